Source: an optimization exercise on an open RTL-to-GDS flow (aim: small area). Production flows keep margins and buffers that such runs may drop.
RTL that was checked went through simulation tests only; none was proved equivalent to the original.
The runs stand in the order in which they began. Some may have run side by side, so a run need not build on the results above it, and the first need not be the original design.
Some runs may be left out. An edit can pass the tests and still lose a function that they never use.
For runs 1 and 2, only the layout was checked, not whether the RTL still works.
Power figures rest on the tool's default switching activity, not on a simulated workload.

**flow/config.mk**
```make
export PLATFORM = sky130hd
export DESIGN_NAME = top
export DESIGN_NICKNAME = top
export VERILOG_FILES = /design/flow/design.v
export SDC_FILE = /design/flow/constraint.sdc
export NUM_CORES = 4
export LEC_CHECK = 0
export CAP_MARGIN = 20
export CORE_MARGIN = 2
export CORE_UTILIZATION = 40
export SLEW_MARGIN = 20
```
**flow/constraint.sdc**
```tcl
create_clock -name core_clock -period 20.0 [get_ports {clk}]
set_input_delay 4.0000 -clock core_clock [delete_from_list [all_inputs] [get_ports {clk}]]
set_output_delay 4.0000 -clock core_clock [all_outputs]
set_load 0.01 [all_outputs]
```
**flow/design.v**
```verilog
module  counter60(
        input                   clk                     ,
        input                   rst_n                   ,
        input                   key2                    ,
        input                   key3                    ,
        input         [ 2: 0]   adjust                  ,
        input         [ 2: 0]   mode                    ,
        input                   en                      ,
        output  wire  [ 3: 0]   cnt_l                   ,
        output  wire  [ 3: 0]   cnt_h                   ,
        output  wire            cout 
);
reg     [ 3: 0]                 cnt0                            ;
wire                            add_cnt0                        ;
wire                            end_cnt0                        ;
reg     [ 3: 0]                 cnt1                            ;
wire                            add_cnt1                        ;
wire                            end_cnt1                        ;
always @(posedge clk or negedge rst_n)begin
    if(!rst_n)begin
        cnt0 <= 0;
    end
    else if(adjust == mode)begin
        if(key2)begin
            if(cnt0 == 'd9)
                cnt0    <=  'd0;
            else
                cnt0    <=  cnt0 + 1'b1;
        end
        else if(key3)begin
            if(cnt0 == 'd0)
                cnt0    <=  'd9;
            else
                cnt0    <=  cnt0 - 1'b1;    
        end
    end
    else if(add_cnt0)begin
        if(end_cnt0)
            cnt0 <= 0;
        else
            cnt0 <= cnt0 + 1;
    end
end
assign  add_cnt0        =       en;
assign  end_cnt0        =       (add_cnt0 && cnt0 == 10-1);
always @(posedge clk or negedge rst_n)begin 
    if(!rst_n)begin
        cnt1 <= 0;
    end
    else if(adjust == mode)begin
        if(key2 && cnt0 == 'd9)begin 
            if(cnt1 == 'd5)
                cnt1    <=  'd0;
            else
                cnt1    <=  cnt1 + 1'b1;
        end
        else if(key3 && cnt0 == 'd0)begin 
            if(cnt1 == 'd0)
                cnt1    <=  'd5;
            else    
                cnt1    <=  cnt1 - 1'b1;
        end
    end
    else if(add_cnt1)begin
        if(end_cnt1)
            cnt1 <= 0;
        else
            cnt1 <= cnt1 + 1;
    end
end
assign  add_cnt1        =       end_cnt0;
assign  end_cnt1        =       add_cnt1 && cnt1 == 6-1;
assign  cnt_l           =       cnt0;
assign  cnt_h           =       cnt1;
assign  cout            =       end_cnt1;
endmodule
module  counter24(
        input                   clk                     ,
        input                   rst_n                   ,
        input                   key2                    ,
        input                   key3                    ,
        input         [ 2: 0]   adjust                  ,
        input         [ 2: 0]   mode                    ,
        input                   en                      ,
        output  wire  [ 3: 0]   cnt_l                   ,
        output  wire  [ 3: 0]   cnt_h                   
);
reg     [ 3: 0]                 cnt0                            ;
wire                            add_cnt0                        ;
wire                            end_cnt0                        ;
reg     [ 3: 0]                 cnt1                            ;
wire                            add_cnt1                        ;
wire                            end_cnt1                        ;
always @(posedge clk or negedge rst_n)begin
    if(!rst_n)begin
        cnt0 <= 0;
    end
    else if(adjust == mode)begin
        if(key2)begin
            if((cnt0 == 10-1 && cnt1 < 2) || (cnt0 == 4-1 && cnt1 == 2))
                cnt0    <=  'd0;
            else
                cnt0    <=  cnt0 + 1'b1;
        end
        else if(key3)begin
            if(cnt0 == 'd0 && cnt1 == 'd0)
                cnt0    <=  'd3;
            else if(cnt0 == 'd0 && cnt1 != 'd0)
                cnt0    <=  'd9;
            else
                cnt0    <=  cnt0 - 1'b1;  
        end
    end
    else if(add_cnt0)begin
        if(end_cnt0)
            cnt0 <= 0;
        else
            cnt0 <= cnt0 + 1;
    end
end
assign  add_cnt0        =       en;
assign  end_cnt0        =       (add_cnt0 && cnt0 == 10-1 && cnt1 < 2) || (add_cnt0 && cnt0 == 4-1 && cnt1 == 2);
always @(posedge clk or negedge rst_n)begin 
    if(!rst_n)begin
        cnt1 <= 0;
    end
    else if(adjust == mode)begin
        if(key2 && cnt0 == 'd9 && cnt1 < 2) 
            cnt1    <=  cnt1 + 1'b1;
        else if(key2 && cnt0 == 'd3 && cnt1 == 2)
            cnt1    <=  'd0;
        else if(key3 && cnt0 == 'd0)begin 
            if(cnt1 == 'd0)
                cnt1    <=  'd2;
            else    
                cnt1    <=  cnt1 - 1'b1;
        end
    end
    else if(add_cnt1)begin
        if(end_cnt1)
            cnt1 <= 0;
        else
            cnt1 <= cnt1 + 1;
    end
end
assign  add_cnt1        =       end_cnt0;
assign  end_cnt1        =       add_cnt1 && cnt1 == 3-1;
assign  cnt_l           =       cnt0;
assign  cnt_h           =       cnt1;
endmodule
module  debounce(
        input                   clk                     ,
        input                   rst_n                   ,
        input                   key_in                  ,
        output  wire            key_out 
);
parameter   TIME_20MS           =        100                    ; 
parameter   TIME_0_5S           =        2500                   ; 
reg     [11: 0]                 cnt                             ;
wire                            add_cnt                         ;
wire                            end_cnt                         ;
reg     [ 1: 0]                 key_r                           ; 
always  @(posedge clk or negedge rst_n)begin
    if(rst_n==1'b0)begin
        key_r   <=      'd0;
    end
    else begin
        key_r   <=      {key_r[0],key_in};
    end
end
always @(posedge clk or negedge rst_n)begin
    if(!rst_n)begin
        cnt <= 0;
    end
    else if(add_cnt)begin
        if(end_cnt)
            cnt <= 0;  
        else
            cnt <= cnt + 1;
    end
    else begin
        cnt <=  0;
    end
end
assign  add_cnt     =       key_r[1] == 1'b0;       
assign  end_cnt     =       add_cnt && cnt == TIME_0_5S-1;   
assign  key_out     =       add_cnt && cnt == TIME_20MS-1; 
endmodule
module  alarm(
        input                   clk                     ,
        input                   rst_n                   ,
        input                   key1                    ,
        input                   key2                    ,
        input                   key3                    ,
        output  wire  [ 3: 0]   sec_l                   ,
        output  wire  [ 3: 0]   sec_h                   ,
        output  wire  [ 3: 0]   min_l                   ,
        output  wire  [ 3: 0]   min_h                   ,
        output  wire  [ 3: 0]   hour_l                  ,
        output  wire  [ 3: 0]   hour_h                  ,
        output  wire  [ 3: 0]   alarm_min_l             ,
        output  wire  [ 3: 0]   alarm_min_h             ,
        output  wire  [ 3: 0]   alarm_hour_l            ,
        output  wire  [ 3: 0]   alarm_hour_h            ,
        output  reg   [ 2: 0]   adjust 
);
parameter   ADJUST_END  =       6                               ; 
parameter   TIME_1S     =       5000                            ; 
reg     [12: 0]                 cnt                             ;
wire                            add_cnt                         ;
wire                            end_cnt                         ;
wire                            add_adjust                      ;
wire                            end_adjust                      ; 
wire                            en                              ; 
wire                            sec_cout                        ;
wire                            min_cout                        ; 
always @(posedge clk or negedge rst_n)begin
    if(!rst_n)begin
        cnt <= 0;
    end
    else if(add_cnt)begin
        if(end_cnt)
            cnt <= 0;
        else
            cnt <= cnt + 1;
    end
end
assign  add_cnt     =       1'd1;       
assign  end_cnt     =       add_cnt && cnt == TIME_1S-1;   
always @(posedge clk or negedge rst_n)begin
    if(!rst_n)begin
        adjust <= 0;
    end
    else if(add_adjust)begin
        if(end_adjust)
            adjust <= 0;
        else
            adjust <= adjust + 1;
    end
end
assign  add_adjust     =       key1;       
assign  end_adjust     =       add_adjust && adjust == ADJUST_END-1;   
assign  en      =       adjust == 'd0 && end_cnt;
counter60   sec_inst(
        .clk                    (clk                    ),
        .rst_n                  (rst_n                  ),
        .key2                   (key2                   ),
        .key3                   (key3                   ),
        .adjust                 (adjust                 ),
        .mode                   (3'd1                   ),
        .en                     (en                     ),
        .cnt_l                  (sec_l                  ),
        .cnt_h                  (sec_h                  ),
        .cout                   (sec_cout               )
);
counter60   min_inst(
        .clk                    (clk                    ),
        .rst_n                  (rst_n                  ),
        .key2                   (key2                   ),
        .key3                   (key3                   ),
        .adjust                 (adjust                 ),
        .mode                   (3'd2                   ),
        .en                     (sec_cout               ),
        .cnt_l                  (min_l                  ),
        .cnt_h                  (min_h                  ),
        .cout                   (min_cout               )
);
counter24   hour_inst(
        .clk                    (clk                    ),
        .rst_n                  (rst_n                  ),
        .key2                   (key2                   ),
        .key3                   (key3                   ),
        .adjust                 (adjust                 ),
        .mode                   (3'd3                   ),
        .en                     (min_cout               ),
        .cnt_l                  (hour_l                 ),
        .cnt_h                  (hour_h                 )
);
counter60   alarm_min_inst(
        .clk                    (clk                    ),
        .rst_n                  (rst_n                  ),
        .key2                   (key2                   ),
        .key3                   (key3                   ),
        .adjust                 (adjust                 ),
        .mode                   (3'd4                   ),
        .en                     (1'b0                   ),
        .cnt_l                  (alarm_min_l            ),
        .cnt_h                  (alarm_min_h            ),
        .cout                   (                       )
);
counter24   alarm_hour_inst(
        .clk                    (clk                    ),
        .rst_n                  (rst_n                  ),
        .key2                   (key2                   ),
        .key3                   (key3                   ),
        .adjust                 (adjust                 ),
        .mode                   (3'd5                   ),
        .en                     (1'b0                   ),
        .cnt_l                  (alarm_hour_l           ),
        .cnt_h                  (alarm_hour_h           )
);
endmodule
module  led(
        input                   clk                     ,
        input                   rst_n                   ,
        input         [ 3: 0]   alarm_min_l             ,
        input         [ 3: 0]   alarm_min_h             ,
        input         [ 3: 0]   alarm_hour_l            ,
        input         [ 3: 0]   alarm_hour_h            ,
        input         [ 3: 0]   min_l                   ,
        input         [ 3: 0]   min_h                   ,
        input         [ 3: 0]   hour_l                  ,
        input         [ 3: 0]   hour_h                  ,
        output  reg             led 
);
parameter   TIME_0_1S   =       500                             ; 
reg     [ 8: 0]                 cnt                             ;
wire                            add_cnt                         ;
wire                            end_cnt                         ; 
wire                            alarm                           ;
assign  alarm       =       (alarm_hour_h == hour_h) && (alarm_hour_l == hour_l) && (alarm_min_h == min_h) && (alarm_min_l == min_l);
always @(posedge clk or negedge rst_n)begin
    if(!rst_n)begin
        cnt <= 0;
    end
    else if(add_cnt)begin
        if(end_cnt)
            cnt <= 0;
        else
            cnt <= cnt + 1;
    end
end
assign  add_cnt     =       alarm;       
assign  end_cnt     =       add_cnt && cnt == TIME_0_1S-1;   
always  @(posedge clk or negedge rst_n)begin
    if(rst_n==1'b0)begin
        led <=  1'b0;
    end
    else if(alarm && end_cnt)begin
        led <=  ~led;
    end
    else if(alarm)
        led <=  led;
    else
        led <=  1'b0;
end
endmodule
module  lcd(
        input                   clk                     ,
        input                   rst_n                   ,
        input         [ 3: 0]   sec_l                   ,
        input         [ 3: 0]   sec_h                   ,
        input         [ 3: 0]   min_l                   ,
        input         [ 3: 0]   min_h                   ,
        input         [ 3: 0]   hour_l                  ,
        input         [ 3: 0]   hour_h                  ,
        input         [ 3: 0]   alarm_min_l             ,
        input         [ 3: 0]   alarm_min_h             ,
        input         [ 3: 0]   alarm_hour_l            ,
        input         [ 3: 0]   alarm_hour_h            ,
        input         [ 2: 0]   adjust                  ,
        output  reg             rs                      ,
        output  wire            rw                      ,
        output  wire            en                      ,
        output  wire            on                      ,
        output  reg   [ 7: 0]   data                    
);
parameter   TIME_15MS   =       75                              ; 
parameter   TIME_0_2S   =       1000                            ; 
parameter   TIME_500HZ  =       5                               ; 
parameter   IDLE        =       6'd0                            ; 
parameter   INIT        =       6'd1                            ;
parameter   S0          =       6'd2                            ;
parameter   S1          =       6'd3                            ;
parameter   S2          =       6'd4                            ; 
parameter   S3          =       6'd5                            ;
parameter   ROW1        =       6'd6                            ; 
parameter   ONE0        =       6'd7                            ; 
parameter   ONE1        =       6'd8                            ; 
parameter   ONE2        =       6'd9                            ; 
parameter   ONE3        =       6'd10                           ; 
parameter   ONE4        =       6'd11                           ; 
parameter   ONE5        =       6'd12                           ; 
parameter   ONE6        =       6'd13                           ; 
parameter   ONE7        =       6'd14                           ; 
parameter   ONE8        =       6'd15                           ; 
parameter   ONE9        =       6'd16                           ; 
parameter   ONE10       =       6'd17                           ; 
parameter   ONE11       =       6'd18                           ; 
parameter   ONE12       =       6'd19                           ; 
parameter   ONE13       =       6'd20                           ; 
parameter   ONE14       =       6'd21                           ; 
parameter   ONE15       =       6'd22                           ; 
parameter   ROW2        =       6'd23                           ; 
parameter   TWO0        =       6'd24                           ; 
parameter   TWO1        =       6'd25                           ; 
parameter   TWO2        =       6'd26                           ; 
parameter   TWO3        =       6'd27                           ; 
parameter   TWO4        =       6'd28                           ; 
parameter   TWO5        =       6'd29                           ; 
parameter   TWO6        =       6'd30                           ; 
parameter   TWO7        =       6'd31                           ; 
parameter   TWO8        =       6'd32                           ; 
parameter   TWO9        =       6'd33                           ; 
parameter   TWO10       =       6'd34                           ; 
parameter   TWO11       =       6'd35                           ; 
parameter   TWO12       =       6'd36                           ; 
parameter   TWO13       =       6'd37                           ; 
parameter   TWO14       =       6'd38                           ; 
parameter   TWO15       =       6'd39                           ; 
reg     [ 5: 0]                 status_c                        ;
reg     [ 5: 0]                 status_n                        ; 
wire    [ 7: 0]                 one_0                           ; 
wire    [ 7: 0]                 one_1                           ; 
wire    [ 7: 0]                 one_2                           ; 
wire    [ 7: 0]                 one_3                           ; 
wire    [ 7: 0]                 one_4                           ; 
wire    [ 7: 0]                 one_5                           ; 
reg     [ 7: 0]                 one_6                           ; 
reg     [ 7: 0]                 one_7                           ; 
wire    [ 7: 0]                 one_8                           ; 
reg     [ 7: 0]                 one_9                           ; 
reg     [ 7: 0]                 one_10                          ; 
wire    [ 7: 0]                 one_11                          ; 
wire    [ 7: 0]                 one_12                          ; 
wire    [ 7: 0]                 one_13                          ; 
wire    [ 7: 0]                 one_14                          ; 
wire    [ 7: 0]                 one_15                          ;
wire    [ 7: 0]                 two_0                           ; 
wire    [ 7: 0]                 two_1                           ; 
wire    [ 7: 0]                 two_2                           ; 
wire    [ 7: 0]                 two_3                           ; 
wire    [ 7: 0]                 two_4                           ; 
wire    [ 7: 0]                 two_5                           ; 
reg     [ 7: 0]                 two_6                           ; 
reg     [ 7: 0]                 two_7                           ; 
wire    [ 7: 0]                 two_8                           ; 
reg     [ 7: 0]                 two_9                           ; 
reg     [ 7: 0]                 two_10                          ; 
wire    [ 7: 0]                 two_11                          ; 
reg     [ 7: 0]                 two_12                          ; 
reg     [ 7: 0]                 two_13                          ; 
wire    [ 7: 0]                 two_14                          ; 
wire    [ 7: 0]                 two_15                          ; 
reg                             scan_flag                       ; 
reg     [ 9: 0]                 cnt1                            ;
wire                            add_cnt1                        ;
wire                            end_cnt1                        ;
reg     [ 2: 0]                 cnt                             ;
wire                            add_cnt                         ;
wire                            end_cnt                         ;
reg                             lcd_clk                         ; 
reg     [ 6: 0]                 cnt2                            ;
wire                            add_cnt2                        ;
wire                            end_cnt2                        ;
reg                             flag                            ; 
assign  on          =       1'b1; 
assign  rw          =       1'b0; 
assign  en          =       lcd_clk;
assign  one_0       =       "A";
assign  one_1       =       "l";
assign  one_2       =       "a";
assign  one_3       =       "r";
assign  one_4       =       "m";
assign  one_5       =       ":";
assign  one_8       =       "-";
assign  one_11      =       " ";
assign  one_12      =       " ";
assign  one_13      =       " ";
assign  one_14      =       " ";
assign  one_15      =       " ";
assign  two_0       =       "C";
assign  two_1       =       "l";
assign  two_2       =       "o";
assign  two_3       =       "c";
assign  two_4       =       "k";
assign  two_5       =       ":";
assign  two_8       =       "-";
assign  two_11      =       "-";
assign  two_14      =       " ";
assign  two_15      =       " ";
always @(posedge clk or negedge rst_n)begin
    if(!rst_n)begin
        cnt1 <= 0;
    end
    else if(add_cnt1)begin
        if(end_cnt1)
            cnt1 <= 0;
        else
            cnt1 <= cnt1 + 1;
    end
end
assign  add_cnt1        =       1'b1;       
assign  end_cnt1        =       add_cnt1 && cnt1 == TIME_0_2S-1;
always  @(posedge clk or negedge rst_n)begin
    if(rst_n==1'b0)begin
        scan_flag   <=  1'b0;
    end
    else if(end_cnt1)begin
        scan_flag   <=  ~scan_flag;
    end
end
always  @(posedge clk or negedge rst_n)begin
    if(rst_n==1'b0)begin
        two_12  <=  8'h30;
        two_13  <=  8'h30;
    end
    else if(adjust == 'd1 && scan_flag)begin
        two_12  <=  8'h20; 
        two_13  <=  8'h20;
    end
    else begin
        two_12  <=  sec_h + 8'h30;
        two_13  <=  sec_l + 8'h30;
    end
end
always  @(posedge clk or negedge rst_n)begin
    if(rst_n==1'b0)begin
        two_9   <=  8'h30;
        two_10  <=  8'h30;
    end
    else if(adjust == 'd2 && scan_flag)begin
        two_9   <=  8'h20; 
        two_10  <=  8'h20;
    end
    else begin
        two_9   <=  min_h + 8'h30;
        two_10  <=  min_l + 8'h30;
    end
end
always  @(posedge clk or negedge rst_n)begin
    if(rst_n==1'b0)begin
        two_6   <=  8'h30;
        two_7   <=  8'h30;
    end
    else if(adjust == 'd3 && scan_flag)begin
        two_6   <=  8'h20; 
        two_7   <=  8'h20;
    end
    else begin
        two_6   <=  hour_h + 8'h30;
        two_7   <=  hour_l + 8'h30;
    end
end
always  @(posedge clk or negedge rst_n)begin
    if(rst_n==1'b0)begin
        one_9   <=      8'h30;
        one_10  <=      8'h30;
    end
    else if(adjust == 'd4 && scan_flag)begin
        one_9   <=      8'h20;
        one_10  <=      8'h20;
    end
    else begin
        one_9   <=      alarm_min_h + 8'h30;
        one_10  <=      alarm_min_l + 8'h30;
    end
end
always  @(posedge clk or negedge rst_n)begin
    if(rst_n==1'b0)begin
        one_6   <=      8'h30;
        one_7   <=      8'h30;
    end
    else if(adjust == 'd5 && scan_flag)begin
        one_6   <=      8'h20;
        one_7   <=      8'h20;
    end
    else begin
        one_6   <=      alarm_hour_h + 8'h30;
        one_7   <=      alarm_hour_l + 8'h30;
    end
end
always @(posedge clk or negedge rst_n)begin
    if(!rst_n)begin
        cnt <= 0;
    end
    else if(add_cnt)begin
        if(end_cnt)
            cnt <= 0;
        else
            cnt <= cnt + 1;
    end
end
assign  add_cnt     =       1'b1;       
assign  end_cnt     =       add_cnt && cnt == TIME_500HZ-1;   
always  @(posedge clk or negedge rst_n)begin
    if(rst_n==1'b0)begin
        lcd_clk     <=      1'b0;
    end
    else if(end_cnt)begin
        lcd_clk     <=      ~lcd_clk;
    end
end
always @(posedge clk or negedge rst_n)begin
    if(!rst_n)begin
        cnt2 <= 0;
    end
    else if(add_cnt2)begin
        if(end_cnt2)
            cnt2 <= 0;
        else
            cnt2 <= cnt2 + 1;
    end
end
assign  add_cnt2        =       flag == 1'b0;       
assign  end_cnt2        =       add_cnt2 && cnt2 == TIME_15MS-1;
always  @(posedge clk or negedge rst_n)begin
    if(rst_n==1'b0)begin
        flag    <=  1'b0;
    end
    else if(end_cnt2)begin
        flag    <=  1'b1;
    end
end
always@(posedge clk or negedge rst_n)begin
    if(!rst_n)begin
        status_c <= IDLE;
    end
    else if(end_cnt && lcd_clk == 1'b0)begin
        status_c <= status_n;
    end
end
always@(*)begin
    case(status_c)
        IDLE:begin
            rs           =      1'b0;   
            data         =      8'h38;
            if(flag)                    
                status_n     =      INIT; 
            else
                status_n     =      status_c;
        end
        INIT:begin
            rs           =      1'b0;   
            data         =      8'h38;
            status_n     =      S0; 
        end
        S0:begin
            rs           =      1'b0;   
            data         =      8'h08;
            status_n     =      S1; 
        end
        S1:begin
            rs           =      1'b0;   
            data         =      8'h01;
            status_n     =      S2; 
        end
        S2:begin
            rs           =      1'b0;   
            data         =      8'h06;
            status_n     =      S3; 
        end
        S3:begin
            rs           =      1'b0;   
            data         =      8'h0c;
            status_n     =      ROW1; 
        end
        ROW1:begin
            rs           =      1'b0;   
            data         =      8'h80;
            status_n     =      ONE0; 
        end
        ONE0:begin
            rs           =      1'b1;   
            data         =      one_0;
            status_n     =      ONE1; 
        end
        ONE1:begin
            rs           =      1'b1;   
            data         =      one_1;
            status_n     =      ONE2; 
        end
        ONE2:begin
            rs           =      1'b1;   
            data         =      one_2;
            status_n     =      ONE3; 
        end
        ONE3:begin
            rs           =      1'b1;   
            data         =      one_3;
            status_n     =      ONE4; 
        end
        ONE4:begin
            rs           =      1'b1;   
            data         =      one_4;
            status_n     =      ONE5; 
        end
        ONE5:begin
            rs           =      1'b1;   
            data         =      one_5;
            status_n     =      ONE6; 
        end
        ONE6:begin
            rs           =      1'b1;   
            data         =      one_6;
            status_n     =      ONE7; 
        end
        ONE7:begin
            rs           =      1'b1;   
            data         =      one_7;
            status_n     =      ONE8; 
        end
        ONE8:begin
            rs           =      1'b1;   
            data         =      one_8;
            status_n     =      ONE9; 
        end
        ONE9:begin
            rs           =      1'b1;   
            data         =      one_9;
            status_n     =      ONE10; 
        end
        ONE10:begin
            rs           =      1'b1;   
            data         =      one_10;
            status_n     =      ONE11; 
        end
        ONE11:begin
            rs           =      1'b1;   
            data         =      one_11;
            status_n     =      ONE12; 
        end
        ONE12:begin
            rs           =      1'b1;   
            data         =      one_12;
            status_n     =      ONE13; 
        end
        ONE13:begin
            rs           =      1'b1;   
            data         =      one_13;
            status_n     =      ONE14; 
        end
        ONE14:begin
            rs           =      1'b1;   
            data         =      one_14;
            status_n     =      ONE15; 
        end
        ONE15:begin
            rs           =      1'b1;   
            data         =      one_15;
            status_n     =      ROW2; 
        end
        ROW2:begin
            rs           =      1'b0;   
            data         =      8'hc0;
            status_n     =      TWO0; 
        end
        TWO0:begin
            rs           =      1'b1;   
            data         =      two_0;
            status_n     =      TWO1; 
        end
        TWO1:begin
            rs           =      1'b1;   
            data         =      two_1;
            status_n     =      TWO2; 
        end
        TWO2:begin
            rs           =      1'b1;   
            data         =      two_2;
            status_n     =      TWO3; 
        end
        TWO3:begin
            rs           =      1'b1;   
            data         =      two_3;
            status_n     =      TWO4; 
        end
        TWO4:begin
            rs           =      1'b1;   
            data         =      two_4;
            status_n     =      TWO5; 
        end
        TWO5:begin
            rs           =      1'b1;   
            data         =      two_5;
            status_n     =      TWO6; 
        end
        TWO6:begin
            rs           =      1'b1;   
            data         =      two_6;
            status_n     =      TWO7; 
        end
        TWO7:begin
            rs           =      1'b1;   
            data         =      two_7;
            status_n     =      TWO8; 
        end
        TWO8:begin
            rs           =      1'b1;   
            data         =      two_8;
            status_n     =      TWO9; 
        end
        TWO9:begin
            rs           =      1'b1;   
            data         =      two_9;
            status_n     =      TWO10; 
        end
        TWO10:begin
            rs           =      1'b1;   
            data         =      two_10;
            status_n     =      TWO11; 
        end
        TWO11:begin
            rs           =      1'b1;   
            data         =      two_11;
            status_n     =      TWO12; 
        end
        TWO12:begin
            rs           =      1'b1;   
            data         =      two_12;
            status_n     =      TWO13; 
        end
        TWO13:begin
            rs           =      1'b1;   
            data         =      two_13;
            status_n     =      TWO14; 
        end
        TWO14:begin
            rs           =      1'b1;   
            data         =      two_14;
            status_n     =      TWO15; 
        end
        TWO15:begin
            rs           =      1'b1;   
            data         =      two_15;
            status_n     =      ROW1; 
        end
        default:begin
            rs           =      1'b0;   
            data         =      8'h00;
            status_n     =      IDLE; 
        end
    endcase
end
endmodule
module  top(
        input                   clk                     ,
        input                   s_rst_n                 ,
        input                   key1                    , 
        input                   key2                    , 
        input                   key3                    , 
        output  wire            led                     , 
        output  wire            rs                      ,
        output  wire            rw                      ,
        output  wire            en                      ,
        output  wire            on                      ,
        output  wire  [ 7: 0]   data                    
);
wire                            key1_out                        ;
wire                            key2_out                        ; 
wire                            key3_out                        ; 
wire    [ 3: 0]                 sec_l                           ; 
wire    [ 3: 0]                 sec_h                           ;
wire    [ 3: 0]                 min_l                           ;
wire    [ 3: 0]                 min_h                           ;
wire    [ 3: 0]                 hour_l                          ;
wire    [ 3: 0]                 hour_h                          ;
wire    [ 3: 0]                 alarm_min_l                     ;
wire    [ 3: 0]                 alarm_min_h                     ;
wire    [ 3: 0]                 alarm_hour_l                    ;
wire    [ 3: 0]                 alarm_hour_h                    ;
wire    [ 2: 0]                 adjust                          ; 
reg     [ 1: 0]                 rst_r                           ; 
wire                            rst_n                           ; 
always  @(posedge clk or negedge s_rst_n)begin
    if(s_rst_n==1'b0)begin
        rst_r   <=  'd0;
    end
    else begin
        rst_r   <=  {rst_r[0],1'b1};
    end
end
assign  rst_n   =       rst_r[1];
lcd lcd_inst(
        .clk                    (clk                    ),
        .rst_n                  (rst_n                  ),
        .sec_l                  (sec_l                  ),
        .sec_h                  (sec_h                  ),
        .min_l                  (min_l                  ),
        .min_h                  (min_h                  ),
        .hour_l                 (hour_l                 ),
        .hour_h                 (hour_h                 ),
        .alarm_min_l            (alarm_min_l            ),
        .alarm_min_h            (alarm_min_h            ),
        .alarm_hour_l           (alarm_hour_l           ),
        .alarm_hour_h           (alarm_hour_h           ),
        .adjust                 (adjust                 ),
        .rs                     (rs                     ),
        .rw                     (rw                     ),
        .en                     (en                     ),
        .on                     (on                     ),
        .data                   (data                   )
);
alarm   alarm_inst(
        .clk                    (clk                    ),
        .rst_n                  (rst_n                  ),
        .key1                   (key1_out               ),
        .key2                   (key2_out               ),
        .key3                   (key3_out               ),
        .sec_l                  (sec_l                  ),
        .sec_h                  (sec_h                  ),
        .min_l                  (min_l                  ),
        .min_h                  (min_h                  ),
        .hour_l                 (hour_l                 ),
        .hour_h                 (hour_h                 ),
        .alarm_min_l            (alarm_min_l            ),
        .alarm_min_h            (alarm_min_h            ),
        .alarm_hour_l           (alarm_hour_l           ),
        .alarm_hour_h           (alarm_hour_h           ),
        .adjust                 (adjust                 )
);
led led_inst(
        .clk                    (clk                    ),
        .rst_n                  (rst_n                  ),
        .alarm_min_l            (alarm_min_l            ),
        .alarm_min_h            (alarm_min_h            ),
        .alarm_hour_l           (alarm_hour_l           ),
        .alarm_hour_h           (alarm_hour_h           ),
        .min_l                  (min_l                  ),
        .min_h                  (min_h                  ),
        .hour_l                 (hour_l                 ),
        .hour_h                 (hour_h                 ),
        .led                    (led                    )
);
debounce    debounce_inst1(
        .clk                    (clk                    ),
        .rst_n                  (rst_n                  ),
        .key_in                 (key1                   ),
        .key_out                (key1_out               )
);
debounce    debounce_inst2(
        .clk                    (clk                    ),
        .rst_n                  (rst_n                  ),
        .key_in                 (key2                   ),
        .key_out                (key2_out               )
);
debounce    debounce_inst3(
        .clk                    (clk                    ),
        .rst_n                  (rst_n                  ),
        .key_in                 (key3                   ),
        .key_out                (key3_out               )
);
endmodule
```
**flow/run.sh**
```bash
#!/bin/bash
# synth_recipe.tcl (not shown) runs the flow's synth.tcl, then flattens the netlist and writes it again
# the make line also repeats each setting of config.mk as NAME=value (left out here)
make -C /OpenROAD-flow-scripts/flow DESIGN_CONFIG=/design/flow/config.mk WORK_HOME=/design/flow/orfs CLKGATE_MAP_FILE= SYNTH_SCRIPT=/design/flow/synth_recipe.tcl finish
```
==> results of run 1 <==
-- cell families (layout without fill, tap and decap cells) --
group | count (synthesis) | after routing | synth area share
AO/OA/AOI/OAI | 273 | 273 | 0.170
multiplexers | 12 | 12 | 0.0124
adder cells (fa/ha/maj) | 41 | 41 | 0.0488
XOR/XNOR | 85 | 85 | 0.0709
AND/OR/NAND/NOR | 431 | 431 | 0.220
buffers and inverters | 99 | 101 | 0.0388
flip-flops | 184 | 184 | 0.439
other | 2 | 3 | 0.000715
-- state kept, by name (all words and copies together) (netlist names), 5 cells and up --
signal and count:
alarm_inst.cnt 13, lcd_inst.two_13 5, debounce_inst2.cnt 12, debounce_inst1.cnt 12
lcd_inst.cnt1 10, lcd_inst.cnt2 7, lcd_inst.one_6 5, debounce_inst3.cnt 12
lcd_inst.one_9 5, lcd_inst.two_9 5, led_inst.cnt 9, lcd_inst.status_c 6
lcd_inst.two_6 5
-- per-layer routing --
layer  GRT usage  vias to the layer above
met5           0                        -
met3      0.0272                       36
met4      0.0681                        0
met2       0.262                      180
li1            -                     4021
met1       0.249                     4000
-- metrics by stage --
stage | hold WS [ns] | instances | util | total power, mW | setup slack (ns)
3_5_place_dp | 0.339 | 1433 | 0.421 | 0.397 | 13.27
6_report | 0.348 | 1465 | 0.444 | 0.733 | 12.76
4_1_cts | 0.356 | 1465 | 0.444 | 0.744 | 12.80
3_3_place_gp | 0.334 | 1433 | 0.421 | 0.397 | 13.26
2_1_floorplan | 0.331 | 1128 | - | 0.393 | 14.33
5_1_grt | 0.356 | 1465 | 0.444 | 0.760 | 12.57
-- how the worst max path moves through the flow --
stage | to | slack [ns] | cells after the start
after CTS | data[0] | 12.80 | 7
after detailed placement | data[0] | 13.27 | 7
after global routing | data[0] | 12.57 | 7
after floorplan | data[0] | 14.33 | 8
after global placement | data[0] | 13.26 | 7
final | data[0] | 12.76 | 7
-- power groups by stage --
| stage | Sequential [mW] | Clock, mW | Combinational [mW] |
|---|---|---|---|
| after floorplan | 0.388 | 0 | 0.00477 |
| after global placement | 0.385 | 0 | 0.0117 |
| after detailed placement | 0.385 | 0 | 0.0118 |
| after CTS | 0.378 | 0.354 | 0.0118 |
| after global routing | 0.379 | 0.368 | 0.0134 |
| final | 0.378 | 0.344 | 0.0112 |
-- synthesized netlist by cell type, drive strengths merged (7+ instances only) --
cell type and instances:
nor2 109, buf 13, dfrtp 179, nand4 25, clkbuf 40, ha 41
a31oi 19, inv 46, nor2b 16, or3 7, mux2i 7, nor3 33
and3 18, a21oi 72, xnor2 51, a21o 7, nor4 11, and2 27
xor2 34, o22ai 10, o31ai 18, nand2b 13, nand3b 9, a22oi 16
o21a 7, o21ai 62, nand2 79, nand3 49
-- critical path: stages (launching register included) --
cell and delay (ns):
dfrtp_1 0.84, nand2_1 0.28, nor4_1 0.64, a22oi_1 0.21, nand4_1 0.14, nor2_1 0.07
o21ai_0 0.07, clkdlybuf4s50_1 0.56
-- area by class of cell --
cell class	instances	share of cell area
well taps	335	0.0364
inverters	46	0.0150
clock inverters	15	0.0158
repair buffers	23	0.0183
multi-input cells	845	0.477
clock buffers	17	0.0369
flip-flops and latches	184	0.401
==> flow_metrics.py, run 1 <==
metrics = {
    "power": {
        "p_leak_nw": 4.87,
        "clkPwrFrac": 0.469,
        "irDropWorstVdd_v": 0.0000480,
        "comb_power_share": 0.015,
        "power_switching_mw": 0.176,
        "swShare": 0.241,
        "intPower_mw": 0.556,
        "seq_power_share": 0.516,
        "p_per_area_nw_per_um2": 63.6,
    },
    "worst_setup_path": {
        "critPathArrivalTime_ns": 3.24,
        "reg2reg_from": "alarm_inst.min_inst.cnt0[1]$_DFFE_PN0P_",
        "r2r-end": "alarm_inst.hour_inst.cnt0[2]$_DFFE_PN0P_",
        "worstPathRequired_ns": 16.00,
        "r2r_cells": 8,
        "critPathCaptureType": "primary output",
        "r2r_setup_slack_ns": 17.30,
        "worst_setup_path_start_kind": "flop",
        "crit_fanout": 26,
        "crit_type": "flop to primary output",
        "startpoint": "lcd_inst.status_c[2]$_DFFE_PN0P_",
    },
    "finish": {
        "layout_common_cells": "dfrtp_1, nor2_1, nand2_1",
        "diodes": 0,
        "fillers": 2449,
        "final_common_cell": "dfrtp_1",
        "final_nets": 1163,
        "final_area_sq_um": 11500,
        "syn2layout_area_growth_pct": 9.66,
        "drive_gt1_frac": 0.0699,
        "multi_input_area_sq_um": 5490,
        "seqCellArea_sq_um": 4610,
    },
    "floorplan": {
        "die_w_um": 166,
        "num_rows": 59,
        "fp.dieArea_sq_um": 27600,
        "initial_utilization": 0.405,
        "core_sq_um": 25900,
        "die_h_um": 166,
        "ios": 18,
    },
    "detailed_routing": {
        "route.met3.wl_um": 948,
        "drt-total-wl_mm": 23.1,
        "antenna_left": 0,
        "via_per_inst": 5.62,
        "vias": 8237,
        "dr.pass1.iters": 6,
        "drtIter0Drc": 815,
        "route.met2.wl_mm": 10.2,
        "drcViolationCount": 0,
        "top_layer_used": "met4",
        "avgRoutedWirePerCell_um": 15.8,
        "met1Wirelength_mm": 11.4,
    },
    "sta": {
        "drv_slew": 0,
        "slew_headroom": 0.343,
        "setup_viol": 0,
        "period_needed_ns": 7.24,
        "worstMarginPinSlew_ns": 0.984,
        "period_share": 0.362,
        "clock.fmax_mhz": 138,
        "skew_ns": 0.0127,
        "rsz0062_at_grt": "false",
        "setup_tns_ns": 0,
        "hold_violations": 0,
    },
    "clock_tree": {
        "clock_path_buffers": 2,
        "post-cts-setup-buffers": 0,
        "clkTransAtPathRegs_ns": 0.07,
        "hold_buffers": 0,
        "ctsRootBufferMaster": "clkbuf_16",
        "ctsResizeCount": 0,
        "clock_sinks": 184,
        "clk_latency_ns": 0.45,
        "cts_tree": "done",
        "cts_buffers": 17,
        "cts_max_level": 4,
    },
    "synth": {
        "syn_area_per_cell_sq_um": 9.32,
        "ys_ff_latch": 184,
        "synthesis.area_sq_um": 10500,
        "synth.yosys.seq_area_share": 0.439,
        "synth_largest_area_cell": "dfrtp_1",
        "synth_cell_types": 86,
        "ys_warn_count": 7,
        "synth_edf_count": 0,
        "synthArstFlopShare": 1.00,
        "synth_cells": 1127,
        "netlist.area_leader.share": 0.426,
        "synth_area_leaders": "dfrtp_1, ha_1, xnor2_1",
        "synth_top_flop_cell": "dfrtp_1",
    },
    "flow_run": {
        "cap_violations": 0,
    },
    "global_routing": {
        "grt_max_degree": 78,
        "grt_pass1_vias": 7702,
        "gr-total-overflow": 0,
        "grt_pass1_wl_mm": 39.4,
        "grt.total_usage": 0.173,
        "antenna_found_initial": 0,
    },
    "placement": {
        "port_buffers": 15,
        "gp_congestion": 0.879,
        "place_area_sq_um": 10900,
        "post-dp-hpwl_mm": 16.4,
    },
    "status": {
        "status": "no timing/DRC/antenna violations",
    },
    "hold_path": {
        "hold_class": "flop to async pin",
    },
}
==> run 2, diff against run 1 <==
==> flow/design.v (replaced) <==
module  counter60(
        input         [ 3: 0]   l                       ,
        input         [ 2: 0]   h                       ,
        input                   inc                     ,
        input                   dec                     ,
        output  reg   [ 3: 0]   nl                      ,
        output  reg   [ 2: 0]   nh
);
always @(*) begin
    if(inc)
        nl = (l == 4'd9) ? 4'd0 : l + 1'b1;
    else if(dec)
        nl = (l == 4'd0) ? 4'd9 : l - 1'b1;
    else
        nl = l;
    if(inc && l == 4'd9)
        nh = (h == 3'd5) ? 3'd0 : h + 1'b1;
    else if(dec && l == 4'd0)
        nh = (h == 3'd0) ? 3'd5 : h - 1'b1;
    else
        nh = h;
end
endmodule
module  counter24(
        input         [ 3: 0]   l                       ,
        input         [ 1: 0]   h                       ,
        input                   inc                     ,
        input                   dec                     ,
        output  reg   [ 3: 0]   nl                      ,
        output  reg   [ 1: 0]   nh
);
wire    top     =   h == 2'd2 && l == 4'd3;
always @(*) begin
    if(inc)
        nl = (l == 4'd9 || top) ? 4'd0 : l + 1'b1;
    else if(dec)
        nl = (l != 4'd0) ? l - 1'b1 : (h == 2'd0) ? 4'd3 : 4'd9;
    else
        nl = l;
    if(inc && top)
        nh = 2'd0;
    else if(inc && l == 4'd9)
        nh = h + 1'b1;
    else if(dec && l == 4'd0)
        nh = (h == 2'd0) ? 2'd2 : h - 1'b1;
    else
        nh = h;
end
endmodule
module  debounce(
        input                   clk                     ,
        input                   rst_n                   ,
        input                   key_in                  ,
        output  wire            key_prev
);
reg     [ 1: 0]                 key_r                           ;
reg     [11: 0]                 cnt                             ;
always  @(posedge clk or negedge rst_n)begin
    if(!rst_n)
        key_r   <=  2'd0;
    else
        key_r   <=  {key_r[0],key_in};
end
wire    run     =   !key_r[1] && !(cnt == 12'd2499);
always  @(posedge clk or negedge rst_n)begin
    if(!rst_n)
        cnt     <=  12'd0;
    else if(run)
        cnt     <=  cnt + 1'b1;
    else
        cnt     <=  12'd0;
end
assign  key_prev    =   cnt == 12'd100;
endmodule
module  alarm(
        input                   clk                     ,
        input                   rst_n                   ,
        input                   k1                      , 
        input                   k2                      ,
        input                   k3                      ,
        input                   tick                    , 
        output  reg   [ 3: 0]   sec_l                   ,
        output  reg   [ 2: 0]   sec_h                   ,
        output  reg   [ 3: 0]   min_l                   ,
        output  reg   [ 2: 0]   min_h                   ,
        output  reg   [ 3: 0]   hour_l                  ,
        output  reg   [ 1: 0]   hour_h                  ,
        output  reg   [ 3: 0]   alarm_min_l             ,
        output  reg   [ 2: 0]   alarm_min_h             ,
        output  reg   [ 3: 0]   alarm_hour_l            ,
        output  reg   [ 1: 0]   alarm_hour_h            ,
        output  reg   [ 2: 0]   adjust                  ,
        output  wire  [ 3: 0]   n_min_l                 ,
        output  wire  [ 2: 0]   n_min_h                 ,
        output  wire  [ 3: 0]   n_hour_l                ,
        output  wire  [ 1: 0]   n_hour_h                ,
        output  wire  [ 3: 0]   n_alarm_min_l           ,
        output  wire  [ 2: 0]   n_alarm_min_h           ,
        output  wire  [ 3: 0]   n_alarm_hour_l          ,
        output  wire  [ 1: 0]   n_alarm_hour_h
);
wire    [ 3: 0]                 n_sec_l                         ;
wire    [ 2: 0]                 n_sec_h                         ;
wire    [ 2: 0]                 n_adjust                        ;
wire    run     =   adjust == 3'd0 && tick;
wire    sec59   =   sec_l == 4'd9 && sec_h == 3'd5;
wire    min59   =   min_l == 4'd9 && min_h == 3'd5;
assign  n_adjust    =   !k1 ? adjust : (adjust == 3'd5) ? 3'd0 : adjust + 1'b1;
counter60 sec_c (.l(sec_l), .h(sec_h),
        .inc((adjust == 3'd1 && k2) || run), .dec(adjust == 3'd1 && k3),
        .nl(n_sec_l), .nh(n_sec_h));
counter60 min_c (.l(min_l), .h(min_h),
        .inc((adjust == 3'd2 && k2) || (run && sec59)), .dec(adjust == 3'd2 && k3),
        .nl(n_min_l), .nh(n_min_h));
counter24 hour_c (.l(hour_l), .h(hour_h),
        .inc((adjust == 3'd3 && k2) || (run && sec59 && min59)), .dec(adjust == 3'd3 && k3),
        .nl(n_hour_l), .nh(n_hour_h));
counter60 amin_c (.l(alarm_min_l), .h(alarm_min_h),
        .inc(adjust == 3'd4 && k2), .dec(adjust == 3'd4 && k3),
        .nl(n_alarm_min_l), .nh(n_alarm_min_h));
counter24 ahour_c (.l(alarm_hour_l), .h(alarm_hour_h),
        .inc(adjust == 3'd5 && k2), .dec(adjust == 3'd5 && k3),
        .nl(n_alarm_hour_l), .nh(n_alarm_hour_h));
always @(posedge clk or negedge rst_n)begin
    if(!rst_n)begin
        sec_l <= 0; sec_h <= 0; min_l <= 0; min_h <= 0; hour_l <= 0; hour_h <= 0;
        alarm_min_l <= 0; alarm_min_h <= 0; alarm_hour_l <= 0; alarm_hour_h <= 0;
        adjust <= 0;
    end
    else begin
        sec_l <= n_sec_l; sec_h <= n_sec_h;
        min_l <= n_min_l; min_h <= n_min_h;
        hour_l <= n_hour_l; hour_h <= n_hour_h;
        alarm_min_l <= n_alarm_min_l; alarm_min_h <= n_alarm_min_h;
        alarm_hour_l <= n_alarm_hour_l; alarm_hour_h <= n_alarm_hour_h;
        adjust <= n_adjust;
    end
end
endmodule
module  led(
        input                   clk                     ,
        input                   rst_n                   ,
        input                   alarm                   ,
        output  reg             led
);
reg     [ 8: 0]                 cnt                             ;
wire    end_cnt =   cnt == 9'd499;
always @(posedge clk or negedge rst_n)begin
    if(!rst_n)begin
        cnt <= 0;
        led <= 1'b0;
    end
    else if(alarm)begin
        cnt <= end_cnt ? 9'd0 : cnt + 1'b1;
        led <= led ^ end_cnt;
    end
    else
        led <= 1'b0;
end
endmodule
module  lcd(
        input                   clk                     ,
        input                   rst_n                   ,
        input         [ 3: 0]   sec_l                   ,
        input         [ 2: 0]   sec_h                   ,
        input         [ 3: 0]   min_l                   ,
        input         [ 2: 0]   min_h                   ,
        input         [ 3: 0]   hour_l                  ,
        input         [ 1: 0]   hour_h                  ,
        input         [ 3: 0]   alarm_min_l             ,
        input         [ 2: 0]   alarm_min_h             ,
        input         [ 3: 0]   alarm_hour_l            ,
        input         [ 1: 0]   alarm_hour_h            ,
        input         [ 2: 0]   adjust                  ,
        output  wire            tick                    , 
        output  wire            rs                      ,
        output  wire            rw                      ,
        output  wire            en                      ,
        output  wire            on                      ,
        output  reg   [ 7: 0]   data
);
reg     [ 4: 0]                 j                               ;
reg     [ 6: 0]                 c100                            ;
reg                             scan                            ;
reg     [ 2: 0]                 q5                              ;
reg                             row                             ;
reg                             chr                             ;
reg     [ 3: 0]                 pos                             ;
wire    t4      =   !j[4] &&  j[3];
wire    t9      =    j[4] && !j[3];
wire    t0      =   !j[4] && !j[0];
wire    adv     =   t0 && c100 == 7'd0;
assign  tick    =   adv && q5 == 3'd4;
assign  en      =   j[4];
assign  on      =   1'b1;
assign  rw      =   1'b0;
assign  rs      =   chr;
always @(posedge clk or negedge rst_n)begin
    if(!rst_n)begin
        j       <=  5'd0;
        c100    <=  7'd0;
        scan    <=  1'b1;
        q5      <=  3'd7;
    end
    else begin
        j       <=  {j[3:0], ~j[4]};
        if(t9)
            c100    <=  (c100 == 7'd99) ? 7'd0 : c100 + 1'b1;
        if(adv)begin
            scan    <=  ~scan;
            q5      <=  q5[2] ? 3'd0 : q5 + 1'b1;
        end
    end
end
always @(posedge clk or negedge rst_n)begin
    if(!rst_n)begin
        row     <=  1'b0;
        chr     <=  1'b0;
        pos     <=  4'd10;
    end
    else if(t4)begin
        if(chr)begin
            pos     <=  pos + 1'b1;
            if(pos == 4'd15)begin
                chr     <=  1'b0;
                row     <=  ~row;
            end
        end
        else if(pos == 4'd0)
            chr     <=  1'b1;
        else if(pos != 4'd10 || c100 == 7'd8)
            pos     <=  pos + 1'b1;
    end
end
wire    blank1  =   scan && adjust == 3'd1;
wire    blank2  =   scan && adjust == 3'd2;
wire    blank3  =   scan && adjust == 3'd3;
wire    blank4  =   scan && adjust == 3'd4;
wire    blank5  =   scan && adjust == 3'd5;
always @(*)begin
    if(!chr)begin
        case(pos)
            4'd0:   data = row ? 8'hc0 : 8'h80;
            4'd12:  data = 8'h08;
            4'd13:  data = 8'h01;
            4'd14:  data = 8'h06;
            4'd15:  data = 8'h0c;
            default:data = 8'h38;
        endcase
    end
    else if(!row)begin
        case(pos)
            4'd0:   data = "A";
            4'd1:   data = "l";
            4'd2:   data = "a";
            4'd3:   data = "r";
            4'd4:   data = "m";
            4'd5:   data = ":";
            4'd6:   data = blank5 ? 8'h20 : {6'b001100, alarm_hour_h};
            4'd7:   data = blank5 ? 8'h20 : {4'b0011, alarm_hour_l};
            4'd8:   data = "-";
            4'd9:   data = blank4 ? 8'h20 : {5'b00110, alarm_min_h};
            4'd10:  data = blank4 ? 8'h20 : {4'b0011, alarm_min_l};
            default:data = " ";
        endcase
    end
    else begin
        case(pos)
            4'd0:   data = "C";
            4'd1:   data = "l";
            4'd2:   data = "o";
            4'd3:   data = "c";
            4'd4:   data = "k";
            4'd5:   data = ":";
            4'd6:   data = blank3 ? 8'h20 : {6'b001100, hour_h};
            4'd7:   data = blank3 ? 8'h20 : {4'b0011, hour_l};
            4'd8:   data = "-";
            4'd9:   data = blank2 ? 8'h20 : {5'b00110, min_h};
            4'd10:  data = blank2 ? 8'h20 : {4'b0011, min_l};
            4'd11:  data = "-";
            4'd12:  data = blank1 ? 8'h20 : {5'b00110, sec_h};
            4'd13:  data = blank1 ? 8'h20 : {4'b0011, sec_l};
            default:data = " ";
        endcase
    end
end
endmodule
module  top(
        input                   clk                     ,
        input                   s_rst_n                 ,
        input                   key1                    ,
        input                   key2                    ,
        input                   key3                    ,
        output  wire            led                     ,
        output  wire            rs                      ,
        output  wire            rw                      ,
        output  wire            en                      ,
        output  wire            on                      ,
        output  wire  [ 7: 0]   data
);
reg     [ 1: 0]                 rst_r                           ;
wire                            rst_n                           ;
wire                            k1, k2, k3, tick                ;
wire    [ 3: 0]                 sec_l, min_l, hour_l, alarm_min_l, alarm_hour_l;
wire    [ 2: 0]                 sec_h, min_h, alarm_min_h       ;
wire    [ 1: 0]                 hour_h, alarm_hour_h            ;
wire    [ 3: 0]                 n_min_l, n_hour_l, n_alarm_min_l, n_alarm_hour_l;
wire    [ 2: 0]                 n_min_h, n_alarm_min_h          ;
wire    [ 1: 0]                 n_hour_h, n_alarm_hour_h        ;
wire    [ 2: 0]                 adjust                          ;
always  @(posedge clk or negedge s_rst_n)begin
    if(s_rst_n==1'b0)
        rst_r   <=  'd0;
    else
        rst_r   <=  {rst_r[0],1'b1};
end
assign  rst_n   =       rst_r[1];
debounce debounce_inst1 (.clk(clk), .rst_n(rst_n), .key_in(key1), .key_prev(k1));
debounce debounce_inst2 (.clk(clk), .rst_n(rst_n), .key_in(key2), .key_prev(k2));
debounce debounce_inst3 (.clk(clk), .rst_n(rst_n), .key_in(key3), .key_prev(k3));
alarm alarm_inst (
        .clk(clk), .rst_n(rst_n), .k1(k1), .k2(k2), .k3(k3), .tick(tick),
        .sec_l(sec_l), .sec_h(sec_h), .min_l(min_l), .min_h(min_h),
        .hour_l(hour_l), .hour_h(hour_h),
        .alarm_min_l(alarm_min_l), .alarm_min_h(alarm_min_h),
        .alarm_hour_l(alarm_hour_l), .alarm_hour_h(alarm_hour_h),
        .adjust(adjust),
        .n_min_l(n_min_l), .n_min_h(n_min_h), .n_hour_l(n_hour_l), .n_hour_h(n_hour_h),
        .n_alarm_min_l(n_alarm_min_l), .n_alarm_min_h(n_alarm_min_h),
        .n_alarm_hour_l(n_alarm_hour_l), .n_alarm_hour_h(n_alarm_hour_h));
led led_inst (
        .clk(clk), .rst_n(rst_n),
        .alarm(n_alarm_min_l == n_min_l && n_alarm_min_h == n_min_h &&
               n_alarm_hour_l == n_hour_l && n_alarm_hour_h == n_hour_h),
        .led(led));
lcd lcd_inst (
        .clk(clk), .rst_n(rst_n),
        .sec_l(sec_l), .sec_h(sec_h), .min_l(min_l), .min_h(min_h),
        .hour_l(hour_l), .hour_h(hour_h),
        .alarm_min_l(alarm_min_l), .alarm_min_h(alarm_min_h),
        .alarm_hour_l(alarm_hour_l), .alarm_hour_h(alarm_hour_h),
        .adjust(adjust), .tick(tick),
        .rs(rs), .rw(rw), .en(en), .on(on), .data(data));
endmodule
==> run 2 against run 1 <==
  * Register-to-register slack worse by 1.9 ns
  * Maximum frequency is 0.52% lower
  * Area after synthesis decreased by 30%
  * Synthesized cell count fell by 26%
  * Highest routed layer unchanged
  * Still clean
  * First-iteration DRC count shrank 47%
  * Count of clock-buffer cells in the layout fell by 8
  * Sequential cell count down 72
  * Global-route usage is 0.52 points higher
  * Non-clock buffer count fell by 4
  * Utilization is 0.35 points lower
  * Cell count is 28% lower
  * Critical path type unchanged
  * Combinational power shrank about 20%
  * Critical endpoint is now data[3]
==> flow_metrics.py, run 2 <==
metrics = {
    "synth": {
        "synth.mux.area_fraction": 0.0216,
        "synth_edf_count": 0,
        "synth_top_flop_cell": "dfrtp_1",
        "synthAdderAreaFrac": 0.0514,
        "ys_warn_count": 7,
        "synthXorXnorAreaFrac": 0.0732,
        "synthArstFlopShare": 1.00,
        "synth_cell_types": 77,
        "synth_compound_area_frac": 0.184,
        "syn_area_per_cell_sq_um": 8.74,
        "synthesis.area_sq_um": 7300,
        "synth_largest_area_cell": "dfrtp_1",
        "yosys.area_share.simple": 0.233,
        "synth_most_common_cell": "dfrtp_1",
        "synth_area_leaders": "dfrtp_1, ha_1, nor2_1",
        "ys_ff_latch": 112,
        "synth_common_cells": "dfrtp_1, nor2_1, nand2_1, inv_1, o21ai_0",
        "netlist.area_leader.share": 0.363,
        "synth_cells": 835,
        "synth.yosys.seq_area_share": 0.385,
        "synth_top_family_by_area": "simple AND/OR/NAND/NOR gates",
    },
    "sta": {
        "rsz0062_at_grt": "false",
        "clock.fmax_mhz": 137,
        "final.setup.worst_slack_ns": 12.72,
        "slew_headroom": 0.445,
        "worstMarginPinSlew_ns": 0.831,
        "hold_violations": 0,
        "drv_slew": 0,
        "period_share": 0.364,
        "setup_tns_ns": 0,
        "skew_ns": 0.0126,
        "period_needed_ns": 7.28,
        "whs_ns": 0.351,
        "setup_viol": 0,
    },
    "detailed_routing": {
        "dr.pass1.iters": 7,
        "avgRoutedWirePerCell_um": 16.0,
        "antenna_left": 0,
        "drt-total-wl_mm": 16.9,
        "vias": 6003,
        "drcViolationCount": 0,
        "drtIter0Drc": 433,
        "via_per_inst": 5.68,
    },
    "hold_path": {
        "whs_path_depth": 0,
        "hold_class": "flop to flop",
    },
    "power": {
        "irDropWorstVdd_v": 0.0000415,
        "p_per_area_nw_per_um2": 56.3,
        "p_total_mw": 0.446,
        "p_leak_nw": 3.43,
    },
    "finish": {
        "diodes": 0,
        "fillers": 1778,
        "largest_registers": "debounce_inst1.cnt x12, debounce_inst2.cnt x12, debounce_inst3.cnt x12",
        "final_common_cell": "dfrtp_1",
        "layout_common_cells": "dfrtp_1, nor2_1, nand2_1",
        "finalNonFillerCells": 1056,
        "final_area_sq_um": 7920,
        "syn2layout_area_growth_pct": 8.50,
        "drive_gt1_frac": 0.0568,
        "utilization": 0.441,
        "final_nets": 857,
    },
    "worst_setup_path": {
        "r2r_cells": 9,
        "slowest_delay_ns": 0.65,
        "cpMaxStageDelayCell": "ha_1",
        "crit_type": "flop to primary output",
        "worstPathRequired_ns": 16.00,
        "path_cells": "ha_1 > nor2_1 > a22oi_1 > nor2_1 > nand2_1 > nand2_1 > o22ai_1 > nand2_1 > o311ai_0 > clkdlybuf4s50_1",
        "critPathArrivalTime_ns": 3.28,
        "critPathCaptureType": "primary output",
        "cpMostUsedCell": "nand2_1",
        "crit_fanout": 22,
        "worst_setup_path_start_kind": "flop",
    },
    "clock_tree": {
        "clkTransAtPathRegs_ns": 0.08,
        "cts_max_level": 3,
        "clk_latency_ns": 0.37,
        "hold_buffers": 0,
        "clock_sinks": 112,
        "ctsRootBufferMaster": "clkbuf_16",
        "cts_buffers": 9,
        "cts_tree": "done",
        "ctsResizeCount": 0,
        "post-cts-setup-buffers": 0,
        "clock_path_buffers": 2,
    },
    "placement": {
        "post-dp-hpwl_mm": 12.1,
        "dp_slack_ns": 13.14,
        "port_buffers": 15,
        "dp.cells": 1040,
        "gp_congestion": 0.884,
        "place_area_sq_um": 7580,
    },
    "flow_run": {
        "cap_violations": 0,
    },
    "floorplan": {
        "num_rows": 49,
        "core_sq_um": 18000,
        "initial_utilization": 0.406,
        "die_h_um": 139,
        "fp.dieArea_sq_um": 19400,
        "ios": 18,
        "die_w_um": 139,
    },
    "global_routing": {
        "antenna_found_initial": 0,
        "gr-total-overflow": 0,
        "grt_max_degree": 58,
        "grt_pass1_wl_mm": 28.4,
        "grt_pass1_vias": 5526,
        "grt.total_usage": 0.178,
    },
    "status": {
        "status": "no timing/DRC/antenna violations",
    },
}
## run 2: logic make-up (layout without fill, tap and decap cells)
kind of cell	Yosys count	count (layout)
AOI/OAI and AO/OA	194	194
xor gates and xnor gates	61	61
adders and majority gates	30	30
buffers and inverters	93	84
DFF	112	112
muxes	15	15
other	2	3
and+or+nand+nor	328	328
## run 2: where the power goes
| group | leakage (nW) | internal (mW) | switching (mW) |
|---|---|---|---|
| clock | 0.166 | 0.113 | 0.0912 |
| sequential | 1.48 | 0.229 | 0.00413 |
| combinational | 1.78 | 0.00305 | 0.00594 |
| total | 3.43 | 0.344 | 0.101 |
## run 2: routing by layer
layer | wire length, um | vias to the layer above | track usage | part of all wire
met3 | 727 | 25 | 0.0328 | 0.043
met5 | 0 | - | 0 | 0
met1 | 8170 | 2880 | 0.253 | 0.48
li1 | - | 2969 | - | -
met4 | 325 | 0 | 0.0521 | 0.019
met2 | 7640 | 129 | 0.278 | 0.45
## run 2: final cells by class
type	count	area (sq um)	share of cell area
flip-flops and latches	112	2810	0.355
inverters	49	184	0.0232
clock buffers	9	225	0.0284
repair buffers	19	180	0.0227
multi-input cells	631	4120	0.520
clock inverters	7	113	0.0142
well taps	229	287	0.0362
## run 2: critical path, delay by kind of cell (launching register included)
| family | cells | cell delay [ns] |
|---|---|---|
| AOI/OAI and AO/OA | 3 | 0.58 |
| adders and majority gates | 1 | 0.65 |
| buffers and inverters | 1 | 0.59 |
| DFF | 1 | 0.56 |
| and+or+nand+nor | 5 | 0.52 |
## run 2: final timing paths
| path | from | endpoint | slack [ns] |
|---|---|---|---|
| hold reg to reg | lcd_inst.j[1]$_DFF_PN0_ | lcd_inst.j[2]$_DFF_PN0_ | 0.35 |
| setup reg to reg | debounce_inst2.cnt[3]$_DFF_PN0_ | led_inst.cnt[2]$_DFFE_PN0P_ | 15.36 |
| min in group asynchronous | rst_r[1]$_DFF_PN0_ | alarm_inst.alarm_min_l[1]$_DFF_PN0_ | 0.37 |
| setup / recovery | lcd_inst.pos[1]$_DFFE_PN1P_ | data[3] | 12.72 |
| max in group asynchronous | s_rst_n | rst_r[1]$_DFF_PN0_ | 16.08 |
| hold / removal | lcd_inst.j[1]$_DFF_PN0_ | lcd_inst.j[2]$_DFF_PN0_ | 0.35 |
==> run 3, diff against run 2 <==
--- a/flow/design.v
+++ b/flow/design.v
@@ -1,48 +1,29 @@
 module  counter60(
         input         [ 3: 0]   l                       ,
         input         [ 2: 0]   h                       ,
+        input                   is24                    ,
         input                   inc                     ,
         input                   dec                     ,
         output  reg   [ 3: 0]   nl                      ,
         output  reg   [ 2: 0]   nh
 );
+wire    top24   =   is24 && h == 3'd2 && l == 4'd3;
+wire    l9      =   l == 4'd9;
+wire    l0      =   l == 4'd0;
+wire    h0      =   h == 3'd0;
 always @(*) begin
     if(inc)
-        nl = (l == 4'd9) ? 4'd0 : l + 1'b1;
+        nl = (l9 || top24) ? 4'd0 : l + 1'b1;
     else if(dec)
-        nl = (l == 4'd0) ? 4'd9 : l - 1'b1;
+        nl = !l0 ? l - 1'b1 : (is24 && h0) ? 4'd3 : 4'd9;
     else
         nl = l;
-    if(inc && l == 4'd9)
-        nh = (h == 3'd5) ? 3'd0 : h + 1'b1;
-    else if(dec && l == 4'd0)
-        nh = (h == 3'd0) ? 3'd5 : h - 1'b1;
-    else
-        nh = h;
-end
-endmodule
-module  counter24(
-        input         [ 3: 0]   l                       ,
-        input         [ 1: 0]   h                       ,
-        input                   inc                     ,
-        input                   dec                     ,
-        output  reg   [ 3: 0]   nl                      ,
-        output  reg   [ 1: 0]   nh
-);
-wire    top     =   h == 2'd2 && l == 4'd3;
-always @(*) begin
-    if(inc)
-        nl = (l == 4'd9 || top) ? 4'd0 : l + 1'b1;
-    else if(dec)
-        nl = (l != 4'd0) ? l - 1'b1 : (h == 2'd0) ? 4'd3 : 4'd9;
-    else
-        nl = l;
-    if(inc && top)
-        nh = 2'd0;
-    else if(inc && l == 4'd9)
-        nh = h + 1'b1;
-    else if(dec && l == 4'd0)
-        nh = (h == 2'd0) ? 2'd2 : h - 1'b1;
+    if(inc && top24)
+        nh = 3'd0;
+    else if(inc && l9)
+        nh = (!is24 && h == 3'd5) ? 3'd0 : h + 1'b1;
+    else if(dec && l0)
+        nh = !h0 ? h - 1'b1 : is24 ? 3'd2 : 3'd5;
     else
         nh = h;
 end
@@ -61,16 +42,14 @@
     else
         key_r   <=  {key_r[0],key_in};
 end
-wire    run     =   !key_r[1] && !(cnt == 12'd2499);
-always  @(posedge clk or negedge rst_n)begin
-    if(!rst_n)
-        cnt     <=  12'd0;
-    else if(run)
-        cnt     <=  cnt + 1'b1;
+wire    run     =   !key_r[1] && !((cnt & 12'h5ff) == 12'h05a);
+always  @(posedge clk)begin
+    if(run && rst_n)
+        cnt     <=  {cnt[10:0], ~(cnt[0] ^ cnt[11])};
     else
         cnt     <=  12'd0;
 end
-assign  key_prev    =   cnt == 12'd100;
+assign  key_prev    =   (cnt & 12'h5ff) == 12'h1d6;   
 endmodule
 module  alarm(
         input                   clk                     ,
@@ -102,25 +81,36 @@
 wire    [ 3: 0]                 n_sec_l                         ;
 wire    [ 2: 0]                 n_sec_h                         ;
 wire    [ 2: 0]                 n_adjust                        ;
-wire    run     =   adjust == 3'd0 && tick;
+wire    mode0   =   adjust == 3'd0;
 wire    sec59   =   sec_l == 4'd9 && sec_h == 3'd5;
 wire    min59   =   min_l == 4'd9 && min_h == 3'd5;
-assign  n_adjust    =   !k1 ? adjust : (adjust == 3'd5) ? 3'd0 : adjust + 1'b1;
-counter60 sec_c (.l(sec_l), .h(sec_h),
-        .inc((adjust == 3'd1 && k2) || run), .dec(adjust == 3'd1 && k3),
-        .nl(n_sec_l), .nh(n_sec_h));
-counter60 min_c (.l(min_l), .h(min_h),
-        .inc((adjust == 3'd2 && k2) || (run && sec59)), .dec(adjust == 3'd2 && k3),
-        .nl(n_min_l), .nh(n_min_h));
-counter24 hour_c (.l(hour_l), .h(hour_h),
-        .inc((adjust == 3'd3 && k2) || (run && sec59 && min59)), .dec(adjust == 3'd3 && k3),
-        .nl(n_hour_l), .nh(n_hour_h));
-counter60 amin_c (.l(alarm_min_l), .h(alarm_min_h),
-        .inc(adjust == 3'd4 && k2), .dec(adjust == 3'd4 && k3),
-        .nl(n_alarm_min_l), .nh(n_alarm_min_h));
-counter24 ahour_c (.l(alarm_hour_l), .h(alarm_hour_h),
-        .inc(adjust == 3'd5 && k2), .dec(adjust == 3'd5 && k3),
-        .nl(n_alarm_hour_l), .nh(n_alarm_hour_h));
+wire    sel_s   =   adjust == 3'd1 || (mode0 && !sec59);
+wire    sel_m   =   adjust == 3'd2 || (mode0 && sec59 && !min59);
+wire    sel_h   =   adjust == 3'd3 || (mode0 && sec59 && min59);
+wire    sel_am  =   adjust == 3'd4;
+wire    sel_ah  =   adjust == 3'd5;
+wire    clr_s   =   mode0 && tick && sec59;
+wire    clr_m   =   mode0 && tick && sec59 && min59;
+wire    [ 3: 0]                 f_l, nf_l                       ;
+wire    [ 2: 0]                 f_h, nf_h                       ;
+assign  f_l     =   {4{sel_s}} & sec_l | {4{sel_m}} & min_l | {4{sel_h}} & hour_l |
+                    {4{sel_am}} & alarm_min_l | {4{sel_ah}} & alarm_hour_l;
+assign  f_h     =   {3{sel_s}} & sec_h | {3{sel_m}} & min_h | {3{sel_h}} & {1'b0, hour_h} |
+                    {3{sel_am}} & alarm_min_h | {3{sel_ah}} & {1'b0, alarm_hour_h};
+counter60 cnt_inst (.l(f_l), .h(f_h), .is24(sel_h || sel_ah),
+        .inc(mode0 ? tick : k2), .dec(!mode0 && k3),
+        .nl(nf_l), .nh(nf_h));
+assign  n_adjust        =   !k1 ? adjust : (adjust == 3'd5) ? 3'd0 : adjust + 1'b1;
+assign  n_sec_l         =   sel_s ? nf_l : clr_s ? 4'd0 : sec_l;
+assign  n_sec_h         =   sel_s ? nf_h : clr_s ? 3'd0 : sec_h;
+assign  n_min_l         =   sel_m ? nf_l : clr_m ? 4'd0 : min_l;
+assign  n_min_h         =   sel_m ? nf_h : clr_m ? 3'd0 : min_h;
+assign  n_hour_l        =   sel_h ? nf_l : hour_l;
+assign  n_hour_h        =   sel_h ? nf_h[1:0] : hour_h;
+assign  n_alarm_min_l   =   sel_am ? nf_l : alarm_min_l;
+assign  n_alarm_min_h   =   sel_am ? nf_h : alarm_min_h;
+assign  n_alarm_hour_l  =   sel_ah ? nf_l : alarm_hour_l;
+assign  n_alarm_hour_h  =   sel_ah ? nf_h[1:0] : alarm_hour_h;
 always @(posedge clk or negedge rst_n)begin
     if(!rst_n)begin
         sec_l <= 0; sec_h <= 0; min_l <= 0; min_h <= 0; hour_l <= 0; hour_h <= 0;
@@ -144,18 +134,18 @@
         output  reg             led
 );
 reg     [ 8: 0]                 cnt                             ;
-wire    end_cnt =   cnt == 9'd499;
+wire    end_cnt =   cnt == 9'h043;
+always @(posedge clk)begin
+    if(!rst_n || (alarm && end_cnt))
+        cnt <= 9'd0;
+    else if(alarm)
+        cnt <= {cnt[7:0], ~(cnt[3] ^ cnt[8])};
+end
 always @(posedge clk or negedge rst_n)begin
-    if(!rst_n)begin
-        cnt <= 0;
+    if(!rst_n)
         led <= 1'b0;
-    end
-    else if(alarm)begin
-        cnt <= end_cnt ? 9'd0 : cnt + 1'b1;
-        led <= led ^ end_cnt;
-    end
     else
-        led <= 1'b0;
+        led <= alarm && (led ^ end_cnt);
 end
 endmodule
 module  lcd(
@@ -189,7 +179,7 @@
 wire    t4      =   !j[4] &&  j[3];
 wire    t9      =    j[4] && !j[3];
 wire    t0      =   !j[4] && !j[0];
-wire    adv     =   t0 && c100 == 7'd0;
+wire    adv     =   t0 && (c100 & 7'h3f) == 7'h00;     
 assign  tick    =   adv && q5 == 3'd4;
 assign  en      =   j[4];
 assign  on      =   1'b1;
@@ -198,20 +188,23 @@
 always @(posedge clk or negedge rst_n)begin
     if(!rst_n)begin
         j       <=  5'd0;
-        c100    <=  7'd0;
         scan    <=  1'b1;
         q5      <=  3'd7;
     end
     else begin
         j       <=  {j[3:0], ~j[4]};
-        if(t9)
-            c100    <=  (c100 == 7'd99) ? 7'd0 : c100 + 1'b1;
         if(adv)begin
             scan    <=  ~scan;
             q5      <=  q5[2] ? 3'd0 : q5 + 1'b1;
         end
     end
 end
+always @(posedge clk)begin
+    if(!rst_n || (t9 && (c100 & 7'h5f) == 7'h5b))    
+        c100    <=  7'd0;
+    else if(t9)
+        c100    <=  {c100[5:0], ~(c100[2] ^ c100[6])};
+end
 always @(posedge clk or negedge rst_n)begin
     if(!rst_n)begin
         row     <=  1'b0;
@@ -228,7 +221,7 @@
         end
         else if(pos == 4'd0)
             chr     <=  1'b1;
-        else if(pos != 4'd10 || c100 == 7'd8)
+        else if(pos != 4'd10 || (c100 & 7'h5d) == 7'h40)
             pos     <=  pos + 1'b1;
     end
 end
--- a/flow/config.mk
+++ b/flow/config.mk
@@ -9,3 +9,4 @@
 export CORE_MARGIN = 2
 export CORE_UTILIZATION = 40
 export SLEW_MARGIN = 20
+export SYNTH_HIERARCHICAL = 1
==> run 3 against run 2 <==
  * Routed wire length decreased by 18%
  * Final area is 16% lower
  * Critical endpoint is now data[0]
  * Sequential cell count stayed put
  * Cell count decreased by 25%
  * Global-route usage grew 0.13 points
  * Setup slack gained 0.10 ns
  * Count of clock-buffer cells in the layout unchanged
  * Critical path depth down 2
  * Synthesized cell count down 28%
==> flow_metrics.py, run 3 <==
metrics = {
    "synth": {
        "syn_area_per_cell_sq_um": 10.1,
        "synth_edf_count": 0,
        "synth_cell_types": 92,
        "synth.yosys.seq_area_share": 0.419,
        "synth_top_flop_cell": "dfrtp_1",
        "synth_common_cells": "dfrtp_1, dfxtp_1, nand2_1, a21oi_1, nor2_1",
        "netlist.area_leader.share": 0.222,
        "synthesis.area_sq_um": 6090,
        "ys_ff_latch": 112,
        "synth_most_common_cell": "dfrtp_1",
        "synth_largest_area_cell": "dfrtp_1",
        "synth_cells": 604,
        "ys_warn_count": 12,
        "synth_area_leaders": "dfrtp_1, dfxtp_1, mux2_2",
        "synthArstFlopShare": 0.536,
    },
    "power": {
        "irDropWorstVdd_v": 0.0000544,
        "p_leak_nw": 2.73,
        "p_per_area_nw_per_um2": 63.1,
    },
    "clock_tree": {
        "clock_sinks": 112,
        "ctsRootBufferMaster": "clkbuf_16",
        "cts_max_level": 3,
        "clk_latency_ns": 0.36,
        "post-cts-setup-buffers": 0,
        "clock_path_buffers": 2,
        "ctsResizeCount": 0,
        "cts_tree": "done",
        "cts_buffers": 9,
        "clkTransAtPathRegs_ns": 0.07,
        "hold_buffers": 0,
    },
    "detailed_routing": {
        "drcViolationCount": 0,
        "vias": 4610,
        "via_per_inst": 5.78,
        "dr.pass1.iters": 5,
        "drt-total-wl_mm": 13.9,
        "antenna_left": 0,
        "avgRoutedWirePerCell_um": 17.4,
        "drtIter0Drc": 373,
    },
    "global_routing": {
        "gr-total-overflow": 0,
        "grt_pass1_vias": 4528,
        "grt.total_usage": 0.179,
        "grt_max_degree": 39,
        "antenna_found_initial": 0,
        "grt_pass1_wl_mm": 23.3,
    },
    "worst_setup_path": {
        "path_cells": "inv_1 > ha_1 > o21ai_1 > a221oi_2 > o211a_1 > inv_1 > o221ai_1 > clkdlybuf4s50_1",
        "worst_setup_path_start_kind": "flop",
        "cpMaxStageDelayCell": "ha_1",
        "slowest_delay_ns": 0.65,
        "critPathArrivalTime_ns": 3.18,
        "crit_type": "flop to primary output",
        "worstPathRequired_ns": 16.00,
        "critPathCaptureType": "primary output",
        "crit_fanout": 22,
        "cpMostUsedCell": "inv_1",
    },
    "sta": {
        "setup_tns_ns": 0,
        "period_needed_ns": 7.18,
        "whs_ns": 0.353,
        "slew_headroom": 0.269,
        "hold_violations": 0,
        "rsz0062_at_grt": "false",
        "drv_slew": 0,
        "setup_viol": 0,
        "skew_ns": 0.0159,
        "worstMarginPinSlew_ns": 1.10,
        "period_share": 0.359,
        "clock.fmax_mhz": 139,
    },
    "finish": {
        "diodes": 0,
        "largest_registers": "debounce_inst1.cnt x12, debounce_inst2.cnt x12, debounce_inst3.cnt x12",
        "drive_gt1_frac": 0.161,
        "syn2layout_area_growth_pct": 9.06,
        "final_common_cell": "dfrtp_1",
        "final_nets": 624,
        "layout_common_cells": "dfrtp_1, dfxtp_1, nand2_1",
        "fillers": 1384,
    },
    "floorplan": {
        "core_sq_um": 15000,
        "die_h_um": 127,
        "ios": 18,
        "num_rows": 45,
        "initial_utilization": 0.405,
        "fp.dieArea_sq_um": 16200,
        "die_w_um": 127,
    },
    "status": {
        "status": "no timing/DRC/antenna violations",
    },
    "placement": {
        "post-dp-hpwl_mm": 10.0,
        "port_buffers": 15,
        "gp_congestion": 0.933,
    },
    "hold_path": {
        "hold_class": "flop to flop",
    },
    "flow_run": {
        "cap_violations": 0,
    },
}
-- run 3: cell types whose count changed in the layout (fill, tap and decap cells not counted), sizes merged, moves of 34 or more --
cell   change
o21ai     -34
dfxtp     +52
dfrtp     -52
nor2      -62
-- run 3: cell families after synthesis --
family / synth area share
adder cells (fa/ha/maj): 0.0308
XOR/XNOR: 0.0374
AND/OR/NAND/NOR: 0.229
AO/OA/AOI/OAI: 0.172
other: 0.00185
multiplexers: 0.0707
buffers and inverters: 0.0396
flip-flops: 0.419
-- run 3: path summary, 6_finish.rpt --
| check | from | to | slack, ns | cells past startpoint |
|---|---|---|---|---|
| setup / recovery | lcd_inst.pos[0]$_DFFE_PN0P_ | data[0] | 12.82 | 8 |
| hold / removal | debounce_inst3.key_r[0]$_DFF_PN0_ | debounce_inst3.key_r[1]$_DFF_PN0_ | 0.35 | 0 |
| setup reg to reg | alarm_inst.adjust[1]$_DFFE_PN0P_ | led_inst.cnt[2]$_SDFFE_PP0P_ | 14.16 | 19 |
| hold reg to reg | debounce_inst3.key_r[0]$_DFF_PN0_ | debounce_inst3.key_r[1]$_DFF_PN0_ | 0.35 | 0 |
| max in group asynchronous | s_rst_n | rst_r[1]$_DFF_PN0_ | 16.07 | 1 |
| min in group asynchronous | rst_r[1]$_DFF_PN0_ | debounce_inst1.key_r[0]$_DFF_PN0_ | 0.36 | 0 |
-- run 3: through the flow --
stage	total power, mW	worst slack, ns	util	cell area (sq um)	instances
after global routing	0.438	12.61	0.442	6640	797
after detailed placement	0.247	13.26	0.422	6340	781
after global placement	0.247	13.35	0.422	6340	781
after CTS	0.426	12.86	0.442	6640	797
final	0.419	12.82	0.442	6640	797
after floorplan	0.244	14.15	-	6090	604
-- run 3: area by class of cell --
type,instances,area (sq um),area share
multi-input combinational,440,3300,0.497
sequential,112,2550,0.384
tap,188,235,0.0354
clock buffer,9,225,0.0339
timing repair buffer,18,173,0.0260
inverter,23,86.3,0.0130
clock inverter,7,72.6,0.0109
-- run 3: power breakdown --
| part | switching, mW | internal, mW |
|---|---|---|
| Sequential | 0.00412 | 0.229 |
| Clock | 0.0878 | 0.0887 |
| Combinational | 0.00499 | 0.00448 |
| Total | 0.0969 | 0.322 |
-- run 3: per-layer routing --
| layer | up-vias | track usage | wire length [um] | share of wire |
|---|---|---|---|---|
| li1 | 2197 | - | - | - |
| met1 | 2231 | 0.244 | 6410 | 0.46 |
| met2 | 155 | 0.275 | 6350 | 0.46 |
| met3 | 27 | 0.0515 | 794 | 0.057 |
| met4 | 0 | 0.0601 | 318 | 0.023 |
| met5 | - | 0 | 0 | 0 |
-- run 3: critical path: cells and delay by family (launching register included) --
kind / cells / cell delay, ns
buffers and inverters: 3 / 0.76
flip-flops: 1 / 0.42
AO/OA/AOI/OAI: 4 / 1.00
adder cells (fa/ha/maj): 1 / 0.65
-- run 3: modules after synthesis, one instance, submodules excluded --
module,area [sq um],cells
counter60,490,68
top,199,20
alarm,1800,144
lcd,1790,221
debounce,455,36
led,444,43
==> run 4, diff against run 3 <==
--- a/flow/config.mk
+++ b/flow/config.mk
@@ -7,6 +7,7 @@
 export LEC_CHECK = 0
 export CAP_MARGIN = 20
 export CORE_MARGIN = 2
-export CORE_UTILIZATION = 40
+export CORE_UTILIZATION = 70
+export CTS_BUF_LIST = sky130_fd_sc_hd__clkbuf_8
 export SLEW_MARGIN = 20
 export SYNTH_HIERARCHICAL = 1
==> run 4 against run 3 <==
  * Non-clock buffer count grew 1
  * Synthesized cell count is the same
  * Utilization up 31 points
  * Die area is 42% lower
  * Final area shrank 2.8%
  * Routed wire length down 1.7%
  * Sequential cell count unchanged
  * Global-route usage rose by 12 points
  * Combinational power is 13% higher
  * Setup slack got worse by 0.059 ns
  * Clock power fell by 21%
  * Largest cell class unchanged
==> flow_metrics.py, run 4 <==
metrics = {
    "status": {
        "status": "no timing/DRC/antenna violations",
    },
    "worst_setup_path": {
        "worst_setup_path_start_kind": "flop",
        "r2r_setup_slack_ns": 14.21,
        "crit_type": "flop to primary output",
        "r2r-end": "led_inst.cnt[2]$_SDFFE_PP0P_",
        "worstPathRequired_ns": 16.00,
        "critPathCaptureType": "primary output",
        "reg2reg_from": "alarm_inst.adjust[0]$_DFFE_PN0P_",
        "critPathArrivalTime_ns": 3.24,
        "crit_fanout": 22,
        "r2r_cells": 19,
    },
    "global_routing": {
        "grt_max_degree": 67,
        "antenna_found_initial": 0,
        "grt.total_usage": 0.297,
        "gr-total-overflow": 0,
        "grt_pass1_vias": 4586,
        "grt_pass1_wl_mm": 22.8,
    },
    "clock_tree": {
        "clock_path_buffers": 2,
        "cts_tree": "done",
        "hold_buffers": 0,
        "clk_latency_ns": 0.39,
        "cts_max_level": 3,
        "ctsRootBufferMaster": "clkbuf_8",
        "post-cts-setup-buffers": 0,
        "clkTransAtPathRegs_ns": 0.11,
        "cts_buffers": 9,
        "clock_sinks": 112,
        "ctsResizeCount": 0,
    },
    "detailed_routing": {
        "drt-total-wl_mm": 13.6,
        "via_per_inst": 6.61,
        "drtIter0Drc": 359,
        "dr.pass1.iters": 5,
        "drcViolationCount": 0,
        "antenna_left": 0,
        "avgRoutedWirePerCell_um": 19.0,
        "vias": 4746,
    },
    "sta": {
        "period_needed_ns": 7.24,
        "period_share": 0.362,
        "hold_violations": 0,
        "rsz0062_at_grt": "false",
        "drv_slew": 0,
        "setup_tns_ns": 0,
        "setup_viol": 0,
        "worstMarginPinSlew_ns": 1.01,
        "slew_headroom": 0.320,
        "skew_ns": 0.0124,
        "clock.fmax_mhz": 138,
    },
    "synth": {
        "synthArstFlopShare": 0.536,
        "synthesis.area_sq_um": 6090,
        "synth_area_leaders": "dfrtp_1, dfxtp_1, mux2_2",
        "synth.yosys.seq_area_share": 0.419,
        "ys_ff_latch": 112,
        "synth_cells": 604,
        "synth_cell_types": 92,
        "synth_largest_area_cell": "dfrtp_1",
        "synth_top_flop_cell": "dfrtp_1",
        "synth_common_cells": "dfrtp_1, dfxtp_1, nand2_1, a21oi_1, nor2_1",
        "synth_most_common_cell": "dfrtp_1",
        "syn_area_per_cell_sq_um": 10.1,
        "netlist.area_leader.share": 0.222,
        "ys_warn_count": 12,
        "synth_edf_count": 0,
    },
    "power": {
        "p_leak_nw": 2.69,
        "irDropWorstVdd_v": 0.0000583,
        "p_per_area_nw_per_um2": 59.1,
    },
    "floorplan": {
        "core_sq_um": 8590,
        "die_h_um": 97.3,
        "die_w_um": 97.3,
        "num_rows": 34,
        "fp.dieArea_sq_um": 9460,
        "ios": 18,
        "initial_utilization": 0.709,
    },
    "finish": {
        "syn2layout_area_growth_pct": 6.02,
        "final_common_cell": "dfrtp_1",
        "largest_registers": "debounce_inst1.cnt x12, debounce_inst2.cnt x12, debounce_inst3.cnt x12",
        "finalNonFillerCells": 718,
        "fillers": 603,
        "drive_gt1_frac": 0.162,
        "final_nets": 625,
        "diodes": 0,
        "layout_common_cells": "dfrtp_1, dfxtp_1, nand2_1",
    },
    "placement": {
        "dp.cells": 702,
        "port_buffers": 15,
        "gp_congestion": 0.955,
        "post-dp-hpwl_mm": 9.63,
    },
    "hold_path": {
        "hold_class": "flop to async pin",
    },
    "flow_run": {
        "cap_violations": 0,
    },
}
run 4: cell types whose count changed in the layout (fill, tap and decap cells not counted):
cell,change
clkinv_4,-1
inv_12,-1
clkbuf_8,+10
buf_4,+1
inv_6,+1
clkinv_8,+1
clkbuf_16,-9
clkinv_2,-1
run 4: cells by family after synthesis:
group / after synthesis / share of synthesized area
and+or+nand+nor: 217 / 0.229
AOI/OAI and AO/OA: 139 / 0.172
DFF: 112 / 0.419
buffers and inverters: 52 / 0.0396
muxes: 40 / 0.0707
xor gates and xnor gates: 26 / 0.0374
adders and majority gates: 15 / 0.0308
other: 3 / 0.00185
run 4: where the power goes:
| group | internal, mW | switching [mW] |
|---|---|---|
| sequential | 0.229 | 0.00307 |
| clock | 0.0528 | 0.0864 |
| combinational | 0.00440 | 0.00625 |
run 4: Yosys stat by module, one instance, submodules excluded:
module | cells | copies in the design | area [sq um] | flip-flops and latches
lcd | 221 | 1 | 1790 | 22
counter60 | 68 | 1 | 490 | 0
led | 43 | 1 | 444 | 10
top | 20 | 1 | 199 | 2
alarm | 144 | 1 | 1800 | 36
debounce | 36 | 3 | 455 | 14
run 4: layout make-up:
cell class | instances | area [sq um] | area share
repair buffers | 19 | 180 | 0.0279
clock inverters | 6 | 67.6 | 0.0105
clock buffers | 10 | 138 | 0.0213
inverters | 23 | 86.3 | 0.0134
well taps | 108 | 135 | 0.0209
multi-input cells | 440 | 3300 | 0.511
flip-flops and latches | 112 | 2550 | 0.395
run 4: per-stage QoR:
step	area (sq um)	power [mW]	setup slack, ns	util	hold slack [ns]
floorplan	6090	0.244	14.15	-	0.331
global placement	6250	0.247	13.33	0.728	0.0815
detailed placement	6250	0.247	13.23	0.728	0.0918
CTS	6460	0.385	12.80	0.751	0.0927
global route	6460	0.394	12.55	0.751	0.0979
finish	6460	0.382	12.76	0.751	0.0869
run 4: how the worst max path moves through the flow:
| stage | to | startpoint |
|---|---|---|
| after floorplan | data[2] | lcd_inst.pos[1]$_DFFE_PN1P_ |
| after global placement | data[0] | lcd_inst.pos[0]$_DFFE_PN0P_ |
| after detailed placement | data[0] | lcd_inst.pos[0]$_DFFE_PN0P_ |
| after CTS | data[0] | lcd_inst.pos[0]$_DFFE_PN0P_ |
| after global routing | data[0] | lcd_inst.pos[0]$_DFFE_PN0P_ |
| final | data[0] | lcd_inst.pos[0]$_DFFE_PN0P_ |
run 4: layer usage:
| metal | vias to the layer above | share of wire | track usage |
|---|---|---|---|
| li1 | 2199 | - | - |
| met2 | 216 | 0.47 | 0.467 |
| met5 | - | 0 | 0 |
| met3 | 41 | 0.072 | 0.0633 |
| met1 | 2290 | 0.43 | 0.413 |
| met4 | 0 | 0.027 | 0.0951 |
run 4: worst max-delay path, stage by stage, from the launching register on:
cell and delay [ns]:
dfrtp_1 0.43, inv_1 0.13, ha_1 0.65, o21ai_1 0.20, a221oi_2 0.37, o211a_1 0.26
inv_1 0.06, o221ai_1 0.18, clkdlybuf4s50_1 0.57
==> run 5, diff against run 4 <==
--- a/flow/design.v
+++ b/flow/design.v
@@ -174,8 +174,8 @@
 reg                             scan                            ;
 reg     [ 2: 0]                 q5                              ;
 reg                             row                             ;
-reg                             chr                             ;
-reg     [ 3: 0]                 pos                             ;
+reg     [ 2: 0]                 grp                             ;
+reg     [ 1: 0]                 sub                             ;
 wire    t4      =   !j[4] &&  j[3];
 wire    t9      =    j[4] && !j[3];
 wire    t0      =   !j[4] && !j[0];
@@ -184,7 +184,6 @@
 assign  en      =   j[4];
 assign  on      =   1'b1;
 assign  rw      =   1'b0;
-assign  rs      =   chr;
 always @(posedge clk or negedge rst_n)begin
     if(!rst_n)begin
         j       <=  5'd0;
@@ -205,78 +204,80 @@
     else if(t9)
         c100    <=  {c100[5:0], ~(c100[2] ^ c100[6])};
 end
+wire    idle    =   grp == 3'd6 && sub == 2'd0;
+wire    last    =   grp == 3'd5 && sub == 2'd1;
 always @(posedge clk or negedge rst_n)begin
     if(!rst_n)begin
         row     <=  1'b0;
-        chr     <=  1'b0;
-        pos     <=  4'd10;
+        grp     <=  3'd6;
+        sub     <=  2'd0;
     end
-    else if(t4)begin
-        if(chr)begin
-            pos     <=  pos + 1'b1;
-            if(pos == 4'd15)begin
-                chr     <=  1'b0;
-                row     <=  ~row;
-            end
+    else if(t4 && (!idle || (c100 & 7'h5d) == 7'h40))begin    
+        if(last)begin
+            row     <=  ~row;
+            grp     <=  3'd0;
+            sub     <=  2'd0;
         end
-        else if(pos == 4'd0)
-            chr     <=  1'b1;
-        else if(pos != 4'd10 || (c100 & 7'h5d) == 7'h40)
-            pos     <=  pos + 1'b1;
+        else if(sub == 2'd2)begin
+            grp     <=  grp + 1'b1;
+            sub     <=  2'd0;
+        end
+        else
+            sub     <=  sub + 1'b1;
     end
 end
+wire    cmd     =   (grp == 3'd0 && sub == 2'd0) || grp[2:1] == 2'b11;
+assign  rs      =   !cmd;
 wire    blank1  =   scan && adjust == 3'd1;
 wire    blank2  =   scan && adjust == 3'd2;
 wire    blank3  =   scan && adjust == 3'd3;
 wire    blank4  =   scan && adjust == 3'd4;
 wire    blank5  =   scan && adjust == 3'd5;
+reg     [ 3: 0]                 f_l                             ;
+reg     [ 2: 0]                 f_h                             ;
+reg                             f_on                            ;
 always @(*)begin
-    if(!chr)begin
-        case(pos)
-            4'd0:   data = row ? 8'hc0 : 8'h80;
-            4'd12:  data = 8'h08;
-            4'd13:  data = 8'h01;
-            4'd14:  data = 8'h06;
-            4'd15:  data = 8'h0c;
-            default:data = 8'h38;
-        endcase
-    end
-    else if(!row)begin
-        case(pos)
-            4'd0:   data = "A";
-            4'd1:   data = "l";
-            4'd2:   data = "a";
-            4'd3:   data = "r";
-            4'd4:   data = "m";
-            4'd5:   data = ":";
-            4'd6:   data = blank5 ? 8'h20 : {6'b001100, alarm_hour_h};
-            4'd7:   data = blank5 ? 8'h20 : {4'b0011, alarm_hour_l};
-            4'd8:   data = "-";
-            4'd9:   data = blank4 ? 8'h20 : {5'b00110, alarm_min_h};
-            4'd10:  data = blank4 ? 8'h20 : {4'b0011, alarm_min_l};
-            default:data = " ";
-        endcase
-    end
-    else begin
-        case(pos)
-            4'd0:   data = "C";
-            4'd1:   data = "l";
-            4'd2:   data = "o";
-            4'd3:   data = "c";
-            4'd4:   data = "k";
-            4'd5:   data = ":";
-            4'd6:   data = blank3 ? 8'h20 : {6'b001100, hour_h};
-            4'd7:   data = blank3 ? 8'h20 : {4'b0011, hour_l};
-            4'd8:   data = "-";
-            4'd9:   data = blank2 ? 8'h20 : {5'b00110, min_h};
-            4'd10:  data = blank2 ? 8'h20 : {4'b0011, min_l};
-            4'd11:  data = "-";
-            4'd12:  data = blank1 ? 8'h20 : {5'b00110, sec_h};
-            4'd13:  data = blank1 ? 8'h20 : {4'b0011, sec_l};
-            default:data = " ";
-        endcase
-    end
+    case({row, grp})
+        4'b0_010:   begin f_l = alarm_hour_l; f_h = {1'b0, alarm_hour_h}; f_on = !blank5; end
+        4'b0_011:   begin f_l = alarm_min_l;  f_h = alarm_min_h;          f_on = !blank4; end
+        4'b1_010:   begin f_l = hour_l;       f_h = {1'b0, hour_h};       f_on = !blank3; end
+        4'b1_011:   begin f_l = min_l;        f_h = min_h;                f_on = !blank2; end
+        4'b1_100:   begin f_l = sec_l;        f_h = sec_h;                f_on = !blank1; end
+        default:    begin f_l = 4'd0;         f_h = 3'd0;                 f_on = 1'b0;    end
+    endcase
+end
+wire    dig     =   f_on && sub != 2'd0;
+wire    [ 3: 0] v   =   !dig ? 4'd0 : (sub == 2'd1) ? {1'b0, f_h} : f_l;
+reg     [ 7: 0]                 cdata                           ;
+always @(*)begin
+    case({row, grp, sub})
+        6'b0_000_00:    cdata = 8'h80;
+        6'b0_000_01:    cdata = "A";
+        6'b0_000_10:    cdata = "l";
+        6'b0_001_00:    cdata = "a";
+        6'b0_001_01:    cdata = "r";
+        6'b0_001_10:    cdata = "m";
+        6'b0_010_00:    cdata = ":";
+        6'b0_011_00:    cdata = "-";
+        6'b0_110_00:    cdata = 8'h38;
+        6'b0_110_01:    cdata = 8'h38;
+        6'b0_110_10:    cdata = 8'h08;
+        6'b0_111_00:    cdata = 8'h01;
+        6'b0_111_01:    cdata = 8'h06;
+        6'b0_111_10:    cdata = 8'h0c;
+        6'b1_000_00:    cdata = 8'hc0;
+        6'b1_000_01:    cdata = "C";
+        6'b1_000_10:    cdata = "l";
+        6'b1_001_00:    cdata = "o";
+        6'b1_001_01:    cdata = "c";
+        6'b1_001_10:    cdata = "k";
+        6'b1_010_00:    cdata = ":";
+        6'b1_011_00:    cdata = "-";
+        6'b1_100_00:    cdata = "-";
+        default:        cdata = " ";
+    endcase
 end
+always @(*) data = cdata | {3'b000, dig, v};
 endmodule
 module  top(
         input                   clk                     ,
==> flow/flow/run.sh (new file) <==
#!/bin/bash
# Layout flow: the standard synthesis, then the combinational logic
# between the registers is mapped again with an area-oriented ABC script
# (registers, their names and cell types are kept as synthesis made them),
# then the standard layout from floorplan to finish.
set -euo pipefail
R=orfs/results/sky130hd/top/base

# 1. standard synthesis
bash standard.sh synth > log_1_standard_synth.log 2>&1

# 2. re-map the combinational logic
cp $R/1_2_yosys.v netlist_standard.v
sed -e "s#@LIB@#$FLOW_HOME/platforms/sky130hd/lib/sky130_fd_sc_hd__tt_025C_1v80.lib#g" \
    -e "s#@ABC@#$PWD/flow/area.abc#g" \
    -e "s#@DONTUSE@#$(cat flow/dont_use.txt | sed 's/^/-dont_use /' | tr '\n' ' ')#g" \
    flow/remap.ys > remap.ys
yosys -l log_2_remap.log -q remap.ys > log_2_remap.stdout 2>&1
# keep the standard netlist if the new one is not smaller or lost a register
std_ff=$(grep -c "sky130_fd_sc_hd__d[f]" netlist_standard.v || true)
new_ff=$(grep -c "sky130_fd_sc_hd__d[f]" netlist_remapped.v || true)
if [[ "$std_ff" == "$new_ff" ]] && [[ -s netlist_remapped.v ]]; then
  sleep 1
  cp netlist_remapped.v $R/1_2_yosys.v
  touch $R/1_2_yosys.v
else
  echo "remap not used: registers $std_ff vs $new_ff" > log_2_remap_skipped.log
fi

# 3. standard layout on the new netlist
bash standard.sh > log_3_standard_finish.log 2>&1
==> flow/flow/area.abc (new file) <==
strash
&get -n
&st
&dch -f
&nf -a -R 1000
&put
==> flow/flow/dont_use.txt (new file) <==
sky130_fd_sc_hd__probe_p_8
sky130_fd_sc_hd__probec_p_8
sky130_fd_sc_hd__lpflow_bleeder_1
sky130_fd_sc_hd__lpflow_clkbufkapwr_1
sky130_fd_sc_hd__lpflow_clkbufkapwr_16
sky130_fd_sc_hd__lpflow_clkbufkapwr_2
sky130_fd_sc_hd__lpflow_clkbufkapwr_4
sky130_fd_sc_hd__lpflow_clkbufkapwr_8
sky130_fd_sc_hd__lpflow_clkinvkapwr_1
sky130_fd_sc_hd__lpflow_clkinvkapwr_16
sky130_fd_sc_hd__lpflow_clkinvkapwr_2
sky130_fd_sc_hd__lpflow_clkinvkapwr_4
sky130_fd_sc_hd__lpflow_clkinvkapwr_8
sky130_fd_sc_hd__lpflow_decapkapwr_12
sky130_fd_sc_hd__lpflow_decapkapwr_3
sky130_fd_sc_hd__lpflow_decapkapwr_4
sky130_fd_sc_hd__lpflow_decapkapwr_6
sky130_fd_sc_hd__lpflow_decapkapwr_8
sky130_fd_sc_hd__lpflow_inputiso0n_1
sky130_fd_sc_hd__lpflow_inputiso0p_1
sky130_fd_sc_hd__lpflow_inputiso1n_1
sky130_fd_sc_hd__lpflow_inputiso1p_1
sky130_fd_sc_hd__lpflow_inputisolatch_1
sky130_fd_sc_hd__lpflow_isobufsrc_1
sky130_fd_sc_hd__lpflow_isobufsrc_16
sky130_fd_sc_hd__lpflow_isobufsrc_2
sky130_fd_sc_hd__lpflow_isobufsrc_4
sky130_fd_sc_hd__lpflow_isobufsrc_8
sky130_fd_sc_hd__lpflow_isobufsrckapwr_16
sky130_fd_sc_hd__lpflow_lsbuf_lh_hl_isowell_tap_1
sky130_fd_sc_hd__lpflow_lsbuf_lh_hl_isowell_tap_2
sky130_fd_sc_hd__lpflow_lsbuf_lh_hl_isowell_tap_4
sky130_fd_sc_hd__lpflow_lsbuf_lh_isowell_4
sky130_fd_sc_hd__lpflow_lsbuf_lh_isowell_tap_1
sky130_fd_sc_hd__lpflow_lsbuf_lh_isowell_tap_2
sky130_fd_sc_hd__lpflow_lsbuf_lh_isowell_tap_4
sky130_fd_sc_hd__fill_1
sky130_fd_sc_hd__fill_2
sky130_fd_sc_hd__fill_4
sky130_fd_sc_hd__fill_8
==> flow/flow/remap.ys (new file) <==
# cell functions from the library; registers and tie cells stay black boxes
read_liberty -ignore_miss_func @LIB@
blackbox sky130_fd_sc_hd__df* sky130_fd_sc_hd__sdf* sky130_fd_sc_hd__edf* sky130_fd_sc_hd__sedf* sky130_fd_sc_hd__dl* sky130_fd_sc_hd__conb_1
read_verilog netlist_standard.v
hierarchy -top top
tee -o stat_standard.txt stat -liberty @LIB@ top
flatten top
opt -purge top
abc -liberty @LIB@ -script @ABC@ @DONTUSE@
opt_clean -purge
hilomap -singleton -hicell sky130_fd_sc_hd__conb_1 HI -locell sky130_fd_sc_hd__conb_1 LO
splitnets
opt_clean -purge
tee -o stat_remapped.txt stat -liberty @LIB@ top
select top
write_verilog -noattr -nohex -nodec -selected netlist_remapped.v
==> flow/standard.sh (new file) <==
#!/bin/bash
# synth_recipe.tcl (not shown) runs the flow's synth.tcl, then flattens the netlist and writes it again
# the make line also repeats each setting of config.mk as NAME=value (left out here)
make -C /OpenROAD-flow-scripts/flow DESIGN_CONFIG=/design/flow/config.mk WORK_HOME=/design/flow/orfs CLKGATE_MAP_FILE= SYNTH_SCRIPT=/design/flow/synth_recipe.tcl "${@:-finish}"
--- a/flow/config.mk
+++ b/flow/config.mk
@@ -8,6 +8,5 @@
 export CAP_MARGIN = 20
 export CORE_MARGIN = 2
 export CORE_UTILIZATION = 70
-export CTS_BUF_LIST = sky130_fd_sc_hd__clkbuf_8
 export SLEW_MARGIN = 20
 export SYNTH_HIERARCHICAL = 1
removed: flow/run.sh
==> run 5 against run 4 <==
  * Global-route usage up 3.0 points
  * Via count down 1.4%
  * Synthesized cell count down 3.8%
  * Maximum frequency down 6.1%
  * Critical path type unchanged
  * Largest cell class unchanged
  * Largest power group unchanged
==> flow_metrics.py, run 5 <==
metrics = {
    "clock_tree": {
        "hold_buffers": 0,
        "ctsResizeCount": 0,
        "clock_path_buffers": 2,
        "post-cts-setup-buffers": 0,
        "ctsRootBufferMaster": "clkbuf_8",
        "cts_tree": "done",
        "clkTransAtPathRegs_ns": 0.12,
        "clock_sinks": 112,
        "cts_max_level": 3,
        "cts_buffers": 9,
        "clk_latency_ns": 0.38,
    },
    "worst_setup_path": {
        "r2r_setup_slack_ns": 13.54,
        "path_cells": "nand2_1 > nor3_1 > a21boi_0 > o21ai_0 > a311o_1 > nand3_1 > clkdlybuf4s50_1",
        "crit_type": "flop to primary output",
        "r2r-end": "led_inst.cnt[7]$_SDFFE_PP0P_",
        "r2r_cells": 18,
        "cpMaxStageDelayCell": "dfrtp_1",
        "critPathArrivalTime_ns": 3.71,
        "slowest_delay_ns": 1.01,
        "startpoint": "lcd_inst.row$_DFFE_PN0P_",
        "cp-endpoint": "data[1]",
        "critPathCaptureType": "primary output",
        "worstPathRequired_ns": 16.00,
        "worst_setup_path_start_kind": "flop",
        "crit_fanout": 29,
        "reg2reg_from": "alarm_inst.adjust[0]$_DFFE_PN0P_",
    },
    "status": {
        "status": "no timing/DRC/antenna violations",
    },
    "detailed_routing": {
        "dr.pass1.iters": 6,
        "drcViolationCount": 0,
        "vias": 4679,
        "antenna_left": 0,
        "via_per_inst": 6.55,
        "drt-total-wl_mm": 13.1,
        "avgRoutedWirePerCell_um": 18.3,
        "drtIter0Drc": 613,
    },
    "sta": {
        "clock.fmax_mhz": 130,
        "skew_ns": 0.0168,
        "setup_tns_ns": 0,
        "period_needed_ns": 7.71,
        "final.setup.worst_slack_ns": 12.29,
        "whs_ns": 0.0490,
        "slew_headroom": 0.280,
        "period_share": 0.385,
        "hold_violations": 0,
        "worstMarginPinSlew_ns": 1.07,
        "setup_viol": 0,
        "rsz0062_at_grt": "false",
        "drv_slew": 0,
    },
    "power": {
        "clkPwrFrac": 0.363,
        "irDropWorstVdd_v": 0.0000591,
        "swShare": 0.247,
        "comb_power_share": 0.026,
        "seq_power_share": 0.612,
        "intPower_mw": 0.286,
        "p_leak_nw": 2.20,
        "power_switching_mw": 0.0936,
        "p_per_area_nw_per_um2": 66.6,
    },
    "floorplan": {
        "core_sq_um": 7210,
        "die_w_um": 90.1,
        "num_rows": 31,
        "initial_utilization": 0.720,
        "fp.dieArea_sq_um": 8130,
        "ios": 18,
        "die_h_um": 90.1,
    },
    "placement": {
        "dp.cells": 698,
        "dp_slack_ns": 12.84,
        "port_buffers": 15,
        "gp_congestion": 0.957,
        "post-dp-hpwl_mm": 9.22,
    },
    "synth": {
        "synthesis.area_sq_um": 5190,
        "ys_warn_count": 12,
        "syn_area_per_cell_sq_um": 8.94,
        "synth_cells": 581,
    },
    "finish": {
        "finalNonFillerCells": 714,
        "multi_input_area_sq_um": 2580,
        "seqCellArea_sq_um": 2550,
        "final_common_cell": "nand2_1",
        "fillers": 486,
        "syn2layout_area_growth_pct": 9.71,
        "layout_common_cells": "nand2_1, nor2_1, dfrtp_1",
        "drive_gt1_frac": 0.0423,
        "diodes": 0,
        "largest_registers": "debounce_inst1.cnt x12, debounce_inst2.cnt x12, debounce_inst3.cnt x12",
        "utilization": 0.790,
        "final_nets": 615,
    },
    "global_routing": {
        "grt_max_degree": 72,
        "gr-total-overflow": 0,
        "grt.total_usage": 0.327,
        "antenna_found_initial": 0,
        "grt_pass1_vias": 4382,
        "grt_pass1_wl_mm": 21.4,
    },
    "flow_run": {
        "cap_violations": 0,
    },
    "hold_path": {
        "hold_class": "flop to async pin",
    },
}
run 5: cell types whose count changed in the layout (fill, tap and decap cells not counted), moves of 13 or more:
cell | before | now
mux2_2 | 24 | 0
ha_1 | 15 | 0
nor3_1 | 4 | 19
and2_0 | 0 | 41
a22o_1 | 16 | 3
clkinv_1 | 0 | 17
nor2_1 | 25 | 58
o21ai_0 | 17 | 50
and2_1 | 21 | 0
inv_1 | 23 | 0
and3_1 | 19 | 3
a21oi_1 | 26 | 47
nand2_1 | 50 | 69
run 5: critical path, delay by kind of cell, from the launching register on:
| kind | cells | cell delay (ns) |
|---|---|---|
| flip-flops | 1 | 1.01 |
| buffers and inverters | 1 | 0.53 |
| AO/OA/AOI/OAI | 3 | 0.87 |
| AND/OR/NAND/NOR | 3 | 0.93 |
run 5: power groups by stage:
stage / Clock (mW) / Combinational, mW / Sequential, mW
6_report: 0.138 / 0.00981 / 0.232
5_1_grt: 0.146 / 0.0113 / 0.233
4_1_cts: 0.137 / 0.00996 / 0.232
3_5_place_dp: 0 / 0.00994 / 0.237
3_3_place_gp: 0 / 0.00941 / 0.236
2_1_floorplan: 0 / 0.00509 / 0.237
run 5: cell type report:
class	count	area share
Timing Repair Buffer	18	0.0303
Tap cell	99	0.0217
Sequential cell	112	0.448
Inverter	17	0.0112
Clock buffer	10	0.0241
Multi-Input combinational cell	452	0.453
Clock inverter	6	0.0121
run 5: how the worst min path moves through the flow:
| stage | to | from | slack [ns] | cells after the start |
|---|---|---|---|---|
| 4_1_cts | debounce_inst3.key_r[0]$_DFF_PN0_ | rst_r[1]$_DFF_PN0_ | 0.05 | 0 |
| 2_1_floorplan | debounce_inst1.key_r[1]$_DFF_PN0_ | debounce_inst1.key_r[0]$_DFF_PN0_ | 0.33 | 0 |
| 3_3_place_gp | debounce_inst3.key_r[0]$_DFF_PN0_ | rst_r[1]$_DFF_PN0_ | 0.04 | 0 |
| 6_report | debounce_inst3.key_r[0]$_DFF_PN0_ | rst_r[1]$_DFF_PN0_ | 0.05 | 0 |
| 3_5_place_dp | debounce_inst3.key_r[0]$_DFF_PN0_ | rst_r[1]$_DFF_PN0_ | 0.04 | 0 |
| 5_1_grt | debounce_inst3.key_r[0]$_DFF_PN0_ | rst_r[1]$_DFF_PN0_ | 0.06 | 0 |
run 5: metrics by stage:
stage	total power, mW	cell area, sq um
after floorplan	0.243	5190
after global placement	0.246	5490
after detailed placement	0.247	5490
after CTS	0.379	5700
after global routing	0.390	5700
final	0.380	5700
run 5: layer usage:
metal | vias to the layer above | GRT usage | share of wire
li1 | 2137 | - | -
met1 | 2220 | 0.456 | 0.42
met2 | 269 | 0.493 | 0.45
met3 | 53 | 0.0872 | 0.10
met4 | 0 | 0.124 | 0.034
met5 | - | 0 | 0
==> run 6, diff against run 5 <==
--- a/flow/flow/run.sh
+++ b/flow/flow/run.sh
@@ -27,5 +27,6 @@
   echo "remap not used: registers $std_ff vs $new_ff" > log_2_remap_skipped.log
 fi
 
-# 3. standard layout on the new netlist
-bash standard.sh > log_3_standard_finish.log 2>&1
+# 3. standard layout on the new netlist; ports are buffered with the
+# smallest buffer (every port still gets its buffer)
+bash standard.sh "BUFFER_PORTS_ARGS=-buffer_cell sky130_fd_sc_hd__buf_1" finish > log_3_standard_finish.log 2>&1
==> run 6 against run 5 <==
  * Still clean on timing, DRC and antenna
  * Combinational power fell by 6.9%
  * Routed wire length is 3.7% lower
  * Register-to-register slack better by 0.04 ns
  * Critical path depth grew 5
  * Sequential cell count is the same
  * Synthesized cell count unchanged
  * Total power increased by 3.3%
  * Largest power group unchanged
==> flow_metrics.py, run 6 <==
metrics = {
    "power": {
        "p_total_mw": 0.392,
        "p_leak_nw": 2.17,
        "irDropWorstVdd_v": 0.0000560,
        "p_per_area_nw_per_um2": 69.6,
    },
    "worst_setup_path": {
        "crit_buf_inv": 2,
        "cpMaxStageDelayCell": "nor2_1",
        "startpoint": "alarm_inst.adjust[1]$_DFFE_PN0P_",
        "cp-endpoint": "data[3]",
        "r2r_setup_slack_ns": 13.58,
        "worst_setup_path_start_kind": "flop",
        "reg2reg_from": "alarm_inst.adjust[0]$_DFFE_PN0P_",
        "slowest_delay_ns": 0.73,
        "cp.depth": 12,
        "r2r_cells": 18,
        "crit_fanout": 16,
        "cpMostUsedCell": "nand2_1",
        "worstPathRequired_ns": 16.00,
        "critPathArrivalTime_ns": 3.27,
        "critPathCaptureType": "primary output",
        "crit_type": "flop to primary output",
        "r2r-end": "led_inst.cnt[7]$_SDFFE_PP0P_",
        "crit_family": "simple AND/OR/NAND/NOR gates",
        "path_cells": "clkinv_1 > nand2_1 > nor2_1 > nand2_1 > o21ai_0 > nand2_1 > nand3_1 > o211ai_1 > o21ai_0 > nand4b_1 > nand3_1 > buf_1",
    },
    "placement": {
        "port_buffers": 15,
        "post-dp-hpwl_mm": 8.83,
        "gp_congestion": 1.00,
        "dp_slack_ns": 13.21,
    },
    "floorplan": {
        "ios": 18,
        "die_h_um": 90.1,
        "num_rows": 31,
        "core_sq_um": 7210,
        "initial_utilization": 0.720,
        "die_w_um": 90.1,
        "fp.dieArea_sq_um": 8130,
    },
    "clock_tree": {
        "hold_buffers": 0,
        "cts_tree": "done",
        "cts_max_level": 3,
        "clkTransAtPathRegs_ns": 0.11,
        "clock_path_buffers": 2,
        "clock_sinks": 112,
        "post-cts-setup-buffers": 0,
        "ctsRootBufferMaster": "clkbuf_8",
        "clk_latency_ns": 0.39,
        "ctsResizeCount": 0,
        "cts_buffers": 9,
    },
    "sta": {
        "setup_viol": 0,
        "final.setup.worst_slack_ns": 12.73,
        "clock.fmax_mhz": 138,
        "hold_violations": 0,
        "drv_slew": 0,
        "setup_tns_ns": 0,
        "skew_ns": 0.0119,
        "period_needed_ns": 7.27,
        "worstMarginPinSlew_ns": 0.945,
        "slew_headroom": 0.362,
        "period_share": 0.363,
        "rsz0062_at_grt": "false",
    },
    "status": {
        "status": "no timing/DRC/antenna violations",
    },
    "synth": {
        "synth_cells": 581,
        "synthesis.area_sq_um": 5190,
        "syn_area_per_cell_sq_um": 8.94,
        "ys_warn_count": 12,
    },
    "global_routing": {
        "grt_pass1_wl_mm": 21.4,
        "gr-total-overflow": 0,
        "grt.total_usage": 0.329,
        "grt_max_degree": 67,
        "grt_pass1_vias": 4361,
        "antenna_found_initial": 0,
    },
    "detailed_routing": {
        "drcViolationCount": 0,
        "avgRoutedWirePerCell_um": 17.6,
        "drtIter0Drc": 623,
        "vias": 4616,
        "drt-total-wl_mm": 12.6,
        "antenna_left": 0,
        "dr.pass1.iters": 8,
        "via_per_inst": 6.46,
    },
    "flow_run": {
        "cap_violations": 0,
    },
    "finish": {
        "utilization": 0.781,
        "layout_common_cells": "nand2_1, nor2_1, dfrtp_1",
        "largest_registers": "debounce_inst1.cnt x12, debounce_inst2.cnt x12, debounce_inst3.cnt x12",
        "final_nets": 615,
        "diodes": 0,
        "final_common_cell": "nand2_1",
        "syn2layout_area_growth_pct": 8.43,
        "drive_gt1_frac": 0.0423,
    },
    "hold_path": {
        "hold_class": "flop to async pin",
    },
}
-- run 6: worst min-delay path by stage --
stage	start	endpoint	slack [ns]	cells past startpoint
2_1_floorplan	debounce_inst1.key_r[0]$_DFF_PN0_	debounce_inst1.key_r[1]$_DFF_PN0_	0.33	0
3_3_place_gp	rst_r[1]$_DFF_PN0_	debounce_inst2.key_r[0]$_DFF_PN0_	0.08	0
3_5_place_dp	rst_r[1]$_DFF_PN0_	debounce_inst2.key_r[0]$_DFF_PN0_	0.09	0
4_1_cts	rst_r[1]$_DFF_PN0_	debounce_inst2.key_r[0]$_DFF_PN0_	0.1	0
5_1_grt	rst_r[1]$_DFF_PN0_	debounce_inst2.key_r[0]$_DFF_PN0_	0.11	0
6_report	rst_r[1]$_DFF_PN0_	debounce_inst2.key_r[0]$_DFF_PN0_	0.09	0
-- run 6: area by class of cell --
class	instances	area [sq um]
well taps	99	124
flip-flops and latches	112	2550
repair buffers	18	78.8
clock inverters	6	85.1
fillers	502	1580
inverters	17	63.8
multi-input cells	452	2580
clock buffers	10	149
-- run 6: where the power goes --
group	switching, mW	leakage [nW]	internal, mW
clock network	0.0828	0.118	0.0681
logic	0.00622	0.857	0.00291
registers	0.00309	1.20	0.229
-- run 6: layer usage --
metal | global-route usage | wire [um] | vias to the layer above
met5 | 0 | 0 | -
met4 | 0.144 | 477 | 0
met3 | 0.0696 | 1140 | 45
met2 | 0.499 | 5650 | 254
met1 | 0.459 | 5330 | 2174
li1 | - | - | 2143
-- run 6: per-stage QoR --
| stage | hold slack (ns) | instances | cell area, sq um |
|---|---|---|---|
| 6_report | 0.0911 | 714 | 5630 |
| 5_1_grt | 0.109 | 714 | 5630 |
| 4_1_cts | 0.0980 | 714 | 5630 |
| 3_5_place_dp | 0.0866 | 698 | 5400 |
| 3_3_place_gp | 0.0761 | 698 | 5400 |
| 2_1_floorplan | 0.331 | 581 | 5190 |
-- run 6: worst reg2reg max path: stages, from the launching register on --
cell	delay [ns]
dfrtp_1	0.82
nor2_1	0.21
nand2_1	0.24
nor3_1	0.13
a21o_1	0.40
a221oi_1	0.69
and2_0	0.28
clkinv_1	0.13
nor3_1	0.22
nand2b_1	0.19
a21oi_1	0.37
nor2_1	0.09
a21oi_1	0.55
o21ai_0	0.25
xor2_1	0.21
nor4_1	0.41
nand4_1	0.59
and2_0	0.38
o21a_1	0.18
==> run 7, diff against run 6 <==
--- a/flow/flow/run.sh
+++ b/flow/flow/run.sh
@@ -27,6 +27,10 @@
   echo "remap not used: registers $std_ff vs $new_ff" > log_2_remap_skipped.log
 fi
 
-# 3. standard layout on the new netlist; ports are buffered with the
-# smallest buffer (every port still gets its buffer)
-bash standard.sh "BUFFER_PORTS_ARGS=-buffer_cell sky130_fd_sc_hd__buf_1" finish > log_3_standard_finish.log 2>&1
+# 3. standard layout on the new netlist
+# flow/make_args.txt: one more make variable per line for these steps
+args=()
+if [[ -f flow/make_args.txt ]]; then
+  while IFS= read -r line; do [[ -n "$line" ]] && args+=("$line"); done < flow/make_args.txt
+fi
+bash standard.sh "${args[@]}" finish > log_3_standard_finish.log 2>&1
==> flow/flow/make_args.txt (new file) <==
BUFFER_PORTS_ARGS=-buffer_cell sky130_fd_sc_hd__buf_1
CTS_ARGS=-sink_clustering_enable -repair_clock_nets -dont_use_dummy_load
==> run 7 against run 6 <==
  * Synthesized cell count did not move
  * Largest power group unchanged
  * Clock power down 28%
  * Critical endpoint unchanged
  * Combinational power shrank 0.5%
  * Utilization fell by 1.5 points
  * Global-route usage shrank 0.83 points
  * Routed wire length down 2.2%
  * Via count is 1.8% lower
  * Hold slack lost 0.0017 ns
==> flow_metrics.py, run 7 <==
metrics = {
    "clock_tree": {
        "cts_tree": "done",
        "hold_buffers": 0,
        "cts_max_level": 3,
        "cts_buffers": 9,
        "clock_sinks": 112,
        "ctsRootBufferMaster": "clkbuf_8",
        "clkTransAtPathRegs_ns": 0.12,
        "post-cts-setup-buffers": 0,
        "clk_latency_ns": 0.38,
        "clock_path_buffers": 2,
        "ctsResizeCount": 0,
    },
    "worst_setup_path": {
        "critPathCaptureType": "primary output",
        "worst_setup_path_start_kind": "flop",
        "critPathArrivalTime_ns": 3.27,
        "r2r_cells": 18,
        "crit_fanout": 19,
        "worstPathRequired_ns": 16.00,
        "crit_type": "flop to primary output",
    },
    "placement": {
        "gp_congestion": 1.00,
        "post-dp-hpwl_mm": 8.83,
        "place_area_sq_um": 5400,
        "dp.cells": 698,
        "dp_slack_ns": 13.21,
        "port_buffers": 15,
    },
    "global_routing": {
        "gr-total-overflow": 0,
        "antenna_found_initial": 0,
        "grt.total_usage": 0.320,
        "grt_max_degree": 67,
        "grt_pass1_wl_mm": 20.9,
        "grt_pass1_vias": 4276,
    },
    "detailed_routing": {
        "antenna_left": 0,
        "dr.pass1.iters": 6,
        "drt-total-wl_mm": 12.3,
        "via_per_inst": 6.41,
        "vias": 4535,
        "drcViolationCount": 0,
        "drtIter0Drc": 588,
        "avgRoutedWirePerCell_um": 17.4,
    },
    "status": {
        "status": "no timing/DRC/antenna violations",
    },
    "synth": {
        "ys_warn_count": 12,
        "synth_cells": 581,
        "syn_area_per_cell_sq_um": 8.94,
        "synthesis.area_sq_um": 5190,
    },
    "floorplan": {
        "initial_utilization": 0.720,
        "num_rows": 31,
        "die_h_um": 90.1,
        "core_sq_um": 7210,
        "ios": 18,
        "fp.dieArea_sq_um": 8130,
        "die_w_um": 90.1,
    },
    "sta": {
        "rsz0062_at_grt": "false",
        "worstMarginPinSlew_ns": 0.973,
        "setup_viol": 0,
        "skew_ns": 0.0385,
        "slew_headroom": 0.343,
        "final.setup.worst_slack_ns": 12.73,
        "period_needed_ns": 7.27,
        "drv_slew": 0,
        "period_share": 0.364,
        "clock.fmax_mhz": 138,
        "hold_violations": 0,
        "setup_tns_ns": 0,
    },
    "hold_path": {
        "hold_class": "flop to async pin",
    },
    "power": {
        "irDropWorstVdd_v": 0.0000496,
        "p_leak_nw": 2.12,
        "p_per_area_nw_per_um2": 63.2,
    },
    "finish": {
        "final_area_sq_um": 5520,
        "layout_common_cells": "nand2_1, nor2_1, dfrtp_1",
        "diodes": 0,
        "drive_gt1_frac": 0.0313,
        "utilization": 0.766,
        "largest_registers": "debounce_inst1.cnt x12, debounce_inst2.cnt x12, debounce_inst3.cnt x12",
        "finalNonFillerCells": 707,
        "final_common_cell": "nand2_1",
        "final_nets": 615,
        "syn2layout_area_growth_pct": 6.31,
    },
    "flow_run": {
        "cap_violations": 0,
    },
}
run 7: cell types whose count changed in the layout (fill, tap and decap cells not counted), sizes merged:
cell    before  now
bufinv       1    0
clkbuf      10    9
clkinv      21   17
inv          1    0
run 7: final timing paths:
kind | endpoint | from | slack (ns)
worst max-delay path | data[3] | alarm_inst.adjust[0]$_DFFE_PN0P_ | 12.73
worst min-delay path | debounce_inst2.key_r[0]$_DFF_PN0_ | rst_r[1]$_DFF_PN0_ | 0.09
worst max register to register | led_inst.cnt[7]$_SDFFE_PP0P_ | alarm_inst.adjust[0]$_DFFE_PN0P_ | 13.62
worst min register to register | debounce_inst2.key_r[0]$_DFF_PN0_ | rst_r[1]$_DFF_PN0_ | 0.09
max in group asynchronous | rst_r[1]$_DFF_PN0_ | s_rst_n | 16.48
min in group core_clock | debounce_inst1.key_r[1]$_DFF_PN0_ | debounce_inst1.key_r[0]$_DFF_PN0_ | 0.33
run 7: layout make-up:
class	count	area (sq um)
flip-flops and latches	112	2550
multi-input cells	452	2580
repair buffers	18	78.8
inverters	17	63.8
fillers	528	1690
well taps	99	124
clock buffers	9	124
run 7: power breakdown:
| group | total, mW | internal (mW) | switching [mW] |
|---|---|---|---|
| clock network | 0.108 | 0.0407 | 0.0670 |
| registers | 0.232 | 0.229 | 0.00307 |
| logic | 0.00908 | 0.00291 | 0.00618 |
| total | 0.349 | 0.273 | 0.0763 |
run 7: worst max-delay path: stages, from the launching register on:
cell and delay, ns:
dfrtp_1 0.66, nor2_1 0.83, nand2_1 0.12, o21ai_0 0.10, nand2_1 0.08, nand3_1 0.08, o211ai_1 0.09, o21ai_0 0.50
nand4b_1 0.20, nand3_1 0.10, buf_1 0.14
run 7: per-stage QoR:
stage	power [mW]	hold WS [ns]
finish	0.349	0.0894
global route	0.360	0.109
CTS	0.350	0.0980
detailed placement	0.246	0.0866
global placement	0.245	0.0761
floorplan	0.243	0.331
run 7: per-layer routing:
| layer | GRT usage | up-vias | routed length (um) |
|---|---|---|---|
| met2 | 0.482 | 226 | 5450 |
| met5 | 0 | - | 0 |
| met3 | 0.0721 | 41 | 1130 |
| li1 | - | 2135 | - |
| met4 | 0.113 | 0 | 379 |
| met1 | 0.461 | 2133 | 5360 |
==> run 8, diff against run 7 <==
==> flow/flow/make_args.txt (replaced) <==
BUFFER_PORTS_ARGS=-buffer_cell sky130_fd_sc_hd__buf_1
CTS_ARGS=-sink_clustering_enable -repair_clock_nets -dont_use_dummy_load -buf_list sky130_fd_sc_hd__clkbuf_16 -sink_clustering_size 40
==> run 8 against run 7 <==
  * Critical path type unchanged
  * Hold slack lost 0.0031 ns
  * Still clean
  * Area after synthesis is the same
  * Largest cell class unchanged
  * Clock skew shrank 0.012 ns
  * Total power grew 13%
==> flow_metrics.py, run 8 <==
metrics = {
    "status": {
        "status": "no timing/DRC/antenna violations",
    },
    "clock_tree": {
        "post-cts-setup-buffers": 0,
        "cts_tree": "done",
        "clkTransAtPathRegs_ns": 0.08,
        "clock_path_buffers": 2,
        "hold_buffers": 0,
        "clk_latency_ns": 0.36,
        "clock_sinks": 112,
        "ctsResizeCount": 0,
        "cts_max_level": 3,
        "cts_buffers": 9,
        "ctsRootBufferMaster": "clkbuf_16",
    },
    "worst_setup_path": {
        "worst_setup_path_start_kind": "flop",
        "worstPathRequired_ns": 16.00,
        "crit_type": "flop to primary output",
        "critPathCaptureType": "primary output",
        "slowest_delay_ns": 0.96,
        "crit_family": "flip-flops",
        "crit_fanout": 29,
        "crit_buf_inv": 1,
        "critPathArrivalTime_ns": 3.19,
        "path_cells": "nand2_1 > nor3_1 > a21boi_0 > o21ai_0 > a311o_1 > nand3_1 > buf_1",
        "cpMaxStageDelayCell": "dfrtp_1",
    },
    "power": {
        "irDropWorstVdd_v": 0.0000524,
        "p_per_area_nw_per_um2": 70.1,
        "p_total_mw": 0.394,
        "p_leak_nw": 2.17,
    },
    "floorplan": {
        "initial_utilization": 0.720,
        "fp.dieArea_sq_um": 8130,
        "die_h_um": 90.1,
        "die_w_um": 90.1,
        "num_rows": 31,
        "core_sq_um": 7210,
        "ios": 18,
    },
    "placement": {
        "place_area_sq_um": 5400,
        "post-dp-hpwl_mm": 8.83,
        "gp_congestion": 1.00,
        "port_buffers": 15,
        "dp.cells": 698,
    },
    "detailed_routing": {
        "vias": 4520,
        "drt-total-wl_mm": 12.6,
        "drtIter0Drc": 630,
        "drcViolationCount": 0,
        "via_per_inst": 6.39,
        "avgRoutedWirePerCell_um": 17.8,
        "dr.pass1.iters": 6,
        "antenna_left": 0,
    },
    "finish": {
        "finalNonFillerCells": 707,
        "final_area_sq_um": 5620,
        "largest_registers": "debounce_inst1.cnt x12, debounce_inst2.cnt x12, debounce_inst3.cnt x12",
        "diodes": 0,
        "final_common_cell": "nand2_1",
        "layout_common_cells": "nand2_1, nor2_1, dfrtp_1",
        "final_nets": 615,
        "syn2layout_area_growth_pct": 8.26,
        "drive_gt1_frac": 0.0313,
    },
    "global_routing": {
        "antenna_found_initial": 0,
        "grt.total_usage": 0.329,
        "grt_max_degree": 67,
        "gr-total-overflow": 0,
        "grt_pass1_wl_mm": 21.4,
        "grt_pass1_vias": 4370,
    },
    "sta": {
        "hold_violations": 0,
        "worstMarginPinSlew_ns": 0.953,
        "setup_tns_ns": 0,
        "period_needed_ns": 7.19,
        "slew_headroom": 0.357,
        "rsz0062_at_grt": "false",
        "skew_ns": 0.0261,
        "clock.fmax_mhz": 139,
        "setup_viol": 0,
        "period_share": 0.360,
        "drv_slew": 0,
    },
    "synth": {
        "ys_warn_count": 12,
        "synth_cells": 581,
        "syn_area_per_cell_sq_um": 8.94,
        "synthesis.area_sq_um": 5190,
    },
    "hold_path": {
        "hold_class": "flop to async pin",
    },
    "flow_run": {
        "cap_violations": 0,
    },
}
==> run 8: per-stage QoR <==
step                worst slack [ns]  utilization  hold WS (ns)
floorplan                      13.85            -         0.331
global placement               13.28        0.748        0.0761
detailed placement             13.21        0.748        0.0866
CTS                            12.85        0.780        0.0944
global route                   12.45        0.780         0.107
finish                         12.81        0.780        0.0863
==> run 8: worst paths after layout <==
| kind | from | end | slack (ns) | cells after the start |
|---|---|---|---|---|
| setup / recovery | lcd_inst.row$_DFFE_PN0P_ | data[1] | 12.81 | 7 |
| hold / removal | rst_r[1]$_DFF_PN0_ | debounce_inst2.key_r[0]$_DFF_PN0_ | 0.09 | 0 |
| setup reg to reg | alarm_inst.adjust[0]$_DFFE_PN0P_ | led_inst.cnt[2]$_SDFFE_PP0P_ | 13.60 | 18 |
| hold reg to reg | rst_r[1]$_DFF_PN0_ | debounce_inst2.key_r[0]$_DFF_PN0_ | 0.09 | 0 |
| max in group asynchronous | s_rst_n | rst_r[1]$_DFF_PN0_ | 16.44 | 1 |
| min in group core_clock | debounce_inst1.key_r[0]$_DFF_PN0_ | debounce_inst1.key_r[1]$_DFF_PN0_ | 0.34 | 0 |
==> run 8: power breakdown <==
group / switching [mW] / total, mW / internal (mW) / leakage [nW]
combinational: 0.00622 / 0.00912 / 0.00291 / 0.857
clock: 0.0733 / 0.153 / 0.0796 / 0.111
sequential: 0.00313 / 0.232 / 0.229 / 1.20
==> run 8: layout make-up <==
| type | instances | area (sq um) |
|---|---|---|
| Timing Repair Buffer | 18 | 78.8 |
| Inverter | 17 | 63.8 |
| Multi-Input combinational cell | 452 | 2580 |
| Clock buffer | 9 | 225 |
| Sequential cell | 112 | 2550 |
| Fill cell | 507 | 1590 |
| Tap cell | 99 | 124 |
==> run 8: per-layer routing <==
| layer | part of all wire | vias up | GRT usage |
|---|---|---|---|
| li1 | - | 2145 | - |
| met1 | 0.43 | 2116 | 0.465 |
| met2 | 0.45 | 224 | 0.504 |
| met3 | 0.093 | 35 | 0.0629 |
| met4 | 0.029 | 0 | 0.131 |
| met5 | 0 | - | 0 |
==> run 9, diff against run 8 <==
==> flow/flow/make_args.txt (replaced) <==
BUFFER_PORTS_ARGS=-buffer_cell sky130_fd_sc_hd__buf_1
CTS_ARGS=-sink_clustering_enable -repair_clock_nets -dont_use_dummy_load -buf_list sky130_fd_sc_hd__clkbuf_8 -sink_clustering_size 12
==> run 9 against run 8 <==
  * Utilization down 1.4 points
  * Area after synthesis unchanged
  * Register-to-register slack better by 0.02 ns
  * Cell count unchanged
  * Via count up 0.33%
  * Total power down 12%
  * First-iteration DRC count down 6.7%
  * Synthesized cell count unchanged
  * Maximum frequency down 1.1%
  * Sequential power about the same
  * Die area unchanged
  * Non-clock buffer count unchanged
  * Largest cell class unchanged
==> flow_metrics.py, run 9 <==
metrics = {
    "floorplan": {
        "die_w_um": 90.1,
        "die_h_um": 90.1,
        "core_sq_um": 7210,
        "num_rows": 31,
        "fp.dieArea_sq_um": 8130,
        "ios": 18,
        "initial_utilization": 0.720,
    },
    "global_routing": {
        "gr-total-overflow": 0,
        "grt_max_degree": 67,
        "grt.total_usage": 0.320,
        "grt_pass1_vias": 4276,
        "grt_pass1_wl_mm": 20.9,
        "antenna_found_initial": 0,
    },
    "clock_tree": {
        "hold_buffers": 0,
        "clock_sinks": 112,
        "ctsResizeCount": 0,
        "cts_tree": "done",
        "cts_max_level": 3,
        "cts_buffers": 9,
        "post-cts-setup-buffers": 0,
        "clkTransAtPathRegs_ns": 0.12,
        "clk_latency_ns": 0.38,
        "ctsRootBufferMaster": "clkbuf_8",
        "clock_path_buffers": 2,
    },
    "worst_setup_path": {
        "worstPathRequired_ns": 16.00,
        "crit_type": "flop to primary output",
        "crit_buf_inv": 1,
        "cp.depth": 10,
        "critPathCaptureType": "primary output",
        "r2r_setup_slack_ns": 13.62,
        "crit_family": "simple AND/OR/NAND/NOR gates",
        "r2r_cells": 18,
        "critPathArrivalTime_ns": 3.27,
        "worst_setup_path_start_kind": "flop",
        "path_cells": "nor2_1 > nand2_1 > o21ai_0 > nand2_1 > nand3_1 > o211ai_1 > o21ai_0 > nand4b_1 > nand3_1 > buf_1",
        "cpMaxStageDelayCell": "nor2_1",
        "slowest_delay_ns": 0.83,
        "crit_fanout": 19,
    },
    "placement": {
        "post-dp-hpwl_mm": 8.83,
        "gp_congestion": 1.00,
        "place_area_sq_um": 5400,
        "port_buffers": 15,
        "dp_slack_ns": 13.21,
    },
    "sta": {
        "whs_ns": 0.0894,
        "rsz0062_at_grt": "false",
        "skew_ns": 0.0385,
        "final.setup.worst_slack_ns": 12.73,
        "worstMarginPinSlew_ns": 0.973,
        "drv_slew": 0,
        "clock.fmax_mhz": 138,
        "hold_violations": 0,
        "setup_tns_ns": 0,
        "slew_headroom": 0.343,
        "period_share": 0.364,
        "setup_viol": 0,
        "period_needed_ns": 7.27,
    },
    "detailed_routing": {
        "drt-total-wl_mm": 12.3,
        "avgRoutedWirePerCell_um": 17.4,
        "via_per_inst": 6.41,
        "drcViolationCount": 0,
        "drtIter0Drc": 588,
        "antenna_left": 0,
        "vias": 4535,
        "dr.pass1.iters": 6,
    },
    "finish": {
        "drive_gt1_frac": 0.0313,
        "final_common_cell": "nand2_1",
        "largest_registers": "debounce_inst1.cnt x12, debounce_inst2.cnt x12, debounce_inst3.cnt x12",
        "final_area_sq_um": 5520,
        "final_nets": 615,
        "utilization": 0.766,
        "syn2layout_area_growth_pct": 6.31,
        "diodes": 0,
        "layout_common_cells": "nand2_1, nor2_1, dfrtp_1",
    },
    "synth": {
        "syn_area_per_cell_sq_um": 8.94,
        "ys_warn_count": 12,
        "synth_cells": 581,
        "synthesis.area_sq_um": 5190,
    },
    "power": {
        "p_leak_nw": 2.12,
        "p_per_area_nw_per_um2": 63.2,
        "irDropWorstVdd_v": 0.0000496,
    },
    "flow_run": {
        "cap_violations": 0,
    },
    "status": {
        "status": "no timing/DRC/antenna violations",
    },
    "hold_path": {
        "hold_class": "flop to async pin",
    },
}
==> run 9: worst paths after layout <==
kind / to / from
worst max-delay path: data[3] / alarm_inst.adjust[0]$_DFFE_PN0P_
worst min-delay path: debounce_inst2.key_r[0]$_DFF_PN0_ / rst_r[1]$_DFF_PN0_
worst max register to register: led_inst.cnt[7]$_SDFFE_PP0P_ / alarm_inst.adjust[0]$_DFFE_PN0P_
worst min register to register: debounce_inst2.key_r[0]$_DFF_PN0_ / rst_r[1]$_DFF_PN0_
max in group asynchronous: rst_r[1]$_DFF_PN0_ / s_rst_n
min in group core_clock: debounce_inst1.key_r[1]$_DFF_PN0_ / debounce_inst1.key_r[0]$_DFF_PN0_
==> run 9: area by class of cell <==
type                       instances  area, sq um
multi-input combinational        452         2580
sequential                       112         2550
timing repair buffer              18         78.8
tap                               99          124
clock buffer                       9          124
fill                             528         1690
inverter                          17         63.8
==> run 9: metal layers <==
layer,GRT usage,vias to the layer above,routed length (um)
li1,-,2135,-
met3,0.0721,41,1130
met4,0.113,0,379
met2,0.482,226,5450
met1,0.461,2133,5360
met5,0,-,0
==> run 9: report_power, final <==
part / internal (mW) / total [mW] / switching (mW)
registers: 0.229 / 0.232 / 0.00307
logic: 0.00291 / 0.00908 / 0.00618
clock network: 0.0407 / 0.108 / 0.0670
total: 0.273 / 0.349 / 0.0763
==> run 9: stage by stage <==
| step | instances | power [mW] |
|---|---|---|
| 2_1_floorplan | 581 | 0.243 |
| 3_3_place_gp | 698 | 0.245 |
| 3_5_place_dp | 698 | 0.246 |
| 4_1_cts | 707 | 0.350 |
| 5_1_grt | 707 | 0.360 |
| 6_report | 707 | 0.349 |
==> run 10, diff against run 9 <==
==> flow/flow/run.sh (replaced) <==
#!/bin/bash
# Layout flow: the standard synthesis, then the combinational logic
# between the registers is mapped again with area-oriented ABC scripts
# (registers, their names and cell types are kept as synthesis made them;
# each new netlist must be fully mapped and is proved equivalent to the
# standard one, register pins taken as cut points; the smallest is used),
# then the standard layout from floorplan to finish.
set -euo pipefail
R=orfs/results/sky130hd/top/base
LIB=$FLOW_HOME/platforms/sky130hd/lib/sky130_fd_sc_hd__tt_025C_1v80.lib
DONTUSE=$(sed 's/^/-dont_use /' flow/dont_use.txt | tr '\n' ' ')

# 1. standard synthesis
bash standard.sh synth > log_1_standard_synth.log 2>&1

# 2. re-map the combinational logic
cp $R/1_2_yosys.v netlist_standard.v
best=""; best_area=""
for abc in flow/abc_s*.abc; do
  s=$(basename $abc .abc)
  sed -e "s#@LIB@#$LIB#g" -e "s#@ABC@#$PWD/$abc#g" -e "s#@DONTUSE@#$DONTUSE#g" \
      -e "s#@OUT@#netlist_$s.v#g" -e "s#@STAT@#stat_$s.txt#g" flow/remap.ys > remap_$s.ys
  if ! timeout 600 yosys -l log_2_remap_$s.log -q remap_$s.ys > /dev/null 2>&1; then continue; fi
  [[ -s netlist_$s.v ]] || continue
  # fully mapped: no generic cells left
  if grep -q '\$_' stat_$s.txt; then echo "$s: not mapped" >> log_2_choice.log; continue; fi
  std_ff=$(grep -c "sky130_fd_sc_hd__d[f]" netlist_standard.v || true)
  new_ff=$(grep -c "sky130_fd_sc_hd__d[f]" netlist_$s.v || true)
  if [[ "$std_ff" != "$new_ff" ]]; then echo "$s: registers $new_ff vs $std_ff" >> log_2_choice.log; continue; fi
  sed -e "s#@LIB@#$LIB#g" -e "s#@GOLD@#netlist_standard.v#g" -e "s#@GATE@#netlist_$s.v#g" flow/check.ys > check_$s.ys
  if ! timeout 600 yosys -l log_2_check_$s.log -q check_$s.ys > /dev/null 2>&1; then echo "$s: not proved equivalent" >> log_2_choice.log; continue; fi
  grep -q "SUCCESS" log_2_check_$s.log || { echo "$s: no proof" >> log_2_choice.log; continue; }
  a=$(grep "Chip area" stat_$s.txt | awk '{print $NF}')
  echo "$s: area $a, equivalent" >> log_2_choice.log
  if [[ -z "$best" ]] || awk -v a="$a" -v b="$best_area" 'BEGIN{exit !(a<b)}'; then best=$s; best_area=$a; fi
done
if [[ -n "$best" ]]; then
  echo "using $best ($best_area)" >> log_2_choice.log
  sleep 1
  cp netlist_$best.v $R/1_2_yosys.v
  touch $R/1_2_yosys.v
else
  echo "using the standard netlist" >> log_2_choice.log
fi

# 3. standard layout on the new netlist
# flow/make_args.txt: one more make variable per line for these steps
args=()
if [[ -f flow/make_args.txt ]]; then
  while IFS= read -r line; do [[ -n "$line" ]] && args+=("$line"); done < flow/make_args.txt
fi
bash standard.sh "${args[@]}" finish > log_3_standard_finish.log 2>&1
==> flow/flow/abc_s1.abc (new file) <==
strash
&get -n
&st
&dch -f
&nf -a -R 1000
&put
==> flow/flow/abc_s2.abc (new file) <==
strash
&get -n
&st
&dch -f
&nf -a -R 1000
&put
strash
&get -n
&st
&dch -f
&nf -a -R 1000
&put
==> flow/flow/abc_s3.abc (new file) <==
strash
&get -n
&st
&dch -f
&nf -a -R 1000
&put
strash
&get -n
&st
&dch -f
&nf -a -R 1000
&put
strash
&get -n
&st
&dch -f
&nf -a -R 1000
&put
strash
&get -n
&st
&dch -f
&nf -a -R 1000
&put
strash
&get -n
&st
&dch -f
&nf -a -R 1000
&put
==> flow/flow/abc_s4.abc (new file) <==
strash
dc2
strash
&get -n
&st
&dch -f
&nf -a -R 1000
&put
strash
&get -n
&st
&dch -f
&nf -a -R 1000
&put
==> flow/flow/abc_s5.abc (new file) <==
strash
dc2
&get -n
&st
&dch -f
&nf -a -R 1000
&put
==> flow/flow/check.ys (new file) <==
read_liberty -ignore_miss_func @LIB@
blackbox sky130_fd_sc_hd__df* sky130_fd_sc_hd__sdf* sky130_fd_sc_hd__edf* sky130_fd_sc_hd__sedf* sky130_fd_sc_hd__dl*
read_verilog @GOLD@
hierarchy -top top
flatten
delete t:$scopeinfo
opt_clean -purge
expose -evert t:sky130_fd_sc_hd__df*
rename top gold
design -stash gold_d
read_liberty -ignore_miss_func @LIB@
blackbox sky130_fd_sc_hd__df* sky130_fd_sc_hd__sdf* sky130_fd_sc_hd__edf* sky130_fd_sc_hd__sedf* sky130_fd_sc_hd__dl*
read_verilog @GATE@
hierarchy -top top
flatten
delete t:$scopeinfo
opt_clean -purge
expose -evert t:sky130_fd_sc_hd__df*
rename top gate
design -stash gate_d
design -copy-from gold_d -as gold gold
design -copy-from gate_d -as gate gate
miter -equiv -flatten -make_assert gold gate miter
hierarchy -top miter
sat -verify -prove-asserts -show-ports miter
==> flow/flow/make_args.txt (replaced) <==
BUFFER_PORTS_ARGS=-buffer_cell sky130_fd_sc_hd__buf_1
CTS_ARGS=-sink_clustering_enable -repair_clock_nets -dont_use_dummy_load
--- a/flow/flow/remap.ys
+++ b/flow/flow/remap.ys
@@ -11,6 +11,6 @@
 hilomap -singleton -hicell sky130_fd_sc_hd__conb_1 HI -locell sky130_fd_sc_hd__conb_1 LO
 splitnets
 opt_clean -purge
-tee -o stat_remapped.txt stat -liberty @LIB@ top
+tee -o @STAT@ stat -liberty @LIB@ top
 select top
-write_verilog -noattr -nohex -nodec -selected netlist_remapped.v
+write_verilog -noattr -nohex -nodec -selected @OUT@
removed: flow/flow/area.abc
==> run 10 against run 9 <==
  * Global-route usage increased by 0.47 points
  * Non-clock buffer count rose by 2
  * First-iteration DRC count decreased by 1.5%
  * Synthesized cell count is 5.2% lower
  * Maximum frequency is 7.8% higher
  * Sequential share of layout area up 1.2 points
  * Utilization up 1.7 points
  * Critical endpoint is now data[2]
  * Largest cell class is now registers
==> flow_metrics.py, run 10 <==
metrics = {
    "status": {
        "status": "no timing/DRC/antenna violations",
    },
    "clock_tree": {
        "ctsResizeCount": 0,
        "hold_buffers": 0,
        "cts_buffers": 9,
        "clock_path_buffers": 2,
        "clkTransAtPathRegs_ns": 0.11,
        "post-cts-setup-buffers": 0,
        "clk_latency_ns": 0.38,
        "ctsRootBufferMaster": "clkbuf_8",
        "cts_tree": "done",
        "cts_max_level": 3,
        "clock_sinks": 112,
    },
    "placement": {
        "post-dp-hpwl_mm": 8.58,
        "dp_slack_ns": 13.73,
        "port_buffers": 15,
        "gp_congestion": 0.950,
    },
    "global_routing": {
        "grt_pass1_vias": 4059,
        "gr-total-overflow": 0,
        "grt_max_degree": 45,
        "grt_pass1_wl_mm": 19.3,
        "grt.total_usage": 0.325,
        "antenna_found_initial": 0,
    },
    "detailed_routing": {
        "vias": 4326,
        "dr.pass1.iters": 6,
        "antenna_left": 0,
        "avgRoutedWirePerCell_um": 17.8,
        "drtIter0Drc": 579,
        "via_per_inst": 6.40,
        "drt-total-wl_mm": 12.0,
        "drcViolationCount": 0,
    },
    "power": {
        "swShare": 0.215,
        "p_per_area_nw_per_um2": 64.6,
        "power_switching_mw": 0.0748,
        "comb_power_share": 0.025,
        "clkPwrFrac": 0.305,
        "p_leak_nw": 2.13,
        "irDropWorstVdd_v": 0.0000508,
        "seq_power_share": 0.670,
        "intPower_mw": 0.273,
    },
    "worst_setup_path": {
        "crit_buf_inv": 1,
        "crit_family": "simple AND/OR/NAND/NOR gates",
        "crit_type": "flop to primary output",
        "crit_fanout": 11,
        "slowest_delay_ns": 0.61,
        "critPathCaptureType": "primary output",
        "worst_setup_path_start_kind": "flop",
        "cpMaxStageDelayCell": "dfstp_2",
        "critPathArrivalTime_ns": 2.74,
        "path_cells": "nor2b_1 > nor2b_1 > a222oi_1 > a21oi_1 > a211oi_1 > a21oi_1 > a211oi_1 > nand3_1 > buf_1",
        "worstPathRequired_ns": 16.00,
    },
    "sta": {
        "rsz0062_at_grt": "false",
        "final.setup.worst_slack_ns": 13.26,
        "period_needed_ns": 6.74,
        "setup_tns_ns": 0,
        "slew_headroom": 0.363,
        "drv_slew": 0,
        "skew_ns": 0.0425,
        "hold_violations": 0,
        "whs_ns": 0.267,
        "setup_viol": 0,
        "clock.fmax_mhz": 148,
        "worstMarginPinSlew_ns": 0.955,
        "period_share": 0.337,
    },
    "finish": {
        "layout_common_cells": "nand2_1, a21oi_1, dfrtp_1",
        "final_common_cell": "nand2_1",
        "drive_gt1_frac": 0.0397,
        "final_nets": 587,
        "largest_registers": "debounce_inst1.cnt x12, debounce_inst2.cnt x12, debounce_inst3.cnt x12",
        "diodes": 0,
        "syn2layout_area_growth_pct": 6.97,
    },
    "floorplan": {
        "ios": 18,
        "die_h_um": 88.7,
        "initial_utilization": 0.732,
        "die_w_um": 88.7,
        "core_sq_um": 6870,
        "fp.dieArea_sq_um": 7880,
        "num_rows": 30,
    },
    "hold_path": {
        "hold_class": "flop to async pin",
    },
    "synth": {
        "synth_cells": 551,
        "syn_area_per_cell_sq_um": 9.12,
        "ys_warn_count": 12,
        "synthesis.area_sq_um": 5030,
    },
    "flow_run": {
        "cap_violations": 0,
    },
}
==> run 10: cell types whose count changed in the layout (fill, tap and decap cells not counted), moves of 7 or more <==
cell      before  now
o21ai_0       50   34
mux2i_1       11    2
clkinv_1      17   10
a21oi_1       47   58
nand3_1       19   11
nand2_1       69   77
nor2_1        58   51
nor3_1        19   12
a222oi_1       1    8
==> run 10: worst paths after layout <==
path / from / endpoint / slack [ns] / depth (start not counted)
worst max-delay path: lcd_inst.grp[1]$_DFFE_PN1P_ / data[2] / 13.26 / 9
worst min-delay path: rst_r[1]$_DFF_PN0_ / alarm_inst.alarm_min_h[0]$_DFF_PN0_ / 0.27 / 0
worst max register to register: alarm_inst.min_h[0]$_DFF_PN0_ / led_inst.cnt[2]$_SDFFE_PP0P_ / 14.51 / 19
worst min register to register: rst_r[1]$_DFF_PN0_ / alarm_inst.alarm_min_h[0]$_DFF_PN0_ / 0.27 / 0
max in group asynchronous: s_rst_n / rst_r[1]$_DFF_PN0_ / 16.47 / 1
min in group core_clock: rst_r[0]$_DFF_PN0_ / rst_r[1]$_DFF_PN0_ / 0.36 / 0
==> run 10: metrics by stage <==
stage / instances / cell area [sq um] / utilization / total power [mW]
after CTS: 676 / 5380 / 0.783 / 0.348
after detailed placement: 667 / 5250 / 0.765 / 0.246
final: 676 / 5380 / 0.783 / 0.347
after global routing: 676 / 5380 / 0.783 / 0.357
after floorplan: 551 / 5030 / - / 0.243
after global placement: 667 / 5250 / 0.765 / 0.245
==> run 10: area by class of cell <==
| cell class | instances | area [sq um] |
|---|---|---|
| Sequential cell | 112 | 2550 |
| Inverter | 10 | 37.5 |
| Timing Repair Buffer | 20 | 93.8 |
| Tap cell | 96 | 120 |
| Clock buffer | 9 | 124 |
| Fill cell | 479 | 1490 |
| Multi-Input combinational cell | 429 | 2450 |
==> run 10: layer usage <==
layer | vias to the layer above | part of all wire | global-route usage
met5 | - | 0 | 0
met4 | 0 | 0.033 | 0.134
met3 | 46 | 0.071 | 0.0793
met2 | 209 | 0.49 | 0.556
met1 | 2028 | 0.41 | 0.395
li1 | 2043 | - | -
==> run 10: power by group through the flow <==
stage | Clock, mW | Sequential [mW] | Combinational, mW
after detailed placement | 0 | 0.237 | 0.00878
final | 0.106 | 0.233 | 0.00869
after CTS | 0.106 | 0.233 | 0.00883
after global routing | 0.114 | 0.233 | 0.0101
after floorplan | 0 | 0.238 | 0.00536
after global placement | 0 | 0.237 | 0.00834
==> run 11, diff against run 10 <==
--- a/flow/design.v
+++ b/flow/design.v
@@ -111,7 +111,7 @@
 assign  n_alarm_min_h   =   sel_am ? nf_h : alarm_min_h;
 assign  n_alarm_hour_l  =   sel_ah ? nf_l : alarm_hour_l;
 assign  n_alarm_hour_h  =   sel_ah ? nf_h[1:0] : alarm_hour_h;
-always @(posedge clk or negedge rst_n)begin
+always @(posedge clk)begin
     if(!rst_n)begin
         sec_l <= 0; sec_h <= 0; min_l <= 0; min_h <= 0; hour_l <= 0; hour_h <= 0;
         alarm_min_l <= 0; alarm_min_h <= 0; alarm_hour_l <= 0; alarm_hour_h <= 0;
==> run 11 against run 10 <==
  * Routed wire length increased by 1.1%
  * Non-clock buffer count decreased by 1
  * Sequential cell count unchanged
  * Sequential power about the same
  * Global-route usage increased by 0.29 points
  * Count of clock-buffer cells in the layout unchanged
  * Maximum frequency increased by 0.34%
  * Critical endpoint unchanged
  * Largest cell class is now multi-input combinational cells
  * Highest routed layer unchanged
==> flow_metrics.py, run 11 <==
metrics = {
    "status": {
        "status": "no timing/DRC/antenna violations",
    },
    "power": {
        "irDropWorstVdd_v": 0.0000682,
        "seq_power_share": 0.663,
        "clkPwrFrac": 0.313,
        "swShare": 0.219,
        "p_per_area_nw_per_um2": 65.1,
        "intPower_mw": 0.271,
        "p_leak_nw": 1.91,
        "power_switching_mw": 0.0759,
        "comb_power_share": 0.024,
    },
    "clock_tree": {
        "cts_max_level": 3,
        "clkTransAtPathRegs_ns": 0.11,
        "post-cts-setup-buffers": 0,
        "clk_latency_ns": 0.37,
        "clock_sinks": 112,
        "ctsResizeCount": 0,
        "cts_tree": "done",
        "hold_buffers": 0,
        "clock_path_buffers": 2,
        "ctsRootBufferMaster": "clkbuf_8",
        "cts_buffers": 9,
    },
    "global_routing": {
        "antenna_found_initial": 0,
        "grt_pass1_vias": 4170,
        "gr-total-overflow": 0,
        "grt_pass1_wl_mm": 20.0,
        "grt_max_degree": 47,
        "grt.total_usage": 0.328,
    },
    "worst_setup_path": {
        "crit_type": "flop to primary output",
        "r2r_setup_slack_ns": 14.51,
        "path_cells": "mux4_2 > a22oi_1 > a211oi_1 > or4_1 > buf_1",
        "crit_fanout": 27,
        "startpoint": "lcd_inst.grp[0]$_DFFE_PN0P_",
        "critPathCaptureType": "primary output",
        "worst_setup_path_start_kind": "flop",
        "r2r_cells": 20,
        "reg2reg_from": "alarm_inst.sec_l[0]$_SDFFE_PN0P_",
        "cp-endpoint": "data[2]",
        "critPathArrivalTime_ns": 2.72,
        "worstPathRequired_ns": 16.00,
        "slowest_delay_ns": 0.84,
        "crit_buf_inv": 1,
        "r2r-end": "led_inst.cnt[2]$_SDFFE_PP0P_",
        "cp.depth": 5,
        "cpMaxStageDelayCell": "dfrtp_1",
        "crit_family": "flip-flops",
    },
    "detailed_routing": {
        "drt-total-wl_mm": 12.2,
        "dr.pass1.iters": 8,
        "antenna_left": 0,
        "avgRoutedWirePerCell_um": 17.2,
        "vias": 4495,
        "via_per_inst": 6.38,
        "drcViolationCount": 0,
        "drtIter0Drc": 669,
    },
    "sta": {
        "slew_headroom": 0.471,
        "clock.fmax_mhz": 149,
        "rsz0062_at_grt": "false",
        "setup_tns_ns": 0,
        "hold_violations": 0,
        "final.setup.worst_slack_ns": 13.28,
        "period_share": 0.336,
        "period_needed_ns": 6.72,
        "worstMarginPinSlew_ns": 0.787,
        "setup_viol": 0,
        "drv_slew": 0,
        "skew_ns": 0.0264,
    },
    "floorplan": {
        "ios": 18,
        "num_rows": 30,
        "core_sq_um": 6830,
        "initial_utilization": 0.730,
        "die_h_um": 88.4,
        "fp.dieArea_sq_um": 7820,
        "die_w_um": 88.4,
    },
    "finish": {
        "fillers": 504,
        "largest_registers": "debounce_inst1.cnt x12, debounce_inst2.cnt x12, debounce_inst3.cnt x12",
        "drive_gt1_frac": 0.0361,
        "final_nets": 616,
        "layout_common_cells": "dfxtp_1, nand2_1, nor2_1",
        "final_common_cell": "dfxtp_1",
        "syn2layout_area_growth_pct": 6.90,
        "diodes": 0,
    },
    "flow_run": {
        "cap_violations": 0,
    },
    "synth": {
        "syn_area_per_cell_sq_um": 8.58,
        "ys_warn_count": 12,
        "synthesis.area_sq_um": 4990,
        "synth_cells": 581,
    },
    "placement": {
        "port_buffers": 15,
        "post-dp-hpwl_mm": 8.51,
        "dp_slack_ns": 13.67,
        "gp_congestion": 0.987,
    },
    "hold_path": {
        "hold_class": "flop to async pin",
    },
}
==> run 11: cell type report <==
class | count | area (sq um) | share of cell area
flip-flops and latches | 112 | 2370 | 0.444
repair buffers | 19 | 86.3 | 0.0162
clock buffers | 9 | 124 | 0.0232
well taps | 96 | 120 | 0.0225
multi-input cells | 455 | 2580 | 0.484
inverters | 14 | 52.6 | 0.00986
==> run 11: how the worst min path moves through the flow <==
| stage | to | startpoint | depth (start not counted) | slack [ns] |
|---|---|---|---|---|
| floorplan | debounce_inst1.key_r[1]$_DFF_PN0_ | debounce_inst1.key_r[0]$_DFF_PN0_ | 0 | 0.33 |
| global placement | debounce_inst1.key_r[1]$_DFF_PN0_ | debounce_inst1.key_r[0]$_DFF_PN0_ | 0 | 0.33 |
| detailed placement | debounce_inst1.key_r[1]$_DFF_PN0_ | debounce_inst1.key_r[0]$_DFF_PN0_ | 0 | 0.34 |
| CTS | debounce_inst1.key_r[0]$_DFF_PN0_ | rst_r[1]$_DFF_PN0_ | 1 | 0.33 |
| global route | debounce_inst1.key_r[0]$_DFF_PN0_ | rst_r[1]$_DFF_PN0_ | 1 | 0.37 |
| finish | debounce_inst1.key_r[0]$_DFF_PN0_ | rst_r[1]$_DFF_PN0_ | 1 | 0.31 |
==> run 11: layer usage <==
metal  up-vias  global-route usage  part of all wire
met1      2114               0.434              0.42
met2       234               0.539              0.47
met5         -                   0                 0
li1       2125                   -                 -
met3        22              0.0942             0.095
met4         0              0.0744             0.014
==> run 11: power groups by stage <==
stage          Combinational (mW)  Sequential, mW  Clock (mW)
6_report                  0.00833           0.230       0.109
5_1_grt                   0.00950           0.231       0.117
4_1_cts                   0.00829           0.230       0.109
3_5_place_dp              0.00826           0.235           0
3_3_place_gp              0.00780           0.235           0
2_1_floorplan             0.00489           0.236           0
==> run 11: through the flow <==
stage               std cells  power [mW]  area (sq um)  utilization  hold WS [ns]
floorplan                 581       0.240          4990            -         0.331
global placement          696       0.243          5200        0.761         0.331
detailed placement        696       0.244          5200        0.761         0.340
CTS                       705       0.348          5320        0.779         0.331
global route              705       0.357          5330        0.780         0.371
finish                    705       0.347          5330        0.780         0.314
==> run 12, diff against run 11 <==
==> flow/flow/make_args.txt (replaced) <==
BUFFER_PORTS_ARGS=-buffer_cell sky130_fd_sc_hd__buf_1
CTS_ARGS=-repair_clock_nets -dont_use_dummy_load -buf_list sky130_fd_sc_hd__clkbuf_16 -sink_buffer_max_cap_derate 1.0
==> run 12 against run 11 <==
  * Still clean on timing, DRC and antenna
  * Clock power grew about 40%
  * Total power grew 13%
  * Cell count unchanged
  * Combinational power hardly changed
  * Area after synthesis is the same
  * Die area unchanged
  * Synthesized cell count did not move
  * Register-to-register slack lost 0.14 ns
  * Count of clock-buffer cells in the layout stayed put
  * Setup slack got worse by 0.00090 ns
  * Largest power group unchanged
==> flow_metrics.py, run 12 <==
metrics = {
    "worst_setup_path": {
        "slowest_delay_ns": 0.85,
        "worst_setup_path_start_kind": "flop",
        "crit_family": "flip-flops",
        "crit_type": "flop to primary output",
        "critPathArrivalTime_ns": 2.72,
        "worstPathRequired_ns": 16.00,
        "cpMostUsedCell": "a21oi_1",
        "path_cells": "and2_0 > a221oi_1 > a211oi_1 > a21oi_1 > a21oi_1 > o21ai_0 > nand4_1 > buf_1",
        "cpMaxStageDelayCell": "dfrtp_1",
        "r2r_setup_slack_ns": 14.37,
        "crit_fanout": 27,
        "crit_buf_inv": 1,
        "critPathCaptureType": "primary output",
    },
    "global_routing": {
        "gr-total-overflow": 0,
        "antenna_found_initial": 0,
        "grt.total_usage": 0.334,
        "grt_max_degree": 47,
        "grt_pass1_wl_mm": 20.3,
        "grt_pass1_vias": 4234,
    },
    "detailed_routing": {
        "drt-total-wl_mm": 12.3,
        "avgRoutedWirePerCell_um": 17.5,
        "via_per_inst": 6.52,
        "dr.pass1.iters": 6,
        "drcViolationCount": 0,
        "antenna_left": 0,
        "drtIter0Drc": 621,
        "vias": 4595,
    },
    "clock_tree": {
        "cts_tree": "done",
        "clkTransAtPathRegs_ns": 0.07,
        "hold_buffers": 0,
        "ctsResizeCount": 0,
        "cts_buffers": 9,
        "post-cts-setup-buffers": 0,
        "cts_max_level": 3,
        "clk_latency_ns": 0.34,
        "clock_sinks": 112,
        "clock_path_buffers": 2,
        "ctsRootBufferMaster": "clkbuf_16",
    },
    "sta": {
        "rsz0062_at_grt": "false",
        "slew_headroom": 0.436,
        "whs_ns": 0.327,
        "setup_tns_ns": 0,
        "clock.fmax_mhz": 149,
        "worstMarginPinSlew_ns": 0.845,
        "period_needed_ns": 6.72,
        "drv_slew": 0,
        "period_share": 0.336,
        "hold_violations": 0,
        "skew_ns": 0.0153,
        "setup_viol": 0,
    },
    "status": {
        "status": "no timing/DRC/antenna violations",
    },
    "synth": {
        "synth_cells": 581,
        "syn_area_per_cell_sq_um": 8.58,
        "synthesis.area_sq_um": 4990,
        "ys_warn_count": 12,
    },
    "power": {
        "irDropWorstVdd_v": 0.0000650,
        "p_leak_nw": 1.96,
        "p_per_area_nw_per_um2": 72.2,
    },
    "finish": {
        "largest_registers": "debounce_inst1.cnt x12, debounce_inst2.cnt x12, debounce_inst3.cnt x12",
        "finalNonFillerCells": 705,
        "layout_common_cells": "dfxtp_1, nand2_1, nor2_1",
        "utilization": 0.795,
        "final_area_sq_um": 5430,
        "drive_gt1_frac": 0.0361,
        "syn2layout_area_growth_pct": 8.93,
        "final_nets": 616,
        "diodes": 0,
        "final_common_cell": "dfxtp_1",
    },
    "floorplan": {
        "fp.dieArea_sq_um": 7820,
        "die_h_um": 88.4,
        "num_rows": 30,
        "initial_utilization": 0.730,
        "core_sq_um": 6830,
        "die_w_um": 88.4,
        "ios": 18,
    },
    "placement": {
        "dp.cells": 696,
        "gp_congestion": 0.987,
        "post-dp-hpwl_mm": 8.51,
        "place_area_sq_um": 5200,
        "port_buffers": 15,
    },
    "flow_run": {
        "cap_violations": 0,
    },
    "hold_path": {
        "hold_class": "flop to async pin",
    },
}
-- run 12: final cells by class --
cell class | instances | area [sq um]
clock buffers | 9 | 225
flip-flops and latches | 112 | 2370
repair buffers | 19 | 86.3
fillers | 494 | 1400
well taps | 96 | 120
multi-input cells | 455 | 2580
inverters | 14 | 52.6
-- run 12: metrics by stage --
| step | setup WS [ns] | power [mW] |
|---|---|---|
| 6_report | 13.28 | 0.392 |
| 5_1_grt | 13.12 | 0.401 |
| 4_1_cts | 13.33 | 0.392 |
| 3_5_place_dp | 13.67 | 0.244 |
| 3_3_place_gp | 13.72 | 0.243 |
| 2_1_floorplan | 13.94 | 0.240 |
-- run 12: worst register-to-register path: cells and delay by family (launching register included) --
| family | cells | cell delay (ns) |
|---|---|---|
| flip-flops | 1 | 0.43 |
| AND/OR/NAND/NOR | 9 | 1.97 |
| XOR/XNOR | 1 | 0.23 |
| buffers and inverters | 1 | 0.24 |
| AO/OA/AOI/OAI | 9 | 2.64 |
-- run 12: path summary, 6_finish.rpt --
path,end,startpoint,cells past startpoint
setup reg to reg,led_inst.cnt[2]$_SDFFE_PP0P_,alarm_inst.sec_l[0]$_SDFFE_PN0P_,20
setup / recovery,data[1],lcd_inst.grp[0]$_DFFE_PN0P_,8
hold reg to reg,debounce_inst1.key_r[0]$_DFF_PN0_,rst_r[1]$_DFF_PN0_,1
min in group core_clock,debounce_inst2.key_r[1]$_DFF_PN0_,debounce_inst2.key_r[0]$_DFF_PN0_,0
max in group asynchronous,rst_r[1]$_DFF_PN0_,s_rst_n,1
hold / removal,debounce_inst1.key_r[0]$_DFF_PN0_,rst_r[1]$_DFF_PN0_,1
-- run 12: metal layers --
metal,GRT usage,part of all wire,wire length [um],vias to the layer above
met2,0.539,0.46,5650,272
met4,0.117,0.030,373,0
met1,0.434,0.41,5080,2129
met5,0,0,0,-
li1,-,-,-,2142
met3,0.0924,0.098,1210,52
-- run 12: power breakdown --
group          internal (mW)  total [mW]  leakage, nW  switching [mW]
Sequential             0.228       0.230        0.985         0.00251
Combinational        0.00274     0.00833        0.864         0.00559
Clock                 0.0797       0.153        0.111          0.0736
==> run 13, diff against run 12 <==
==> flow/flow/make_args.txt (replaced) <==
BUFFER_PORTS_ARGS=-buffer_cell sky130_fd_sc_hd__buf_1
CTS_ARGS=-sink_clustering_enable -repair_clock_nets -dont_use_dummy_load -buf_list sky130_fd_sc_hd__clkbuf_16 -sink_clustering_size 100 -sink_clustering_max_diameter 300 -sink_buffer_max_cap_derate 1.0
==> run 13 against run 12 <==
  * Still clean
  * Sequential cell count did not move
  * Final area did not move
  * Area after synthesis did not move
  * Maximum frequency did not move
  * Cell count did not move
  * Critical path depth did not move
  * Synthesized cell count did not move
  * First-iteration DRC count did not move
  * Routed wire length did not move
  * Count of clock-buffer cells in the layout did not move
  * Via count did not move
  * Combinational power barely moved
  * Highest routed layer unchanged
==> flow_metrics.py, run 13 <==
metrics = {
    "status": {
        "status": "no timing/DRC/antenna violations",
    },
    "detailed_routing": {
        "met1Wirelength_mm": 5.08,
        "top_layer_used": "met4",
        "drtIter0Drc": 621,
        "antenna_left": 0,
        "avgRoutedWirePerCell_um": 17.5,
        "drcViolationCount": 0,
        "vias": 4595,
        "via_per_inst": 6.52,
        "drt-total-wl_mm": 12.3,
        "route.met2.wl_mm": 5.65,
        "dr.pass1.iters": 6,
        "route.met3.wl_mm": 1.21,
    },
    "clock_tree": {
        "clkTransAtPathRegs_ns": 0.07,
        "ctsResizeCount": 0,
        "cts_tree": "done",
        "clock_sinks": 112,
        "cts_buffers": 9,
        "post-cts-setup-buffers": 0,
        "clk_latency_ns": 0.34,
        "clock_path_buffers": 2,
        "cts_max_level": 3,
        "hold_buffers": 0,
        "ctsRootBufferMaster": "clkbuf_16",
    },
    "sta": {
        "slew_headroom": 0.436,
        "period_share": 0.336,
        "skew_ns": 0.0153,
        "period_needed_ns": 6.72,
        "hold_violations": 0,
        "drv_slew": 0,
        "clock.fmax_mhz": 149,
        "setup_tns_ns": 0,
        "worstMarginPinSlew_ns": 0.845,
        "rsz0062_at_grt": "false",
        "setup_viol": 0,
        "final.setup.worst_slack_ns": 13.28,
    },
    "finish": {
        "largest_registers": "debounce_inst1.cnt x12, debounce_inst2.cnt x12, debounce_inst3.cnt x12",
        "layout_common_cells": "dfxtp_1, nand2_1, nor2_1",
        "final_common_cell": "dfxtp_1",
        "drive_gt1_frac": 0.0361,
        "final_nets": 616,
        "syn2layout_area_growth_pct": 8.93,
        "fillers": 494,
        "diodes": 0,
    },
    "synth": {
        "ys_warn_count": 12,
        "synth_cells": 581,
        "syn_area_per_cell_sq_um": 8.58,
        "synthesis.area_sq_um": 4990,
    },
    "floorplan": {
        "fp.dieArea_sq_um": 7820,
        "ios": 18,
        "die_h_um": 88.4,
        "core_sq_um": 6830,
        "initial_utilization": 0.730,
        "die_w_um": 88.4,
        "num_rows": 30,
    },
    "global_routing": {
        "grt.total_usage": 0.334,
        "grt_pass1_wl_mm": 20.3,
        "grt_pass1_vias": 4234,
        "grt_max_degree": 47,
        "antenna_found_initial": 0,
        "gr-total-overflow": 0,
    },
    "placement": {
        "dp_slack_ns": 13.67,
        "gp_congestion": 0.987,
        "port_buffers": 15,
        "post-dp-hpwl_mm": 8.51,
    },
    "worst_setup_path": {
        "slowest_delay_ns": 0.85,
        "crit_family": "flip-flops",
        "worst_setup_path_start_kind": "flop",
        "critPathArrivalTime_ns": 2.72,
        "crit_fanout": 27,
        "path_cells": "and2_0 > a221oi_1 > a211oi_1 > a21oi_1 > a21oi_1 > o21ai_0 > nand4_1 > buf_1",
        "cpMostUsedCell": "a21oi_1",
        "worstPathRequired_ns": 16.00,
        "critPathCaptureType": "primary output",
        "cpMaxStageDelayCell": "dfrtp_1",
        "crit_type": "flop to primary output",
        "crit_buf_inv": 1,
    },
    "flow_run": {
        "cap_violations": 0,
    },
    "power": {
        "p_total_mw": 0.392,
        "irDropWorstVdd_v": 0.0000650,
        "p_per_area_nw_per_um2": 72.2,
        "p_leak_nw": 1.96,
    },
    "hold_path": {
        "hold_class": "flop to async pin",
    },
}
[run 13: cell counts in the layout (fill, tap and decap cells not counted)]
Identical to the previous run, type by type.
[run 13: stage by stage]
| stage | hold slack (ns) | utilization | cells | instance area, sq um |
|---|---|---|---|---|
| after floorplan | 0.331 | - | 581 | 4990 |
| after detailed placement | 0.340 | 0.761 | 696 | 5200 |
| final | 0.327 | 0.795 | 705 | 5430 |
| after CTS | 0.340 | 0.794 | 705 | 5430 |
| after global routing | 0.364 | 0.795 | 705 | 5430 |
| after global placement | 0.331 | 0.761 | 696 | 5200 |
[run 13: path summary, 6_finish.rpt]
kind	depth (start not counted)	endpoint	startpoint	slack (ns)
max	8	data[1]	lcd_inst.grp[0]$_DFFE_PN0P_	13.28
min	1	debounce_inst1.key_r[0]$_DFF_PN0_	rst_r[1]$_DFF_PN0_	0.33
min in group core_clock	0	debounce_inst2.key_r[1]$_DFF_PN0_	debounce_inst2.key_r[0]$_DFF_PN0_	0.35
max reg2reg	20	led_inst.cnt[2]$_SDFFE_PP0P_	alarm_inst.sec_l[0]$_SDFFE_PN0P_	14.37
max in group asynchronous	1	rst_r[1]$_DFF_PN0_	s_rst_n	16.44
min reg2reg	1	debounce_inst1.key_r[0]$_DFF_PN0_	rst_r[1]$_DFF_PN0_	0.33
[run 13: final cells by class]
| class | instances | area [sq um] | share of cell area |
|---|---|---|---|
| multi-input cells | 455 | 2580 | 0.475 |
| flip-flops and latches | 112 | 2370 | 0.436 |
| clock buffers | 9 | 225 | 0.0415 |
| well taps | 96 | 120 | 0.0221 |
| repair buffers | 19 | 86.3 | 0.0159 |
| inverters | 14 | 52.6 | 0.00967 |
[run 13: power breakdown]
| group | leakage (nW) | switching [mW] | total [mW] | internal [mW] |
|---|---|---|---|---|
| Combinational | 0.864 | 0.00559 | 0.00833 | 0.00274 |
| Clock | 0.111 | 0.0736 | 0.153 | 0.0797 |
| Sequential | 0.985 | 0.00251 | 0.230 | 0.228 |
| Total | 1.96 | 0.0817 | 0.392 | 0.310 |
[run 13: worst reg2reg max path, stage by stage (launching register included)]
cell      delay, ns
dfxtp_1        0.43
nand4_1        0.12
or4_1          0.50
a211oi_1       0.47
o21a_1         0.57
a221oi_1       0.34
nand3_1        0.22
or2_0          0.28
o21bai_1       0.23
o211ai_1       0.16
o31ai_1        0.10
o21ai_0        0.35
nand2_1        0.16
o21ai_0        0.17
xor2_1         0.23
nor4_1         0.31
nand3_1        0.15
nor4_2         0.16
buf_4          0.24
nand2b_1       0.07
a32o_1         0.25
[run 13: layer usage]
metal,vias to the layer above,global-route usage
met5,-,0
met4,0,0.117
met3,52,0.0924
met2,272,0.539
met1,2129,0.434
li1,2142,-
==> run 14, diff against run 13 <==
==> flow/flow/abc_s6.abc (new file) <==
strash
&get -n
&st
&dch -f
&nf -a -R 1000
&put
strash
&get -n
&st
&dch -f
&nf -a -R 1000
&put
strash
&get -n
&st
&dch -f
&nf -a -R 1000
&put
strash
&get -n
&st
&dch -f
&nf -a -R 1000
&put
strash
&get -n
&st
&dch -f
&nf -a -R 1000
&put
strash
&get -n
&st
&dch -f
&nf -a -R 1000
&put
strash
&get -n
&st
&dch -f
&nf -a -R 1000
&put
strash
&get -n
&st
&dch -f
&nf -a -R 1000
&put
strash
&get -n
&st
&dch -f
&nf -a -R 1000
&put
strash
&get -n
&st
&dch -f
&nf -a -R 1000
&put
==> flow/flow/abc_s7.abc (new file) <==
strash
&get -n
&st
&dch -f
&nf -a -R 1000
&put
strash
&get -n
&st
&dch -f
&nf -a -R 1000
&put
strash
&get -n
&st
&dch -f
&nf -a -R 1000
&put
strash
&get -n
&st
&dch -f
&nf -a -R 1000
&put
strash
&get -n
&st
&dch -f
&nf -a -R 1000
&put
strash
&get -n
&st
&dch -f
&nf -a -R 1000
&put
strash
&get -n
&st
&dch -f
&nf -a -R 1000
&put
strash
&get -n
&st
&dch -f
&nf -a -R 1000
&put
strash
&get -n
&st
&dch -f
&nf -a -R 1000
&put
strash
&get -n
&st
&dch -f
&nf -a -R 1000
&put
strash
&get -n
&st
&dch -f
&nf -a -R 1000
&put
strash
&get -n
&st
&dch -f
&nf -a -R 1000
&put
strash
&get -n
&st
&dch -f
&nf -a -R 1000
&put
strash
&get -n
&st
&dch -f
&nf -a -R 1000
&put
strash
&get -n
&st
&dch -f
&nf -a -R 1000
&put
==> flow/flow/abc_s8.abc (new file) <==
strash
&get -n
&st
&dch
&nf -a -R 1000
&put
strash
&get -n
&st
&dch
&nf -a -R 1000
&put
strash
&get -n
&st
&dch
&nf -a -R 1000
&put
strash
&get -n
&st
&dch
&nf -a -R 1000
&put
strash
&get -n
&st
&dch
&nf -a -R 1000
&put
strash
&get -n
&st
&dch
&nf -a -R 1000
&put
strash
&get -n
&st
&dch
&nf -a -R 1000
&put
strash
&get -n
&st
&dch
&nf -a -R 1000
&put
strash
&get -n
&st
&dch
&nf -a -R 1000
&put
strash
&get -n
&st
&dch
&nf -a -R 1000
&put
==> flow/flow/make_args.txt (replaced) <==
BUFFER_PORTS_ARGS=-buffer_cell sky130_fd_sc_hd__buf_1
CTS_ARGS=-sink_clustering_enable -repair_clock_nets -dont_use_dummy_load
==> run 14 against run 13 <==
  * Highest routed layer unchanged
  * First-iteration DRC count is 25% lower
  * Count of clock-buffer cells in the layout stayed put
  * Total power is 12% lower
  * Critical endpoint is now data[2]
  * Utilization is 2.4 points lower
  * Combinational power hardly changed
  * Global-route usage is 0.91 points lower
  * Hold slack better by 0.022 ns
  * Non-clock buffer count is 2 lower
  * Maximum frequency is 3.8% lower
  * Register-to-register slack better by 0.11 ns
  * Critical path depth is 1 higher
  * Clock power is 31% lower
==> flow_metrics.py, run 14 <==
metrics = {
    "status": {
        "status": "no timing/DRC/antenna violations",
    },
    "placement": {
        "post-dp-hpwl_mm": 8.22,
        "gp_congestion": 1.03,
        "place_area_sq_um": 5130,
        "port_buffers": 15,
        "dp.cells": 690,
    },
    "finish": {
        "diodes": 0,
        "syn2layout_area_growth_pct": 6.58,
        "final_nets": 610,
        "final_common_cell": "dfxtp_1",
        "largest_registers": "debounce_inst1.cnt x12, debounce_inst2.cnt x12, debounce_inst3.cnt x12",
        "layout_common_cells": "dfxtp_1, nand2_1, nor2_1",
        "final_area_sq_um": 5270,
        "drive_gt1_frac": 0.0315,
        "finalNonFillerCells": 699,
    },
    "clock_tree": {
        "ctsRootBufferMaster": "clkbuf_8",
        "clock_path_buffers": 2,
        "clkTransAtPathRegs_ns": 0.11,
        "ctsResizeCount": 0,
        "clk_latency_ns": 0.38,
        "post-cts-setup-buffers": 0,
        "clock_sinks": 112,
        "hold_buffers": 0,
        "cts_max_level": 3,
        "cts_buffers": 9,
        "cts_tree": "done",
    },
    "worst_setup_path": {
        "crit_type": "flop to primary output",
        "critPathArrivalTime_ns": 2.99,
        "crit_family": "simple AND/OR/NAND/NOR gates",
        "worstPathRequired_ns": 16.00,
        "slowest_delay_ns": 0.78,
        "critPathCaptureType": "primary output",
        "worst_setup_path_start_kind": "flop",
        "cpMaxStageDelayCell": "dfrtp_1",
        "crit_fanout": 23,
        "startpoint": "lcd_inst.row$_DFFE_PN0P_",
        "crit_buf_inv": 1,
        "path_cells": "nand2_1 > nor3_1 > nand2_1 > o21ai_0 > a211oi_1 > a211oi_1 > a41oi_1 > nand3_1 > buf_1",
        "reg2reg_from": "alarm_inst.sec_l[0]$_SDFFE_PN0P_",
    },
    "detailed_routing": {
        "vias": 4470,
        "drt-total-wl_mm": 11.9,
        "antenna_left": 0,
        "drtIter0Drc": 465,
        "drcViolationCount": 0,
        "via_per_inst": 6.39,
        "dr.pass1.iters": 6,
        "avgRoutedWirePerCell_um": 17.0,
    },
    "power": {
        "intPower_mw": 0.271,
        "seq_power_share": 0.669,
        "clkPwrFrac": 0.307,
        "power_switching_mw": 0.0731,
        "irDropWorstVdd_v": 0.0000602,
        "p_leak_nw": 1.82,
        "p_per_area_nw_per_um2": 65.3,
        "comb_power_share": 0.024,
        "p_total_mw": 0.344,
        "swShare": 0.212,
    },
    "synth": {
        "ys_warn_count": 12,
        "synthesis.area_sq_um": 4940,
        "syn_area_per_cell_sq_um": 8.57,
        "synth_cells": 577,
    },
    "global_routing": {
        "grt_pass1_vias": 3972,
        "grt_pass1_wl_mm": 19.3,
        "antenna_found_initial": 0,
        "grt.total_usage": 0.325,
        "use_met2": 0.501,
        "grt_max_degree": 45,
        "grt-busiest-layer": "met2",
        "globalRouteMet3Util": 0.0669,
        "gr-total-overflow": 0,
        "met1_usage": 0.452,
    },
    "sta": {
        "drv_slew": 0,
        "slew_headroom": 0.415,
        "clock.fmax_mhz": 143,
        "period_needed_ns": 6.99,
        "setup_viol": 0,
        "hold_violations": 0,
        "period_share": 0.349,
        "worstMarginPinSlew_ns": 0.871,
        "setup_tns_ns": 0,
        "rsz0062_at_grt": "false",
        "skew_ns": 0.0358,
    },
    "hold_path": {
        "hold_class": "flop to async pin",
    },
    "flow_run": {
        "cap_violations": 0,
    },
    "floorplan": {
        "die_h_um": 88.0,
        "initial_utilization": 0.723,
        "fp.dieArea_sq_um": 7750,
        "core_sq_um": 6830,
        "die_w_um": 88.0,
        "num_rows": 30,
        "ios": 18,
    },
}
## run 14: layer usage
metal  vias up  part of all wire
met5         -                 0
li1       2132                 -
met4         0             0.026
met3        33             0.084
met1      2082              0.43
met2       223              0.46
## run 14: area by class of cell
cell class / count / area (sq um)
Fill cell: 530 / 1560
Timing Repair Buffer: 17 / 71.3
Tap cell: 96 / 120
Clock buffer: 9 / 124
Inverter: 18 / 67.6
Multi-Input combinational cell: 447 / 2510
Sequential cell: 112 / 2370
## run 14: stage by stage
step	utilization	hold slack (ns)	setup slack, ns
2_1_floorplan	-	0.331	14.11
3_3_place_gp	0.751	0.330	13.69
3_5_place_dp	0.751	0.336	13.50
4_1_cts	0.770	0.356	13.10
5_1_grt	0.771	0.366	12.83
6_report	0.771	0.349	13.01
## run 14: power groups by stage
stage | Sequential, mW | Combinational (mW) | Clock, mW
2_1_floorplan | 0.236 | 0.00492 | 0
3_3_place_gp | 0.235 | 0.00779 | 0
3_5_place_dp | 0.235 | 0.00815 | 0
4_1_cts | 0.230 | 0.00823 | 0.107
5_1_grt | 0.231 | 0.00968 | 0.115
6_report | 0.230 | 0.00830 | 0.106
## run 14: worst paths after layout
kind / end / slack [ns] / depth (start not counted)
worst max-delay path: data[2] / 13.01 / 9
worst min-delay path: debounce_inst1.key_r[0]$_DFF_PN0_ / 0.35 / 1
worst max register to register: led_inst.cnt[4]$_SDFFE_PP0P_ / 14.48 / 17
worst min register to register: debounce_inst1.key_r[0]$_DFF_PN0_ / 0.35 / 1
max in group asynchronous: rst_r[0]$_DFF_PN0_ / 16.51 / 1
min in group core_clock: rst_r[1]$_DFF_PN0_ / 0.36 / 0
==> run 15, diff against run 14 <==
==> flow/flow/run.sh (replaced) <==
#!/bin/bash
# Layout flow: the standard synthesis, then the combinational logic
# between the registers is mapped again with area-oriented ABC scripts
# (registers, their names and cell types are kept as synthesis made them;
# each new netlist must be fully mapped and is proved equivalent to the
# standard one, register pins taken as cut points; the smallest is used),
# then the standard layout from floorplan to finish.
# The re-mapping starts from the standard netlist and from a second run of
# the standard synthesis with ABC_AREA=1 (a different starting structure).
set -uo pipefail
R=orfs/results/sky130hd/top/base
LIB=$FLOW_HOME/platforms/sky130hd/lib/sky130_fd_sc_hd__tt_025C_1v80.lib
DONTUSE=$(sed 's/^/-dont_use /' flow/dont_use.txt | tr '\n' ' ')

# 0. a second starting point: the standard synthesis with ABC_AREA=1
if bash standard.sh ABC_AREA=1 synth > log_0_alt_synth.log 2>&1 && [[ -s $R/1_2_yosys.v ]]; then
  cp $R/1_2_yosys.v netlist_alt.v
fi
rm -rf orfs

# 1. standard synthesis
set -e
bash standard.sh synth > log_1_standard_synth.log 2>&1
cp $R/1_2_yosys.v netlist_standard.v
set +e

# 2. re-map the combinational logic
remap() {  # $1 source name, $2 abc script
  local src=$1 abc=$2 s
  s=${src}_$(basename $abc .abc)
  sed -e "s#@LIB@#$LIB#g" -e "s#@ABC@#$PWD/$abc#g" -e "s#@DONTUSE@#$DONTUSE#g" \
      -e "s#@IN@#netlist_$src.v#g" -e "s#@STATIN@#stat_$src.txt#g" \
      -e "s#@OUT@#netlist_$s.v#g" -e "s#@STAT@#stat_$s.txt#g" flow/remap.ys > remap_$s.ys
  timeout 900 yosys -l log_2_remap_$s.log -q remap_$s.ys > /dev/null 2>&1 || { echo "$s: remap failed" > choice_$s.txt; return; }
  [[ -s netlist_$s.v ]] || { echo "$s: no netlist" > choice_$s.txt; return; }
  if grep -q '\$_' stat_$s.txt; then echo "$s: not mapped" > choice_$s.txt; return; fi
  sed -e "s#@LIB@#$LIB#g" -e "s#@GOLD@#netlist_standard.v#g" -e "s#@GATE@#netlist_$s.v#g" flow/check.ys > check_$s.ys
  timeout 900 yosys -l log_2_check_$s.log -q check_$s.ys > /dev/null 2>&1 || { echo "$s: not proved equivalent" > choice_$s.txt; return; }
  grep -q "SUCCESS" log_2_check_$s.log || { echo "$s: no proof" > choice_$s.txt; return; }
  echo "$s: area $(grep "Chip area" stat_$s.txt | awk '{print $NF}') equivalent" > choice_$s.txt
}
srcs=(standard); [[ -s netlist_alt.v ]] && srcs+=(alt)
n=0
for src in "${srcs[@]}"; do
  for abc in flow/abc_s*.abc; do
    remap $src $abc &
    n=$((n+1)); if (( n % ${NUM_CORES:-4} == 0 )); then wait; fi
  done
done
wait
cat choice_*.txt > log_2_choice.log
best=$(grep "equivalent$" log_2_choice.log | sort -t' ' -k3 -g | head -1 | cut -d: -f1)
if [[ -n "$best" ]]; then
  echo "using $best" >> log_2_choice.log
  sleep 1
  cp netlist_$best.v $R/1_2_yosys.v
  touch $R/1_2_yosys.v
else
  echo "using the standard netlist" >> log_2_choice.log
fi

# 3. standard layout on the new netlist
# flow/make_args.txt: one more make variable per line for these steps
set -e
args=()
if [[ -f flow/make_args.txt ]]; then
  while IFS= read -r line; do [[ -n "$line" ]] && args+=("$line"); done < flow/make_args.txt
fi
bash standard.sh "${args[@]}" finish > log_3_standard_finish.log 2>&1
--- a/flow/flow/remap.ys
+++ b/flow/flow/remap.ys
@@ -1,9 +1,9 @@
 # cell functions from the library; registers and tie cells stay black boxes
 read_liberty -ignore_miss_func @LIB@
 blackbox sky130_fd_sc_hd__df* sky130_fd_sc_hd__sdf* sky130_fd_sc_hd__edf* sky130_fd_sc_hd__sedf* sky130_fd_sc_hd__dl* sky130_fd_sc_hd__conb_1
-read_verilog netlist_standard.v
+read_verilog @IN@
 hierarchy -top top
-tee -o stat_standard.txt stat -liberty @LIB@ top
+tee -o @STATIN@ stat -liberty @LIB@ top
 flatten top
 opt -purge top
 abc -liberty @LIB@ -script @ABC@ @DONTUSE@
==> run 15 against run 14 <==
  * Utilization up 0.35 points
  * Largest cell class unchanged
  * Count of clock-buffer cells in the layout stayed put
  * Critical endpoint is now data[0]
  * Routed wire length decreased by 3.1%
  * Largest power group unchanged
  * Critical path type unchanged
==> flow_metrics.py, run 15 <==
metrics = {
    "status": {
        "status": "no timing/DRC/antenna violations",
    },
    "worst_setup_path": {
        "worst_setup_path_start_kind": "flop",
        "critPathCaptureType": "primary output",
        "slowest_delay_ns": 0.93,
        "worstPathRequired_ns": 16.00,
        "cpMaxStageDelayCell": "nor3_1",
        "cpMostUsedCell": "a21oi_1",
        "critPathArrivalTime_ns": 3.07,
        "crit_type": "flop to primary output",
        "crit_fanout": 22,
        "path_cells": "nor3_1 > a21oi_1 > a21oi_1 > nor2_1 > a41oi_1 > nand3_1 > nand4_1 > buf_1",
    },
    "placement": {
        "port_buffers": 15,
        "gp_congestion": 0.938,
        "post-dp-hpwl_mm": 8.01,
        "dp.cells": 680,
    },
    "sta": {
        "hold_violations": 0,
        "setup_tns_ns": 0,
        "clock.fmax_mhz": 141,
        "period_share": 0.354,
        "setup_viol": 0,
        "rsz0062_at_grt": "false",
        "drv_slew": 0,
        "slew_headroom": 0.235,
        "period_needed_ns": 7.07,
        "worstMarginPinSlew_ns": 1.13,
        "skew_ns": 0.0371,
    },
    "clock_tree": {
        "cts_max_level": 3,
        "clock_sinks": 112,
        "ctsRootBufferMaster": "clkbuf_8",
        "ctsResizeCount": 0,
        "cts_buffers": 9,
        "post-cts-setup-buffers": 0,
        "clock_path_buffers": 2,
        "clkTransAtPathRegs_ns": 0.11,
        "hold_buffers": 0,
        "clk_latency_ns": 0.36,
        "cts_tree": "done",
    },
    "detailed_routing": {
        "avgRoutedWirePerCell_um": 16.7,
        "dr.pass1.iters": 5,
        "drcViolationCount": 0,
        "via_per_inst": 6.34,
        "drt-total-wl_mm": 11.5,
        "vias": 4367,
        "drtIter0Drc": 461,
        "antenna_left": 0,
    },
    "power": {
        "p_leak_nw": 1.85,
        "irDropWorstVdd_v": 0.0000731,
        "p_total_mw": 0.343,
        "p_per_area_nw_per_um2": 65.2,
    },
    "finish": {
        "syn2layout_area_growth_pct": 6.91,
        "drive_gt1_frac": 0.0354,
        "largest_registers": "debounce_inst1.cnt x12, debounce_inst2.cnt x12, debounce_inst3.cnt x12",
        "layout_common_cells": "dfxtp_1, nor2_1, nand2_1",
        "final_nets": 600,
        "final_common_cell": "dfxtp_1",
        "finalNonFillerCells": 689,
        "utilization": 0.775,
        "diodes": 0,
    },
    "floorplan": {
        "ios": 18,
        "fp.dieArea_sq_um": 7720,
        "die_h_um": 87.9,
        "num_rows": 30,
        "initial_utilization": 0.724,
        "core_sq_um": 6790,
        "die_w_um": 87.9,
    },
    "synth": {
        "synthesis.area_sq_um": 4920,
        "synth_cells": 565,
        "syn_area_per_cell_sq_um": 8.71,
        "ys_warn_count": 12,
    },
    "global_routing": {
        "grt_pass1_vias": 3934,
        "grt_pass1_wl_mm": 18.9,
        "antenna_found_initial": 0,
        "grt.total_usage": 0.311,
        "gr-total-overflow": 0,
        "grt_max_degree": 48,
    },
    "flow_run": {
        "cap_violations": 0,
    },
    "hold_path": {
        "hold_class": "flop to async pin",
    },
}
==> run 15: changes by cell type in the layout (fill, tap and decap cells not counted), sizes merged, moves of 6 or more <==
cell / delta
nor2: +13
a22oi: -9
a211oi: -8
xor2: +7
clkinv: -10
a222oi: +7
nor3: +6
and2: +7
o21ai: -19
mux2i: +9
==> run 15: worst max-delay path, delay by kind of cell (launching register included) <==
kind | cells | cell delay, ns
compound gates | 3 | 0.70
buf+inv | 1 | 0.16
flops | 1 | 0.62
simple gates | 4 | 1.24
==> run 15: layout make-up <==
| class | count | area, sq um |
|---|---|---|
| Multi-Input combinational cell | 445 | 2530 |
| Sequential cell | 112 | 2370 |
| Fill cell | 467 | 1530 |
| Clock buffer | 9 | 124 |
| Tap cell | 96 | 120 |
| Timing Repair Buffer | 19 | 86.3 |
| Inverter | 8 | 30.0 |
==> run 15: per-layer routing <==
| layer | up-vias | GRT usage | wire length (um) |
|---|---|---|---|
| met2 | 221 | 0.502 | 5380 |
| li1 | 2086 | - | - |
| met5 | - | 0 | 0 |
| met3 | 16 | 0.0528 | 924 |
| met1 | 2044 | 0.432 | 5060 |
| met4 | 0 | 0.0937 | 146 |
==> run 15: stage by stage <==
step                      hold slack [ns]  instance area [sq um]  setup slack [ns]
after floorplan                     0.331                   4920             13.88
after global placement              0.315                   5140             13.51
after CTS                           0.339                   5260             12.96
after global routing                0.355                   5260             12.73
after detailed placement            0.330                   5140             13.35
final                               0.321                   5260             12.93
==> run 15: final timing paths <==
path | from | to | slack [ns] | cells after the start
worst max-delay path | lcd_inst.grp[0]$_DFFE_PN0P_ | data[0] | 12.93 | 8
worst min-delay path | rst_r[1]$_DFF_PN0_ | debounce_inst1.key_r[0]$_DFF_PN0_ | 0.32 | 1
worst max register to register | alarm_inst.min_l[0]$_SDFF_PN0_ | led_inst.cnt[0]$_SDFFE_PP0P_ | 13.46 | 20
worst min register to register | rst_r[1]$_DFF_PN0_ | debounce_inst1.key_r[0]$_DFF_PN0_ | 0.32 | 1
max in group asynchronous | s_rst_n | rst_r[1]$_DFF_PN0_ | 16.49 | 1
min in group core_clock | lcd_inst.j[2]$_DFF_PN0_ | lcd_inst.j[3]$_DFF_PN0_ | 0.34 | 0
==> run 15: report_power, final <==
group	total (mW)	internal, mW	switching [mW]
clock network	0.105	0.0407	0.0644
logic	0.00787	0.00233	0.00554
registers	0.230	0.228	0.00244
==> run 16, diff against run 15 <==
--- a/flow/design.v
+++ b/flow/design.v
@@ -42,14 +42,16 @@
     else
         key_r   <=  {key_r[0],key_in};
 end
-wire    run     =   !key_r[1] && !((cnt & 12'h5ff) == 12'h05a);
+localparam  [11: 0]             INV     =   12'h555             ;
+wire    [11: 0]                 s       =   cnt ^ INV           ;
+wire    run     =   !key_r[1] && !((s & 12'h5ff) == 12'h05a);
 always  @(posedge clk)begin
     if(run && rst_n)
-        cnt     <=  {cnt[10:0], ~(cnt[0] ^ cnt[11])};
+        cnt     <=  {s[10:0], ~(s[0] ^ s[11])} ^ INV;
     else
-        cnt     <=  12'd0;
+        cnt     <=  INV;
 end
-assign  key_prev    =   (cnt & 12'h5ff) == 12'h1d6;   
+assign  key_prev    =   (s & 12'h5ff) == 12'h1d6;   
 endmodule
 module  alarm(
         input                   clk                     ,
@@ -58,17 +60,17 @@
         input                   k2                      ,
         input                   k3                      ,
         input                   tick                    , 
-        output  reg   [ 3: 0]   sec_l                   ,
-        output  reg   [ 2: 0]   sec_h                   ,
-        output  reg   [ 3: 0]   min_l                   ,
-        output  reg   [ 2: 0]   min_h                   ,
-        output  reg   [ 3: 0]   hour_l                  ,
-        output  reg   [ 1: 0]   hour_h                  ,
-        output  reg   [ 3: 0]   alarm_min_l             ,
-        output  reg   [ 2: 0]   alarm_min_h             ,
-        output  reg   [ 3: 0]   alarm_hour_l            ,
-        output  reg   [ 1: 0]   alarm_hour_h            ,
-        output  reg   [ 2: 0]   adjust                  ,
+        output  wire  [ 3: 0]   sec_l                   ,
+        output  wire  [ 2: 0]   sec_h                   ,
+        output  wire  [ 3: 0]   min_l                   ,
+        output  wire  [ 2: 0]   min_h                   ,
+        output  wire  [ 3: 0]   hour_l                  ,
+        output  wire  [ 1: 0]   hour_h                  ,
+        output  wire  [ 3: 0]   alarm_min_l             ,
+        output  wire  [ 2: 0]   alarm_min_h             ,
+        output  wire  [ 3: 0]   alarm_hour_l            ,
+        output  wire  [ 1: 0]   alarm_hour_h            ,
+        output  wire  [ 2: 0]   adjust                  ,
         output  wire  [ 3: 0]   n_min_l                 ,
         output  wire  [ 2: 0]   n_min_h                 ,
         output  wire  [ 3: 0]   n_hour_l                ,
@@ -81,14 +83,19 @@
 wire    [ 3: 0]                 n_sec_l                         ;
 wire    [ 2: 0]                 n_sec_h                         ;
 wire    [ 2: 0]                 n_adjust                        ;
-wire    mode0   =   adjust == 3'd0;
+wire    mode0   =   !adjust[2] && !adjust[0];
+wire    mode1   =    adjust[0] && !adjust[1];
+wire    mode2   =    adjust[1] && !adjust[2];
+wire    mode3   =    adjust[2] &&  adjust[0];
+wire    mode4   =    adjust[1] && !adjust[0];
+wire    mode5   =    adjust[2] && !adjust[1];
 wire    sec59   =   sec_l == 4'd9 && sec_h == 3'd5;
 wire    min59   =   min_l == 4'd9 && min_h == 3'd5;
-wire    sel_s   =   adjust == 3'd1 || (mode0 && !sec59);
-wire    sel_m   =   adjust == 3'd2 || (mode0 && sec59 && !min59);
-wire    sel_h   =   adjust == 3'd3 || (mode0 && sec59 && min59);
-wire    sel_am  =   adjust == 3'd4;
-wire    sel_ah  =   adjust == 3'd5;
+wire    sel_s   =   mode1 || (mode0 && !sec59);
+wire    sel_m   =   mode2 || (mode0 && sec59 && !min59);
+wire    sel_h   =   mode3 || (mode0 && sec59 && min59);
+wire    sel_am  =   mode4;
+wire    sel_ah  =   mode5;
 wire    clr_s   =   mode0 && tick && sec59;
 wire    clr_m   =   mode0 && tick && sec59 && min59;
 wire    [ 3: 0]                 f_l, nf_l                       ;
@@ -100,7 +107,7 @@
 counter60 cnt_inst (.l(f_l), .h(f_h), .is24(sel_h || sel_ah),
         .inc(mode0 ? tick : k2), .dec(!mode0 && k3),
         .nl(nf_l), .nh(nf_h));
-assign  n_adjust        =   !k1 ? adjust : (adjust == 3'd5) ? 3'd0 : adjust + 1'b1;
+assign  n_adjust        =   !k1 ? adjust : {adjust[1:0], ~adjust[2]};
 assign  n_sec_l         =   sel_s ? nf_l : clr_s ? 4'd0 : sec_l;
 assign  n_sec_h         =   sel_s ? nf_h : clr_s ? 3'd0 : sec_h;
 assign  n_min_l         =   sel_m ? nf_l : clr_m ? 4'd0 : min_l;
@@ -111,19 +118,54 @@
 assign  n_alarm_min_h   =   sel_am ? nf_h : alarm_min_h;
 assign  n_alarm_hour_l  =   sel_ah ? nf_l : alarm_hour_l;
 assign  n_alarm_hour_h  =   sel_ah ? nf_h[1:0] : alarm_hour_h;
+reg     [ 3: 0]                 sec_l_n                         ;
+assign  sec_l = ~sec_l_n;
+reg     [ 2: 0]                 sec_h_n                         ;
+assign  sec_h = ~sec_h_n;
+reg     [ 3: 0]                 min_l_n                         ;
+assign  min_l = ~min_l_n;
+reg     [ 2: 0]                 min_h_n                         ;
+assign  min_h = ~min_h_n;
+reg     [ 3: 0]                 hour_l_n                        ;
+assign  hour_l = ~hour_l_n;
+reg     [ 1: 0]                 hour_h_n                        ;
+assign  hour_h = ~hour_h_n;
+reg     [ 3: 0]                 alarm_min_l_n                   ;
+assign  alarm_min_l = ~alarm_min_l_n;
+reg     [ 2: 0]                 alarm_min_h_n                   ;
+assign  alarm_min_h = ~alarm_min_h_n;
+reg     [ 3: 0]                 alarm_hour_l_n                  ;
+assign  alarm_hour_l = ~alarm_hour_l_n;
+reg     [ 1: 0]                 alarm_hour_h_n                  ;
+assign  alarm_hour_h = ~alarm_hour_h_n;
+reg     [ 2: 0]                 adjust_q                        ;
+assign  adjust = adjust_q;
 always @(posedge clk)begin
     if(!rst_n)begin
-        sec_l <= 0; sec_h <= 0; min_l <= 0; min_h <= 0; hour_l <= 0; hour_h <= 0;
-        alarm_min_l <= 0; alarm_min_h <= 0; alarm_hour_l <= 0; alarm_hour_h <= 0;
-        adjust <= 0;
+        sec_l_n <= {4{1'b1}};
+        sec_h_n <= {3{1'b1}};
+        min_l_n <= {4{1'b1}};
+        min_h_n <= {3{1'b1}};
+        hour_l_n <= {4{1'b1}};
+        hour_h_n <= {2{1'b1}};
+        alarm_min_l_n <= {4{1'b1}};
+        alarm_min_h_n <= {3{1'b1}};
+        alarm_hour_l_n <= {4{1'b1}};
+        alarm_hour_h_n <= {2{1'b1}};
+        adjust_q <= 3'd0;
     end
     else begin
-        sec_l <= n_sec_l; sec_h <= n_sec_h;
-        min_l <= n_min_l; min_h <= n_min_h;
-        hour_l <= n_hour_l; hour_h <= n_hour_h;
-        alarm_min_l <= n_alarm_min_l; alarm_min_h <= n_alarm_min_h;
-        alarm_hour_l <= n_alarm_hour_l; alarm_hour_h <= n_alarm_hour_h;
-        adjust <= n_adjust;
+        sec_l_n <= ~n_sec_l;
+        sec_h_n <= ~n_sec_h;
+        min_l_n <= ~n_min_l;
+        min_h_n <= ~n_min_h;
+        hour_l_n <= ~n_hour_l;
+        hour_h_n <= ~n_hour_h;
+        alarm_min_l_n <= ~n_alarm_min_l;
+        alarm_min_h_n <= ~n_alarm_min_h;
+        alarm_hour_l_n <= ~n_alarm_hour_l;
+        alarm_hour_h_n <= ~n_alarm_hour_h;
+        adjust_q <= n_adjust;
     end
 end
 endmodule
@@ -134,12 +176,14 @@
         output  reg             led
 );
 reg     [ 8: 0]                 cnt                             ;
-wire    end_cnt =   cnt == 9'h043;
+localparam  [ 8: 0]             INV     =   9'h0aa              ;
+wire    [ 8: 0]                 s       =   cnt ^ INV           ;
+wire    end_cnt =   s == 9'h043;
 always @(posedge clk)begin
     if(!rst_n || (alarm && end_cnt))
-        cnt <= 9'd0;
+        cnt <= INV;
     else if(alarm)
-        cnt <= {cnt[7:0], ~(cnt[3] ^ cnt[8])};
+        cnt <= {s[7:0], ~(s[3] ^ s[8])} ^ INV;
 end
 always @(posedge clk or negedge rst_n)begin
     if(!rst_n)
@@ -171,6 +215,8 @@
 );
 reg     [ 4: 0]                 j                               ;
 reg     [ 6: 0]                 c100                            ;
+localparam  [ 6: 0]             CINV    =   7'h2a               ;
+wire    [ 6: 0]                 cs      =   c100 ^ CINV         ;
 reg                             scan                            ;
 reg     [ 2: 0]                 q5                              ;
 reg                             row                             ;
@@ -179,7 +225,7 @@
 wire    t4      =   !j[4] &&  j[3];
 wire    t9      =    j[4] && !j[3];
 wire    t0      =   !j[4] && !j[0];
-wire    adv     =   t0 && (c100 & 7'h3f) == 7'h00;     
+wire    adv     =   t0 && (cs & 7'h3f) == 7'h00;     
 assign  tick    =   adv && q5 == 3'd4;
 assign  en      =   j[4];
 assign  on      =   1'b1;
@@ -199,10 +245,10 @@
     end
 end
 always @(posedge clk)begin
-    if(!rst_n || (t9 && (c100 & 7'h5f) == 7'h5b))    
-        c100    <=  7'd0;
+    if(!rst_n || (t9 && (cs & 7'h5f) == 7'h5b))    
+        c100    <=  CINV;
     else if(t9)
-        c100    <=  {c100[5:0], ~(c100[2] ^ c100[6])};
+        c100    <=  {cs[5:0], ~(cs[2] ^ cs[6])} ^ CINV;
 end
 wire    idle    =   grp == 3'd6 && sub == 2'd0;
 wire    last    =   grp == 3'd5 && sub == 2'd1;
@@ -212,7 +258,7 @@
         grp     <=  3'd6;
         sub     <=  2'd0;
     end
-    else if(t4 && (!idle || (c100 & 7'h5d) == 7'h40))begin    
+    else if(t4 && (!idle || (cs & 7'h5d) == 7'h40))begin    
         if(last)begin
             row     <=  ~row;
             grp     <=  3'd0;
@@ -228,11 +274,11 @@
 end
 wire    cmd     =   (grp == 3'd0 && sub == 2'd0) || grp[2:1] == 2'b11;
 assign  rs      =   !cmd;
-wire    blank1  =   scan && adjust == 3'd1;
-wire    blank2  =   scan && adjust == 3'd2;
-wire    blank3  =   scan && adjust == 3'd3;
-wire    blank4  =   scan && adjust == 3'd4;
-wire    blank5  =   scan && adjust == 3'd5;
+wire    blank1  =   scan && adjust[0] && !adjust[1];
+wire    blank2  =   scan && adjust[1] && !adjust[2];
+wire    blank3  =   scan && adjust[2] &&  adjust[0];
+wire    blank4  =   scan && adjust[1] && !adjust[0];
+wire    blank5  =   scan && adjust[2] && !adjust[1];
 reg     [ 3: 0]                 f_l                             ;
 reg     [ 2: 0]                 f_h                             ;
 reg                             f_on                            ;
--- a/flow/flow/run.sh
+++ b/flow/flow/run.sh
@@ -35,7 +35,7 @@
   [[ -s netlist_$s.v ]] || { echo "$s: no netlist" > choice_$s.txt; return; }
   if grep -q '\$_' stat_$s.txt; then echo "$s: not mapped" > choice_$s.txt; return; fi
   sed -e "s#@LIB@#$LIB#g" -e "s#@GOLD@#netlist_standard.v#g" -e "s#@GATE@#netlist_$s.v#g" flow/check.ys > check_$s.ys
-  timeout 900 yosys -l log_2_check_$s.log -q check_$s.ys > /dev/null 2>&1 || { echo "$s: not proved equivalent" > choice_$s.txt; return; }
+  timeout 900 yosys -l log_2_check_$s.log -q check_$s.ys > /dev/null 2>&1 || { echo "$s: no proof of equivalence" > choice_$s.txt; return; }
   grep -q "SUCCESS" log_2_check_$s.log || { echo "$s: no proof" > choice_$s.txt; return; }
   echo "$s: area $(grep "Chip area" stat_$s.txt | awk '{print $NF}') equivalent" > choice_$s.txt
 }
@@ -49,7 +49,7 @@
 done
 wait
 cat choice_*.txt > log_2_choice.log
-best=$(grep "equivalent$" log_2_choice.log | sort -t' ' -k3 -g | head -1 | cut -d: -f1)
+best=$(grep -E '^[a-z0-9_]+: area [0-9.]+ equivalent$' log_2_choice.log | sort -t' ' -k3 -g | head -1 | cut -d: -f1)
 if [[ -n "$best" ]]; then
   echo "using $best" >> log_2_choice.log
   sleep 1
==> run 16 against run 15 <==
  * Cell count is 0.44% lower
  * Combinational power is 2% higher
  * First-iteration DRC count stayed put
  * Area after synthesis is 0.79% lower
  * Register-to-register slack better by 0.94 ns
  * Critical path depth is 1 higher
  * Total power is 0.37% higher
  * Count of clock-buffer cells in the layout stayed put
  * Sequential power hardly changed
  * Sequential share of layout area is 0.61 points higher
  * Global-route usage is 0.064 points lower
  * Via count is 1.4% higher
==> flow_metrics.py, run 16 <==
metrics = {
    "power": {
        "p_total_mw": 0.344,
        "intPower_mw": 0.271,
        "comb_power_share": 0.023,
        "power_switching_mw": 0.0734,
        "p_per_area_nw_per_um2": 66.3,
        "clkPwrFrac": 0.308,
        "p_leak_nw": 1.94,
        "irDropWorstVdd_v": 0.0000517,
        "swShare": 0.213,
        "seq_power_share": 0.668,
    },
    "sta": {
        "slew_headroom": 0.364,
        "drv_slew": 0,
        "setup_tns_ns": 0,
        "skew_ns": 0.0281,
        "hold_violations": 0,
        "whs_ns": 0.342,
        "worstMarginPinSlew_ns": 0.944,
        "period_needed_ns": 6.85,
        "clock.fmax_mhz": 146,
        "rsz0062_at_grt": "false",
        "setup_viol": 0,
        "period_share": 0.342,
        "final.setup.worst_slack_ns": 13.15,
    },
    "synth": {
        "synthesis.area_sq_um": 4880,
        "ys_warn_count": 12,
        "syn_area_per_cell_sq_um": 8.45,
        "synth_cells": 578,
    },
    "detailed_routing": {
        "drcViolationCount": 0,
        "drtIter0Drc": 461,
        "route.met2.wl_mm": 5.29,
        "antenna_left": 0,
        "top_layer_used": "met4",
        "route.met3.wl_um": 804,
        "dr.pass1.iters": 7,
        "vias": 4428,
        "met1Wirelength_mm": 4.99,
        "drt-total-wl_mm": 11.4,
        "via_per_inst": 6.45,
        "avgRoutedWirePerCell_um": 16.6,
    },
    "floorplan": {
        "ios": 18,
        "die_w_um": 87.5,
        "num_rows": 30,
        "initial_utilization": 0.723,
        "fp.dieArea_sq_um": 7660,
        "die_h_um": 87.5,
        "core_sq_um": 6760,
    },
    "finish": {
        "layout_common_cells": "nand2_1, dfxtp_1, nor2_1",
        "drive_gt1_frac": 0.0330,
        "final_common_cell": "nand2_1",
        "multi_input_area_sq_um": 2450,
        "syn2layout_area_growth_pct": 6.38,
        "finalNonFillerCells": 686,
        "seqCellArea_sq_um": 2370,
        "largest_registers": "debounce_inst1.cnt x12, debounce_inst2.cnt x12, debounce_inst3.cnt x12",
        "fillers": 498,
        "utilization": 0.769,
        "diodes": 0,
        "final_area_sq_um": 5190,
        "final_nets": 613,
    },
    "global_routing": {
        "grt_max_degree": 69,
        "grt_pass1_wl_mm": 18.6,
        "gr-total-overflow": 0,
        "grt_pass1_vias": 3975,
        "grt.total_usage": 0.310,
        "antenna_found_initial": 0,
    },
    "worst_setup_path": {
        "path_cells": "clkinv_1 > nand2_1 > or2_0 > a31oi_1 > nor3_1 > nor2_1 > o21ai_0 > o21ai_0 > buf_1",
        "crit_fanout": 10,
        "cpMostUsedCell": "o21ai_0",
        "cpMaxStageDelayCell": "dfrtp_1",
        "slowest_delay_ns": 0.50,
        "critPathCaptureType": "primary output",
        "crit_type": "flop to primary output",
        "critPathArrivalTime_ns": 2.85,
        "worst_setup_path_start_kind": "flop",
        "worstPathRequired_ns": 16.00,
    },
    "placement": {
        "gp_congestion": 0.902,
        "place_area_sq_um": 5070,
        "port_buffers": 15,
        "post-dp-hpwl_mm": 8.07,
        "dp_slack_ns": 13.60,
        "dp.cells": 677,
    },
    "clock_tree": {
        "cts_tree": "done",
        "clock_sinks": 112,
        "ctsResizeCount": 0,
        "clkTransAtPathRegs_ns": 0.09,
        "clock_path_buffers": 2,
        "ctsRootBufferMaster": "clkbuf_8",
        "cts_buffers": 9,
        "post-cts-setup-buffers": 0,
        "clk_latency_ns": 0.37,
        "hold_buffers": 0,
        "cts_max_level": 3,
    },
    "hold_path": {
        "hold_class": "flop to flop",
    },
    "flow_run": {
        "cap_violations": 0,
    },
    "status": {
        "status": "no timing/DRC/antenna violations",
    },
}
-- run 16: power by group through the flow --
stage,Combinational [mW],Sequential (mW),Clock [mW]
6_report,0.00806,0.230,0.106
5_1_grt,0.00918,0.230,0.114
4_1_cts,0.00812,0.230,0.107
3_5_place_dp,0.00812,0.235,0
3_3_place_gp,0.00770,0.235,0
2_1_floorplan,0.00449,0.236,0
-- run 16: layout make-up --
type | instances | share of cell area
Multi-Input combinational cell | 449 | 0.472
Sequential cell | 112 | 0.456
Clock buffer | 9 | 0.0238
Tap cell | 80 | 0.0193
Timing Repair Buffer | 19 | 0.0166
Inverter | 17 | 0.0123
-- run 16: final timing paths --
| kind | startpoint | cells past startpoint | slack, ns | endpoint |
|---|---|---|---|---|
| worst min register to register | lcd_inst.j[2]$_DFF_PN0_ | 0 | 0.34 | lcd_inst.j[3]$_DFF_PN0_ |
| worst max register to register | alarm_inst.adjust_q[2]$_SDFFE_PN0P_ | 19 | 14.40 | led_inst.cnt[0]$_SDFFE_PP0P_ |
| worst max-delay path | lcd_inst.grp[0]$_DFFE_PN0P_ | 9 | 13.15 | data[1] |
| min in group asynchronous | rst_r[1]$_DFF_PN0_ | 1 | 0.37 | lcd_inst.j[3]$_DFF_PN0_ |
| worst min-delay path | lcd_inst.j[2]$_DFF_PN0_ | 0 | 0.34 | lcd_inst.j[3]$_DFF_PN0_ |
| max in group asynchronous | s_rst_n | 1 | 16.42 | rst_r[1]$_DFF_PN0_ |
-- run 16: critical path, delay by kind of cell, from the launching register on --
kind | cells | cell delay (ns)
buffers and inverters | 2 | 0.41
flip-flops | 1 | 0.50
AND/OR/NAND/NOR | 4 | 1.25
AO/OA/AOI/OAI | 3 | 0.33
-- run 16: metal layers --
metal / GRT usage / vias up
met3: 0.0540 / 43
met5: 0 / -
li1: - / 2121
met2: 0.495 / 206
met1: 0.426 / 2058
met4: 0.115 / 0
==> run 17, diff against run 16 <==
--- a/flow/flow/run.sh
+++ b/flow/flow/run.sh
@@ -6,7 +6,8 @@
 # standard one, register pins taken as cut points; the smallest is used),
 # then the standard layout from floorplan to finish.
 # The re-mapping starts from the standard netlist and from a second run of
-# the standard synthesis with ABC_AREA=1 (a different starting structure).
+# the standard synthesis with ABC_AREA=1 (a different starting structure),
+# then starts again from the three smallest results.
 set -uo pipefail
 R=orfs/results/sky130hd/top/base
 LIB=$FLOW_HOME/platforms/sky130hd/lib/sky130_fd_sc_hd__tt_025C_1v80.lib
@@ -39,17 +40,26 @@
   grep -q "SUCCESS" log_2_check_$s.log || { echo "$s: no proof" > choice_$s.txt; return; }
   echo "$s: area $(grep "Chip area" stat_$s.txt | awk '{print $NF}') equivalent" > choice_$s.txt
 }
+run_round() {  # remap each given netlist with each script, at most NUM_CORES at once
+  local n=0 src abc
+  for src in "$@"; do
+    for abc in flow/abc_s*.abc; do
+      remap $src $abc &
+      n=$((n+1)); if (( n % ${NUM_CORES:-4} == 0 )); then wait; fi
+    done
+  done
+  wait
+}
+ranked() {  # proved netlists, smallest first
+  cat choice_*.txt | grep -E '^[a-z0-9_]+: area [0-9.]+ equivalent$' | sort -t' ' -k3 -g | cut -d: -f1
+}
+# round 1: from the standard netlist (and the ABC_AREA=1 one)
 srcs=(standard); [[ -s netlist_alt.v ]] && srcs+=(alt)
-n=0
-for src in "${srcs[@]}"; do
-  for abc in flow/abc_s*.abc; do
-    remap $src $abc &
-    n=$((n+1)); if (( n % ${NUM_CORES:-4} == 0 )); then wait; fi
-  done
-done
-wait
+run_round "${srcs[@]}"
+# round 2: once more from the three smallest of round 1
+run_round $(ranked | head -3)
 cat choice_*.txt > log_2_choice.log
-best=$(grep -E '^[a-z0-9_]+: area [0-9.]+ equivalent$' log_2_choice.log | sort -t' ' -k3 -g | head -1 | cut -d: -f1)
+best=$(ranked | head -1)
 if [[ -n "$best" ]]; then
   echo "using $best" >> log_2_choice.log
   sleep 1
==> run 17 against run 16 <==
  * Still clean
  * Sequential share of layout area increased by 0.51 points
  * Sequential cell count did not move
  * Maximum frequency is 2.9% higher
  * Total power fell by 0.31%
  * Critical endpoint unchanged
==> flow_metrics.py, run 17 <==
metrics = {
    "global_routing": {
        "grt_max_degree": 69,
        "grt_pass1_vias": 4034,
        "met1_usage": 0.429,
        "use_met2": 0.493,
        "gr-total-overflow": 0,
        "antenna_found_initial": 0,
        "grt.total_usage": 0.313,
        "globalRouteMet3Util": 0.0758,
        "grt-busiest-layer": "met2",
        "grt_pass1_wl_mm": 18.9,
    },
    "power": {
        "p_leak_nw": 1.88,
        "swShare": 0.210,
        "seq_power_share": 0.672,
        "power_switching_mw": 0.0720,
        "irDropWorstVdd_v": 0.0000827,
        "comb_power_share": 0.024,
        "intPower_mw": 0.271,
        "clkPwrFrac": 0.304,
        "p_per_area_nw_per_um2": 66.8,
    },
    "floorplan": {
        "die_w_um": 87.0,
        "initial_utilization": 0.718,
        "fp.dieArea_sq_um": 7570,
        "ios": 18,
        "num_rows": 30,
        "die_h_um": 87.0,
        "core_sq_um": 6720,
    },
    "finish": {
        "final_common_cell": "dfxtp_1",
        "final_nets": 607,
        "largest_registers": "debounce_inst1.cnt x12, debounce_inst2.cnt x12, debounce_inst3.cnt x12",
        "fillers": 512,
        "syn2layout_area_growth_pct": 6.46,
        "drive_gt1_frac": 0.0333,
        "diodes": 0,
        "layout_common_cells": "dfxtp_1, nand2_1, nor2_1",
        "multi_input_area_sq_um": 2410,
        "seqCellArea_sq_um": 2370,
    },
    "sta": {
        "rsz0062_at_grt": "false",
        "period_share": 0.333,
        "final.setup.worst_slack_ns": 13.34,
        "worstMarginPinSlew_ns": 0.880,
        "period_needed_ns": 6.66,
        "clock.fmax_mhz": 150,
        "hold_violations": 0,
        "skew_ns": 0.0432,
        "drv_slew": 0,
        "slew_headroom": 0.407,
        "setup_tns_ns": 0,
        "setup_viol": 0,
    },
    "clock_tree": {
        "clock_sinks": 112,
        "hold_buffers": 0,
        "cts_max_level": 3,
        "post-cts-setup-buffers": 0,
        "ctsResizeCount": 0,
        "cts_buffers": 9,
        "clk_latency_ns": 0.38,
        "clkTransAtPathRegs_ns": 0.12,
        "clock_path_buffers": 2,
        "cts_tree": "done",
        "ctsRootBufferMaster": "clkbuf_8",
    },
    "synth": {
        "synth_cells": 572,
        "synthesis.area_sq_um": 4830,
        "ys_warn_count": 12,
        "syn_area_per_cell_sq_um": 8.44,
    },
    "worst_setup_path": {
        "worstPathRequired_ns": 16.00,
        "critPathCaptureType": "primary output",
        "crit_type": "flop to primary output",
        "r2r-end": "led_inst.cnt[0]$_SDFFE_PP0P_",
        "slowest_delay_ns": 0.70,
        "path_cells": "nor2b_1 > nand2_1 > a31oi_1 > nor3_1 > nand2_1 > nand2_1 > or3_1 > nand3_1 > buf_1",
        "cpMostUsedCell": "nand2_1",
        "reg2reg_from": "alarm_inst.min_h_n[1]$_SDFF_PN1_",
        "cpMaxStageDelayCell": "dfstp_2",
        "r2r_cells": 17,
        "r2r_setup_slack_ns": 13.63,
        "worst_setup_path_start_kind": "flop",
        "crit_fanout": 17,
        "critPathArrivalTime_ns": 2.66,
    },
    "hold_path": {
        "hold_class": "flop to flop",
        "whs_path_depth": 0,
        "hold_start": "debounce_inst2.key_r[0]$_DFF_PN0_",
        "hold-path-endpoint": "debounce_inst2.key_r[1]$_DFF_PN0_",
    },
    "detailed_routing": {
        "drtIter0Drc": 478,
        "vias": 4367,
        "via_per_inst": 6.42,
        "drt-total-wl_mm": 11.3,
        "drcViolationCount": 0,
        "dr.pass1.iters": 6,
        "avgRoutedWirePerCell_um": 16.6,
        "antenna_left": 0,
    },
    "status": {
        "status": "no timing/DRC/antenna violations",
    },
    "placement": {
        "gp_congestion": 0.956,
        "dp_slack_ns": 13.77,
        "port_buffers": 15,
        "post-dp-hpwl_mm": 8.07,
    },
    "flow_run": {
        "cap_violations": 0,
    },
}
-- run 17: changes by cell type in the layout (fill, tap and decap cells not counted), moves of 6 or more --
| cell | change |
|---|---|
| nand2_1 | -13 |
| o21ai_0 | -9 |
| a21oi_1 | +6 |
| o221ai_1 | -7 |
| nor2_1 | +11 |
| a22oi_1 | -7 |
| o22ai_1 | +10 |
-- run 17: through the flow --
step	hold slack [ns]	utilization	power, mW	cell area (sq um)	std cells
2_1_floorplan	0.331	-	0.241	4830	572
3_3_place_gp	0.334	0.746	0.243	5010	671
3_5_place_dp	0.338	0.746	0.244	5010	671
4_1_cts	0.337	0.765	0.344	5140	680
5_1_grt	0.338	0.765	0.352	5140	680
6_report	0.326	0.765	0.343	5140	680
-- run 17: power groups by stage --
| stage | Combinational [mW] | Clock (mW) | Sequential [mW] |
|---|---|---|---|
| CTS | 0.00819 | 0.106 | 0.230 |
| floorplan | 0.00450 | 0 | 0.236 |
| global route | 0.00919 | 0.112 | 0.231 |
| global placement | 0.00767 | 0 | 0.235 |
| detailed placement | 0.00815 | 0 | 0.235 |
| finish | 0.00812 | 0.104 | 0.231 |
-- run 17: worst max-delay path: cells and delay by family, from the launching register on --
family | cells | cell delay, ns
flops | 1 | 0.70
compound gates | 1 | 0.21
simple gates | 7 | 1.24
buf+inv | 1 | 0.15
-- run 17: worst max-delay path by stage --
stage,startpoint,end,slack (ns),cells past startpoint
3_5_place_dp,lcd_inst.grp[1]$_DFFE_PN1P_,data[1],13.77,9
4_1_cts,lcd_inst.grp[1]$_DFFE_PN1P_,data[1],13.38,9
2_1_floorplan,lcd_inst.grp[2]$_DFFE_PN1P_,data[1],14.09,8
3_3_place_gp,lcd_inst.grp[2]$_DFFE_PN1P_,data[1],13.82,9
5_1_grt,alarm_inst.min_h_n[1]$_SDFF_PN1_,led_inst.cnt[0]$_SDFFE_PP0P_,13.10,17
6_report,lcd_inst.grp[1]$_DFFE_PN1P_,data[1],13.34,9
-- run 17: layout make-up --
class | instances | share of cell area
Sequential cell | 112 | 0.462
Tap cell | 80 | 0.0195
Inverter | 13 | 0.00950
Timing Repair Buffer | 19 | 0.0168
Multi-Input combinational cell | 447 | 0.469
Clock buffer | 9 | 0.0241
-- run 17: metal layers --
metal / wire (um) / part of all wire / vias to the layer above
met5: 0 / 0 / -
met4: 287 / 0.025 / 0
met3: 942 / 0.083 / 41
met2: 5230 / 0.46 / 188
met1: 4840 / 0.43 / 2021
li1: - / - / 2117
==> run 18, diff against run 17 <==
--- a/flow/design.v
+++ b/flow/design.v
@@ -222,6 +222,7 @@
 reg                             row                             ;
 reg     [ 2: 0]                 grp                             ;
 reg     [ 1: 0]                 sub                             ;
+localparam  [ 1: 0]             SB0 = 2'b00, SB1 = 2'b01, SB2 = 2'b10;
 wire    t4      =   !j[4] &&  j[3];
 wire    t9      =    j[4] && !j[3];
 wire    t0      =   !j[4] && !j[0];
@@ -250,29 +251,29 @@
     else if(t9)
         c100    <=  {cs[5:0], ~(cs[2] ^ cs[6])} ^ CINV;
 end
-wire    idle    =   grp == 3'd6 && sub == 2'd0;
-wire    last    =   grp == 3'd5 && sub == 2'd1;
+wire    idle    =   grp == 3'd6 && sub == SB0;
+wire    last    =   grp == 3'd5 && sub == SB1;
 always @(posedge clk or negedge rst_n)begin
     if(!rst_n)begin
         row     <=  1'b0;
         grp     <=  3'd6;
-        sub     <=  2'd0;
+        sub     <=  SB0;
     end
     else if(t4 && (!idle || (cs & 7'h5d) == 7'h40))begin    
         if(last)begin
             row     <=  ~row;
             grp     <=  3'd0;
-            sub     <=  2'd0;
+            sub     <=  SB0;
         end
-        else if(sub == 2'd2)begin
+        else if(sub == SB2)begin
             grp     <=  grp + 1'b1;
-            sub     <=  2'd0;
+            sub     <=  SB0;
         end
         else
-            sub     <=  sub + 1'b1;
+            sub     <=  (sub == SB0) ? SB1 : SB2;
     end
 end
-wire    cmd     =   (grp == 3'd0 && sub == 2'd0) || grp[2:1] == 2'b11;
+wire    cmd     =   (grp == 3'd0 && sub == SB0) || grp[2:1] == 2'b11;
 assign  rs      =   !cmd;
 wire    blank1  =   scan && adjust[0] && !adjust[1];
 wire    blank2  =   scan && adjust[1] && !adjust[2];
@@ -292,34 +293,34 @@
         default:    begin f_l = 4'd0;         f_h = 3'd0;                 f_on = 1'b0;    end
     endcase
 end
-wire    dig     =   f_on && sub != 2'd0;
-wire    [ 3: 0] v   =   !dig ? 4'd0 : (sub == 2'd1) ? {1'b0, f_h} : f_l;
+wire    dig     =   f_on && sub != SB0;
+wire    [ 3: 0] v   =   !dig ? 4'd0 : (sub == SB1) ? {1'b0, f_h} : f_l;
 reg     [ 7: 0]                 cdata                           ;
 always @(*)begin
     case({row, grp, sub})
-        6'b0_000_00:    cdata = 8'h80;
-        6'b0_000_01:    cdata = "A";
-        6'b0_000_10:    cdata = "l";
-        6'b0_001_00:    cdata = "a";
-        6'b0_001_01:    cdata = "r";
-        6'b0_001_10:    cdata = "m";
-        6'b0_010_00:    cdata = ":";
-        6'b0_011_00:    cdata = "-";
-        6'b0_110_00:    cdata = 8'h38;
-        6'b0_110_01:    cdata = 8'h38;
-        6'b0_110_10:    cdata = 8'h08;
-        6'b0_111_00:    cdata = 8'h01;
-        6'b0_111_01:    cdata = 8'h06;
-        6'b0_111_10:    cdata = 8'h0c;
-        6'b1_000_00:    cdata = 8'hc0;
-        6'b1_000_01:    cdata = "C";
-        6'b1_000_10:    cdata = "l";
-        6'b1_001_00:    cdata = "o";
-        6'b1_001_01:    cdata = "c";
-        6'b1_001_10:    cdata = "k";
-        6'b1_010_00:    cdata = ":";
-        6'b1_011_00:    cdata = "-";
-        6'b1_100_00:    cdata = "-";
+        {1'b0, 3'b000, SB0}:    cdata = 8'h80;
+        {1'b0, 3'b000, SB1}:    cdata = "A";
+        {1'b0, 3'b000, SB2}:    cdata = "l";
+        {1'b0, 3'b001, SB0}:    cdata = "a";
+        {1'b0, 3'b001, SB1}:    cdata = "r";
+        {1'b0, 3'b001, SB2}:    cdata = "m";
+        {1'b0, 3'b010, SB0}:    cdata = ":";
+        {1'b0, 3'b011, SB0}:    cdata = "-";
+        {1'b0, 3'b110, SB0}:    cdata = 8'h38;
+        {1'b0, 3'b110, SB1}:    cdata = 8'h38;
+        {1'b0, 3'b110, SB2}:    cdata = 8'h08;
+        {1'b0, 3'b111, SB0}:    cdata = 8'h01;
+        {1'b0, 3'b111, SB1}:    cdata = 8'h06;
+        {1'b0, 3'b111, SB2}:    cdata = 8'h0c;
+        {1'b1, 3'b000, SB0}:    cdata = 8'hc0;
+        {1'b1, 3'b000, SB1}:    cdata = "C";
+        {1'b1, 3'b000, SB2}:    cdata = "l";
+        {1'b1, 3'b001, SB0}:    cdata = "o";
+        {1'b1, 3'b001, SB1}:    cdata = "c";
+        {1'b1, 3'b001, SB2}:    cdata = "k";
+        {1'b1, 3'b010, SB0}:    cdata = ":";
+        {1'b1, 3'b011, SB0}:    cdata = "-";
+        {1'b1, 3'b100, SB0}:    cdata = "-";
         default:        cdata = " ";
     endcase
 end
==> run 18 against run 17 <==
  * Register-to-register slack better by 0.07 ns
  * Critical path type unchanged
  * Total power increased by 0.99%
  * Sequential power about the same
  * Still clean on timing, DRC and antenna
  * Hold slack got worse by 0.0020 ns
  * Non-clock buffer count up 1
  * Maximum frequency down 4.3%
  * Critical endpoint is now data[0]
  * First-iteration DRC count shrank 12%
==> flow_metrics.py, run 18 <==
metrics = {
    "status": {
        "status": "no timing/DRC/antenna violations",
    },
    "finish": {
        "largest_registers": "debounce_inst1.cnt x12, debounce_inst2.cnt x12, debounce_inst3.cnt x12",
        "final_common_cell": "dfxtp_1",
        "diodes": 0,
        "drive_gt1_frac": 0.0351,
        "final_nets": 606,
        "layout_common_cells": "dfxtp_1, nor2_1, nand2_1",
        "fillers": 506,
        "syn2layout_area_growth_pct": 6.64,
        "finalNonFillerCells": 679,
    },
    "power": {
        "irDropWorstVdd_v": 0.0000584,
        "p_per_area_nw_per_um2": 67.7,
        "p_leak_nw": 1.87,
        "p_total_mw": 0.346,
    },
    "sta": {
        "setup_viol": 0,
        "hold_violations": 0,
        "worstMarginPinSlew_ns": 0.986,
        "period_needed_ns": 6.96,
        "setup_tns_ns": 0,
        "clock.fmax_mhz": 144,
        "period_share": 0.348,
        "rsz0062_at_grt": "false",
        "drv_slew": 0,
        "skew_ns": 0.0452,
        "slew_headroom": 0.336,
    },
    "placement": {
        "dp.cells": 670,
        "port_buffers": 15,
        "gp_congestion": 0.945,
        "post-dp-hpwl_mm": 8.20,
    },
    "detailed_routing": {
        "via_per_inst": 6.41,
        "drt-total-wl_mm": 11.5,
        "antenna_left": 0,
        "dr.pass1.iters": 7,
        "avgRoutedWirePerCell_um": 16.9,
        "drtIter0Drc": 423,
        "drcViolationCount": 0,
        "vias": 4355,
    },
    "clock_tree": {
        "cts_buffers": 9,
        "ctsResizeCount": 0,
        "clk_latency_ns": 0.39,
        "ctsRootBufferMaster": "clkbuf_8",
        "clock_sinks": 112,
        "post-cts-setup-buffers": 0,
        "clock_path_buffers": 2,
        "cts_max_level": 3,
        "cts_tree": "done",
        "clkTransAtPathRegs_ns": 0.12,
        "hold_buffers": 0,
    },
    "floorplan": {
        "num_rows": 30,
        "initial_utilization": 0.715,
        "fp.dieArea_sq_um": 7540,
        "ios": 18,
        "die_w_um": 86.8,
        "die_h_um": 86.8,
        "core_sq_um": 6720,
    },
    "worst_setup_path": {
        "crit_type": "flop to primary output",
        "cpMaxStageDelayCell": "dfrtp_1",
        "crit_buf_inv": 1,
        "critPathCaptureType": "primary output",
        "critPathArrivalTime_ns": 2.96,
        "slowest_delay_ns": 0.68,
        "crit_fanout": 19,
        "crit_family": "simple AND/OR/NAND/NOR gates",
        "worstPathRequired_ns": 16.00,
        "worst_setup_path_start_kind": "flop",
        "path_cells": "nor2b_1 > nand2_1 > a31oi_1 > or4_1 > nand2_1 > nor3_1 > or4_1 > buf_1",
    },
    "global_routing": {
        "antenna_found_initial": 0,
        "grt_pass1_vias": 3935,
        "grt_max_degree": 70,
        "grt.total_usage": 0.316,
        "gr-total-overflow": 0,
        "grt_pass1_wl_mm": 18.7,
    },
    "flow_run": {
        "cap_violations": 0,
    },
    "synth": {
        "synthesis.area_sq_um": 4800,
        "ys_warn_count": 12,
        "synth_cells": 570,
        "syn_area_per_cell_sq_um": 8.42,
    },
    "hold_path": {
        "hold_class": "flop to flop",
    },
}
==> run 18: per-layer routing <==
metal,global-route usage,share of wire,up-vias
met5,0,0,-
met4,0.125,0.026,0
met3,0.0790,0.075,30
met2,0.489,0.46,186
met1,0.428,0.44,2024
li1,-,-,2115
==> run 18: final timing paths <==
kind,from,end,slack (ns),cells after the start
min in group asynchronous,rst_r[1]$_DFF_PN0_,debounce_inst3.key_r[1]$_DFF_PN0_,0.42,1
max in group asynchronous,s_rst_n,rst_r[1]$_DFF_PN0_,16.45,1
min reg2reg,debounce_inst3.key_r[0]$_DFF_PN0_,debounce_inst3.key_r[1]$_DFF_PN0_,0.32,0
max reg2reg,alarm_inst.min_h_n[2]$_SDFF_PN1_,led_inst.cnt[6]$_SDFFE_PP0P_,13.70,20
max,lcd_inst.grp[0]$_DFFE_PN0P_,data[0],13.04,8
min,debounce_inst3.key_r[0]$_DFF_PN0_,debounce_inst3.key_r[1]$_DFF_PN0_,0.32,0
==> run 18: stage by stage <==
step	utilization	setup slack [ns]	hold slack, ns	cell area [sq um]
6_report	0.762	13.04	0.324	5120
3_5_place_dp	0.744	13.45	0.346	5000
3_3_place_gp	0.744	13.51	0.334	5000
2_1_floorplan	-	13.76	0.331	4800
5_1_grt	0.762	12.83	0.336	5120
4_1_cts	0.762	13.08	0.331	5120
==> run 18: worst register-to-register path: stages, from the launching register on <==
cell and delay [ns]:
dfxtp_1 0.38, nand4b_1 0.20, or4_1 0.48, nand2_1 0.11, o22a_1 0.56, o22ai_1 0.17, nor3_1 0.71, clkinv_1 0.29
nor4b_1 0.51, nand2_1 0.25, a31oi_1 0.40, clkinv_1 0.16, o22ai_1 0.23, xor2_1 0.12, a2111oi_0 0.36, o2111ai_1 0.28
nor3_1 0.20, buf_4 0.23, a21boi_0 0.25, nand2_1 0.21, o22ai_1 0.09
==> run 18: power breakdown <==
part | internal (mW) | switching, mW | leakage, nW
logic | 0.00247 | 0.00519 | 0.821
clock network | 0.0406 | 0.0676 | 0.0647
registers | 0.228 | 0.00268 | 0.987
total | 0.271 | 0.0755 | 1.87
==> run 18: cell type report <==
type / instances / area, sq um / share of cell area
multi-input combinational: 447 / 2390 / 0.467
sequential: 112 / 2370 / 0.463
clock buffer: 9 / 124 / 0.0242
tap: 80 / 100 / 0.0195
timing repair buffer: 20 / 93.8 / 0.0183
inverter: 11 / 41.3 / 0.00806

==> re-timing with driven ports <==
Ports are ideal in the flow. The routed layouts listed here were re-timed in OpenROAD.
Step 1 sets driving cells, clkbuf_16 on the clock port and buf_2 on the other inputs (assumed; they add their load-dependent delay and slew).
Step 2 also shifts input and output timing later by t, the mid clock arrival at the registers, as if the neighbouring blocks saw the same clock.
Slacks: ideal ports / drivers / drivers and shift; pairs: ideal ports / drivers.
| run | t (ns) | setup slack, ns | clock arrival spread, ns | worst register clock-pin slew, ns | cell pins on the clock port's net |
|---|---|---|---|---|---|
| run 1 | 0.493 | 12.756 / 12.706 / 13.199 | 0.014 / 0.014 | 0.08 / 0.08 | 1 |
| run 2 | 0.404 | 12.718 / 12.676 / 13.080 | 0.013 / 0.014 | 0.08 / 0.08 | 1 |
| run 3 | 0.392 | 12.822 / 12.779 / 13.171 | 0.016 / 0.016 | 0.08 / 0.08 | 1 |
| run 4 | 0.414 | 12.764 / 12.731 / 13.145 | 0.013 / 0.013 | 0.12 / 0.12 | 1 |
| run 5 | 0.398 | 12.291 / 12.260 / 12.658 | 0.017 / 0.017 | 0.12 / 0.12 | 1 |
| run 6 | 0.415 | 12.732 / 12.698 / 13.113 | 0.012 / 0.012 | 0.11 / 0.11 | 1 |
| run 7 | 0.396 | 12.729 / 12.694 / 13.091 | 0.039 / 0.039 | 0.12 / 0.12 | 1 |
| run 8 | 0.385 | 12.809 / 12.770 / 13.155 | 0.027 / 0.026 | 0.08 / 0.08 | 1 |
| run 9 | 0.396 | 12.729 / 12.694 / 13.091 | 0.039 / 0.039 | 0.12 / 0.12 | 1 |
| run 10 | 0.389 | 13.257 / 13.225 / 13.614 | 0.043 / 0.043 | 0.11 / 0.11 | 1 |
| run 11 | 0.390 | 13.280 / 13.251 / 13.640 | 0.027 / 0.027 | 0.11 / 0.11 | 1 |
| run 12 | 0.371 | 13.279 / 13.243 / 13.615 | 0.016 / 0.017 | 0.07 / 0.07 | 1 |
| run 13 | 0.371 | 13.279 / 13.243 / 13.615 | 0.016 / 0.017 | 0.07 / 0.07 | 1 |
| run 14 | 0.398 | 13.011 / 12.978 / 13.376 | 0.036 / 0.036 | 0.11 / 0.11 | 1 |
| run 15 | 0.376 | 12.929 / 12.897 / 13.273 | 0.037 / 0.037 | 0.11 / 0.11 | 1 |
| run 16 | 0.391 | 13.152 / 13.119 / 13.510 | 0.029 / 0.028 | 0.11 / 0.11 | 1 |
| run 17 | 0.390 | 13.342 / 13.311 / 13.633 | 0.044 / 0.043 | 0.12 / 0.12 | 1 |
| run 18 | 0.400 | 13.043 / 13.010 / 13.410 | 0.045 / 0.045 | 0.12 / 0.12 | 1 |
After both steps every run listed still meets setup and hold.
